This design comes from an exercise in tuning for small area on the open sky130 flow, not from production work. Function was checked by simulation only, so behaviour that the tests miss may differ from the original. Runs are listed by start time; runs that overlapped did not see each other's results, and the first one shown may already differ from the original design. Not every run is shown, and edits may drop behaviour that the tests do not exercise.

File: design/flow/run.sh
#!/bin/bash
# synth_recipe.tcl (not shown) runs the flow's synth.tcl, then flattens the netlist and writes it again
# the make line also repeats each setting of config.mk as NAME=value (left out here)
make -C /OpenROAD-flow-scripts/flow DESIGN_CONFIG=/design/flow/config.mk WORK_HOME=/design/flow/orfs CLKGATE_MAP_FILE= SYNTH_SCRIPT=/design/flow/synth_recipe.tcl finish
File: design/flow/design.v
module line_buf #(parameter D=129)
	(input iCLK,
	 input [7:0] iX,
	 output [8*D-1:0] oP);
reg [8*D-1:0] sr;
always @(posedge iCLK)
	sr <= {sr[8*(D-1)-1:0], iX};
assign oP = sr;
endmodule
module fa(input a, b, c, output s, co);
  assign s = a ^ b ^ c;
  assign co = (a & b) | (a & c) | (b & c);
endmodule
module ha(input a, b, output s, co);
  assign s = a ^ b;
  assign co = a & b;
endmodule
module rowstage0(
  input [7:0] x0, x1, x2, x3, x4,
  input [7:0] w0, w1, w2, w3, w4,
  output [15:0] s,
  output [15:0] so);
  wire n0 = ~(x0[0] & w0[0]);
  wire n1 = ~(x0[0] & w0[1]);
  wire n2 = ~(x0[0] & w0[2]);
  wire n3 = ~(x0[0] & w0[3]);
  wire n4 = ~(x0[0] & w0[4]);
  wire n5 = ~(x0[0] & w0[5]);
  wire n6 = ~(x0[0] & w0[6]);
  wire n7 = x0[0] & w0[7];
  wire n8 = ~(x0[1] & w0[0]);
  wire n9 = ~(x0[1] & w0[1]);
  wire n10 = ~(x0[1] & w0[2]);
  wire n11 = ~(x0[1] & w0[3]);
  wire n12 = ~(x0[1] & w0[4]);
  wire n13 = ~(x0[1] & w0[5]);
  wire n14 = ~(x0[1] & w0[6]);
  wire n15 = x0[1] & w0[7];
  wire n16 = ~(x0[2] & w0[0]);
  wire n17 = ~(x0[2] & w0[1]);
  wire n18 = ~(x0[2] & w0[2]);
  wire n19 = ~(x0[2] & w0[3]);
  wire n20 = ~(x0[2] & w0[4]);
  wire n21 = ~(x0[2] & w0[5]);
  wire n22 = ~(x0[2] & w0[6]);
  wire n23 = x0[2] & w0[7];
  wire n24 = ~(x0[3] & w0[0]);
  wire n25 = ~(x0[3] & w0[1]);
  wire n26 = ~(x0[3] & w0[2]);
  wire n27 = ~(x0[3] & w0[3]);
  wire n28 = ~(x0[3] & w0[4]);
  wire n29 = ~(x0[3] & w0[5]);
  wire n30 = ~(x0[3] & w0[6]);
  wire n31 = x0[3] & w0[7];
  wire n32 = ~(x0[4] & w0[0]);
  wire n33 = ~(x0[4] & w0[1]);
  wire n34 = ~(x0[4] & w0[2]);
  wire n35 = ~(x0[4] & w0[3]);
  wire n36 = ~(x0[4] & w0[4]);
  wire n37 = ~(x0[4] & w0[5]);
  wire n38 = ~(x0[4] & w0[6]);
  wire n39 = x0[4] & w0[7];
  wire n40 = ~(x0[5] & w0[0]);
  wire n41 = ~(x0[5] & w0[1]);
  wire n42 = ~(x0[5] & w0[2]);
  wire n43 = ~(x0[5] & w0[3]);
  wire n44 = ~(x0[5] & w0[4]);
  wire n45 = ~(x0[5] & w0[5]);
  wire n46 = ~(x0[5] & w0[6]);
  wire n47 = x0[5] & w0[7];
  wire n48 = ~(x0[6] & w0[0]);
  wire n49 = ~(x0[6] & w0[1]);
  wire n50 = ~(x0[6] & w0[2]);
  wire n51 = ~(x0[6] & w0[3]);
  wire n52 = ~(x0[6] & w0[4]);
  wire n53 = ~(x0[6] & w0[5]);
  wire n54 = ~(x0[6] & w0[6]);
  wire n55 = x0[6] & w0[7];
  wire n56 = x0[7] & w0[0];
  wire n57 = x0[7] & w0[1];
  wire n58 = x0[7] & w0[2];
  wire n59 = x0[7] & w0[3];
  wire n60 = x0[7] & w0[4];
  wire n61 = x0[7] & w0[5];
  wire n62 = x0[7] & w0[6];
  wire n63 = ~(x0[7] & w0[7]);
  wire n64 = ~(x1[0] & w1[0]);
  wire n65 = ~(x1[0] & w1[1]);
  wire n66 = ~(x1[0] & w1[2]);
  wire n67 = ~(x1[0] & w1[3]);
  wire n68 = ~(x1[0] & w1[4]);
  wire n69 = ~(x1[0] & w1[5]);
  wire n70 = ~(x1[0] & w1[6]);
  wire n71 = x1[0] & w1[7];
  wire n72 = ~(x1[1] & w1[0]);
  wire n73 = ~(x1[1] & w1[1]);
  wire n74 = ~(x1[1] & w1[2]);
  wire n75 = ~(x1[1] & w1[3]);
  wire n76 = ~(x1[1] & w1[4]);
  wire n77 = ~(x1[1] & w1[5]);
  wire n78 = ~(x1[1] & w1[6]);
  wire n79 = x1[1] & w1[7];
  wire n80 = ~(x1[2] & w1[0]);
  wire n81 = ~(x1[2] & w1[1]);
  wire n82 = ~(x1[2] & w1[2]);
  wire n83 = ~(x1[2] & w1[3]);
  wire n84 = ~(x1[2] & w1[4]);
  wire n85 = ~(x1[2] & w1[5]);
  wire n86 = ~(x1[2] & w1[6]);
  wire n87 = x1[2] & w1[7];
  wire n88 = ~(x1[3] & w1[0]);
  wire n89 = ~(x1[3] & w1[1]);
  wire n90 = ~(x1[3] & w1[2]);
  wire n91 = ~(x1[3] & w1[3]);
  wire n92 = ~(x1[3] & w1[4]);
  wire n93 = ~(x1[3] & w1[5]);
  wire n94 = ~(x1[3] & w1[6]);
  wire n95 = x1[3] & w1[7];
  wire n96 = ~(x1[4] & w1[0]);
  wire n97 = ~(x1[4] & w1[1]);
  wire n98 = ~(x1[4] & w1[2]);
  wire n99 = ~(x1[4] & w1[3]);
  wire n100 = ~(x1[4] & w1[4]);
  wire n101 = ~(x1[4] & w1[5]);
  wire n102 = ~(x1[4] & w1[6]);
  wire n103 = x1[4] & w1[7];
  wire n104 = ~(x1[5] & w1[0]);
  wire n105 = ~(x1[5] & w1[1]);
  wire n106 = ~(x1[5] & w1[2]);
  wire n107 = ~(x1[5] & w1[3]);
  wire n108 = ~(x1[5] & w1[4]);
  wire n109 = ~(x1[5] & w1[5]);
  wire n110 = ~(x1[5] & w1[6]);
  wire n111 = x1[5] & w1[7];
  wire n112 = ~(x1[6] & w1[0]);
  wire n113 = ~(x1[6] & w1[1]);
  wire n114 = ~(x1[6] & w1[2]);
  wire n115 = ~(x1[6] & w1[3]);
  wire n116 = ~(x1[6] & w1[4]);
  wire n117 = ~(x1[6] & w1[5]);
  wire n118 = ~(x1[6] & w1[6]);
  wire n119 = x1[6] & w1[7];
  wire n120 = x1[7] & w1[0];
  wire n121 = x1[7] & w1[1];
  wire n122 = x1[7] & w1[2];
  wire n123 = x1[7] & w1[3];
  wire n124 = x1[7] & w1[4];
  wire n125 = x1[7] & w1[5];
  wire n126 = x1[7] & w1[6];
  wire n127 = ~(x1[7] & w1[7]);
  wire n128 = ~(x2[0] & w2[0]);
  wire n129 = ~(x2[0] & w2[1]);
  wire n130 = ~(x2[0] & w2[2]);
  wire n131 = ~(x2[0] & w2[3]);
  wire n132 = ~(x2[0] & w2[4]);
  wire n133 = ~(x2[0] & w2[5]);
  wire n134 = ~(x2[0] & w2[6]);
  wire n135 = x2[0] & w2[7];
  wire n136 = ~(x2[1] & w2[0]);
  wire n137 = ~(x2[1] & w2[1]);
  wire n138 = ~(x2[1] & w2[2]);
  wire n139 = ~(x2[1] & w2[3]);
  wire n140 = ~(x2[1] & w2[4]);
  wire n141 = ~(x2[1] & w2[5]);
  wire n142 = ~(x2[1] & w2[6]);
  wire n143 = x2[1] & w2[7];
  wire n144 = ~(x2[2] & w2[0]);
  wire n145 = ~(x2[2] & w2[1]);
  wire n146 = ~(x2[2] & w2[2]);
  wire n147 = ~(x2[2] & w2[3]);
  wire n148 = ~(x2[2] & w2[4]);
  wire n149 = ~(x2[2] & w2[5]);
  wire n150 = ~(x2[2] & w2[6]);
  wire n151 = x2[2] & w2[7];
  wire n152 = ~(x2[3] & w2[0]);
  wire n153 = ~(x2[3] & w2[1]);
  wire n154 = ~(x2[3] & w2[2]);
  wire n155 = ~(x2[3] & w2[3]);
  wire n156 = ~(x2[3] & w2[4]);
  wire n157 = ~(x2[3] & w2[5]);
  wire n158 = ~(x2[3] & w2[6]);
  wire n159 = x2[3] & w2[7];
  wire n160 = ~(x2[4] & w2[0]);
  wire n161 = ~(x2[4] & w2[1]);
  wire n162 = ~(x2[4] & w2[2]);
  wire n163 = ~(x2[4] & w2[3]);
  wire n164 = ~(x2[4] & w2[4]);
  wire n165 = ~(x2[4] & w2[5]);
  wire n166 = ~(x2[4] & w2[6]);
  wire n167 = x2[4] & w2[7];
  wire n168 = ~(x2[5] & w2[0]);
  wire n169 = ~(x2[5] & w2[1]);
  wire n170 = ~(x2[5] & w2[2]);
  wire n171 = ~(x2[5] & w2[3]);
  wire n172 = ~(x2[5] & w2[4]);
  wire n173 = ~(x2[5] & w2[5]);
  wire n174 = ~(x2[5] & w2[6]);
  wire n175 = x2[5] & w2[7];
  wire n176 = ~(x2[6] & w2[0]);
  wire n177 = ~(x2[6] & w2[1]);
  wire n178 = ~(x2[6] & w2[2]);
  wire n179 = ~(x2[6] & w2[3]);
  wire n180 = ~(x2[6] & w2[4]);
  wire n181 = ~(x2[6] & w2[5]);
  wire n182 = ~(x2[6] & w2[6]);
  wire n183 = x2[6] & w2[7];
  wire n184 = x2[7] & w2[0];
  wire n185 = x2[7] & w2[1];
  wire n186 = x2[7] & w2[2];
  wire n187 = x2[7] & w2[3];
  wire n188 = x2[7] & w2[4];
  wire n189 = x2[7] & w2[5];
  wire n190 = x2[7] & w2[6];
  wire n191 = ~(x2[7] & w2[7]);
  wire n192 = ~(x3[0] & w3[0]);
  wire n193 = ~(x3[0] & w3[1]);
  wire n194 = ~(x3[0] & w3[2]);
  wire n195 = ~(x3[0] & w3[3]);
  wire n196 = ~(x3[0] & w3[4]);
  wire n197 = ~(x3[0] & w3[5]);
  wire n198 = ~(x3[0] & w3[6]);
  wire n199 = x3[0] & w3[7];
  wire n200 = ~(x3[1] & w3[0]);
  wire n201 = ~(x3[1] & w3[1]);
  wire n202 = ~(x3[1] & w3[2]);
  wire n203 = ~(x3[1] & w3[3]);
  wire n204 = ~(x3[1] & w3[4]);
  wire n205 = ~(x3[1] & w3[5]);
  wire n206 = ~(x3[1] & w3[6]);
  wire n207 = x3[1] & w3[7];
  wire n208 = ~(x3[2] & w3[0]);
  wire n209 = ~(x3[2] & w3[1]);
  wire n210 = ~(x3[2] & w3[2]);
  wire n211 = ~(x3[2] & w3[3]);
  wire n212 = ~(x3[2] & w3[4]);
  wire n213 = ~(x3[2] & w3[5]);
  wire n214 = ~(x3[2] & w3[6]);
  wire n215 = x3[2] & w3[7];
  wire n216 = ~(x3[3] & w3[0]);
  wire n217 = ~(x3[3] & w3[1]);
  wire n218 = ~(x3[3] & w3[2]);
  wire n219 = ~(x3[3] & w3[3]);
  wire n220 = ~(x3[3] & w3[4]);
  wire n221 = ~(x3[3] & w3[5]);
  wire n222 = ~(x3[3] & w3[6]);
  wire n223 = x3[3] & w3[7];
  wire n224 = ~(x3[4] & w3[0]);
  wire n225 = ~(x3[4] & w3[1]);
  wire n226 = ~(x3[4] & w3[2]);
  wire n227 = ~(x3[4] & w3[3]);
  wire n228 = ~(x3[4] & w3[4]);
  wire n229 = ~(x3[4] & w3[5]);
  wire n230 = ~(x3[4] & w3[6]);
  wire n231 = x3[4] & w3[7];
  wire n232 = ~(x3[5] & w3[0]);
  wire n233 = ~(x3[5] & w3[1]);
  wire n234 = ~(x3[5] & w3[2]);
  wire n235 = ~(x3[5] & w3[3]);
  wire n236 = ~(x3[5] & w3[4]);
  wire n237 = ~(x3[5] & w3[5]);
  wire n238 = ~(x3[5] & w3[6]);
  wire n239 = x3[5] & w3[7];
  wire n240 = ~(x3[6] & w3[0]);
  wire n241 = ~(x3[6] & w3[1]);
  wire n242 = ~(x3[6] & w3[2]);
  wire n243 = ~(x3[6] & w3[3]);
  wire n244 = ~(x3[6] & w3[4]);
  wire n245 = ~(x3[6] & w3[5]);
  wire n246 = ~(x3[6] & w3[6]);
  wire n247 = x3[6] & w3[7];
  wire n248 = x3[7] & w3[0];
  wire n249 = x3[7] & w3[1];
  wire n250 = x3[7] & w3[2];
  wire n251 = x3[7] & w3[3];
  wire n252 = x3[7] & w3[4];
  wire n253 = x3[7] & w3[5];
  wire n254 = x3[7] & w3[6];
  wire n255 = ~(x3[7] & w3[7]);
  wire n256 = ~(x4[0] & w4[0]);
  wire n257 = ~(x4[0] & w4[1]);
  wire n258 = ~(x4[0] & w4[2]);
  wire n259 = ~(x4[0] & w4[3]);
  wire n260 = ~(x4[0] & w4[4]);
  wire n261 = ~(x4[0] & w4[5]);
  wire n262 = ~(x4[0] & w4[6]);
  wire n263 = x4[0] & w4[7];
  wire n264 = ~(x4[1] & w4[0]);
  wire n265 = ~(x4[1] & w4[1]);
  wire n266 = ~(x4[1] & w4[2]);
  wire n267 = ~(x4[1] & w4[3]);
  wire n268 = ~(x4[1] & w4[4]);
  wire n269 = ~(x4[1] & w4[5]);
  wire n270 = ~(x4[1] & w4[6]);
  wire n271 = x4[1] & w4[7];
  wire n272 = ~(x4[2] & w4[0]);
  wire n273 = ~(x4[2] & w4[1]);
  wire n274 = ~(x4[2] & w4[2]);
  wire n275 = ~(x4[2] & w4[3]);
  wire n276 = ~(x4[2] & w4[4]);
  wire n277 = ~(x4[2] & w4[5]);
  wire n278 = ~(x4[2] & w4[6]);
  wire n279 = x4[2] & w4[7];
  wire n280 = ~(x4[3] & w4[0]);
  wire n281 = ~(x4[3] & w4[1]);
  wire n282 = ~(x4[3] & w4[2]);
  wire n283 = ~(x4[3] & w4[3]);
  wire n284 = ~(x4[3] & w4[4]);
  wire n285 = ~(x4[3] & w4[5]);
  wire n286 = ~(x4[3] & w4[6]);
  wire n287 = x4[3] & w4[7];
  wire n288 = ~(x4[4] & w4[0]);
  wire n289 = ~(x4[4] & w4[1]);
  wire n290 = ~(x4[4] & w4[2]);
  wire n291 = ~(x4[4] & w4[3]);
  wire n292 = ~(x4[4] & w4[4]);
  wire n293 = ~(x4[4] & w4[5]);
  wire n294 = ~(x4[4] & w4[6]);
  wire n295 = x4[4] & w4[7];
  wire n296 = ~(x4[5] & w4[0]);
  wire n297 = ~(x4[5] & w4[1]);
  wire n298 = ~(x4[5] & w4[2]);
  wire n299 = ~(x4[5] & w4[3]);
  wire n300 = ~(x4[5] & w4[4]);
  wire n301 = ~(x4[5] & w4[5]);
  wire n302 = ~(x4[5] & w4[6]);
  wire n303 = x4[5] & w4[7];
  wire n304 = ~(x4[6] & w4[0]);
  wire n305 = ~(x4[6] & w4[1]);
  wire n306 = ~(x4[6] & w4[2]);
  wire n307 = ~(x4[6] & w4[3]);
  wire n308 = ~(x4[6] & w4[4]);
  wire n309 = ~(x4[6] & w4[5]);
  wire n310 = ~(x4[6] & w4[6]);
  wire n311 = x4[6] & w4[7];
  wire n312 = x4[7] & w4[0];
  wire n313 = x4[7] & w4[1];
  wire n314 = x4[7] & w4[2];
  wire n315 = x4[7] & w4[3];
  wire n316 = x4[7] & w4[4];
  wire n317 = x4[7] & w4[5];
  wire n318 = x4[7] & w4[6];
  wire n319 = ~(x4[7] & w4[7]);
  wire n320, n321;
  fa u0(.a(n5), .b(n12), .c(n19), .s(n320), .co(n321));
  wire n322 = ~n26;
  wire n323, n324;
  fa u1(.a(n6), .b(n13), .c(n20), .s(n323), .co(n324));
  wire n325, n326;
  fa u2(.a(n27), .b(n34), .c(n41), .s(n325), .co(n326));
  wire n327, n328;
  fa u3(.a(n48), .b(n70), .c(n77), .s(n327), .co(n328));
  wire n329, n330;
  fa u4(.a(n84), .b(n91), .c(n98), .s(n329), .co(n330));
  wire n331, n332;
  fa u5(.a(n105), .b(n112), .c(n134), .s(n331), .co(n332));
  wire n333, n334;
  fa u6(.a(n7), .b(n14), .c(n21), .s(n333), .co(n334));
  wire n335, n336;
  fa u7(.a(n28), .b(n35), .c(n42), .s(n335), .co(n336));
  wire n337, n338;
  fa u8(.a(n49), .b(n56), .c(n71), .s(n337), .co(n338));
  wire n339, n340;
  fa u9(.a(n78), .b(n85), .c(n92), .s(n339), .co(n340));
  wire n341, n342;
  fa u10(.a(n99), .b(n106), .c(n113), .s(n341), .co(n342));
  wire n343, n344;
  fa u11(.a(n120), .b(n135), .c(n142), .s(n343), .co(n344));
  wire n345, n346;
  fa u12(.a(n149), .b(n156), .c(n163), .s(n345), .co(n346));
  wire n347, n348;
  fa u13(.a(n170), .b(n177), .c(n184), .s(n347), .co(n348));
  wire n349, n350;
  fa u14(.a(n199), .b(n206), .c(n213), .s(n349), .co(n350));
  wire n351, n352;
  fa u15(.a(n15), .b(n22), .c(n29), .s(n351), .co(n352));
  wire n353, n354;
  fa u16(.a(n36), .b(n43), .c(n50), .s(n353), .co(n354));
  wire n355, n356;
  fa u17(.a(n57), .b(n79), .c(n86), .s(n355), .co(n356));
  wire n357, n358;
  fa u18(.a(n93), .b(n100), .c(n107), .s(n357), .co(n358));
  wire n359, n360;
  fa u19(.a(n114), .b(n121), .c(n143), .s(n359), .co(n360));
  wire n361, n362;
  fa u20(.a(n150), .b(n157), .c(n164), .s(n361), .co(n362));
  wire n363, n364;
  fa u21(.a(n171), .b(n178), .c(n185), .s(n363), .co(n364));
  wire n365, n366;
  fa u22(.a(n207), .b(n214), .c(n221), .s(n365), .co(n366));
  wire n367, n368;
  fa u23(.a(n23), .b(n30), .c(n37), .s(n367), .co(n368));
  wire n369, n370;
  fa u24(.a(n44), .b(n51), .c(n58), .s(n369), .co(n370));
  wire n371, n372;
  fa u25(.a(n87), .b(n94), .c(n101), .s(n371), .co(n372));
  wire n373, n374;
  fa u26(.a(n108), .b(n115), .c(n122), .s(n373), .co(n374));
  wire n375, n376;
  fa u27(.a(n151), .b(n158), .c(n165), .s(n375), .co(n376));
  wire n377, n378;
  fa u28(.a(n31), .b(n38), .c(n45), .s(n377), .co(n378));
  wire n379 = ~n52;
  wire n380, n381;
  fa u29(.a(n3), .b(n10), .c(n17), .s(n380), .co(n381));
  wire n382, n383;
  fa u30(.a(n4), .b(n11), .c(n18), .s(n382), .co(n383));
  wire n384, n385;
  fa u31(.a(n25), .b(n32), .c(n68), .s(n384), .co(n385));
  wire n386, n387;
  fa u32(.a(n75), .b(n82), .c(n89), .s(n386), .co(n387));
  wire n388, n389;
  fa u33(.a(n96), .b(n132), .c(n139), .s(n388), .co(n389));
  wire n390, n391;
  fa u34(.a(n322), .b(n33), .c(n40), .s(n390), .co(n391));
  wire n392, n393;
  fa u35(.a(n69), .b(n76), .c(n83), .s(n392), .co(n393));
  wire n394, n395;
  fa u36(.a(n90), .b(n97), .c(n104), .s(n394), .co(n395));
  wire n396, n397;
  fa u37(.a(n133), .b(n140), .c(n147), .s(n396), .co(n397));
  wire n398, n399;
  fa u38(.a(n154), .b(n161), .c(n168), .s(n398), .co(n399));
  wire n400, n401;
  fa u39(.a(n197), .b(n204), .c(n211), .s(n400), .co(n401));
  wire n402, n403;
  ha h0(.a(n218), .b(n225), .s(n402), .co(n403));
  wire n404, n405;
  fa u40(.a(n26), .b(n141), .c(n148), .s(n404), .co(n405));
  wire n406, n407;
  fa u41(.a(n155), .b(n162), .c(n169), .s(n406), .co(n407));
  wire n408, n409;
  fa u42(.a(n176), .b(n198), .c(n205), .s(n408), .co(n409));
  wire n410, n411;
  fa u43(.a(n212), .b(n219), .c(n226), .s(n410), .co(n411));
  wire n412, n413;
  fa u44(.a(n233), .b(n240), .c(n262), .s(n412), .co(n413));
  wire n414, n415;
  fa u45(.a(n269), .b(n276), .c(n283), .s(n414), .co(n415));
  wire n416, n417;
  fa u46(.a(n290), .b(n297), .c(n304), .s(n416), .co(n417));
  wire n418, n419;
  fa u47(.a(n321), .b(n323), .c(n325), .s(n418), .co(n419));
  wire n420, n421;
  fa u48(.a(n220), .b(n227), .c(n234), .s(n420), .co(n421));
  wire n422, n423;
  fa u49(.a(n241), .b(n248), .c(n263), .s(n422), .co(n423));
  wire n424, n425;
  fa u50(.a(n270), .b(n277), .c(n284), .s(n424), .co(n425));
  wire n426, n427;
  fa u51(.a(n291), .b(n298), .c(n305), .s(n426), .co(n427));
  wire n428, n429;
  fa u52(.a(n312), .b(n324), .c(n326), .s(n428), .co(n429));
  wire n430, n431;
  fa u53(.a(n328), .b(n330), .c(n332), .s(n430), .co(n431));
  wire n432, n433;
  fa u54(.a(n333), .b(n335), .c(n337), .s(n432), .co(n433));
  wire n434, n435;
  fa u55(.a(n339), .b(n341), .c(n343), .s(n434), .co(n435));
  wire n436 = ~n345;
  wire n437, n438;
  fa u56(.a(n228), .b(n235), .c(n242), .s(n437), .co(n438));
  wire n439, n440;
  fa u57(.a(n249), .b(n271), .c(n278), .s(n439), .co(n440));
  wire n441, n442;
  fa u58(.a(n285), .b(n292), .c(n299), .s(n441), .co(n442));
  wire n443, n444;
  fa u59(.a(n306), .b(n313), .c(n334), .s(n443), .co(n444));
  wire n445, n446;
  fa u60(.a(n336), .b(n338), .c(n340), .s(n445), .co(n446));
  wire n447, n448;
  fa u61(.a(n342), .b(n344), .c(n346), .s(n447), .co(n448));
  wire n449, n450;
  fa u62(.a(n348), .b(n350), .c(n351), .s(n449), .co(n450));
  wire n451, n452;
  fa u63(.a(n353), .b(n355), .c(n357), .s(n451), .co(n452));
  wire n453, n454;
  fa u64(.a(n359), .b(n361), .c(n363), .s(n453), .co(n454));
  wire n455, n456;
  fa u65(.a(n172), .b(n179), .c(n186), .s(n455), .co(n456));
  wire n457, n458;
  fa u66(.a(n215), .b(n222), .c(n229), .s(n457), .co(n458));
  wire n459, n460;
  fa u67(.a(n236), .b(n243), .c(n250), .s(n459), .co(n460));
  wire n461, n462;
  fa u68(.a(n279), .b(n286), .c(n293), .s(n461), .co(n462));
  wire n463, n464;
  fa u69(.a(n300), .b(n307), .c(n314), .s(n463), .co(n464));
  wire n465, n466;
  fa u70(.a(n352), .b(n354), .c(n356), .s(n465), .co(n466));
  wire n467, n468;
  fa u71(.a(n358), .b(n360), .c(n362), .s(n467), .co(n468));
  wire n469, n470;
  fa u72(.a(n364), .b(n366), .c(n367), .s(n469), .co(n470));
  wire n471, n472;
  fa u73(.a(n369), .b(n371), .c(n373), .s(n471), .co(n472));
  wire n473, n474;
  fa u74(.a(n379), .b(n59), .c(n95), .s(n473), .co(n474));
  wire n475, n476;
  fa u75(.a(n102), .b(n109), .c(n116), .s(n475), .co(n476));
  wire n477, n478;
  fa u76(.a(n123), .b(n159), .c(n166), .s(n477), .co(n478));
  wire n479, n480;
  fa u77(.a(n173), .b(n180), .c(n187), .s(n479), .co(n480));
  wire n481, n482;
  fa u78(.a(n223), .b(n230), .c(n237), .s(n481), .co(n482));
  wire n483, n484;
  fa u79(.a(n244), .b(n251), .c(n287), .s(n483), .co(n484));
  wire n485, n486;
  fa u80(.a(n294), .b(n301), .c(n308), .s(n485), .co(n486));
  wire n487, n488;
  fa u81(.a(n315), .b(n368), .c(n370), .s(n487), .co(n488));
  wire n489, n490;
  fa u82(.a(n372), .b(n374), .c(n376), .s(n489), .co(n490));
  wire n491, n492;
  fa u83(.a(n52), .b(n39), .c(n46), .s(n491), .co(n492));
  wire n493, n494;
  fa u84(.a(n53), .b(n60), .c(n103), .s(n493), .co(n494));
  wire n495, n496;
  fa u85(.a(n110), .b(n117), .c(n124), .s(n495), .co(n496));
  wire n497, n498;
  fa u86(.a(n167), .b(n174), .c(n181), .s(n497), .co(n498));
  wire n499, n500;
  fa u87(.a(n188), .b(n231), .c(n238), .s(n499), .co(n500));
  wire n501, n502;
  fa u88(.a(n245), .b(n252), .c(n295), .s(n501), .co(n502));
  wire n503, n504;
  fa u89(.a(n47), .b(n54), .c(n61), .s(n503), .co(n504));
  wire n505, n506;
  fa u90(.a(n2), .b(n9), .c(n16), .s(n505), .co(n506));
  wire n507, n508;
  fa u91(.a(n24), .b(n67), .c(n74), .s(n507), .co(n508));
  wire n509, n510;
  fa u92(.a(n81), .b(n88), .c(n131), .s(n509), .co(n510));
  wire n511, n512;
  fa u93(.a(n138), .b(n145), .c(n152), .s(n511), .co(n512));
  wire n513 = ~n195;
  wire n514, n515;
  fa u94(.a(n146), .b(n153), .c(n160), .s(n514), .co(n515));
  wire n516, n517;
  fa u95(.a(n196), .b(n203), .c(n210), .s(n516), .co(n517));
  wire n518, n519;
  fa u96(.a(n217), .b(n224), .c(n260), .s(n518), .co(n519));
  wire n520, n521;
  fa u97(.a(n267), .b(n274), .c(n281), .s(n520), .co(n521));
  wire n522, n523;
  fa u98(.a(n288), .b(n381), .c(n382), .s(n522), .co(n523));
  wire n524, n525;
  fa u99(.a(n232), .b(n261), .c(n268), .s(n524), .co(n525));
  wire n526, n527;
  fa u100(.a(n275), .b(n282), .c(n289), .s(n526), .co(n527));
  wire n528, n529;
  fa u101(.a(n296), .b(n383), .c(n385), .s(n528), .co(n529));
  wire n530, n531;
  fa u102(.a(n387), .b(n389), .c(n390), .s(n530), .co(n531));
  wire n532, n533;
  fa u103(.a(n392), .b(n394), .c(n396), .s(n532), .co(n533));
  wire n534, n535;
  ha h1(.a(n398), .b(n400), .s(n534), .co(n535));
  wire n536, n537;
  fa u104(.a(n391), .b(n393), .c(n395), .s(n536), .co(n537));
  wire n538, n539;
  fa u105(.a(n397), .b(n399), .c(n401), .s(n538), .co(n539));
  wire n540, n541;
  fa u106(.a(n403), .b(n404), .c(n406), .s(n540), .co(n541));
  wire n542, n543;
  fa u107(.a(n408), .b(n410), .c(n412), .s(n542), .co(n543));
  wire n544, n545;
  fa u108(.a(n414), .b(n416), .c(n327), .s(n544), .co(n545));
  wire n546, n547;
  fa u109(.a(n329), .b(n331), .c(n418), .s(n546), .co(n547));
  wire n548, n549;
  fa u110(.a(n405), .b(n407), .c(n409), .s(n548), .co(n549));
  wire n550, n551;
  fa u111(.a(n411), .b(n413), .c(n415), .s(n550), .co(n551));
  wire n552, n553;
  fa u112(.a(n417), .b(n420), .c(n422), .s(n552), .co(n553));
  wire n554, n555;
  fa u113(.a(n424), .b(n426), .c(n436), .s(n554), .co(n555));
  wire n556, n557;
  fa u114(.a(n347), .b(n349), .c(n419), .s(n556), .co(n557));
  wire n558, n559;
  fa u115(.a(n428), .b(n430), .c(n432), .s(n558), .co(n559));
  wire n560, n561;
  fa u116(.a(n421), .b(n423), .c(n425), .s(n560), .co(n561));
  wire n562, n563;
  fa u117(.a(n427), .b(n345), .c(n437), .s(n562), .co(n563));
  wire n564, n565;
  fa u118(.a(n439), .b(n441), .c(n365), .s(n564), .co(n565));
  wire n566, n567;
  fa u119(.a(n429), .b(n431), .c(n433), .s(n566), .co(n567));
  wire n568, n569;
  fa u120(.a(n435), .b(n443), .c(n445), .s(n568), .co(n569));
  wire n570, n571;
  fa u121(.a(n447), .b(n449), .c(n451), .s(n570), .co(n571));
  wire n572, n573;
  fa u122(.a(n438), .b(n440), .c(n442), .s(n572), .co(n573));
  wire n574, n575;
  fa u123(.a(n455), .b(n457), .c(n459), .s(n574), .co(n575));
  wire n576, n577;
  fa u124(.a(n461), .b(n463), .c(n375), .s(n576), .co(n577));
  wire n578, n579;
  fa u125(.a(n444), .b(n446), .c(n448), .s(n578), .co(n579));
  wire n580, n581;
  fa u126(.a(n450), .b(n452), .c(n454), .s(n580), .co(n581));
  wire n582, n583;
  fa u127(.a(n465), .b(n467), .c(n469), .s(n582), .co(n583));
  wire n584, n585;
  fa u128(.a(n456), .b(n458), .c(n460), .s(n584), .co(n585));
  wire n586, n587;
  fa u129(.a(n462), .b(n464), .c(n473), .s(n586), .co(n587));
  wire n588, n589;
  fa u130(.a(n475), .b(n477), .c(n479), .s(n588), .co(n589));
  wire n590, n591;
  fa u131(.a(n481), .b(n483), .c(n485), .s(n590), .co(n591));
  wire n592, n593;
  fa u132(.a(n377), .b(n466), .c(n468), .s(n592), .co(n593));
  wire n594, n595;
  fa u133(.a(n470), .b(n472), .c(n487), .s(n594), .co(n595));
  wire n596, n597;
  fa u134(.a(n302), .b(n309), .c(n316), .s(n596), .co(n597));
  wire n598, n599;
  fa u135(.a(n474), .b(n476), .c(n478), .s(n598), .co(n599));
  wire n600, n601;
  fa u136(.a(n480), .b(n482), .c(n484), .s(n600), .co(n601));
  wire n602, n603;
  fa u137(.a(n486), .b(n491), .c(n493), .s(n602), .co(n603));
  wire n604, n605;
  fa u138(.a(n495), .b(n497), .c(n499), .s(n604), .co(n605));
  wire n606, n607;
  fa u139(.a(n501), .b(n378), .c(n488), .s(n606), .co(n607));
  wire n608, n609;
  fa u140(.a(n111), .b(n118), .c(n125), .s(n608), .co(n609));
  wire n610, n611;
  fa u141(.a(n175), .b(n182), .c(n189), .s(n610), .co(n611));
  wire n612, n613;
  fa u142(.a(n239), .b(n246), .c(n253), .s(n612), .co(n613));
  wire n614, n615;
  fa u143(.a(n303), .b(n310), .c(n317), .s(n614), .co(n615));
  wire n616, n617;
  fa u144(.a(n492), .b(n494), .c(n496), .s(n616), .co(n617));
  wire n618, n619;
  fa u145(.a(n498), .b(n500), .c(n502), .s(n618), .co(n619));
  wire n620, n621;
  fa u146(.a(n55), .b(n62), .c(n119), .s(n620), .co(n621));
  wire n622, n623;
  fa u147(.a(n126), .b(n183), .c(n190), .s(n622), .co(n623));
  wire n624, n625;
  fa u148(.a(n1), .b(n8), .c(n65), .s(n624), .co(n625));
  wire n626, n627;
  fa u149(.a(n66), .b(n73), .c(n80), .s(n626), .co(n627));
  wire n628, n629;
  fa u150(.a(n130), .b(n137), .c(n144), .s(n628), .co(n629));
  wire n630, n631;
  ha h2(.a(n194), .b(n201), .s(n630), .co(n631));
  wire n632, n633;
  fa u151(.a(n513), .b(n202), .c(n209), .s(n632), .co(n633));
  wire n634, n635;
  fa u152(.a(n216), .b(n259), .c(n266), .s(n634), .co(n635));
  wire n636, n637;
  fa u153(.a(n273), .b(n280), .c(n506), .s(n636), .co(n637));
  wire n638, n639;
  ha h3(.a(n507), .b(n509), .s(n638), .co(n639));
  wire n640, n641;
  fa u154(.a(n195), .b(n508), .c(n510), .s(n640), .co(n641));
  wire n642, n643;
  fa u155(.a(n512), .b(n514), .c(n516), .s(n642), .co(n643));
  wire n644, n645;
  fa u156(.a(n518), .b(n520), .c(n384), .s(n644), .co(n645));
  wire n646, n647;
  fa u157(.a(n386), .b(n388), .c(n522), .s(n646), .co(n647));
  wire n648, n649;
  fa u158(.a(n515), .b(n517), .c(n519), .s(n648), .co(n649));
  wire n650, n651;
  fa u159(.a(n521), .b(n524), .c(n526), .s(n650), .co(n651));
  wire n652, n653;
  fa u160(.a(n402), .b(n320), .c(n523), .s(n652), .co(n653));
  wire n654, n655;
  fa u161(.a(n528), .b(n530), .c(n532), .s(n654), .co(n655));
  wire n656, n657;
  fa u162(.a(n525), .b(n527), .c(n529), .s(n656), .co(n657));
  wire n658, n659;
  fa u163(.a(n531), .b(n533), .c(n535), .s(n658), .co(n659));
  wire n660, n661;
  fa u164(.a(n536), .b(n538), .c(n540), .s(n660), .co(n661));
  wire n662, n663;
  fa u165(.a(n542), .b(n544), .c(n546), .s(n662), .co(n663));
  wire n664, n665;
  fa u166(.a(n537), .b(n539), .c(n541), .s(n664), .co(n665));
  wire n666, n667;
  fa u167(.a(n543), .b(n545), .c(n548), .s(n666), .co(n667));
  wire n668, n669;
  fa u168(.a(n550), .b(n552), .c(n554), .s(n668), .co(n669));
  wire n670, n671;
  fa u169(.a(n434), .b(n547), .c(n556), .s(n670), .co(n671));
  wire n672, n673;
  fa u170(.a(n549), .b(n551), .c(n553), .s(n672), .co(n673));
  wire n674, n675;
  fa u171(.a(n555), .b(n560), .c(n562), .s(n674), .co(n675));
  wire n676, n677;
  fa u172(.a(n564), .b(n453), .c(n557), .s(n676), .co(n677));
  wire n678, n679;
  fa u173(.a(n559), .b(n566), .c(n568), .s(n678), .co(n679));
  wire n680, n681;
  fa u174(.a(n561), .b(n563), .c(n565), .s(n680), .co(n681));
  wire n682, n683;
  fa u175(.a(n572), .b(n574), .c(n576), .s(n682), .co(n683));
  wire n684, n685;
  fa u176(.a(n471), .b(n567), .c(n569), .s(n684), .co(n685));
  wire n686, n687;
  fa u177(.a(n571), .b(n578), .c(n580), .s(n686), .co(n687));
  wire n688, n689;
  fa u178(.a(n573), .b(n575), .c(n577), .s(n688), .co(n689));
  wire n690, n691;
  fa u179(.a(n584), .b(n586), .c(n588), .s(n690), .co(n691));
  wire n692, n693;
  fa u180(.a(n590), .b(n489), .c(n579), .s(n692), .co(n693));
  wire n694, n695;
  fa u181(.a(n581), .b(n583), .c(n592), .s(n694), .co(n695));
  wire n696, n697;
  fa u182(.a(n596), .b(n585), .c(n587), .s(n696), .co(n697));
  wire n698, n699;
  fa u183(.a(n589), .b(n591), .c(n598), .s(n698), .co(n699));
  wire n700, n701;
  fa u184(.a(n600), .b(n602), .c(n604), .s(n700), .co(n701));
  wire n702, n703;
  fa u185(.a(n490), .b(n593), .c(n595), .s(n702), .co(n703));
  wire n704, n705;
  fa u186(.a(n597), .b(n608), .c(n610), .s(n704), .co(n705));
  wire n706, n707;
  fa u187(.a(n612), .b(n614), .c(n503), .s(n706), .co(n707));
  wire n708, n709;
  fa u188(.a(n599), .b(n601), .c(n603), .s(n708), .co(n709));
  wire n710, n711;
  fa u189(.a(n605), .b(n616), .c(n618), .s(n710), .co(n711));
  wire n712, n713;
  fa u190(.a(n247), .b(n254), .c(n311), .s(n712), .co(n713));
  wire n714, n715;
  fa u191(.a(n318), .b(n609), .c(n611), .s(n714), .co(n715));
  wire n716, n717;
  fa u192(.a(n613), .b(n615), .c(n620), .s(n716), .co(n717));
  wire n718, n719;
  fa u193(.a(n622), .b(n504), .c(n617), .s(n718), .co(n719));
  wire n720, n721;
  fa u194(.a(n63), .b(n127), .c(n191), .s(n720), .co(n721));
  wire n722, n723;
  fa u195(.a(n72), .b(n129), .c(n136), .s(n722), .co(n723));
  wire n724 = ~n193;
  wire n725, n726;
  fa u196(.a(n208), .b(n258), .c(n265), .s(n725), .co(n726));
  wire n727, n728;
  fa u197(.a(n272), .b(n625), .c(n626), .s(n727), .co(n728));
  wire n729, n730;
  ha h4(.a(n628), .b(n630), .s(n729), .co(n730));
  wire n731, n732;
  fa u198(.a(n627), .b(n629), .c(n631), .s(n731), .co(n732));
  wire n733, n734;
  fa u199(.a(n632), .b(n634), .c(n511), .s(n733), .co(n734));
  wire n735, n736;
  fa u200(.a(n380), .b(n636), .c(n638), .s(n735), .co(n736));
  wire n737, n738;
  fa u201(.a(n633), .b(n635), .c(n637), .s(n737), .co(n738));
  wire n739, n740;
  fa u202(.a(n639), .b(n640), .c(n642), .s(n739), .co(n740));
  wire n741 = ~(n644 ^ n646);
  wire n742 = n644 | n646;
  wire n743, n744;
  fa u203(.a(n641), .b(n643), .c(n645), .s(n743), .co(n744));
  wire n745, n746;
  fa u204(.a(n648), .b(n650), .c(n534), .s(n745), .co(n746));
  wire n747, n748;
  fa u205(.a(n647), .b(n652), .c(n654), .s(n747), .co(n748));
  wire n749, n750;
  fa u206(.a(n649), .b(n651), .c(n653), .s(n749), .co(n750));
  wire n751, n752;
  fa u207(.a(n655), .b(n656), .c(n658), .s(n751), .co(n752));
  wire n753 = ~(n660 ^ n662);
  wire n754 = n660 | n662;
  wire n755, n756;
  fa u208(.a(n657), .b(n659), .c(n661), .s(n755), .co(n756));
  wire n757, n758;
  fa u209(.a(n664), .b(n666), .c(n668), .s(n757), .co(n758));
  wire n759, n760;
  fa u210(.a(n558), .b(n663), .c(n670), .s(n759), .co(n760));
  wire n761, n762;
  fa u211(.a(n665), .b(n667), .c(n669), .s(n761), .co(n762));
  wire n763, n764;
  fa u212(.a(n672), .b(n674), .c(n570), .s(n763), .co(n764));
  wire n765, n766;
  fa u213(.a(n671), .b(n676), .c(n678), .s(n765), .co(n766));
  wire n767, n768;
  fa u214(.a(n673), .b(n675), .c(n680), .s(n767), .co(n768));
  wire n769, n770;
  fa u215(.a(n682), .b(n582), .c(n677), .s(n769), .co(n770));
  wire n771, n772;
  fa u216(.a(n679), .b(n684), .c(n686), .s(n771), .co(n772));
  wire n773, n774;
  fa u217(.a(n681), .b(n683), .c(n688), .s(n773), .co(n774));
  wire n775, n776;
  fa u218(.a(n690), .b(n594), .c(n685), .s(n775), .co(n776));
  wire n777, n778;
  fa u219(.a(n687), .b(n692), .c(n694), .s(n777), .co(n778));
  wire n779, n780;
  fa u220(.a(n689), .b(n691), .c(n696), .s(n779), .co(n780));
  wire n781, n782;
  fa u221(.a(n698), .b(n700), .c(n606), .s(n781), .co(n782));
  wire n783, n784;
  fa u222(.a(n693), .b(n695), .c(n702), .s(n783), .co(n784));
  wire n785, n786;
  fa u223(.a(n704), .b(n706), .c(n697), .s(n785), .co(n786));
  wire n787, n788;
  fa u224(.a(n699), .b(n701), .c(n708), .s(n787), .co(n788));
  wire n789, n790;
  fa u225(.a(n710), .b(n607), .c(n703), .s(n789), .co(n790));
  wire n791, n792;
  fa u226(.a(n712), .b(n705), .c(n707), .s(n791), .co(n792));
  wire n793, n794;
  fa u227(.a(n714), .b(n716), .c(n619), .s(n793), .co(n794));
  wire n795, n796;
  fa u228(.a(n709), .b(n711), .c(n718), .s(n795), .co(n796));
  wire n797, n798;
  fa u229(.a(n255), .b(n319), .c(n713), .s(n797), .co(n798));
  wire n799, n800;
  fa u230(.a(n720), .b(n621), .c(n623), .s(n799), .co(n800));
  wire n801, n802;
  fa u231(.a(n715), .b(n717), .c(n719), .s(n801), .co(n802));
  wire n803, n804;
  ha h5(.a(n0), .b(n64), .s(n803), .co(n804));
  wire n805, n806;
  fa u232(.a(n724), .b(n200), .c(n257), .s(n805), .co(n806));
  wire n807, n808;
  ha h6(.a(n264), .b(n722), .s(n807), .co(n808));
  wire n809, n810;
  fa u233(.a(n193), .b(n723), .c(n725), .s(n809), .co(n810));
  wire n811, n812;
  fa u234(.a(n505), .b(n727), .c(n729), .s(n811), .co(n812));
  wire n813, n814;
  fa u235(.a(n726), .b(n728), .c(n730), .s(n813), .co(n814));
  wire n815, n816;
  fa u236(.a(n731), .b(n733), .c(n735), .s(n815), .co(n816));
  wire n817, n818;
  fa u237(.a(n732), .b(n734), .c(n736), .s(n817), .co(n818));
  wire n819, n820;
  fa u238(.a(n737), .b(n739), .c(n741), .s(n819), .co(n820));
  wire n821, n822;
  fa u239(.a(n738), .b(n740), .c(n743), .s(n821), .co(n822));
  wire n823, n824;
  fa u240(.a(n745), .b(n742), .c(n747), .s(n823), .co(n824));
  wire n825, n826;
  fa u241(.a(n744), .b(n746), .c(n748), .s(n825), .co(n826));
  wire n827, n828;
  fa u242(.a(n749), .b(n751), .c(n753), .s(n827), .co(n828));
  wire n829, n830;
  fa u243(.a(n750), .b(n752), .c(n755), .s(n829), .co(n830));
  wire n831, n832;
  fa u244(.a(n757), .b(n754), .c(n759), .s(n831), .co(n832));
  wire n833, n834;
  fa u245(.a(n756), .b(n758), .c(n761), .s(n833), .co(n834));
  wire n835, n836;
  fa u246(.a(n763), .b(n760), .c(n765), .s(n835), .co(n836));
  wire n837, n838;
  fa u247(.a(n762), .b(n764), .c(n767), .s(n837), .co(n838));
  wire n839, n840;
  fa u248(.a(n766), .b(n769), .c(n771), .s(n839), .co(n840));
  wire n841, n842;
  fa u249(.a(n768), .b(n773), .c(n770), .s(n841), .co(n842));
  wire n843, n844;
  fa u250(.a(n772), .b(n775), .c(n777), .s(n843), .co(n844));
  wire n845, n846;
  fa u251(.a(n774), .b(n779), .c(n781), .s(n845), .co(n846));
  wire n847, n848;
  fa u252(.a(n776), .b(n778), .c(n783), .s(n847), .co(n848));
  wire n849, n850;
  fa u253(.a(n780), .b(n782), .c(n785), .s(n849), .co(n850));
  wire n851, n852;
  fa u254(.a(n787), .b(n784), .c(n789), .s(n851), .co(n852));
  wire n853, n854;
  fa u255(.a(n791), .b(n793), .c(n786), .s(n853), .co(n854));
  wire n855, n856;
  fa u256(.a(n788), .b(n795), .c(n790), .s(n855), .co(n856));
  wire n857, n858;
  fa u257(.a(n797), .b(n799), .c(n792), .s(n857), .co(n858));
  wire n859, n860;
  fa u258(.a(n794), .b(n796), .c(n801), .s(n859), .co(n860));
  wire n861, n862;
  fa u259(.a(n721), .b(n798), .c(n800), .s(n861), .co(n862));
  wire n863 = ~n802;
  wire n864, n865;
  ha h7(.a(n128), .b(n192), .s(n864), .co(n865));
  wire n866, n867;
  fa u260(.a(n804), .b(n805), .c(n624), .s(n866), .co(n867));
  wire n868, n869;
  fa u261(.a(n806), .b(n808), .c(n809), .s(n868), .co(n869));
  wire n870, n871;
  fa u262(.a(n810), .b(n812), .c(n813), .s(n870), .co(n871));
  wire n872, n873;
  fa u263(.a(n814), .b(n816), .c(n817), .s(n872), .co(n873));
  wire n874, n875;
  fa u264(.a(n818), .b(n821), .c(n820), .s(n874), .co(n875));
  wire n876, n877;
  fa u265(.a(n822), .b(n824), .c(n825), .s(n876), .co(n877));
  wire n878, n879;
  fa u266(.a(n826), .b(n829), .c(n828), .s(n878), .co(n879));
  wire n880, n881;
  fa u267(.a(n830), .b(n833), .c(n832), .s(n880), .co(n881));
  wire n882, n883;
  fa u268(.a(n834), .b(n837), .c(n836), .s(n882), .co(n883));
  wire n884, n885;
  fa u269(.a(n838), .b(n840), .c(n841), .s(n884), .co(n885));
  wire n886, n887;
  fa u270(.a(n845), .b(n842), .c(n844), .s(n886), .co(n887));
  wire n888, n889;
  fa u271(.a(n846), .b(n849), .c(n848), .s(n888), .co(n889));
  wire n890, n891;
  fa u272(.a(n850), .b(n853), .c(n852), .s(n890), .co(n891));
  wire n892, n893;
  fa u273(.a(n857), .b(n854), .c(n859), .s(n892), .co(n893));
  wire n894, n895;
  fa u274(.a(n861), .b(n858), .c(n863), .s(n894), .co(n895));
  wire n896 = ~n862;
  wire n897, n898;
  ha h8(.a(n256), .b(n864), .s(n897), .co(n898));
  wire n899, n900;
  fa u275(.a(n865), .b(n866), .c(n807), .s(n899), .co(n900));
  wire n901, n902;
  fa u276(.a(n867), .b(n868), .c(n811), .s(n901), .co(n902));
  wire n903, n904;
  fa u277(.a(n869), .b(n870), .c(n815), .s(n903), .co(n904));
  wire n905, n906;
  fa u278(.a(n871), .b(n872), .c(n819), .s(n905), .co(n906));
  wire n907, n908;
  fa u279(.a(n873), .b(n823), .c(n874), .s(n907), .co(n908));
  wire n909, n910;
  fa u280(.a(n875), .b(n876), .c(n827), .s(n909), .co(n910));
  wire n911, n912;
  fa u281(.a(n877), .b(n831), .c(n878), .s(n911), .co(n912));
  wire n913, n914;
  fa u282(.a(n835), .b(n879), .c(n880), .s(n913), .co(n914));
  wire n915, n916;
  fa u283(.a(n839), .b(n881), .c(n882), .s(n915), .co(n916));
  wire n917, n918;
  fa u284(.a(n843), .b(n883), .c(n884), .s(n917), .co(n918));
  wire n919, n920;
  fa u285(.a(n847), .b(n885), .c(n886), .s(n919), .co(n920));
  wire n921, n922;
  fa u286(.a(n851), .b(n887), .c(n888), .s(n921), .co(n922));
  wire n923, n924;
  fa u287(.a(n855), .b(n889), .c(n890), .s(n923), .co(n924));
  wire n925, n926;
  fa u288(.a(n892), .b(n856), .c(n891), .s(n925), .co(n926));
  wire n927, n928;
  fa u289(.a(n894), .b(n860), .c(n893), .s(n927), .co(n928));
  wire n929, n930;
  fa u290(.a(n896), .b(n802), .c(n895), .s(n929), .co(n930));
  wire [17:0] ra = {n930, n928, n926, n924, n922, n920, n918, n916, n914, n912, n910, n908, n906, n904, n902, n900, n898, n897};
  wire [17:0] rb = {n862, n929, n927, n925, n923, n921, n919, n917, n915, n913, n911, n909, n907, n905, n903, n901, n899, n803};
  wire [17:0] v = ra + rb;
  wire [17:0] t = ~v;
  wire ovf = (t[17:15] != 3'b000) && (t[17:15] != 3'b111);
  assign s = ovf ? {t[17], {15{~t[17]}}} : t[15:0];
  assign so = {s[15], ~s[14:0]};
endmodule
module rowstage(
  input [7:0] x0, x1, x2, x3, x4,
  input [7:0] w0, w1, w2, w3, w4,
  input [15:0] sw,
  output [15:0] s,
  output [15:0] so);
  wire n0 = ~(x0[0] & w0[0]);
  wire n1 = ~(x0[0] & w0[1]);
  wire n2 = ~(x0[0] & w0[2]);
  wire n3 = ~(x0[0] & w0[3]);
  wire n4 = ~(x0[0] & w0[4]);
  wire n5 = ~(x0[0] & w0[5]);
  wire n6 = ~(x0[0] & w0[6]);
  wire n7 = x0[0] & w0[7];
  wire n8 = ~(x0[1] & w0[0]);
  wire n9 = ~(x0[1] & w0[1]);
  wire n10 = ~(x0[1] & w0[2]);
  wire n11 = ~(x0[1] & w0[3]);
  wire n12 = ~(x0[1] & w0[4]);
  wire n13 = ~(x0[1] & w0[5]);
  wire n14 = ~(x0[1] & w0[6]);
  wire n15 = x0[1] & w0[7];
  wire n16 = ~(x0[2] & w0[0]);
  wire n17 = ~(x0[2] & w0[1]);
  wire n18 = ~(x0[2] & w0[2]);
  wire n19 = ~(x0[2] & w0[3]);
  wire n20 = ~(x0[2] & w0[4]);
  wire n21 = ~(x0[2] & w0[5]);
  wire n22 = ~(x0[2] & w0[6]);
  wire n23 = x0[2] & w0[7];
  wire n24 = ~(x0[3] & w0[0]);
  wire n25 = ~(x0[3] & w0[1]);
  wire n26 = ~(x0[3] & w0[2]);
  wire n27 = ~(x0[3] & w0[3]);
  wire n28 = ~(x0[3] & w0[4]);
  wire n29 = ~(x0[3] & w0[5]);
  wire n30 = ~(x0[3] & w0[6]);
  wire n31 = x0[3] & w0[7];
  wire n32 = ~(x0[4] & w0[0]);
  wire n33 = ~(x0[4] & w0[1]);
  wire n34 = ~(x0[4] & w0[2]);
  wire n35 = ~(x0[4] & w0[3]);
  wire n36 = ~(x0[4] & w0[4]);
  wire n37 = ~(x0[4] & w0[5]);
  wire n38 = ~(x0[4] & w0[6]);
  wire n39 = x0[4] & w0[7];
  wire n40 = ~(x0[5] & w0[0]);
  wire n41 = ~(x0[5] & w0[1]);
  wire n42 = ~(x0[5] & w0[2]);
  wire n43 = ~(x0[5] & w0[3]);
  wire n44 = ~(x0[5] & w0[4]);
  wire n45 = ~(x0[5] & w0[5]);
  wire n46 = ~(x0[5] & w0[6]);
  wire n47 = x0[5] & w0[7];
  wire n48 = ~(x0[6] & w0[0]);
  wire n49 = ~(x0[6] & w0[1]);
  wire n50 = ~(x0[6] & w0[2]);
  wire n51 = ~(x0[6] & w0[3]);
  wire n52 = ~(x0[6] & w0[4]);
  wire n53 = ~(x0[6] & w0[5]);
  wire n54 = ~(x0[6] & w0[6]);
  wire n55 = x0[6] & w0[7];
  wire n56 = x0[7] & w0[0];
  wire n57 = x0[7] & w0[1];
  wire n58 = x0[7] & w0[2];
  wire n59 = x0[7] & w0[3];
  wire n60 = x0[7] & w0[4];
  wire n61 = x0[7] & w0[5];
  wire n62 = x0[7] & w0[6];
  wire n63 = ~(x0[7] & w0[7]);
  wire n64 = ~(x1[0] & w1[0]);
  wire n65 = ~(x1[0] & w1[1]);
  wire n66 = ~(x1[0] & w1[2]);
  wire n67 = ~(x1[0] & w1[3]);
  wire n68 = ~(x1[0] & w1[4]);
  wire n69 = ~(x1[0] & w1[5]);
  wire n70 = ~(x1[0] & w1[6]);
  wire n71 = x1[0] & w1[7];
  wire n72 = ~(x1[1] & w1[0]);
  wire n73 = ~(x1[1] & w1[1]);
  wire n74 = ~(x1[1] & w1[2]);
  wire n75 = ~(x1[1] & w1[3]);
  wire n76 = ~(x1[1] & w1[4]);
  wire n77 = ~(x1[1] & w1[5]);
  wire n78 = ~(x1[1] & w1[6]);
  wire n79 = x1[1] & w1[7];
  wire n80 = ~(x1[2] & w1[0]);
  wire n81 = ~(x1[2] & w1[1]);
  wire n82 = ~(x1[2] & w1[2]);
  wire n83 = ~(x1[2] & w1[3]);
  wire n84 = ~(x1[2] & w1[4]);
  wire n85 = ~(x1[2] & w1[5]);
  wire n86 = ~(x1[2] & w1[6]);
  wire n87 = x1[2] & w1[7];
  wire n88 = ~(x1[3] & w1[0]);
  wire n89 = ~(x1[3] & w1[1]);
  wire n90 = ~(x1[3] & w1[2]);
  wire n91 = ~(x1[3] & w1[3]);
  wire n92 = ~(x1[3] & w1[4]);
  wire n93 = ~(x1[3] & w1[5]);
  wire n94 = ~(x1[3] & w1[6]);
  wire n95 = x1[3] & w1[7];
  wire n96 = ~(x1[4] & w1[0]);
  wire n97 = ~(x1[4] & w1[1]);
  wire n98 = ~(x1[4] & w1[2]);
  wire n99 = ~(x1[4] & w1[3]);
  wire n100 = ~(x1[4] & w1[4]);
  wire n101 = ~(x1[4] & w1[5]);
  wire n102 = ~(x1[4] & w1[6]);
  wire n103 = x1[4] & w1[7];
  wire n104 = ~(x1[5] & w1[0]);
  wire n105 = ~(x1[5] & w1[1]);
  wire n106 = ~(x1[5] & w1[2]);
  wire n107 = ~(x1[5] & w1[3]);
  wire n108 = ~(x1[5] & w1[4]);
  wire n109 = ~(x1[5] & w1[5]);
  wire n110 = ~(x1[5] & w1[6]);
  wire n111 = x1[5] & w1[7];
  wire n112 = ~(x1[6] & w1[0]);
  wire n113 = ~(x1[6] & w1[1]);
  wire n114 = ~(x1[6] & w1[2]);
  wire n115 = ~(x1[6] & w1[3]);
  wire n116 = ~(x1[6] & w1[4]);
  wire n117 = ~(x1[6] & w1[5]);
  wire n118 = ~(x1[6] & w1[6]);
  wire n119 = x1[6] & w1[7];
  wire n120 = x1[7] & w1[0];
  wire n121 = x1[7] & w1[1];
  wire n122 = x1[7] & w1[2];
  wire n123 = x1[7] & w1[3];
  wire n124 = x1[7] & w1[4];
  wire n125 = x1[7] & w1[5];
  wire n126 = x1[7] & w1[6];
  wire n127 = ~(x1[7] & w1[7]);
  wire n128 = ~(x2[0] & w2[0]);
  wire n129 = ~(x2[0] & w2[1]);
  wire n130 = ~(x2[0] & w2[2]);
  wire n131 = ~(x2[0] & w2[3]);
  wire n132 = ~(x2[0] & w2[4]);
  wire n133 = ~(x2[0] & w2[5]);
  wire n134 = ~(x2[0] & w2[6]);
  wire n135 = x2[0] & w2[7];
  wire n136 = ~(x2[1] & w2[0]);
  wire n137 = ~(x2[1] & w2[1]);
  wire n138 = ~(x2[1] & w2[2]);
  wire n139 = ~(x2[1] & w2[3]);
  wire n140 = ~(x2[1] & w2[4]);
  wire n141 = ~(x2[1] & w2[5]);
  wire n142 = ~(x2[1] & w2[6]);
  wire n143 = x2[1] & w2[7];
  wire n144 = ~(x2[2] & w2[0]);
  wire n145 = ~(x2[2] & w2[1]);
  wire n146 = ~(x2[2] & w2[2]);
  wire n147 = ~(x2[2] & w2[3]);
  wire n148 = ~(x2[2] & w2[4]);
  wire n149 = ~(x2[2] & w2[5]);
  wire n150 = ~(x2[2] & w2[6]);
  wire n151 = x2[2] & w2[7];
  wire n152 = ~(x2[3] & w2[0]);
  wire n153 = ~(x2[3] & w2[1]);
  wire n154 = ~(x2[3] & w2[2]);
  wire n155 = ~(x2[3] & w2[3]);
  wire n156 = ~(x2[3] & w2[4]);
  wire n157 = ~(x2[3] & w2[5]);
  wire n158 = ~(x2[3] & w2[6]);
  wire n159 = x2[3] & w2[7];
  wire n160 = ~(x2[4] & w2[0]);
  wire n161 = ~(x2[4] & w2[1]);
  wire n162 = ~(x2[4] & w2[2]);
  wire n163 = ~(x2[4] & w2[3]);
  wire n164 = ~(x2[4] & w2[4]);
  wire n165 = ~(x2[4] & w2[5]);
  wire n166 = ~(x2[4] & w2[6]);
  wire n167 = x2[4] & w2[7];
  wire n168 = ~(x2[5] & w2[0]);
  wire n169 = ~(x2[5] & w2[1]);
  wire n170 = ~(x2[5] & w2[2]);
  wire n171 = ~(x2[5] & w2[3]);
  wire n172 = ~(x2[5] & w2[4]);
  wire n173 = ~(x2[5] & w2[5]);
  wire n174 = ~(x2[5] & w2[6]);
  wire n175 = x2[5] & w2[7];
  wire n176 = ~(x2[6] & w2[0]);
  wire n177 = ~(x2[6] & w2[1]);
  wire n178 = ~(x2[6] & w2[2]);
  wire n179 = ~(x2[6] & w2[3]);
  wire n180 = ~(x2[6] & w2[4]);
  wire n181 = ~(x2[6] & w2[5]);
  wire n182 = ~(x2[6] & w2[6]);
  wire n183 = x2[6] & w2[7];
  wire n184 = x2[7] & w2[0];
  wire n185 = x2[7] & w2[1];
  wire n186 = x2[7] & w2[2];
  wire n187 = x2[7] & w2[3];
  wire n188 = x2[7] & w2[4];
  wire n189 = x2[7] & w2[5];
  wire n190 = x2[7] & w2[6];
  wire n191 = ~(x2[7] & w2[7]);
  wire n192 = ~(x3[0] & w3[0]);
  wire n193 = ~(x3[0] & w3[1]);
  wire n194 = ~(x3[0] & w3[2]);
  wire n195 = ~(x3[0] & w3[3]);
  wire n196 = ~(x3[0] & w3[4]);
  wire n197 = ~(x3[0] & w3[5]);
  wire n198 = ~(x3[0] & w3[6]);
  wire n199 = x3[0] & w3[7];
  wire n200 = ~(x3[1] & w3[0]);
  wire n201 = ~(x3[1] & w3[1]);
  wire n202 = ~(x3[1] & w3[2]);
  wire n203 = ~(x3[1] & w3[3]);
  wire n204 = ~(x3[1] & w3[4]);
  wire n205 = ~(x3[1] & w3[5]);
  wire n206 = ~(x3[1] & w3[6]);
  wire n207 = x3[1] & w3[7];
  wire n208 = ~(x3[2] & w3[0]);
  wire n209 = ~(x3[2] & w3[1]);
  wire n210 = ~(x3[2] & w3[2]);
  wire n211 = ~(x3[2] & w3[3]);
  wire n212 = ~(x3[2] & w3[4]);
  wire n213 = ~(x3[2] & w3[5]);
  wire n214 = ~(x3[2] & w3[6]);
  wire n215 = x3[2] & w3[7];
  wire n216 = ~(x3[3] & w3[0]);
  wire n217 = ~(x3[3] & w3[1]);
  wire n218 = ~(x3[3] & w3[2]);
  wire n219 = ~(x3[3] & w3[3]);
  wire n220 = ~(x3[3] & w3[4]);
  wire n221 = ~(x3[3] & w3[5]);
  wire n222 = ~(x3[3] & w3[6]);
  wire n223 = x3[3] & w3[7];
  wire n224 = ~(x3[4] & w3[0]);
  wire n225 = ~(x3[4] & w3[1]);
  wire n226 = ~(x3[4] & w3[2]);
  wire n227 = ~(x3[4] & w3[3]);
  wire n228 = ~(x3[4] & w3[4]);
  wire n229 = ~(x3[4] & w3[5]);
  wire n230 = ~(x3[4] & w3[6]);
  wire n231 = x3[4] & w3[7];
  wire n232 = ~(x3[5] & w3[0]);
  wire n233 = ~(x3[5] & w3[1]);
  wire n234 = ~(x3[5] & w3[2]);
  wire n235 = ~(x3[5] & w3[3]);
  wire n236 = ~(x3[5] & w3[4]);
  wire n237 = ~(x3[5] & w3[5]);
  wire n238 = ~(x3[5] & w3[6]);
  wire n239 = x3[5] & w3[7];
  wire n240 = ~(x3[6] & w3[0]);
  wire n241 = ~(x3[6] & w3[1]);
  wire n242 = ~(x3[6] & w3[2]);
  wire n243 = ~(x3[6] & w3[3]);
  wire n244 = ~(x3[6] & w3[4]);
  wire n245 = ~(x3[6] & w3[5]);
  wire n246 = ~(x3[6] & w3[6]);
  wire n247 = x3[6] & w3[7];
  wire n248 = x3[7] & w3[0];
  wire n249 = x3[7] & w3[1];
  wire n250 = x3[7] & w3[2];
  wire n251 = x3[7] & w3[3];
  wire n252 = x3[7] & w3[4];
  wire n253 = x3[7] & w3[5];
  wire n254 = x3[7] & w3[6];
  wire n255 = ~(x3[7] & w3[7]);
  wire n256 = ~(x4[0] & w4[0]);
  wire n257 = ~(x4[0] & w4[1]);
  wire n258 = ~(x4[0] & w4[2]);
  wire n259 = ~(x4[0] & w4[3]);
  wire n260 = ~(x4[0] & w4[4]);
  wire n261 = ~(x4[0] & w4[5]);
  wire n262 = ~(x4[0] & w4[6]);
  wire n263 = x4[0] & w4[7];
  wire n264 = ~(x4[1] & w4[0]);
  wire n265 = ~(x4[1] & w4[1]);
  wire n266 = ~(x4[1] & w4[2]);
  wire n267 = ~(x4[1] & w4[3]);
  wire n268 = ~(x4[1] & w4[4]);
  wire n269 = ~(x4[1] & w4[5]);
  wire n270 = ~(x4[1] & w4[6]);
  wire n271 = x4[1] & w4[7];
  wire n272 = ~(x4[2] & w4[0]);
  wire n273 = ~(x4[2] & w4[1]);
  wire n274 = ~(x4[2] & w4[2]);
  wire n275 = ~(x4[2] & w4[3]);
  wire n276 = ~(x4[2] & w4[4]);
  wire n277 = ~(x4[2] & w4[5]);
  wire n278 = ~(x4[2] & w4[6]);
  wire n279 = x4[2] & w4[7];
  wire n280 = ~(x4[3] & w4[0]);
  wire n281 = ~(x4[3] & w4[1]);
  wire n282 = ~(x4[3] & w4[2]);
  wire n283 = ~(x4[3] & w4[3]);
  wire n284 = ~(x4[3] & w4[4]);
  wire n285 = ~(x4[3] & w4[5]);
  wire n286 = ~(x4[3] & w4[6]);
  wire n287 = x4[3] & w4[7];
  wire n288 = ~(x4[4] & w4[0]);
  wire n289 = ~(x4[4] & w4[1]);
  wire n290 = ~(x4[4] & w4[2]);
  wire n291 = ~(x4[4] & w4[3]);
  wire n292 = ~(x4[4] & w4[4]);
  wire n293 = ~(x4[4] & w4[5]);
  wire n294 = ~(x4[4] & w4[6]);
  wire n295 = x4[4] & w4[7];
  wire n296 = ~(x4[5] & w4[0]);
  wire n297 = ~(x4[5] & w4[1]);
  wire n298 = ~(x4[5] & w4[2]);
  wire n299 = ~(x4[5] & w4[3]);
  wire n300 = ~(x4[5] & w4[4]);
  wire n301 = ~(x4[5] & w4[5]);
  wire n302 = ~(x4[5] & w4[6]);
  wire n303 = x4[5] & w4[7];
  wire n304 = ~(x4[6] & w4[0]);
  wire n305 = ~(x4[6] & w4[1]);
  wire n306 = ~(x4[6] & w4[2]);
  wire n307 = ~(x4[6] & w4[3]);
  wire n308 = ~(x4[6] & w4[4]);
  wire n309 = ~(x4[6] & w4[5]);
  wire n310 = ~(x4[6] & w4[6]);
  wire n311 = x4[6] & w4[7];
  wire n312 = x4[7] & w4[0];
  wire n313 = x4[7] & w4[1];
  wire n314 = x4[7] & w4[2];
  wire n315 = x4[7] & w4[3];
  wire n316 = x4[7] & w4[4];
  wire n317 = x4[7] & w4[5];
  wire n318 = x4[7] & w4[6];
  wire n319 = ~(x4[7] & w4[7]);
  wire n320, n321;
  fa u0(.a(n5), .b(n12), .c(n19), .s(n320), .co(n321));
  wire n322, n323;
  fa u1(.a(n26), .b(n33), .c(n40), .s(n322), .co(n323));
  wire n324, n325;
  fa u2(.a(n6), .b(n13), .c(n20), .s(n324), .co(n325));
  wire n326, n327;
  fa u3(.a(n27), .b(n34), .c(n41), .s(n326), .co(n327));
  wire n328, n329;
  fa u4(.a(n48), .b(n70), .c(n77), .s(n328), .co(n329));
  wire n330, n331;
  fa u5(.a(n84), .b(n91), .c(n98), .s(n330), .co(n331));
  wire n332, n333;
  fa u6(.a(n105), .b(n112), .c(n134), .s(n332), .co(n333));
  wire n334 = ~n141;
  wire n335, n336;
  fa u7(.a(n7), .b(n14), .c(n21), .s(n335), .co(n336));
  wire n337, n338;
  fa u8(.a(n28), .b(n35), .c(n42), .s(n337), .co(n338));
  wire n339, n340;
  fa u9(.a(n49), .b(n56), .c(n71), .s(n339), .co(n340));
  wire n341, n342;
  fa u10(.a(n78), .b(n85), .c(n92), .s(n341), .co(n342));
  wire n343, n344;
  fa u11(.a(n99), .b(n106), .c(n113), .s(n343), .co(n344));
  wire n345, n346;
  fa u12(.a(n120), .b(n135), .c(n142), .s(n345), .co(n346));
  wire n347, n348;
  fa u13(.a(n149), .b(n156), .c(n163), .s(n347), .co(n348));
  wire n349, n350;
  fa u14(.a(n170), .b(n177), .c(n184), .s(n349), .co(n350));
  wire n351, n352;
  fa u15(.a(n199), .b(n206), .c(n213), .s(n351), .co(n352));
  wire n353, n354;
  fa u16(.a(n220), .b(n227), .c(n234), .s(n353), .co(n354));
  wire n355, n356;
  fa u17(.a(n15), .b(n22), .c(n29), .s(n355), .co(n356));
  wire n357, n358;
  fa u18(.a(n36), .b(n43), .c(n50), .s(n357), .co(n358));
  wire n359, n360;
  fa u19(.a(n57), .b(n79), .c(n86), .s(n359), .co(n360));
  wire n361, n362;
  fa u20(.a(n93), .b(n100), .c(n107), .s(n361), .co(n362));
  wire n363, n364;
  fa u21(.a(n114), .b(n121), .c(n143), .s(n363), .co(n364));
  wire n365, n366;
  fa u22(.a(n150), .b(n157), .c(n164), .s(n365), .co(n366));
  wire n367, n368;
  fa u23(.a(n171), .b(n178), .c(n185), .s(n367), .co(n368));
  wire n369, n370;
  fa u24(.a(n207), .b(n214), .c(n221), .s(n369), .co(n370));
  wire n371, n372;
  fa u25(.a(n228), .b(n235), .c(n242), .s(n371), .co(n372));
  wire n373, n374;
  fa u26(.a(n23), .b(n30), .c(n37), .s(n373), .co(n374));
  wire n375, n376;
  fa u27(.a(n44), .b(n51), .c(n58), .s(n375), .co(n376));
  wire n377, n378;
  fa u28(.a(n87), .b(n94), .c(n101), .s(n377), .co(n378));
  wire n379, n380;
  fa u29(.a(n108), .b(n115), .c(n122), .s(n379), .co(n380));
  wire n381, n382;
  fa u30(.a(n151), .b(n158), .c(n165), .s(n381), .co(n382));
  wire n383, n384;
  fa u31(.a(n172), .b(n179), .c(n186), .s(n383), .co(n384));
  wire n385, n386;
  fa u32(.a(n31), .b(n38), .c(n45), .s(n385), .co(n386));
  wire n387, n388;
  fa u33(.a(n52), .b(n59), .c(n95), .s(n387), .co(n388));
  wire n389 = ~n102;
  wire n390, n391;
  fa u34(.a(n3), .b(n10), .c(n17), .s(n390), .co(n391));
  wire n392 = ~n24;
  wire n393, n394;
  fa u35(.a(n4), .b(n11), .c(n18), .s(n393), .co(n394));
  wire n395, n396;
  fa u36(.a(n25), .b(n32), .c(n68), .s(n395), .co(n396));
  wire n397, n398;
  fa u37(.a(n75), .b(n82), .c(n89), .s(n397), .co(n398));
  wire n399, n400;
  fa u38(.a(n96), .b(n132), .c(n139), .s(n399), .co(n400));
  wire n401, n402;
  fa u39(.a(n146), .b(n153), .c(n160), .s(n401), .co(n402));
  wire n403, n404;
  fa u40(.a(n69), .b(n76), .c(n83), .s(n403), .co(n404));
  wire n405, n406;
  fa u41(.a(n90), .b(n97), .c(n104), .s(n405), .co(n406));
  wire n407, n408;
  fa u42(.a(n133), .b(n140), .c(n147), .s(n407), .co(n408));
  wire n409, n410;
  fa u43(.a(n154), .b(n161), .c(n168), .s(n409), .co(n410));
  wire n411, n412;
  fa u44(.a(n197), .b(n204), .c(n211), .s(n411), .co(n412));
  wire n413, n414;
  fa u45(.a(n218), .b(n225), .c(n232), .s(n413), .co(n414));
  wire n415, n416;
  fa u46(.a(n261), .b(n268), .c(n275), .s(n415), .co(n416));
  wire n417, n418;
  fa u47(.a(n334), .b(n148), .c(n155), .s(n417), .co(n418));
  wire n419, n420;
  fa u48(.a(n162), .b(n169), .c(n176), .s(n419), .co(n420));
  wire n421, n422;
  fa u49(.a(n198), .b(n205), .c(n212), .s(n421), .co(n422));
  wire n423, n424;
  fa u50(.a(n219), .b(n226), .c(n233), .s(n423), .co(n424));
  wire n425, n426;
  fa u51(.a(n240), .b(n262), .c(n269), .s(n425), .co(n426));
  wire n427, n428;
  fa u52(.a(n276), .b(n283), .c(n290), .s(n427), .co(n428));
  wire n429, n430;
  fa u53(.a(n297), .b(n304), .c(sw[6]), .s(n429), .co(n430));
  wire n431, n432;
  fa u54(.a(n321), .b(n323), .c(n324), .s(n431), .co(n432));
  wire n433, n434;
  fa u55(.a(n141), .b(n241), .c(n248), .s(n433), .co(n434));
  wire n435, n436;
  fa u56(.a(n263), .b(n270), .c(n277), .s(n435), .co(n436));
  wire n437, n438;
  fa u57(.a(n284), .b(n291), .c(n298), .s(n437), .co(n438));
  wire n439, n440;
  fa u58(.a(n305), .b(n312), .c(sw[7]), .s(n439), .co(n440));
  wire n441, n442;
  fa u59(.a(n325), .b(n327), .c(n329), .s(n441), .co(n442));
  wire n443, n444;
  fa u60(.a(n331), .b(n333), .c(n335), .s(n443), .co(n444));
  wire n445, n446;
  fa u61(.a(n337), .b(n339), .c(n341), .s(n445), .co(n446));
  wire n447, n448;
  fa u62(.a(n343), .b(n345), .c(n347), .s(n447), .co(n448));
  wire n449 = ~n349;
  wire n450, n451;
  fa u63(.a(n249), .b(n271), .c(n278), .s(n450), .co(n451));
  wire n452, n453;
  fa u64(.a(n285), .b(n292), .c(n299), .s(n452), .co(n453));
  wire n454, n455;
  fa u65(.a(n306), .b(n313), .c(sw[8]), .s(n454), .co(n455));
  wire n456, n457;
  fa u66(.a(n336), .b(n338), .c(n340), .s(n456), .co(n457));
  wire n458, n459;
  fa u67(.a(n342), .b(n344), .c(n346), .s(n458), .co(n459));
  wire n460, n461;
  fa u68(.a(n348), .b(n350), .c(n352), .s(n460), .co(n461));
  wire n462, n463;
  fa u69(.a(n354), .b(n355), .c(n357), .s(n462), .co(n463));
  wire n464, n465;
  fa u70(.a(n359), .b(n361), .c(n363), .s(n464), .co(n465));
  wire n466, n467;
  fa u71(.a(n365), .b(n367), .c(n369), .s(n466), .co(n467));
  wire n468, n469;
  fa u72(.a(n215), .b(n222), .c(n229), .s(n468), .co(n469));
  wire n470, n471;
  fa u73(.a(n236), .b(n243), .c(n250), .s(n470), .co(n471));
  wire n472, n473;
  fa u74(.a(n279), .b(n286), .c(n293), .s(n472), .co(n473));
  wire n474, n475;
  fa u75(.a(n300), .b(n307), .c(n314), .s(n474), .co(n475));
  wire n476, n477;
  fa u76(.a(sw[9]), .b(n356), .c(n358), .s(n476), .co(n477));
  wire n478, n479;
  fa u77(.a(n360), .b(n362), .c(n364), .s(n478), .co(n479));
  wire n480, n481;
  fa u78(.a(n366), .b(n368), .c(n370), .s(n480), .co(n481));
  wire n482, n483;
  fa u79(.a(n372), .b(n373), .c(n375), .s(n482), .co(n483));
  wire n484, n485;
  fa u80(.a(n377), .b(n379), .c(n381), .s(n484), .co(n485));
  wire n486, n487;
  fa u81(.a(n389), .b(n109), .c(n116), .s(n486), .co(n487));
  wire n488, n489;
  fa u82(.a(n123), .b(n159), .c(n166), .s(n488), .co(n489));
  wire n490, n491;
  fa u83(.a(n173), .b(n180), .c(n187), .s(n490), .co(n491));
  wire n492, n493;
  fa u84(.a(n223), .b(n230), .c(n237), .s(n492), .co(n493));
  wire n494, n495;
  fa u85(.a(n244), .b(n251), .c(n287), .s(n494), .co(n495));
  wire n496, n497;
  fa u86(.a(n294), .b(n301), .c(n308), .s(n496), .co(n497));
  wire n498, n499;
  fa u87(.a(n315), .b(sw[10]), .c(n374), .s(n498), .co(n499));
  wire n500, n501;
  fa u88(.a(n376), .b(n378), .c(n380), .s(n500), .co(n501));
  wire n502, n503;
  fa u89(.a(n382), .b(n384), .c(n385), .s(n502), .co(n503));
  wire n504, n505;
  fa u90(.a(n102), .b(n39), .c(n46), .s(n504), .co(n505));
  wire n506, n507;
  fa u91(.a(n53), .b(n60), .c(n103), .s(n506), .co(n507));
  wire n508, n509;
  fa u92(.a(n110), .b(n117), .c(n124), .s(n508), .co(n509));
  wire n510, n511;
  fa u93(.a(n167), .b(n174), .c(n181), .s(n510), .co(n511));
  wire n512, n513;
  fa u94(.a(n188), .b(n231), .c(n238), .s(n512), .co(n513));
  wire n514, n515;
  fa u95(.a(n245), .b(n252), .c(n295), .s(n514), .co(n515));
  wire n516, n517;
  fa u96(.a(n302), .b(n309), .c(n316), .s(n516), .co(n517));
  wire n518, n519;
  fa u97(.a(n47), .b(n54), .c(n61), .s(n518), .co(n519));
  wire n520, n521;
  fa u98(.a(n111), .b(n118), .c(n125), .s(n520), .co(n521));
  wire n522, n523;
  fa u99(.a(n2), .b(n9), .c(n16), .s(n522), .co(n523));
  wire n524, n525;
  ha h0(.a(n66), .b(n73), .s(n524), .co(n525));
  wire n526, n527;
  fa u100(.a(n392), .b(n67), .c(n74), .s(n526), .co(n527));
  wire n528, n529;
  fa u101(.a(n81), .b(n88), .c(n131), .s(n528), .co(n529));
  wire n530, n531;
  fa u102(.a(n138), .b(n145), .c(n152), .s(n530), .co(n531));
  wire n532, n533;
  fa u103(.a(n195), .b(n202), .c(n209), .s(n532), .co(n533));
  wire n534, n535;
  fa u104(.a(n24), .b(n196), .c(n203), .s(n534), .co(n535));
  wire n536, n537;
  fa u105(.a(n210), .b(n217), .c(n224), .s(n536), .co(n537));
  wire n538, n539;
  fa u106(.a(n260), .b(n267), .c(n274), .s(n538), .co(n539));
  wire n540, n541;
  fa u107(.a(n281), .b(n288), .c(sw[4]), .s(n540), .co(n541));
  wire n542, n543;
  fa u108(.a(n391), .b(n393), .c(n395), .s(n542), .co(n543));
  wire n544, n545;
  fa u109(.a(n282), .b(n289), .c(n296), .s(n544), .co(n545));
  wire n546, n547;
  fa u110(.a(sw[5]), .b(n394), .c(n396), .s(n546), .co(n547));
  wire n548, n549;
  fa u111(.a(n398), .b(n400), .c(n402), .s(n548), .co(n549));
  wire n550, n551;
  fa u112(.a(n403), .b(n405), .c(n407), .s(n550), .co(n551));
  wire n552, n553;
  fa u113(.a(n409), .b(n411), .c(n413), .s(n552), .co(n553));
  wire n554 = ~n415;
  wire n555, n556;
  fa u114(.a(n404), .b(n406), .c(n408), .s(n555), .co(n556));
  wire n557, n558;
  fa u115(.a(n410), .b(n412), .c(n414), .s(n557), .co(n558));
  wire n559, n560;
  fa u116(.a(n416), .b(n417), .c(n419), .s(n559), .co(n560));
  wire n561, n562;
  fa u117(.a(n421), .b(n423), .c(n425), .s(n561), .co(n562));
  wire n563, n564;
  fa u118(.a(n427), .b(n429), .c(n326), .s(n563), .co(n564));
  wire n565, n566;
  fa u119(.a(n328), .b(n330), .c(n332), .s(n565), .co(n566));
  wire n567, n568;
  fa u120(.a(n418), .b(n420), .c(n422), .s(n567), .co(n568));
  wire n569, n570;
  fa u121(.a(n424), .b(n426), .c(n428), .s(n569), .co(n570));
  wire n571, n572;
  fa u122(.a(n430), .b(n433), .c(n435), .s(n571), .co(n572));
  wire n573, n574;
  fa u123(.a(n437), .b(n439), .c(n449), .s(n573), .co(n574));
  wire n575, n576;
  fa u124(.a(n351), .b(n353), .c(n432), .s(n575), .co(n576));
  wire n577, n578;
  fa u125(.a(n441), .b(n443), .c(n445), .s(n577), .co(n578));
  wire n579, n580;
  fa u126(.a(n434), .b(n436), .c(n438), .s(n579), .co(n580));
  wire n581, n582;
  fa u127(.a(n440), .b(n349), .c(n450), .s(n581), .co(n582));
  wire n583, n584;
  fa u128(.a(n452), .b(n454), .c(n371), .s(n583), .co(n584));
  wire n585, n586;
  fa u129(.a(n442), .b(n444), .c(n446), .s(n585), .co(n586));
  wire n587, n588;
  fa u130(.a(n448), .b(n456), .c(n458), .s(n587), .co(n588));
  wire n589, n590;
  fa u131(.a(n460), .b(n462), .c(n464), .s(n589), .co(n590));
  wire n591, n592;
  fa u132(.a(n451), .b(n453), .c(n455), .s(n591), .co(n592));
  wire n593, n594;
  fa u133(.a(n468), .b(n470), .c(n472), .s(n593), .co(n594));
  wire n595, n596;
  fa u134(.a(n474), .b(n383), .c(n457), .s(n595), .co(n596));
  wire n597, n598;
  fa u135(.a(n459), .b(n461), .c(n463), .s(n597), .co(n598));
  wire n599, n600;
  fa u136(.a(n465), .b(n467), .c(n476), .s(n599), .co(n600));
  wire n601, n602;
  fa u137(.a(n478), .b(n480), .c(n482), .s(n601), .co(n602));
  wire n603, n604;
  fa u138(.a(n469), .b(n471), .c(n473), .s(n603), .co(n604));
  wire n605, n606;
  fa u139(.a(n475), .b(n486), .c(n488), .s(n605), .co(n606));
  wire n607, n608;
  fa u140(.a(n490), .b(n492), .c(n494), .s(n607), .co(n608));
  wire n609, n610;
  fa u141(.a(n496), .b(n387), .c(n477), .s(n609), .co(n610));
  wire n611, n612;
  fa u142(.a(n479), .b(n481), .c(n483), .s(n611), .co(n612));
  wire n613, n614;
  fa u143(.a(n485), .b(n498), .c(n500), .s(n613), .co(n614));
  wire n615, n616;
  fa u144(.a(sw[11]), .b(n487), .c(n489), .s(n615), .co(n616));
  wire n617, n618;
  fa u145(.a(n491), .b(n493), .c(n495), .s(n617), .co(n618));
  wire n619, n620;
  fa u146(.a(n497), .b(n504), .c(n506), .s(n619), .co(n620));
  wire n621, n622;
  fa u147(.a(n508), .b(n510), .c(n512), .s(n621), .co(n622));
  wire n623, n624;
  fa u148(.a(n514), .b(n516), .c(n386), .s(n623), .co(n624));
  wire n625, n626;
  fa u149(.a(n388), .b(n499), .c(n501), .s(n625), .co(n626));
  wire n627, n628;
  fa u150(.a(n175), .b(n182), .c(n189), .s(n627), .co(n628));
  wire n629, n630;
  fa u151(.a(n239), .b(n246), .c(n253), .s(n629), .co(n630));
  wire n631, n632;
  fa u152(.a(n303), .b(n310), .c(n317), .s(n631), .co(n632));
  wire n633, n634;
  fa u153(.a(sw[12]), .b(n505), .c(n507), .s(n633), .co(n634));
  wire n635, n636;
  fa u154(.a(n509), .b(n511), .c(n513), .s(n635), .co(n636));
  wire n637, n638;
  fa u155(.a(n515), .b(n517), .c(n518), .s(n637), .co(n638));
  wire n639, n640;
  fa u156(.a(n55), .b(n62), .c(n119), .s(n639), .co(n640));
  wire n641, n642;
  fa u157(.a(n126), .b(n183), .c(n190), .s(n641), .co(n642));
  wire n643, n644;
  fa u158(.a(n247), .b(n254), .c(n311), .s(n643), .co(n644));
  wire n645, n646;
  fa u159(.a(n1), .b(n8), .c(n65), .s(n645), .co(n646));
  wire n647 = ~n72;
  wire n648, n649;
  fa u160(.a(n80), .b(n130), .c(n137), .s(n648), .co(n649));
  wire n650, n651;
  fa u161(.a(n144), .b(n194), .c(n201), .s(n650), .co(n651));
  wire n652, n653;
  fa u162(.a(n208), .b(n258), .c(n265), .s(n652), .co(n653));
  wire n654, n655;
  fa u163(.a(n216), .b(n259), .c(n266), .s(n654), .co(n655));
  wire n656, n657;
  fa u164(.a(n273), .b(n280), .c(sw[3]), .s(n656), .co(n657));
  wire n658, n659;
  fa u165(.a(n523), .b(n525), .c(n526), .s(n658), .co(n659));
  wire n660, n661;
  ha h1(.a(n528), .b(n530), .s(n660), .co(n661));
  wire n662, n663;
  fa u166(.a(n527), .b(n529), .c(n531), .s(n662), .co(n663));
  wire n664, n665;
  fa u167(.a(n533), .b(n534), .c(n536), .s(n664), .co(n665));
  wire n666, n667;
  fa u168(.a(n538), .b(n540), .c(n397), .s(n666), .co(n667));
  wire n668, n669;
  fa u169(.a(n399), .b(n401), .c(n542), .s(n668), .co(n669));
  wire n670, n671;
  fa u170(.a(n535), .b(n537), .c(n539), .s(n670), .co(n671));
  wire n672, n673;
  fa u171(.a(n541), .b(n544), .c(n554), .s(n672), .co(n673));
  wire n674, n675;
  fa u172(.a(n320), .b(n322), .c(n543), .s(n674), .co(n675));
  wire n676, n677;
  fa u173(.a(n546), .b(n548), .c(n550), .s(n676), .co(n677));
  wire n678, n679;
  fa u174(.a(n545), .b(n415), .c(n547), .s(n678), .co(n679));
  wire n680, n681;
  fa u175(.a(n549), .b(n551), .c(n553), .s(n680), .co(n681));
  wire n682, n683;
  fa u176(.a(n555), .b(n557), .c(n559), .s(n682), .co(n683));
  wire n684, n685;
  fa u177(.a(n561), .b(n563), .c(n565), .s(n684), .co(n685));
  wire n686, n687;
  fa u178(.a(n556), .b(n558), .c(n560), .s(n686), .co(n687));
  wire n688, n689;
  fa u179(.a(n562), .b(n564), .c(n566), .s(n688), .co(n689));
  wire n690, n691;
  fa u180(.a(n567), .b(n569), .c(n571), .s(n690), .co(n691));
  wire n692, n693;
  fa u181(.a(n573), .b(n447), .c(n575), .s(n692), .co(n693));
  wire n694, n695;
  fa u182(.a(n568), .b(n570), .c(n572), .s(n694), .co(n695));
  wire n696, n697;
  fa u183(.a(n574), .b(n579), .c(n581), .s(n696), .co(n697));
  wire n698, n699;
  fa u184(.a(n583), .b(n466), .c(n576), .s(n698), .co(n699));
  wire n700, n701;
  fa u185(.a(n578), .b(n585), .c(n587), .s(n700), .co(n701));
  wire n702, n703;
  fa u186(.a(n580), .b(n582), .c(n584), .s(n702), .co(n703));
  wire n704, n705;
  fa u187(.a(n591), .b(n593), .c(n484), .s(n704), .co(n705));
  wire n706, n707;
  fa u188(.a(n586), .b(n588), .c(n590), .s(n706), .co(n707));
  wire n708, n709;
  fa u189(.a(n595), .b(n597), .c(n599), .s(n708), .co(n709));
  wire n710, n711;
  fa u190(.a(n592), .b(n594), .c(n603), .s(n710), .co(n711));
  wire n712, n713;
  fa u191(.a(n605), .b(n607), .c(n502), .s(n712), .co(n713));
  wire n714, n715;
  fa u192(.a(n596), .b(n598), .c(n600), .s(n714), .co(n715));
  wire n716, n717;
  fa u193(.a(n602), .b(n609), .c(n611), .s(n716), .co(n717));
  wire n718, n719;
  fa u194(.a(n604), .b(n606), .c(n608), .s(n718), .co(n719));
  wire n720, n721;
  fa u195(.a(n615), .b(n617), .c(n619), .s(n720), .co(n721));
  wire n722, n723;
  fa u196(.a(n621), .b(n623), .c(n503), .s(n722), .co(n723));
  wire n724, n725;
  fa u197(.a(n610), .b(n612), .c(n614), .s(n724), .co(n725));
  wire n726, n727;
  fa u198(.a(n627), .b(n629), .c(n631), .s(n726), .co(n727));
  wire n728, n729;
  fa u199(.a(n520), .b(n616), .c(n618), .s(n728), .co(n729));
  wire n730, n731;
  fa u200(.a(n620), .b(n622), .c(n624), .s(n730), .co(n731));
  wire n732, n733;
  fa u201(.a(n633), .b(n635), .c(n637), .s(n732), .co(n733));
  wire n734, n735;
  fa u202(.a(n318), .b(sw[13]), .c(n628), .s(n734), .co(n735));
  wire n736, n737;
  fa u203(.a(n630), .b(n632), .c(n639), .s(n736), .co(n737));
  wire n738, n739;
  fa u204(.a(n641), .b(n643), .c(n519), .s(n738), .co(n739));
  wire n740, n741;
  fa u205(.a(n521), .b(n634), .c(n636), .s(n740), .co(n741));
  wire n742, n743;
  fa u206(.a(n63), .b(n127), .c(n191), .s(n742), .co(n743));
  wire n744, n745;
  fa u207(.a(n255), .b(n319), .c(sw[14]), .s(n744), .co(n745));
  wire n746 = ~n0;
  wire n747, n748;
  fa u208(.a(n647), .b(n129), .c(n136), .s(n747), .co(n748));
  wire n749, n750;
  fa u209(.a(n193), .b(n200), .c(n257), .s(n749), .co(n750));
  wire n751, n752;
  fa u210(.a(n72), .b(n272), .c(sw[2]), .s(n751), .co(n752));
  wire n753, n754;
  fa u211(.a(n646), .b(n648), .c(n650), .s(n753), .co(n754));
  wire n755, n756;
  ha h2(.a(n652), .b(n522), .s(n755), .co(n756));
  wire n757, n758;
  fa u212(.a(n649), .b(n651), .c(n653), .s(n757), .co(n758));
  wire n759, n760;
  fa u213(.a(n654), .b(n656), .c(n532), .s(n759), .co(n760));
  wire n761, n762;
  fa u214(.a(n390), .b(n658), .c(n660), .s(n761), .co(n762));
  wire n763, n764;
  fa u215(.a(n655), .b(n657), .c(n659), .s(n763), .co(n764));
  wire n765, n766;
  fa u216(.a(n661), .b(n662), .c(n664), .s(n765), .co(n766));
  wire n767 = ~(n666 ^ n668);
  wire n768 = n666 | n668;
  wire n769, n770;
  fa u217(.a(n663), .b(n665), .c(n667), .s(n769), .co(n770));
  wire n771, n772;
  fa u218(.a(n670), .b(n672), .c(n552), .s(n771), .co(n772));
  wire n773, n774;
  fa u219(.a(n669), .b(n674), .c(n676), .s(n773), .co(n774));
  wire n775, n776;
  fa u220(.a(n671), .b(n673), .c(n431), .s(n775), .co(n776));
  wire n777, n778;
  fa u221(.a(n675), .b(n677), .c(n678), .s(n777), .co(n778));
  wire n779, n780;
  fa u222(.a(n680), .b(n682), .c(n684), .s(n779), .co(n780));
  wire n781, n782;
  fa u223(.a(n679), .b(n681), .c(n683), .s(n781), .co(n782));
  wire n783, n784;
  fa u224(.a(n685), .b(n686), .c(n688), .s(n783), .co(n784));
  wire n785, n786;
  fa u225(.a(n690), .b(n577), .c(n692), .s(n785), .co(n786));
  wire n787, n788;
  fa u226(.a(n687), .b(n689), .c(n691), .s(n787), .co(n788));
  wire n789, n790;
  fa u227(.a(n694), .b(n696), .c(n589), .s(n789), .co(n790));
  wire n791, n792;
  fa u228(.a(n693), .b(n698), .c(n700), .s(n791), .co(n792));
  wire n793, n794;
  fa u229(.a(n695), .b(n697), .c(n702), .s(n793), .co(n794));
  wire n795, n796;
  fa u230(.a(n704), .b(n601), .c(n699), .s(n795), .co(n796));
  wire n797, n798;
  fa u231(.a(n701), .b(n706), .c(n708), .s(n797), .co(n798));
  wire n799, n800;
  fa u232(.a(n703), .b(n705), .c(n710), .s(n799), .co(n800));
  wire n801, n802;
  fa u233(.a(n712), .b(n613), .c(n707), .s(n801), .co(n802));
  wire n803, n804;
  fa u234(.a(n709), .b(n714), .c(n716), .s(n803), .co(n804));
  wire n805, n806;
  fa u235(.a(n711), .b(n713), .c(n718), .s(n805), .co(n806));
  wire n807, n808;
  fa u236(.a(n720), .b(n722), .c(n625), .s(n807), .co(n808));
  wire n809, n810;
  fa u237(.a(n715), .b(n717), .c(n724), .s(n809), .co(n810));
  wire n811, n812;
  fa u238(.a(n726), .b(n719), .c(n721), .s(n811), .co(n812));
  wire n813, n814;
  fa u239(.a(n723), .b(n728), .c(n730), .s(n813), .co(n814));
  wire n815, n816;
  fa u240(.a(n732), .b(n626), .c(n725), .s(n815), .co(n816));
  wire n817, n818;
  fa u241(.a(n727), .b(n734), .c(n736), .s(n817), .co(n818));
  wire n819, n820;
  fa u242(.a(n738), .b(n638), .c(n729), .s(n819), .co(n820));
  wire n821, n822;
  fa u243(.a(n731), .b(n733), .c(n740), .s(n821), .co(n822));
  wire n823, n824;
  fa u244(.a(n742), .b(n744), .c(n640), .s(n823), .co(n824));
  wire n825, n826;
  fa u245(.a(n642), .b(n644), .c(n735), .s(n825), .co(n826));
  wire n827, n828;
  fa u246(.a(n737), .b(n739), .c(n741), .s(n827), .co(n828));
  wire n829, n830;
  fa u247(.a(n746), .b(n64), .c(n128), .s(n829), .co(n830));
  wire n831, n832;
  fa u248(.a(n0), .b(n264), .c(sw[1]), .s(n831), .co(n832));
  wire n833, n834;
  ha h3(.a(n747), .b(n749), .s(n833), .co(n834));
  wire n835, n836;
  fa u249(.a(n748), .b(n750), .c(n751), .s(n835), .co(n836));
  wire n837, n838;
  fa u250(.a(n524), .b(n753), .c(n755), .s(n837), .co(n838));
  wire n839, n840;
  fa u251(.a(n752), .b(n754), .c(n756), .s(n839), .co(n840));
  wire n841, n842;
  fa u252(.a(n757), .b(n759), .c(n761), .s(n841), .co(n842));
  wire n843, n844;
  fa u253(.a(n758), .b(n760), .c(n762), .s(n843), .co(n844));
  wire n845, n846;
  fa u254(.a(n763), .b(n765), .c(n767), .s(n845), .co(n846));
  wire n847, n848;
  fa u255(.a(n764), .b(n766), .c(n769), .s(n847), .co(n848));
  wire n849, n850;
  fa u256(.a(n771), .b(n768), .c(n773), .s(n849), .co(n850));
  wire n851, n852;
  fa u257(.a(n770), .b(n772), .c(n775), .s(n851), .co(n852));
  wire n853, n854;
  fa u258(.a(n774), .b(n777), .c(n779), .s(n853), .co(n854));
  wire n855, n856;
  fa u259(.a(n776), .b(n778), .c(n780), .s(n855), .co(n856));
  wire n857, n858;
  fa u260(.a(n781), .b(n783), .c(n785), .s(n857), .co(n858));
  wire n859, n860;
  fa u261(.a(n782), .b(n784), .c(n787), .s(n859), .co(n860));
  wire n861, n862;
  fa u262(.a(n789), .b(n786), .c(n791), .s(n861), .co(n862));
  wire n863, n864;
  fa u263(.a(n788), .b(n790), .c(n793), .s(n863), .co(n864));
  wire n865, n866;
  fa u264(.a(n792), .b(n795), .c(n797), .s(n865), .co(n866));
  wire n867, n868;
  fa u265(.a(n794), .b(n799), .c(n796), .s(n867), .co(n868));
  wire n869, n870;
  fa u266(.a(n798), .b(n801), .c(n803), .s(n869), .co(n870));
  wire n871, n872;
  fa u267(.a(n800), .b(n805), .c(n807), .s(n871), .co(n872));
  wire n873, n874;
  fa u268(.a(n802), .b(n804), .c(n809), .s(n873), .co(n874));
  wire n875, n876;
  fa u269(.a(n806), .b(n808), .c(n811), .s(n875), .co(n876));
  wire n877, n878;
  fa u270(.a(n813), .b(n810), .c(n815), .s(n877), .co(n878));
  wire n879, n880;
  fa u271(.a(n817), .b(n812), .c(n814), .s(n879), .co(n880));
  wire n881, n882;
  fa u272(.a(n819), .b(n821), .c(n816), .s(n881), .co(n882));
  wire n883, n884;
  fa u273(.a(n823), .b(n818), .c(n825), .s(n883), .co(n884));
  wire n885, n886;
  fa u274(.a(n820), .b(n822), .c(n827), .s(n885), .co(n886));
  wire n887, n888;
  fa u275(.a(sw[15]), .b(n743), .c(n745), .s(n887), .co(n888));
  wire n889, n890;
  fa u276(.a(n824), .b(n826), .c(n828), .s(n889), .co(n890));
  wire n891, n892;
  ha h4(.a(n192), .b(n256), .s(n891), .co(n892));
  wire n893, n894;
  fa u277(.a(n830), .b(n831), .c(n645), .s(n893), .co(n894));
  wire n895, n896;
  fa u278(.a(n832), .b(n834), .c(n835), .s(n895), .co(n896));
  wire n897, n898;
  fa u279(.a(n836), .b(n838), .c(n839), .s(n897), .co(n898));
  wire n899, n900;
  fa u280(.a(n840), .b(n842), .c(n843), .s(n899), .co(n900));
  wire n901, n902;
  fa u281(.a(n844), .b(n847), .c(n846), .s(n901), .co(n902));
  wire n903, n904;
  fa u282(.a(n848), .b(n851), .c(n850), .s(n903), .co(n904));
  wire n905, n906;
  fa u283(.a(n852), .b(n854), .c(n855), .s(n905), .co(n906));
  wire n907, n908;
  fa u284(.a(n856), .b(n859), .c(n858), .s(n907), .co(n908));
  wire n909, n910;
  fa u285(.a(n860), .b(n863), .c(n862), .s(n909), .co(n910));
  wire n911, n912;
  fa u286(.a(n864), .b(n866), .c(n867), .s(n911), .co(n912));
  wire n913, n914;
  fa u287(.a(n871), .b(n868), .c(n870), .s(n913), .co(n914));
  wire n915, n916;
  fa u288(.a(n872), .b(n875), .c(n874), .s(n915), .co(n916));
  wire n917, n918;
  fa u289(.a(n876), .b(n879), .c(n878), .s(n917), .co(n918));
  wire n919, n920;
  fa u290(.a(n883), .b(n880), .c(n885), .s(n919), .co(n920));
  wire n921, n922;
  fa u291(.a(n887), .b(n884), .c(n886), .s(n921), .co(n922));
  wire n923 = ~n888;
  wire n924, n925;
  ha h5(.a(sw[0]), .b(n891), .s(n924), .co(n925));
  wire n926, n927;
  fa u292(.a(n892), .b(n893), .c(n833), .s(n926), .co(n927));
  wire n928, n929;
  fa u293(.a(n894), .b(n895), .c(n837), .s(n928), .co(n929));
  wire n930, n931;
  fa u294(.a(n896), .b(n897), .c(n841), .s(n930), .co(n931));
  wire n932, n933;
  fa u295(.a(n898), .b(n899), .c(n845), .s(n932), .co(n933));
  wire n934, n935;
  fa u296(.a(n900), .b(n849), .c(n901), .s(n934), .co(n935));
  wire n936, n937;
  fa u297(.a(n853), .b(n902), .c(n903), .s(n936), .co(n937));
  wire n938, n939;
  fa u298(.a(n904), .b(n905), .c(n857), .s(n938), .co(n939));
  wire n940, n941;
  fa u299(.a(n906), .b(n861), .c(n907), .s(n940), .co(n941));
  wire n942, n943;
  fa u300(.a(n865), .b(n908), .c(n909), .s(n942), .co(n943));
  wire n944, n945;
  fa u301(.a(n869), .b(n910), .c(n911), .s(n944), .co(n945));
  wire n946, n947;
  fa u302(.a(n873), .b(n912), .c(n913), .s(n946), .co(n947));
  wire n948, n949;
  fa u303(.a(n877), .b(n914), .c(n915), .s(n948), .co(n949));
  wire n950, n951;
  fa u304(.a(n881), .b(n916), .c(n917), .s(n950), .co(n951));
  wire n952, n953;
  fa u305(.a(n919), .b(n882), .c(n918), .s(n952), .co(n953));
  wire n954, n955;
  fa u306(.a(n889), .b(n920), .c(n921), .s(n954), .co(n955));
  wire n956, n957;
  fa u307(.a(n923), .b(n890), .c(n922), .s(n956), .co(n957));
  wire [17:0] ra = {n957, n955, n953, n951, n949, n947, n945, n943, n941, n939, n937, n935, n933, n931, n929, n927, n925, n924};
  wire [17:0] rb = {n888, n956, n954, n952, n950, n948, n946, n944, n942, n940, n938, n936, n934, n932, n930, n928, n926, n829};
  wire [17:0] v = ra + rb;
  wire [17:0] t = ~v;
  wire ovf = (t[17:15] != 3'b000) && (t[17:15] != 3'b111);
  assign s = ovf ? {t[17], {15{~t[17]}}} : t[15:0];
  assign so = {s[15], ~s[14:0]};
endmodule
module decoder(input iCLK, iRSTn, iWren,
	input [4:0] iAddr,
	input [7:0] iWeight,
	output reg [199:0] oW);
integer a;
always @(posedge iCLK, negedge iRSTn)
	if (!iRSTn) oW <= 200'd0;
	else if (iWren)
		for (a = 0; a < 25; a = a + 1)
			if (iAddr == a) oW[8*a +: 8] <= iWeight;
endmodule
module control #(parameter STRIDE=1, xs=32, ws=5)
	(input iValid, iCLK, iRSTn,
	 output reg oValid);
reg [9:0] cnt;      
reg v;
always @(posedge iCLK, negedge iRSTn)
	if (!iRSTn) begin
		cnt <= 10'd0;
		v <= 1'b0;
		oValid <= 1'b0;
	end else begin
		if (iValid) cnt <= cnt + 10'd1;
		v <= iValid && cnt[9:7] != 3'd0 && cnt[4:2] != 3'd0;
		oValid <= v;
	end
endmodule
module convolution #(parameter BW1=16, BW2=16, STRIDE=1, xs=32, ws=5)
	(input iCLK, iRSTn, iWren,
	 input [4:0] iADDR,
	 input [7:0] iWeight,
	 input signed [7:0] iX,
	 input iValid,
	 output signed [BW2-1:0] oPsum,
	 output oValid);
wire [199:0] w;
wire [8*129-1:0] p;
decoder dec1(.iCLK(iCLK), .iRSTn(iRSTn), .iWren(iWren), .iAddr(iADDR),
             .iWeight(iWeight), .oW(w));
line_buf lb(.iCLK(iCLK), .iX(iX), .oP(p));
control cc1(.iCLK(iCLK), .iRSTn(iRSTn), .iValid(iValid), .oValid(oValid));
wire [15:0] s0, s1, s2, s3, s4;
wire [15:0] so0, so1, so2, so3, so4;
reg  [15:0] r0, r1, r2, r3;
reg  [15:0] rout;
rowstage0 st0(.x0(p[8*((4-(0))*31+4-(0)) +: 8]), .x1(p[8*((4-(0))*31+4-(1)) +: 8]), .x2(p[8*((4-(0))*31+4-(2)) +: 8]), .x3(p[8*((4-(0))*31+4-(3)) +: 8]), .x4(p[8*((4-(0))*31+4-(4)) +: 8]),
              .w0(w[8*(5*(0)+(0)) +: 8]), .w1(w[8*(5*(0)+(1)) +: 8]), .w2(w[8*(5*(0)+(2)) +: 8]), .w3(w[8*(5*(0)+(3)) +: 8]), .w4(w[8*(5*(0)+(4)) +: 8]),
              .s(s0), .so(so0));
rowstage st1(.x0(p[8*((4-(1))*31+4-(0)) +: 8]), .x1(p[8*((4-(1))*31+4-(1)) +: 8]), .x2(p[8*((4-(1))*31+4-(2)) +: 8]), .x3(p[8*((4-(1))*31+4-(3)) +: 8]), .x4(p[8*((4-(1))*31+4-(4)) +: 8]),
             .w0(w[8*(5*(1)+(0)) +: 8]), .w1(w[8*(5*(1)+(1)) +: 8]), .w2(w[8*(5*(1)+(2)) +: 8]), .w3(w[8*(5*(1)+(3)) +: 8]), .w4(w[8*(5*(1)+(4)) +: 8]),
             .sw(r0), .s(s1), .so(so1));
rowstage st2(.x0(p[8*((4-(2))*31+4-(0)) +: 8]), .x1(p[8*((4-(2))*31+4-(1)) +: 8]), .x2(p[8*((4-(2))*31+4-(2)) +: 8]), .x3(p[8*((4-(2))*31+4-(3)) +: 8]), .x4(p[8*((4-(2))*31+4-(4)) +: 8]),
             .w0(w[8*(5*(2)+(0)) +: 8]), .w1(w[8*(5*(2)+(1)) +: 8]), .w2(w[8*(5*(2)+(2)) +: 8]), .w3(w[8*(5*(2)+(3)) +: 8]), .w4(w[8*(5*(2)+(4)) +: 8]),
             .sw(r1), .s(s2), .so(so2));
rowstage st3(.x0(p[8*((4-(3))*31+4-(0)) +: 8]), .x1(p[8*((4-(3))*31+4-(1)) +: 8]), .x2(p[8*((4-(3))*31+4-(2)) +: 8]), .x3(p[8*((4-(3))*31+4-(3)) +: 8]), .x4(p[8*((4-(3))*31+4-(4)) +: 8]),
             .w0(w[8*(5*(3)+(0)) +: 8]), .w1(w[8*(5*(3)+(1)) +: 8]), .w2(w[8*(5*(3)+(2)) +: 8]), .w3(w[8*(5*(3)+(3)) +: 8]), .w4(w[8*(5*(3)+(4)) +: 8]),
             .sw(r2), .s(s3), .so(so3));
rowstage st4(.x0(p[8*((4-(4))*31+4-(0)) +: 8]), .x1(p[8*((4-(4))*31+4-(1)) +: 8]), .x2(p[8*((4-(4))*31+4-(2)) +: 8]), .x3(p[8*((4-(4))*31+4-(3)) +: 8]), .x4(p[8*((4-(4))*31+4-(4)) +: 8]),
             .w0(w[8*(5*(4)+(0)) +: 8]), .w1(w[8*(5*(4)+(1)) +: 8]), .w2(w[8*(5*(4)+(2)) +: 8]), .w3(w[8*(5*(4)+(3)) +: 8]), .w4(w[8*(5*(4)+(4)) +: 8]),
             .sw(r3), .s(s4), .so(so4));
always @(posedge iCLK) begin
	r0 <= so0;
	r1 <= so1;
	r2 <= so2;
	r3 <= so3;
	rout <= s4;
end
assign oPsum = rout;
endmodule
File: design/flow/config.mk
export PLATFORM = sky130hd
export DESIGN_NAME = convolution
export DESIGN_NICKNAME = convolution
export VERILOG_FILES = /design/flow/design.v
export SDC_FILE = /design/flow/constraint.sdc
export NUM_CORES = 4
export LEC_CHECK = 0
export CAP_MARGIN = 20
export CORE_MARGIN = 2
export CORE_UTILIZATION = 40
export PLACE_DENSITY = 0.6
export SLEW_MARGIN = 20
export SYNTH_HIERARCHICAL = 1
export SYNTH_MINIMUM_KEEP_SIZE = 0
File: design/flow/constraint.sdc
create_clock -name core_clock -period 8.0 [get_ports {iCLK}]
set_input_delay 1.6000 -clock core_clock [delete_from_list [all_inputs] [get_ports {iCLK}]]
set_output_delay 1.6000 -clock core_clock [all_outputs]
set_load 0.01 [all_outputs]
==> load_flow_metrics.sql, run 1 <==
INSERT INTO impl_metrics (metric_group, metric, value, unit) VALUES
('timing', 'timing.slew.headroom', '0.152', ''),
('global_routing', 'initial_antenna_violation_count', '7', ''),
('timing', 'timing.setup.tns', '0', 'ps'),
('yosys', 'mappedNetlistNets', '7638', ''),
('worst_hold_path', 'hp-start', 'lb.sr[857]', ''),
('drt', 'ant_nets', '0', ''),
('timing', 'fin_ws', '538', 'ps'),
('floorplan', 'start_util', '0.402', ''),
('floorplan', 'die_h', '438', 'um'),
('global_routing', 'globalRouteTotalUtil', '0.212', ''),
('global_routing', 'globalRoute.totalOverflow', '0', ''),
('cts', 'clock-sinks', '1324', ''),
('cts', 'htreeDepth', '4', ''),
('worst_hold_path', 'min_delay_worst_endpoint', 'lb.sr[865]', ''),
('drt', 'dr.first_iter.drc_count', '3477', ''),
('placement', 'routabilityCongestion', '0.952', ''),
('cts', 'numCtsBuffers', '134', ''),
('timing', 'fin_skew', '36.8', 'ps'),
('timing', 'grt_setup_unrepaired', 'no', ''),
('floorplan', 'number_of_placement_rows', '159', ''),
('worst_setup_path', 'critPathArrivalTime', '8170', 'ps'),
('drt', 'met1Wirelength', '79900', 'um'),
('worst_hold_path', 'min_path_type', 'register to register', ''),
('worst_setup_path', 'critical_path.endpoint_type', 'register', ''),
('placement', 'port_buffers', '41', ''),
('worst_setup_path', 'start_kind', 'register', ''),
('cts', 'clock_insertion_delay_worst_skew', '790', 'ps'),
('cts', 'clock_tree.root_cell', 'clkbuf_16', ''),
('timing', 'timing.final.crit_share', '0.933', ''),
('floorplan', 'core', '0.188', 'mm^2'),
('cts', 'holdBufCountCts', '0', ''),
('cells_and_area', 'layout-area-overhead-vs-synth', '8.97', '%'),
('yosys', 'synth_area', '0.0754', 'mm^2'),
('worst_hold_path', 'hold-path-cell-count', '0', ''),
('cells_and_area', 'nets', '7438', ''),
('worst_setup_path', 'crit_type', 'register to register', ''),
('timing', 'achievable-frequency', '0.134', 'GHz'),
('job', 'cap_violations', '0', ''),
('cells_and_area', 'layout-drive-gt1-share', '0.0844', ''),
('drt', 'drt-wirelength-per-cell', '23.4', 'um'),
('drt', 'wirelength', '196000', 'um'),
('drt', 'num_vias', '43400', ''),
('timing', 'timing_worst_slew_pin_value', '1270', 'ps'),
('timing', 'final_critical_delay_including_setup_and_external_delays', '7460', 'ps'),
('worst_setup_path', 'r2r_slack', '540', 'ps'),
('run_status', 'outcome', 'no timing/DRC/antenna violations', ''),
('placement', 'place.detailed.hpwl', '153000', 'um'),
('worst_setup_path', 'worstPathRequired', '8710', 'ps'),
('yosys', 'synth.avg_cell_area', '12.7', 'um^2'),
('floorplan', 'io_pins', '42', ''),
('drt', 'route.top_layer_used', 'met4', ''),
('cts', 'tritoncts', 'done', ''),
('worst_setup_path', 'crit-reg2reg-capture', 'r1[0]', ''),
('drt', 'drc_errors', '0', ''),
('cts', 'maximum_number_of_buffers_from_clock_root_to_sink', '3', ''),
('timing', 'final.hold.worst_slack', '312', 'ps'),
('floorplan', 'die_width', '438', 'um'),
('global_routing', 'first_global_vias', '48100', ''),
('drt', 'met3_wirelength', '12900', 'um'),
('global_routing', 'grt_max_degree', '109', ''),
('placement', 'dp_slack', '499', 'ps'),
('cts', 'clk_transition_reported_paths', '70', 'ps'),
('yosys', 'synth.yosys.warnings', '10', ''),
('timing', 'setup-violations-final', '0', ''),
('worst_setup_path', 'crit_fanout', '11', ''),
('drt', 'drt-vias-per-instance', '5.18', ''),
('worst_setup_path', 'reg2reg_from', 'lb.sr[772]', ''),
('global_routing', 'grt_first_pass_wirelength', '305000', 'um'),
('floorplan', 'design.die.area', '0.192', 'mm^2'),
('drt', 'drt-pass1-iter-count', '5', ''),
('timing', 'slew_violations', '0', ''),
('yosys', 'netlist_instances', '5960', ''),
('worst_setup_path', 'worstRegToRegCells', '17', ''),
('drt', 'met2_wire_len', '93400', 'um'),
('timing', 'finalHoldViolations', '0', '');
-- layout by cell type (no fill, tap or decap), types with 8 or more instances in the layout --
cell             instances
fa_1                  1528
nand2_1               1332
dfxtp_1               1112
and2_1                 357
dfrtp_1                212
mux2_2                 182
clkbuf_16              139
ha_1                   125
a21oi_1                 86
inv_1                   76
buf_4                   56
xnor2_1                 43
clkdlybuf4s50_1         40
o21ai_0                 38
xor2_1                  37
nor2_1                  33
o22a_1                  33
clkbuf_1                31
o211ai_1                27
nor3_1                  23
nand4_1                 22
mux2_1                  20
clkbuf_8                19
a211o_1                 17
a211oi_1                16
o22ai_1                 14
a21o_1                  13
and3_1                  12
nor2b_1                 12
a31oi_1                 12
nor3b_1                 12
clkinv_2                12
nand3_1                 11
nor2_2                   8
a22oi_1                  8
a2111oi_0                8
o221ai_1                 8
inv_6                    8
-- critical path, stage by stage (launching register included) --
cell and delay (ps):
dfxtp_1 720, nand2_1 170, fa_1 460, fa_1 530, fa_1 470, fa_1 580, fa_1 470, fa_1 420
fa_1 510, fa_1 410, ha_1 430, nand4_1 270, o221ai_1 270, or4_1 170, nor3_1 50, a311o_1 470
nor2_1 690, o22a_1 280
-- per-layer routing --
| metal | up-vias | track usage |
|---|---|---|
| met1 | 23000 | 0.284 |
| met2 | 1751 | 0.340 |
| met5 | - | 0 |
| met4 | 0 | 0.0929 |
| li1 | 18200 | - |
| met3 | 428 | 0.0362 |
-- state kept, by name, indices dropped and copies added, names as in the netlist, 10 cells and up --
register	count
r1	16
dec1.oW	200
cc1.cnt	10
r3	16
rout	16
lb.sr	1032
r2	16
r0	16
-- cell type report --
type	count	area [um^2]
Antenna cell	2	5.00
Clock buffer	189	3860
Clock inverter	53	672
Fill cell	17000	105000
Inverter	76	285
Multi-Input combinational cell	4126	45800
Sequential cell	1324	27600
Tap cell	2495	3120
Timing Repair Buffer	98	856
-- stage by stage --
stage / instance area, um^2 / std cells / util
after floorplan: 75400 / 5960 / -
after global placement: 77600 / 8119 / 0.414
after detailed placement: 77600 / 8119 / 0.414
after CTS: 82200 / 8361 / 0.438
after global routing: 82200 / 8361 / 0.438
final: 82200 / 8363 / 0.438
-- worst max path at each step --
stage,end,startpoint,slack (ps)
3_3_place_gp,r1[6],lb.sr[772],590
6_report,r1[0],lb.sr[772],540
5_1_grt,r3[7],lb.sr[284],150
3_5_place_dp,r1[7],lb.sr[772],500
2_1_floorplan,r3[13],dec1.oW[121],1470
4_1_cts,r1[7],lb.sr[772],420
-- timing repair --
action	CTS	global route
gates resized for setup	0	3
buffers inserted	0	0
setup endpoints to repair	0	27
Power of run 1 is not shown: default switching activity piles up to over one toggle a cycle in this logic, so the estimate is an artifact.
==> run 2: changes to the inputs <==
--- a/design/flow/config.mk
+++ b/design/flow/config.mk
@@ -9,4 +9,4 @@
 export CORE_MARGIN = 2
-export CORE_UTILIZATION = 40
-export PLACE_DENSITY = 0.6
+export CORE_UTILIZATION = 60
+export PLACE_DENSITY = 0.7
 export SLEW_MARGIN = 20
==> load_flow_metrics.sql, run 2 <==
INSERT INTO impl_metrics (metric_group, metric, value, unit) VALUES
('cts', 'post-cts-setup-buffers', '0', ''),
('cells_and_area', 'num-fill-cells', '9342', ''),
('global_routing', 'globalRoute.totalOverflow', '0', ''),
('worst_setup_path', 'path_cells', 'nand2_1 > fa_1 > fa_1 > fa_1 > fa_1 > fa_1 > fa_1 > fa_1 > fa_1 > ha_1 > nand4_1 > a2111oi_0 > o211ai_1 > and3_1 > nor2_1 > o22a_1', ''),
('cells_and_area', 'layout-area-overhead-vs-synth', '7.47', '%'),
('timing', 'achievable-frequency', '0.133', 'GHz'),
('yosys', 'synth.avg_cell_area', '12.7', 'um^2'),
('drt', 'num_vias', '43800', ''),
('drt', 'drt-wirelength-per-cell', '26.3', 'um'),
('yosys', 'netlist_instances', '5960', ''),
('cts', 'clock-sinks', '1324', ''),
('cells_and_area', 'largest-register', 'lb.sr', ''),
('floorplan', 'core', '0.125', 'mm^2'),
('timing', 'fin_skew', '58.9', 'ps'),
('worst_setup_path', 'critical_path.most_common_cell', 'fa_1', ''),
('cts', 'tritoncts', 'done', ''),
('cells_and_area', 'largest_register_ffs', '1032', ''),
('placement', 'routabilityCongestion', '0.986', ''),
('timing', 'timing_worst_slew_pin_value', '1080', 'ps'),
('run_status', 'outcome', 'no timing/DRC/antenna violations', ''),
('cells_and_area', 'post-route-util', '0.647', ''),
('cts', 'clock_insertion_delay_worst_skew', '800', 'ps'),
('global_routing', 'first_global_vias', '48400', ''),
('worst_setup_path', 'worstRegToRegCells', '16', ''),
('global_routing', 'globalRouteTotalUtil', '0.325', ''),
('worst_setup_path', 'crit-reg2reg-capture', 'r1[12]', ''),
('worst_hold_path', 'min_path_type', 'register to register', ''),
('floorplan', 'die_h', '359', 'um'),
('worst_hold_path', 'min_delay_worst_endpoint', 'lb.sr[334]', ''),
('worst_hold_path', 'hold-path-cell-count', '0', ''),
('floorplan', 'io_pins', '42', ''),
('cells_and_area', 'mostFrequentLayoutCells', 'fa_1 (1528), nand2_1 (1332), dfxtp_1 (1112), and2_1 (357), dfrtp_1 (212)', ''),
('worst_setup_path', 'critical_path.endpoint_type', 'register', ''),
('timing', 'timing.slew.headroom', '0.278', ''),
('global_routing', 'grt_first_pass_wirelength', '304000', 'um'),
('worst_setup_path', 'slowest_library_cell_on_the_worst_path', 'nor2_1', ''),
('cts', 'post_cts_resized', '0', ''),
('worst_setup_path', 'critPathLaunch', 'lb.sr[782]', ''),
('worst_setup_path', 'critPathArrivalTime', '8240', 'ps'),
('worst_setup_path', 'crit_type', 'register to register', ''),
('cells_and_area', 'nets', '7424', ''),
('worst_setup_path', 'start_kind', 'register', ''),
('floorplan', 'design.die.area', '0.129', 'mm^2'),
('drt', 'ant_nets', '0', ''),
('yosys', 'synth_area', '0.0754', 'mm^2'),
('worst_hold_path', 'hp-start', 'lb.sr[326]', ''),
('drt', 'drc_errors', '0', ''),
('placement', 'place.detailed.hpwl', '151000', 'um'),
('yosys', 'synth.yosys.warnings', '10', ''),
('timing', 'timing.final.crit_share', '0.940', ''),
('worst_setup_path', 'crit_fanout', '16', ''),
('cells_and_area', 'sequential_cell_area', '0.0276', 'mm^2'),
('cts', 'holdBufCountCts', '0', ''),
('cells_and_area', 'layout_commonest_cell', 'fa_1', ''),
('drt', 'drt-pass1-iter-count', '6', ''),
('drt', 'drt-vias-per-instance', '5.84', ''),
('drt', 'wirelength', '197000', 'um'),
('global_routing', 'grt_max_degree', '129', ''),
('timing', 'setup-violations-final', '0', ''),
('cells_and_area', 'multi_input_comb_area', '0.0458', 'mm^2'),
('cells_and_area', 'largest_registers', 'lb.sr x1032, dec1.oW x200', ''),
('drt', 'dr.first_iter.drc_count', '3843', ''),
('cells_and_area', 'layout-drive-gt1-share', '0.0851', ''),
('floorplan', 'start_util', '0.602', ''),
('timing', 'finalHoldViolations', '0', ''),
('cts', 'htreeDepth', '4', ''),
('floorplan', 'number_of_placement_rows', '130', ''),
('job', 'cap_violations', '0', ''),
('global_routing', 'initial_antenna_violation_count', '8', ''),
('floorplan', 'die_width', '359', 'um'),
('worst_setup_path', 'worstPathRequired', '8720', 'ps'),
('timing', 'final_critical_delay_including_setup_and_external_delays', '7520', 'ps'),
('cts', 'clk_transition_reported_paths', '70', 'ps'),
('cts', 'clock_tree.root_cell', 'clkbuf_16', ''),
('timing', 'grt_setup_unrepaired', 'no', ''),
('timing', 'timing.setup.tns', '0', 'ps'),
('worst_setup_path', 'r2r_slack', '480', 'ps'),
('cts', 'maximum_number_of_buffers_from_clock_root_to_sink', '3', ''),
('timing', 'slew_violations', '0', ''),
('placement', 'port_buffers', '41', ''),
('yosys', 'mappedNetlistNets', '7638', ''),
('cts', 'numCtsBuffers', '131', ''),
('worst_setup_path', 'worst_path_largest_cell_delay', '770', 'ps'),
('worst_setup_path', 'reg2reg_from', 'lb.sr[782]', '');
## run 2: cell count changes in the layout (fill, tap and decap cells not counted), sizes merged, moves of 2 or more
cell / change
buf: -5
clkbuf: -15
clkdlybuf4s50: -6
clkinv: +12
clkinvlp: +5
diode: +2
## run 2: per-stage QoR
| step | cell area, um^2 | cells | worst slack (ps) | hold WS (ps) |
|---|---|---|---|---|
| after detailed placement | 76500 | 7263 | 610 | 312 |
| after floorplan | 75400 | 5960 | 1470 | 310 |
| final | 81000 | 7509 | 477 | 284 |
| after global placement | 76500 | 7263 | 690 | 310 |
| after global routing | 81000 | 7506 | 25.0 | 283 |
| after CTS | 81000 | 7505 | 580 | 289 |
## run 2: cell type report
class	instances	share of cell area
tap	1650	0.0255
inverter	76	0.00352
timing repair buffer	87	0.00917
sequential	1324	0.340
clock buffer	174	0.0456
clock inverter	68	0.0109
antenna	4	0.000124
multi-input combinational	4126	0.565
## run 2: routing by layer
layer	wire length [um]	GRT usage
met1	74300	0.418
met2	93600	0.511
met3	15300	0.0691
met4	14200	0.200
met5	13	0
## run 2: worst max-delay path, delay by kind of cell, from the launching register on
kind | cells | cell delay (ps)
AO/OA/AOI/OAI | 3 | 1100
adder cells (fa/ha/maj) | 9 | 4230
flip-flops | 1 | 730
AND/OR/NAND/NOR | 4 | 1410
## run 2: how the worst max path moves through the flow
stage,to,slack (ps),cells after the start
floorplan,r3[13],1470,20
global placement,r2[14],690,16
detailed placement,r1[12],610,16
CTS,r2[11],580,16
global route,r1[12],20,16
finish,r1[12],480,16
Power of run 2 is left out for the same reason.
==> run 3: changes to the inputs <==
--- a/design/flow/config.mk
+++ b/design/flow/config.mk
@@ -9,4 +9,6 @@
 export CORE_MARGIN = 2
-export CORE_UTILIZATION = 60
-export PLACE_DENSITY = 0.7
+export CORE_UTILIZATION = 40
+export CTS_BUF_LIST = sky130_fd_sc_hd__clkbuf_8
+export CTS_CLUSTER_SIZE = 30
+export PLACE_DENSITY = 0.6
 export SLEW_MARGIN = 20
==> load_flow_metrics.sql, run 3 <==
INSERT INTO impl_metrics (metric_group, metric, value, unit) VALUES
('cts', 'maximum_number_of_buffers_from_clock_root_to_sink', '3', ''),
('worst_hold_path', 'hold-path-cell-count', '0', ''),
('floorplan', 'core', '0.188', 'mm^2'),
('cts', 'numCtsBuffers', '203', ''),
('timing', 'slew_violations', '0', ''),
('placement', 'routabilityCongestion', '0.952', ''),
('cts', 'tritoncts', 'done', ''),
('cells_and_area', 'largest_registers', 'lb.sr x1032, dec1.oW x200', ''),
('floorplan', 'design.die.area', '0.192', 'mm^2'),
('cells_and_area', 'layout-area-overhead-vs-synth', '9.23', '%'),
('floorplan', 'number_of_placement_rows', '159', ''),
('cells_and_area', 'layout-drive-gt1-share', '0.101', ''),
('cts', 'holdBufCountCts', '0', ''),
('timing', 'fin_skew', '59.3', 'ps'),
('floorplan', 'die_h', '438', 'um'),
('global_routing', 'globalRouteTotalUtil', '0.213', ''),
('yosys', 'synth.avg_cell_area', '12.7', 'um^2'),
('cts', 'clock_tree.root_cell', 'clkbuf_8', ''),
('cts', 'htreeDepth', '4', ''),
('yosys', 'synth_area', '0.0754', 'mm^2'),
('worst_setup_path', 'worstRegToRegCells', '17', ''),
('cts', 'clock_insertion_delay_worst_skew', '980', 'ps'),
('cts', 'clock-sinks', '1324', ''),
('global_routing', 'grt_first_pass_wirelength', '307000', 'um'),
('timing', 'timing_worst_slew_pin_value', '1240', 'ps'),
('timing', 'timing.slew.headroom', '0.170', ''),
('floorplan', 'start_util', '0.402', ''),
('cells_and_area', 'mostFrequentLayoutCells', 'fa_1 (1528), nand2_1 (1332), dfxtp_1 (1112), and2_1 (357), clkbuf_8 (255)', ''),
('worst_hold_path', 'min_path_type', 'register to register', ''),
('worst_setup_path', 'worst_path_largest_cell_delay', '710', 'ps'),
('cells_and_area', 'layout_commonest_cell', 'fa_1', ''),
('cells_and_area', 'nets', '7508', ''),
('worst_setup_path', 'crit_type', 'register to register', ''),
('worst_setup_path', 'slowest_library_cell_on_the_worst_path', 'dfxtp_1', ''),
('timing', 'achievable-frequency', '0.135', 'GHz'),
('job', 'cap_violations', '0', ''),
('drt', 'drc_errors', '0', ''),
('timing', 'grt_setup_unrepaired', 'no', ''),
('timing', 'setup-violations-final', '0', ''),
('drt', 'drt-vias-per-instance', '5.15', ''),
('floorplan', 'io_pins', '42', ''),
('drt', 'wirelength', '196000', 'um'),
('drt', 'drt-pass1-iter-count', '5', ''),
('drt', 'drt-wirelength-per-cell', '23.1', 'um'),
('worst_setup_path', 'crit_fanout', '11', ''),
('floorplan', 'die_width', '438', 'um'),
('cts', 'clk_transition_reported_paths', '60', 'ps'),
('worst_setup_path', 'start_kind', 'register', ''),
('run_status', 'outcome', 'no timing/DRC/antenna violations', ''),
('timing', 'timing.final.crit_share', '0.928', ''),
('global_routing', 'globalRoute.totalOverflow', '0', ''),
('timing', 'timing.setup.tns', '0', 'ps'),
('worst_setup_path', 'worstPathRequired', '8880', 'ps'),
('yosys', 'netlist_instances', '5960', ''),
('worst_setup_path', 'critPathArrivalTime', '8310', 'ps'),
('worst_setup_path', 'critical_path.endpoint_type', 'register', ''),
('drt', 'ant_nets', '0', ''),
('global_routing', 'grt_max_degree', '109', ''),
('global_routing', 'initial_antenna_violation_count', '7', ''),
('cells_and_area', 'largest-register', 'lb.sr', ''),
('worst_setup_path', 'path_cells', 'nand2_1 > fa_1 > fa_1 > fa_1 > fa_1 > fa_1 > fa_1 > fa_1 > fa_1 > ha_1 > nand4_1 > o221ai_1 > or4_1 > nor3_1 > a311o_1 > nor2_1 > o22a_1', ''),
('timing', 'finalHoldViolations', '0', ''),
('cells_and_area', 'largest_register_ffs', '1032', ''),
('worst_setup_path', 'critical_path.most_common_cell', 'fa_1', ''),
('yosys', 'synth.yosys.warnings', '10', ''),
('drt', 'dr.first_iter.drc_count', '3433', ''),
('yosys', 'mappedNetlistNets', '7638', ''),
('placement', 'port_buffers', '41', ''),
('timing', 'final_critical_delay_including_setup_and_external_delays', '7430', 'ps'),
('placement', 'place.detailed.hpwl', '153000', 'um'),
('global_routing', 'first_global_vias', '48800', ''),
('drt', 'num_vias', '43800', '');
run 3: what timing repair did:
item                       CTS  global route
setup endpoints to repair    0            13
buffers inserted             0             0
gates resized for setup      0             2
run 3: per-stage QoR:
step                utilization  cell area (um^2)  setup WS [ps]  cells  hold WS (ps)
floorplan                     -             75400           1470   5960           310
detailed placement        0.414             77600            499   8119           312
CTS                       0.439             82300            391   8496           287
global route              0.439             82400            119   8499           284
finish                    0.439             82400            574   8502           293
global placement          0.414             77600            591   8119           310
run 3: layout make-up:
type / count / area, um^2
clock inverter: 122 / 1200
clock buffer: 255 / 3510
sequential: 1324 / 27600
fill: 17000 / 105000
tap: 2495 / 3120
antenna: 5 / 12.5
multi-input combinational: 4126 / 45800
timing repair buffer: 99 / 863
inverter: 76 / 285
run 3: critical path: cells and delay by family, from the launching register on:
kind	cells	cell delay (ps)
compound gates	3	1010
simple gates	5	1320
flops	1	710
fa+ha+maj	9	4280
run 3: path summary, 6_finish.rpt:
check / from / to / slack (ps)
worst max register to register: lb.sr[772] / r1[0] / 570
worst min-delay path: lb.sr[112] / lb.sr[120] / 290
worst min register to register: lb.sr[112] / lb.sr[120] / 290
max in group asynchronous: iRSTn / dec1.oW[90] / 5940
worst max-delay path: lb.sr[772] / r1[0] / 570
min in group asynchronous: iRSTn / dec1.oW[61] / 690
run 3: metal layers:
| layer | up-vias | wire [um] | track usage |
|---|---|---|---|
| li1 | 18400 | - | - |
| met2 | 1747 | 93700 | 0.339 |
| met3 | 441 | 12900 | 0.0385 |
| met5 | - | 0 | 0 |
| met4 | 0 | 9580 | 0.102 |
| met1 | 23200 | 80300 | 0.283 |
Power of run 3 is left out for the same reason.
==> run 4: changes to the inputs <==
--- a/design/flow/config.mk
+++ b/design/flow/config.mk
@@ -10,4 +10,4 @@
 export CORE_UTILIZATION = 40
-export CTS_BUF_LIST = sky130_fd_sc_hd__clkbuf_8
-export CTS_CLUSTER_SIZE = 30
+export CTS_CLUSTER_DIAMETER = 60
+export CTS_CLUSTER_SIZE = 25
 export PLACE_DENSITY = 0.6
==> load_flow_metrics.sql, run 4 <==
INSERT INTO impl_metrics (metric_group, metric, value, unit) VALUES
('drt', 'dr.first_iter.drc_count', '3595', ''),
('drt', 'wirelength', '195000', 'um'),
('timing', 'slew_violations', '0', ''),
('placement', 'place.detailed.hpwl', '153000', 'um'),
('timing', 'final_critical_delay_including_setup_and_external_delays', '7570', 'ps'),
('timing', 'timing.final.crit_share', '0.947', ''),
('yosys', 'mappedNetlistNets', '7638', ''),
('worst_setup_path', 'slowest_library_cell_on_the_worst_path', 'a211oi_2', ''),
('cells_and_area', 'largest-register', 'lb.sr', ''),
('cts', 'clock-sinks', '1324', ''),
('floorplan', 'die_h', '438', 'um'),
('worst_setup_path', 'crit_type', 'register to register', ''),
('drt', 'ant_nets', '0', ''),
('cts', 'clock_tree.root_cell', 'clkbuf_16', ''),
('cells_and_area', 'layout-drive-gt1-share', '0.0778', ''),
('placement', 'port_buffers', '41', ''),
('drt', 'drt-pass1-iter-count', '5', ''),
('timing', 'finalHoldViolations', '0', ''),
('global_routing', 'global_route.usage.met1', '0.283', ''),
('cts', 'htreeDepth', '3', ''),
('timing', 'achievable-frequency', '0.132', 'GHz'),
('cells_and_area', 'mostFrequentLayoutCells', 'fa_1 (1528), nand2_1 (1332), dfxtp_1 (1112), and2_1 (357), dfrtp_1 (212)', ''),
('cts', 'post-cts-setup-buffers', '0', ''),
('floorplan', 'die_width', '438', 'um'),
('timing', 'timing.slew.headroom', '0.210', ''),
('run_status', 'outcome', 'no timing/DRC/antenna violations', ''),
('yosys', 'synth.yosys.warnings', '10', ''),
('cells_and_area', 'post-route-util', '0.434', ''),
('cts', 'maximum_number_of_buffers_from_clock_root_to_sink', '3', ''),
('worst_setup_path', 'crit_fanout', '15', ''),
('timing', 'timing_worst_slew_pin_value', '1180', 'ps'),
('worst_setup_path', 'critical_path.endpoint_type', 'register', ''),
('drt', 'num_vias', '43200', ''),
('yosys', 'synth.avg_cell_area', '12.7', 'um^2'),
('cts', 'post_cts_resized', '0', ''),
('floorplan', 'start_util', '0.402', ''),
('cells_and_area', 'nets', '7402', ''),
('timing', 'fin_ws', '425', 'ps'),
('yosys', 'netlist_instances', '5960', ''),
('cts', 'numCtsBuffers', '98', ''),
('floorplan', 'io_pins', '42', ''),
('cells_and_area', 'num-fill-cells', '17000', ''),
('timing', 'grt_setup_unrepaired', 'no', ''),
('floorplan', 'number_of_placement_rows', '159', ''),
('drt', 'drt-vias-per-instance', '5.20', ''),
('global_routing', 'globalRouteTotalUtil', '0.211', ''),
('worst_hold_path', 'min_path_type', 'register to register', ''),
('cts', 'holdBufCountCts', '0', ''),
('global_routing', 'grt_max_degree', '109', ''),
('timing', 'fin_skew', '39.1', 'ps'),
('cells_and_area', 'layout-area-overhead-vs-synth', '7.85', '%'),
('global_routing', 'first_global_vias', '47800', ''),
('worst_setup_path', 'worst_path_largest_cell_delay', '780', 'ps'),
('job', 'cap_violations', '0', ''),
('worst_setup_path', 'critical_path.most_common_cell', 'fa_1', ''),
('cells_and_area', 'sequential_cell_area', '0.0276', 'mm^2'),
('cts', 'clock_insertion_delay_worst_skew', '780', 'ps'),
('worst_setup_path', 'path_cells', 'nand2_1 > fa_1 > fa_1 > fa_1 > fa_1 > fa_1 > fa_1 > fa_1 > fa_1 > ha_1 > nand4_1 > a2111oi_0 > o211ai_1 > and3_1 > a211oi_2 > o22a_1', ''),
('placement', 'placedInstanceArea', '0.0776', 'mm^2'),
('worst_setup_path', 'worstPathRequired', '8700', 'ps'),
('placement', 'routabilityCongestion', '0.952', ''),
('placement', 'dp_slack', '499', 'ps'),
('cells_and_area', 'largest_registers', 'lb.sr x1032, dec1.oW x200', ''),
('cts', 'tritoncts', 'done', ''),
('yosys', 'synth_area', '0.0754', 'mm^2'),
('global_routing', 'grt_use_met3', '0.0336', ''),
('worst_setup_path', 'start_kind', 'register', ''),
('global_routing', 'grt_first_pass_wirelength', '303000', 'um'),
('drt', 'drc_errors', '0', ''),
('global_routing', 'initial_antenna_violation_count', '8', ''),
('cells_and_area', 'largest_register_ffs', '1032', ''),
('cells_and_area', 'stdcell_area', '0.0813', 'mm^2'),
('cts', 'clk_transition_reported_paths', '90', 'ps'),
('worst_setup_path', 'critPathArrivalTime', '8270', 'ps'),
('cells_and_area', 'multi_input_comb_area', '0.0458', 'mm^2'),
('floorplan', 'core', '0.188', 'mm^2'),
('global_routing', 'global_route.usage.met2', '0.339', ''),
('cells_and_area', 'layout_commonest_cell', 'fa_1', ''),
('global_routing', 'globalRoute.busiestLayer', 'met2', ''),
('timing', 'timing.setup.tns', '0', 'ps'),
('timing', 'setup-violations-final', '0', ''),
('global_routing', 'globalRoute.totalOverflow', '0', ''),
('drt', 'drt-wirelength-per-cell', '23.5', 'um'),
('floorplan', 'design.die.area', '0.192', 'mm^2');
==> run 4: cell type report <==
class	count	area share
Timing Repair Buffer	98	0.0105
Sequential cell	1324	0.339
Clock inverter	66	0.0141
Clock buffer	110	0.0312
Multi-Input combinational cell	4126	0.563
Tap cell	2495	0.0384
Antenna cell	4	0.000123
Inverter	76	0.00351
==> run 4: through the flow <==
| step | hold WS [ps] | instances |
|---|---|---|
| CTS | 301 | 8295 |
| floorplan | 310 | 5960 |
| global placement | 310 | 8119 |
| detailed placement | 312 | 8119 |
| global route | 315 | 8297 |
| finish | 302 | 8299 |
==> run 4: final timing paths <==
| path | startpoint | to | slack (ps) | cells after the start |
|---|---|---|---|---|
| max | lb.sr[772] | r1[0] | 430 | 16 |
| min | lb.sr[693] | lb.sr[701] | 300 | 0 |
| max reg2reg | lb.sr[772] | r1[0] | 430 | 16 |
| min reg2reg | lb.sr[693] | lb.sr[701] | 300 | 0 |
| max in group asynchronous | iRSTn | dec1.oW[91] | 5770 | 2 |
| min in group asynchronous | iRSTn | dec1.oW[58] | 890 | 1 |
==> run 4: layer usage <==
layer	wire, um	vias to the layer above
met1	79800	23000
met5	0	-
met4	9810	0
met3	12200	454
li1	-	18100
met2	93000	1641
==> run 4: critical path: cells and delay by family, from the launching register on <==
family / cells / cell delay, ps
fa+ha+maj: 9 / 4250
compound gates: 4 / 1850
flops: 1 / 730
simple gates: 3 / 670
Power of run 4 is left out for the same reason.
==> run 5: changes to the inputs <==
--- a/design/flow/config.mk
+++ b/design/flow/config.mk
@@ -10,4 +10,4 @@
 export CORE_UTILIZATION = 40
-export CTS_CLUSTER_DIAMETER = 60
-export CTS_CLUSTER_SIZE = 25
+export CTS_CLUSTER_DIAMETER = 45
+export CTS_CLUSTER_SIZE = 30
 export PLACE_DENSITY = 0.6
==> load_flow_metrics.sql, run 5 <==
INSERT INTO impl_metrics (metric_group, metric, value, unit) VALUES
('run_status', 'outcome', 'no timing/DRC/antenna violations', ''),
('drt', 'wirelength', '195000', 'um'),
('cts', 'clock_insertion_delay_worst_skew', '810', 'ps'),
('yosys', 'mappedNetlistNets', '7638', ''),
('worst_setup_path', 'worstPathRequired', '8720', 'ps'),
('floorplan', 'start_util', '0.402', ''),
('timing', 'timing.slew.headroom', '0.142', ''),
('drt', 'drc_errors', '0', ''),
('cts', 'clock_tree.root_cell', 'clkbuf_16', ''),
('floorplan', 'die_width', '438', 'um'),
('global_routing', 'grt_first_pass_wirelength', '304000', 'um'),
('timing', 'fin_ws', '351', 'ps'),
('cells_and_area', 'layout-area-overhead-vs-synth', '9.37', '%'),
('worst_setup_path', 'critical-path-top-delay-family', 'adder cells', ''),
('timing', 'finalHoldViolations', '0', ''),
('floorplan', 'number_of_placement_rows', '159', ''),
('yosys', 'synth.yosys.warnings', '10', ''),
('timing', 'grt_setup_unrepaired', 'no', ''),
('placement', 'port_buffers', '41', ''),
('cts', 'clock-sinks', '1324', ''),
('worst_setup_path', 'crit_type', 'register to register', ''),
('cells_and_area', 'largest_register_ffs', '1032', ''),
('job', 'cap_violations', '0', ''),
('cells_and_area', 'layout-drive-gt1-share', '0.0891', ''),
('worst_setup_path', 'crit_fanout', '15', ''),
('drt', 'dr.first_iter.drc_count', '3238', ''),
('floorplan', 'core', '0.188', 'mm^2'),
('cts', 'htreeDepth', '4', ''),
('timing', 'timing.final.crit_share', '0.956', ''),
('timing', 'final.hold.worst_slack', '292', 'ps'),
('cells_and_area', 'layout_commonest_cell', 'fa_1', ''),
('worst_setup_path', 'path_cells', 'nand2_1 > fa_1 > fa_1 > fa_1 > fa_1 > fa_1 > fa_1 > fa_1 > fa_1 > ha_1 > nand4_1 > a2111oi_0 > o211ai_1 > and3_1 > a211oi_2 > o22a_1', ''),
('yosys', 'synth.avg_cell_area', '12.7', 'um^2'),
('worst_setup_path', 'slowest_library_cell_on_the_worst_path', 'a211oi_2', ''),
('timing', 'timing.setup.tns', '0', 'ps'),
('cts', 'numCtsBuffers', '133', ''),
('global_routing', 'first_global_vias', '48100', ''),
('worst_setup_path', 'critical_path.most_common_cell', 'fa_1', ''),
('floorplan', 'die_h', '438', 'um'),
('cells_and_area', 'largest_registers', 'lb.sr x1032, dec1.oW x200', ''),
('drt', 'drt-wirelength-per-cell', '23.3', 'um'),
('cells_and_area', 'num-fill-cells', '16900', ''),
('cts', 'clk_transition_reported_paths', '80', 'ps'),
('timing', 'fin_skew', '49.1', 'ps'),
('timing', 'slew_violations', '0', ''),
('cells_and_area', 'multi_input_comb_area', '0.0458', 'mm^2'),
('global_routing', 'globalRouteTotalUtil', '0.211', ''),
('timing', 'timing_worst_slew_pin_value', '1280', 'ps'),
('cts', 'post-cts-setup-buffers', '0', ''),
('drt', 'drt-vias-per-instance', '5.18', ''),
('global_routing', 'globalRoute.totalOverflow', '0', ''),
('drt', 'ant_nets', '0', ''),
('drt', 'num_vias', '43300', ''),
('cells_and_area', 'mostFrequentLayoutCells', 'fa_1 (1528), nand2_1 (1332), dfxtp_1 (1112), and2_1 (357), dfrtp_1 (212)', ''),
('worst_hold_path', 'min_path_type', 'register to register', ''),
('worst_setup_path', 'cp.buffers_inverters', '0', ''),
('cells_and_area', 'sequential_cell_area', '0.0276', 'mm^2'),
('worst_setup_path', 'critical_path.endpoint_type', 'register', ''),
('cts', 'holdBufCountCts', '0', ''),
('global_routing', 'grt_max_degree', '109', ''),
('placement', 'dp_slack', '499', 'ps'),
('drt', 'drt-pass1-iter-count', '6', ''),
('global_routing', 'initial_antenna_violation_count', '7', ''),
('worst_setup_path', 'r2r_slack', '350', 'ps'),
('yosys', 'netlist_instances', '5960', ''),
('placement', 'place.detailed.hpwl', '153000', 'um'),
('worst_setup_path', 'start_kind', 'register', ''),
('timing', 'final_critical_delay_including_setup_and_external_delays', '7650', 'ps'),
('cts', 'maximum_number_of_buffers_from_clock_root_to_sink', '3', ''),
('yosys', 'synth_area', '0.0754', 'mm^2'),
('worst_setup_path', 'critPathArrivalTime', '8370', 'ps'),
('timing', 'setup-violations-final', '0', ''),
('placement', 'post-place-cells', '8119', ''),
('floorplan', 'design.die.area', '0.192', 'mm^2'),
('cells_and_area', 'largest-register', 'lb.sr', ''),
('cells_and_area', 'stdcell_count', '8364', ''),
('timing', 'achievable-frequency', '0.131', 'GHz'),
('worst_setup_path', 'worst_path_largest_cell_delay', '810', 'ps'),
('placement', 'routabilityCongestion', '0.952', ''),
('cells_and_area', 'insertedDiodeCount', '0', ''),
('cts', 'post_cts_resized', '0', ''),
('cts', 'tritoncts', 'done', ''),
('cells_and_area', 'nets', '7437', ''),
('floorplan', 'io_pins', '42', '');
==> run 5: through the flow <==
step | instance area (um^2) | util
after floorplan | 75400 | -
after global placement | 77600 | 0.414
after detailed placement | 77600 | 0.414
after CTS | 82500 | 0.440
after global routing | 82500 | 0.440
final | 82500 | 0.440
==> run 5: worst paths after layout <==
| check | startpoint | endpoint | cells after the start |
|---|---|---|---|
| min in group asynchronous | iRSTn | dec1.oW[63] | 1 |
| worst min register to register | lb.sr[318] | lb.sr[326] | 0 |
| worst max register to register | lb.sr[772] | r1[0] | 16 |
| max in group asynchronous | iRSTn | dec1.oW[137] | 2 |
| worst min-delay path | lb.sr[318] | lb.sr[326] | 0 |
| worst max-delay path | lb.sr[772] | r1[0] | 16 |
==> run 5: final cells by class <==
cell class	instances	share of cell area
clock inverters	100	0.0169
inverters	76	0.00346
multi-input cells	4126	0.555
flip-flops and latches	1324	0.334
well taps	2495	0.0378
clock buffers	145	0.0418
repair buffers	98	0.0104
==> run 5: layer usage <==
layer  vias up  wire, um  track usage  part of all wire
li1      18200         -            -                 -
met1     23000     80100        0.282              0.41
met2      1701     92900        0.339              0.48
met3       441     12500       0.0359             0.064
met4         0      9710       0.0947             0.050
met5         -         0            0                 0
Power of run 5 is left out for the same reason.
==> run 6: changes to the inputs <==
--- a/design/flow/design.v
+++ b/design/flow/design.v
@@ -1938,7 +1938,6 @@
 integer a;
-always @(posedge iCLK, negedge iRSTn)
-	if (!iRSTn) oW <= 200'd0;
-	else if (iWren)
-		for (a = 0; a < 25; a = a + 1)
-			if (iAddr == a) oW[8*a +: 8] <= iWeight;
+wire [7:0] d = iWeight & {8{iRSTn}};
+always @(posedge iCLK)
+	for (a = 0; a < 25; a = a + 1)
+		if (!iRSTn || (iWren && iAddr == a)) oW[8*a +: 8] <= d;
 endmodule
--- a/design/flow/config.mk
+++ b/design/flow/config.mk
@@ -10,4 +10,4 @@
 export CORE_UTILIZATION = 40
-export CTS_CLUSTER_DIAMETER = 45
-export CTS_CLUSTER_SIZE = 30
+export CTS_CLUSTER_DIAMETER = 100
+export CTS_CLUSTER_SIZE = 20
 export PLACE_DENSITY = 0.6
==> load_flow_metrics.sql, run 6 <==
INSERT INTO impl_metrics (metric_group, metric, value, unit) VALUES
('cts', 'maximum_number_of_buffers_from_clock_root_to_sink', '3', ''),
('cts', 'holdBufCountCts', '0', ''),
('floorplan', 'core', '0.183', 'mm^2'),
('timing', 'slew_violations', '0', ''),
('worst_setup_path', 'r2r_slack', '440', 'ps'),
('timing', 'timing_worst_slew_pin_value', '1130', 'ps'),
('cts', 'clock-sinks', '1324', ''),
('yosys', 'netlist_instances', '5743', ''),
('cells_and_area', 'layout_commonest_cell', 'fa_1', ''),
('worst_setup_path', 'start_kind', 'register', ''),
('floorplan', 'start_util', '0.404', ''),
('yosys', 'synth.avg_cell_area', '12.9', 'um^2'),
('cells_and_area', 'largest_register_ffs', '1032', ''),
('worst_setup_path', 'reg2reg_from', 'lb.sr[534]', ''),
('cts', 'post_cts_resized', '0', ''),
('global_routing', 'grt_first_pass_wirelength', '287000', 'um'),
('drt', 'wirelength', '184000', 'um'),
('timing', 'final_critical_delay_including_setup_and_external_delays', '7560', 'ps'),
('cts', 'htreeDepth', '3', ''),
('worst_hold_path', 'hold-path-cell-count', '0', ''),
('worst_setup_path', 'critical_path.endpoint_type', 'register', ''),
('cells_and_area', 'largest_registers', 'lb.sr x1032, dec1.oW x200', ''),
('floorplan', 'io_pins', '42', ''),
('yosys', 'synth.yosys.warnings', '10', ''),
('cts', 'numCtsBuffers', '80', ''),
('yosys', 'mappedNetlistNets', '7421', ''),
('worst_setup_path', 'crit-reg2reg-capture', 'r2[2]', ''),
('placement', 'routabilityCongestion', '0.923', ''),
('floorplan', 'number_of_placement_rows', '157', ''),
('cts', 'tritoncts', 'done', ''),
('drt', 'drt-vias-per-instance', '5.17', ''),
('worst_setup_path', 'critPathArrivalTime', '8190', 'ps'),
('cells_and_area', 'layout-area-overhead-vs-synth', '6.41', '%'),
('global_routing', 'globalRouteTotalUtil', '0.203', ''),
('job', 'cap_violations', '0', ''),
('worst_setup_path', 'worstPathRequired', '8630', 'ps'),
('cts', 'post-cts-setup-buffers', '0', ''),
('cells_and_area', 'mostFrequentLayoutCells', 'fa_1 (1528), nand2_1 (1320), dfxtp_1 (1112), and2_1 (365), edfxtp_1 (200)', ''),
('drt', 'num_vias', '41500', ''),
('floorplan', 'die_h', '434', 'um'),
('global_routing', 'grt_max_degree', '46', ''),
('run_status', 'outcome', 'no timing/DRC/antenna violations', ''),
('yosys', 'synth_area', '0.0741', 'mm^2'),
('cells_and_area', 'largest-register', 'lb.sr', ''),
('drt', 'dr.first_iter.drc_count', '3212', ''),
('cells_and_area', 'layout-drive-gt1-share', '0.0363', ''),
('timing', 'fin_skew', '47.2', 'ps'),
('drt', 'drc_errors', '0', ''),
('worst_hold_path', 'hp-start', 'lb.sr[661]', ''),
('worst_hold_path', 'min_path_type', 'register to register', ''),
('cts', 'clock_tree.root_cell', 'clkbuf_16', ''),
('cts', 'clock_insertion_delay_worst_skew', '730', 'ps'),
('worst_hold_path', 'min_delay_worst_endpoint', 'lb.sr[669]', ''),
('placement', 'port_buffers', '41', ''),
('cells_and_area', 'insertedDiodeCount', '0', ''),
('global_routing', 'globalRoute.totalOverflow', '0', ''),
('placement', 'place.detailed.hpwl', '148000', 'um'),
('cts', 'clk_transition_reported_paths', '80', 'ps'),
('worst_setup_path', 'crit_type', 'register to register', ''),
('cells_and_area', 'nets', '7198', ''),
('timing', 'achievable-frequency', '0.132', 'GHz'),
('drt', 'drt-wirelength-per-cell', '22.9', 'um'),
('worst_setup_path', 'crit_fanout', '16', ''),
('global_routing', 'initial_antenna_violation_count', '2', ''),
('drt', 'ant_nets', '0', ''),
('timing', 'timing.setup.tns', '0', 'ps'),
('drt', 'drt-pass1-iter-count', '7', ''),
('timing', 'timing.slew.headroom', '0.241', ''),
('floorplan', 'design.die.area', '0.189', 'mm^2'),
('timing', 'grt_setup_unrepaired', 'no', ''),
('timing', 'setup-violations-final', '0', ''),
('floorplan', 'die_width', '434', 'um'),
('global_routing', 'first_global_vias', '46100', ''),
('worst_setup_path', 'worstRegToRegCells', '16', ''),
('timing', 'finalHoldViolations', '0', ''),
('timing', 'timing.final.crit_share', '0.945', '');
[run 6: final cells by class]
cell class	count	area (um^2)
tap	2464	3080
timing repair buffer	106	893
sequential	1324	28600
multi-input combinational	3932	43600
clock buffer	106	2220
fill	16800	105000
clock inverter	15	213
inverter	76	285
[run 6: critical path, cell delays in order (launching register included)]
cell	delay (ps)
dfxtp_1	660
nand2_1	160
fa_1	590
fa_1	440
fa_1	410
fa_1	590
fa_1	430
fa_1	400
fa_1	580
fa_1	440
ha_1	430
nand4_1	250
a2111oi_0	640
o211ai_1	180
and3_1	240
nor2_1	720
o22a_1	280
[run 6: layer usage]
metal | GRT usage | vias up | part of all wire
met5 | 0 | - | 0
li1 | - | 17400 | -
met2 | 0.330 | 1670 | 0.48
met4 | 0.0803 | 0 | 0.046
met3 | 0.0337 | 386 | 0.066
met1 | 0.273 | 22000 | 0.41
[run 6: stage by stage]
step / hold slack, ps / cells / setup slack (ps) / instance area, um^2 / utilization
2_1_floorplan: 310 / 5743 / 1480 / 74100 / -
3_3_place_gp: 310 / 7902 / 642 / 76400 / 0.416
3_5_place_dp: 312 / 7902 / 558 / 76400 / 0.416
4_1_cts: 293 / 8023 / 449 / 78800 / 0.430
5_1_grt: 311 / 8023 / 7.81 / 78800 / 0.430
6_report: 296 / 8023 / 439 / 78800 / 0.430
[run 6: worst max-delay path by stage]
stage                     start      to  cells after the start
finish               lb.sr[534]   r2[2]                     16
floorplan           dec1.oW[41]  r1[13]                     20
global route         lb.sr[534]   r2[2]                     16
detailed placement   lb.sr[534]   r2[2]                     16
global placement     lb.sr[534]   r2[9]                     16
CTS                  lb.sr[534]   r2[2]                     16
Power of run 6 is left out for the same reason.
==> run 7: changes to the inputs <==
--- a/design/flow/config.mk
+++ b/design/flow/config.mk
@@ -10,4 +10,4 @@
 export CORE_UTILIZATION = 40
-export CTS_CLUSTER_DIAMETER = 100
-export CTS_CLUSTER_SIZE = 20
+export CTS_CLUSTER_DIAMETER = 150
+export CTS_CLUSTER_SIZE = 22
 export PLACE_DENSITY = 0.6
==> load_flow_metrics.sql, run 7 <==
INSERT INTO impl_metrics (metric_group, metric, value, unit) VALUES
('worst_setup_path', 'worstPathRequired', '8630', 'ps'),
('drt', 'drt-wirelength-per-cell', '22.9', 'um'),
('worst_hold_path', 'min_path_type', 'register to register', ''),
('global_routing', 'grt_max_degree', '46', ''),
('yosys', 'synth.avg_cell_area', '12.9', 'um^2'),
('floorplan', 'number_of_placement_rows', '157', ''),
('worst_setup_path', 'critPathArrivalTime', '8220', 'ps'),
('timing', 'slew_violations', '0', ''),
('floorplan', 'die_width', '434', 'um'),
('cts', 'numCtsBuffers', '70', ''),
('timing', 'timing.setup.tns', '0', 'ps'),
('cells_and_area', 'largest_registers', 'lb.sr x1032, dec1.oW x200', ''),
('cts', 'holdBufCountCts', '0', ''),
('cts', 'htreeDepth', '3', ''),
('drt', 'num_vias', '41200', ''),
('run_status', 'outcome', 'no timing/DRC/antenna violations', ''),
('global_routing', 'globalRoute.totalOverflow', '0', ''),
('floorplan', 'design.die.area', '0.189', 'mm^2'),
('drt', 'drt-vias-per-instance', '5.15', ''),
('placement', 'port_buffers', '41', ''),
('global_routing', 'initial_antenna_violation_count', '2', ''),
('drt', 'dr.first_iter.drc_count', '3356', ''),
('cells_and_area', 'nets', '7188', ''),
('floorplan', 'io_pins', '42', ''),
('cells_and_area', 'insertedDiodeCount', '0', ''),
('worst_setup_path', 'crit_fanout', '16', ''),
('timing', 'grt_setup_unrepaired', 'no', ''),
('worst_setup_path', 'start_kind', 'register', ''),
('cts', 'post-cts-setup-buffers', '0', ''),
('worst_setup_path', 'critical_path.endpoint_type', 'register', ''),
('floorplan', 'start_util', '0.404', ''),
('drt', 'drc_errors', '0', ''),
('cells_and_area', 'layout_commonest_cell', 'fa_1', ''),
('yosys', 'mappedNetlistNets', '7421', ''),
('worst_setup_path', 'crit_type', 'register to register', ''),
('cells_and_area', 'largest-register', 'lb.sr', ''),
('timing', 'achievable-frequency', '0.132', 'GHz'),
('drt', 'route.top_layer_used', 'met4', ''),
('cts', 'clock-sinks', '1324', ''),
('timing', 'timing_worst_slew_pin_value', '1140', 'ps'),
('drt', 'wirelength', '184000', 'um'),
('placement', 'place.detailed.hpwl', '148000', 'um'),
('timing', 'finalHoldViolations', '0', ''),
('job', 'cap_violations', '0', ''),
('drt', 'met2_wire_len', '88400', 'um'),
('floorplan', 'core', '0.183', 'mm^2'),
('cts', 'clock_insertion_delay_worst_skew', '710', 'ps'),
('drt', 'met1Wirelength', '75500', 'um'),
('global_routing', 'grt_first_pass_wirelength', '286000', 'um'),
('cells_and_area', 'layout-area-overhead-vs-synth', '5.75', '%'),
('yosys', 'netlist_instances', '5743', ''),
('cts', 'maximum_number_of_buffers_from_clock_root_to_sink', '3', ''),
('drt', 'drt-pass1-iter-count', '6', ''),
('global_routing', 'first_global_vias', '45900', ''),
('drt', 'met3_wirelength', '11400', 'um'),
('cells_and_area', 'mostFrequentLayoutCells', 'fa_1 (1528), nand2_1 (1320), dfxtp_1 (1112), and2_1 (365), edfxtp_1 (200)', ''),
('timing', 'final_critical_delay_including_setup_and_external_delays', '7590', 'ps'),
('placement', 'routabilityCongestion', '0.923', ''),
('cells_and_area', 'largest_register_ffs', '1032', ''),
('cts', 'tritoncts', 'done', ''),
('cts', 'clk_transition_reported_paths', '110', 'ps'),
('drt', 'ant_nets', '0', ''),
('global_routing', 'globalRouteTotalUtil', '0.203', ''),
('yosys', 'synth.yosys.warnings', '10', ''),
('timing', 'timing.final.crit_share', '0.948', ''),
('floorplan', 'die_h', '434', 'um'),
('cells_and_area', 'layout-drive-gt1-share', '0.0323', ''),
('cts', 'post_cts_resized', '0', ''),
('timing', 'fin_skew', '33.2', 'ps'),
('cts', 'clock_tree.root_cell', 'clkbuf_16', ''),
('timing', 'setup-violations-final', '0', ''),
('timing', 'timing.slew.headroom', '0.233', ''),
('yosys', 'synth_area', '0.0741', 'mm^2');
run 7: worst max-delay path, cell delays in order (launching register included):
cell and delay (ps):
edfxtp_1 650, nand2_1 160, fa_1 480, fa_1 530
fa_1 460, fa_1 590, fa_1 440, fa_1 410
fa_1 580, fa_1 440, ha_1 440, nand4_1 250
a2111oi_0 640, o211ai_1 180, and3_1 240, nor2_1 720
o22a_1 280
run 7: worst paths after layout:
| kind | slack, ps | end | cells past startpoint | start |
|---|---|---|---|---|
| max in group asynchronous | 6570 | cc1.cnt[6] | 1 | iRSTn |
| hold / removal | 310 | lb.sr[716] | 0 | lb.sr[708] |
| hold reg to reg | 310 | lb.sr[716] | 0 | lb.sr[708] |
| min in group asynchronous | 960 | cc1.oValid | 1 | iRSTn |
| setup / recovery | 410 | r2[2] | 16 | dec1.oW[86] |
| setup reg to reg | 410 | r2[2] | 16 | dec1.oW[86] |
run 7: metal layers:
layer,track usage,vias to the layer above
met4,0.0788,0
met2,0.329,1576
met5,0,-
met3,0.0324,376
li1,-,17400
met1,0.274,21900
run 7: layout make-up:
type / count / area [um^2]
clock buffers: 95 / 1870
clock inverters: 7 / 73.8
fillers: 16900 / 105000
inverters: 76 / 285
multi-input cells: 3932 / 43600
flip-flops and latches: 1324 / 28600
well taps: 2464 / 3080
repair buffers: 106 / 893
run 7: stage by stage:
stage | cells | utilization | hold slack [ps] | worst slack (ps) | area [um^2]
after detailed placement | 7902 | 0.416 | 312 | 558 | 76400
after global routing | 8004 | 0.427 | 322 | 6.52 | 78300
after global placement | 7902 | 0.416 | 310 | 642 | 76400
after CTS | 8004 | 0.427 | 315 | 454 | 78300
after floorplan | 5743 | - | 310 | 1480 | 74100
final | 8004 | 0.427 | 311 | 413 | 78300
Power of run 7 is left out for the same reason.
==> run 8: changes to the inputs <==
--- a/design/flow/design.v
+++ b/design/flow/design.v
@@ -1938,6 +1938,7 @@
 integer a;
-wire [7:0] d = iWeight & {8{iRSTn}};
-always @(posedge iCLK)
-	for (a = 0; a < 25; a = a + 1)
-		if (!iRSTn || (iWren && iAddr == a)) oW[8*a +: 8] <= d;
+always @(posedge iCLK, negedge iRSTn)
+	if (!iRSTn) oW <= 200'd0;
+	else if (iWren)
+		for (a = 0; a < 25; a = a + 1)
+			if (iAddr == a) oW[8*a +: 8] <= iWeight;
 endmodule
==> load_flow_metrics.sql, run 8 <==
INSERT INTO impl_metrics (metric_group, metric, value, unit) VALUES
('run_status', 'outcome', 'no timing/DRC/antenna violations', ''),
('cts', 'tritoncts', 'done', ''),
('worst_hold_path', 'hold-path-cell-count', '0', ''),
('cts', 'clock_tree.root_cell', 'clkbuf_16', ''),
('cells_and_area', 'stdcell_area', '0.0797', 'mm^2'),
('timing', 'finalHoldViolations', '0', ''),
('drt', 'wirelength', '194000', 'um'),
('floorplan', 'io_pins', '42', ''),
('cells_and_area', 'largest_registers', 'lb.sr x1032, dec1.oW x200', ''),
('yosys', 'synth_area', '0.0754', 'mm^2'),
('worst_setup_path', 'crit_type', 'register to register', ''),
('worst_setup_path', 'reg2reg_from', 'lb.sr[772]', ''),
('worst_setup_path', 'critical_path.endpoint_type', 'register', ''),
('timing', 'fin_skew', '52.4', 'ps'),
('floorplan', 'core', '0.188', 'mm^2'),
('drt', 'dr.first_iter.drc_count', '3242', ''),
('timing', 'slew_violations', '0', ''),
('timing', 'grt_setup_unrepaired', 'no', ''),
('worst_setup_path', 'start_kind', 'register', ''),
('cells_and_area', 'mostFrequentLayoutCells', 'fa_1 (1528), nand2_1 (1332), dfxtp_1 (1112), and2_1 (357), dfrtp_1 (212)', ''),
('cts', 'clk_transition_reported_paths', '100', 'ps'),
('worst_hold_path', 'min_delay_worst_endpoint', 'lb.sr[704]', ''),
('cts', 'holdBufCountCts', '0', ''),
('worst_setup_path', 'r2r_slack', '350', 'ps'),
('timing', 'timing_worst_slew_pin_value', '1240', 'ps'),
('floorplan', 'die_h', '438', 'um'),
('cells_and_area', 'largest_register_ffs', '1032', ''),
('worst_hold_path', 'hp-start', 'lb.sr[696]', ''),
('placement', 'placedInstanceArea', '0.0776', 'mm^2'),
('drt', 'drt-wirelength-per-cell', '23.6', 'um'),
('worst_setup_path', 'critPathArrivalTime', '8350', 'ps'),
('job', 'cap_violations', '0', ''),
('timing', 'achievable-frequency', '0.131', 'GHz'),
('cells_and_area', 'largest-register', 'lb.sr', ''),
('cts', 'htreeDepth', '3', ''),
('cells_and_area', 'num-fill-cells', '17200', ''),
('drt', 'ant_nets', '0', ''),
('global_routing', 'globalRoute.totalOverflow', '0', ''),
('global_routing', 'grt_first_pass_wirelength', '303000', 'um'),
('floorplan', 'die_width', '438', 'um'),
('cells_and_area', 'nets', '7374', ''),
('cts', 'maximum_number_of_buffers_from_clock_root_to_sink', '3', ''),
('timing', 'timing.slew.headroom', '0.170', ''),
('floorplan', 'start_util', '0.402', ''),
('yosys', 'synth.avg_cell_area', '12.7', 'um^2'),
('global_routing', 'first_global_vias', '47400', ''),
('drt', 'drt-vias-per-instance', '5.21', ''),
('cts', 'numCtsBuffers', '70', ''),
('cts', 'clock-sinks', '1324', ''),
('cells_and_area', 'layout_commonest_cell', 'fa_1', ''),
('yosys', 'mappedNetlistNets', '7638', ''),
('worst_setup_path', 'worstPathRequired', '8690', 'ps'),
('floorplan', 'number_of_placement_rows', '159', ''),
('drt', 'drc_errors', '0', ''),
('worst_setup_path', 'crit_fanout', '15', ''),
('worst_setup_path', 'worstRegToRegCells', '16', ''),
('drt', 'drt-pass1-iter-count', '5', ''),
('placement', 'place.detailed.hpwl', '153000', 'um'),
('worst_hold_path', 'min_path_type', 'register to register', ''),
('timing', 'timing.setup.tns', '0', 'ps'),
('placement', 'port_buffers', '41', ''),
('yosys', 'netlist_instances', '5960', ''),
('floorplan', 'design.die.area', '0.192', 'mm^2'),
('placement', 'routabilityCongestion', '0.952', ''),
('timing', 'setup-violations-final', '0', ''),
('cells_and_area', 'layout-area-overhead-vs-synth', '5.67', '%'),
('global_routing', 'grt_max_degree', '109', ''),
('cts', 'clock_insertion_delay_worst_skew', '760', 'ps'),
('global_routing', 'initial_antenna_violation_count', '8', ''),
('timing', 'final_critical_delay_including_setup_and_external_delays', '7650', 'ps'),
('drt', 'num_vias', '42900', ''),
('worst_setup_path', 'crit-reg2reg-capture', 'r1[0]', ''),
('cells_and_area', 'layout-drive-gt1-share', '0.0633', ''),
('yosys', 'synth.yosys.warnings', '10', ''),
('global_routing', 'globalRouteTotalUtil', '0.210', ''),
('timing', 'timing.final.crit_share', '0.956', '');
==> run 8: worst max-delay path by stage <==
stage | startpoint | endpoint | depth (start not counted)
floorplan | dec1.oW[121] | r3[13] | 20
global placement | lb.sr[772] | r1[6] | 16
detailed placement | lb.sr[772] | r1[7] | 16
CTS | lb.sr[772] | r1[3] | 16
global route | lb.sr[772] | r1[0] | 16
finish | lb.sr[772] | r1[0] | 16
==> run 8: area by class of cell <==
type / instances / area (um^2) / share of cell area
Multi-Input combinational cell: 4126 / 45800 / 0.575
Antenna cell: 2 / 5.00 / 0.0000628
Tap cell: 2495 / 3120 / 0.0392
Clock inverter: 8 / 158 / 0.00198
Clock buffer: 101 / 1890 / 0.0237
Inverter: 76 / 285 / 0.00358
Timing Repair Buffer: 98 / 856 / 0.0107
Sequential cell: 1324 / 27600 / 0.346
==> run 8: metrics by stage <==
stage,worst slack [ps],utilization,instances,hold WS (ps)
after global placement,591,0.414,8119,310
final,349,0.425,8230,307
after global routing,15.4,0.425,8229,310
after detailed placement,499,0.414,8119,312
after CTS,424,0.425,8228,295
after floorplan,1470,-,5960,310
==> run 8: timing repair <==
| item | 4_1_cts | 5_1_grt |
|---|---|---|
| resized for setup | 0 | 2 |
| buffers inserted | 0 | 0 |
| setup endpoints to repair | 0 | 26 |
==> run 8: worst max-delay path, cell delays in order (launching register included) <==
cell       delay (ps)
dfxtp_1           730
nand2_1           160
fa_1              460
fa_1              530
fa_1              470
fa_1              580
fa_1              460
fa_1              410
fa_1              510
fa_1              410
ha_1              430
nand4_1           270
a2111oi_0         680
o211ai_1          180
and3_1            250
a211oi_2          790
o22a_1            250
==> run 8: per-layer routing <==
| layer | up-vias | GRT usage | share of wire |
|---|---|---|---|
| li1 | 18000 | - | - |
| met3 | 400 | 0.0328 | 0.061 |
| met2 | 1638 | 0.339 | 0.48 |
| met1 | 22800 | 0.283 | 0.41 |
| met4 | 0 | 0.0917 | 0.050 |
| met5 | - | 0 | 0 |
Power of run 8 is left out for the same reason.
==> run 9: changes to the inputs <==
--- a/design/flow/config.mk
+++ b/design/flow/config.mk
@@ -9,6 +9,6 @@
 export CORE_MARGIN = 2
-export CORE_UTILIZATION = 40
+export CORE_UTILIZATION = 55
 export CTS_CLUSTER_DIAMETER = 150
 export CTS_CLUSTER_SIZE = 22
-export PLACE_DENSITY = 0.6
+export PLACE_DENSITY = 0.75
 export SLEW_MARGIN = 20
==> load_flow_metrics.sql, run 9 <==
INSERT INTO impl_metrics (metric_group, metric, value, unit) VALUES
('drt', 'num_vias', '43700', ''),
('global_routing', 'grt_max_degree', '124', ''),
('yosys', 'netlist_instances', '5960', ''),
('placement', 'routabilityCongestion', '1.03', ''),
('worst_setup_path', 'critPathArrivalTime', '8040', 'ps'),
('drt', 'wirelength', '192000', 'um'),
('cells_and_area', 'layout-area-overhead-vs-synth', '4.26', '%'),
('yosys', 'synth_area', '0.0754', 'mm^2'),
('cts', 'clock_insertion_delay_worst_skew', '720', 'ps'),
('timing', 'finalHoldViolations', '0', ''),
('floorplan', 'start_util', '0.555', ''),
('cells_and_area', 'layout-drive-gt1-share', '0.0601', ''),
('drt', 'drc_errors', '0', ''),
('timing', 'achievable-frequency', '0.134', 'GHz'),
('floorplan', 'core', '0.136', 'mm^2'),
('floorplan', 'die_width', '374', 'um'),
('worst_setup_path', 'critical_path.most_common_cell', 'fa_1', ''),
('worst_setup_path', 'worstPathRequired', '8580', 'ps'),
('drt', 'drt-pass1-iter-count', '6', ''),
('cells_and_area', 'largest_register_ffs', '1032', ''),
('global_routing', 'first_global_vias', '48500', ''),
('cells_and_area', 'stdcell_count', '7504', ''),
('yosys', 'synth.avg_cell_area', '12.7', 'um^2'),
('timing', 'setup-violations-final', '0', ''),
('placement', 'port_buffers', '41', ''),
('global_routing', 'initial_antenna_violation_count', '10', ''),
('worst_setup_path', 'crit_fanout', '28', ''),
('cts', 'post-cts-setup-buffers', '0', ''),
('timing', 'slew_violations', '0', ''),
('worst_setup_path', 'critical_path.endpoint_type', 'register', ''),
('floorplan', 'io_pins', '42', ''),
('placement', 'place.detailed.hpwl', '149000', 'um'),
('timing', 'fin_skew', '49.0', 'ps'),
('cts', 'htreeDepth', '3', ''),
('worst_setup_path', 'cp.buffers_inverters', '0', ''),
('worst_setup_path', 'start_kind', 'register', ''),
('cts', 'tritoncts', 'done', ''),
('global_routing', 'globalRouteTotalUtil', '0.287', ''),
('floorplan', 'die_h', '374', 'um'),
('run_status', 'outcome', 'no timing/DRC/antenna violations', ''),
('cells_and_area', 'largest_registers', 'lb.sr x1032, dec1.oW x200', ''),
('timing', 'timing_worst_slew_pin_value', '1030', 'ps'),
('cts', 'numCtsBuffers', '70', ''),
('cells_and_area', 'nets', '7358', ''),
('drt', 'ant_nets', '0', ''),
('global_routing', 'grt_first_pass_wirelength', '301000', 'um'),
('drt', 'dr.first_iter.drc_count', '4193', ''),
('timing', 'timing.final.crit_share', '0.933', ''),
('placement', 'post-place-cells', '7389', ''),
('global_routing', 'globalRoute.totalOverflow', '0', ''),
('cts', 'clock-sinks', '1324', ''),
('floorplan', 'number_of_placement_rows', '135', ''),
('yosys', 'mappedNetlistNets', '7638', ''),
('worst_setup_path', 'crit_type', 'register to register', ''),
('timing', 'grt_setup_unrepaired', 'no', ''),
('drt', 'drt-vias-per-instance', '5.83', ''),
('worst_setup_path', 'critical-path-top-delay-family', 'adder cells', ''),
('worst_setup_path', 'path_cells', 'nand2_1 > fa_1 > fa_1 > fa_1 > fa_1 > fa_1 > fa_1 > fa_1 > fa_1 > ha_1 > nand2_1 > a211oi_1 > and3_1 > or3_1 > a22oi_1 > o22ai_1', ''),
('cts', 'clk_transition_reported_paths', '100', 'ps'),
('timing', 'final_critical_delay_including_setup_and_external_delays', '7470', 'ps'),
('cts', 'holdBufCountCts', '0', ''),
('worst_setup_path', 'slowest_library_cell_on_the_worst_path', 'or3_1', ''),
('cells_and_area', 'mostFrequentLayoutCells', 'fa_1 (1528), nand2_1 (1332), dfxtp_1 (1112), and2_1 (357), dfrtp_1 (212)', ''),
('timing', 'timing.setup.tns', '0', 'ps'),
('worst_setup_path', 'worst_path_largest_cell_delay', '750', 'ps'),
('cts', 'clock_tree.root_cell', 'clkbuf_16', ''),
('cells_and_area', 'layout_commonest_cell', 'fa_1', ''),
('drt', 'drt-wirelength-per-cell', '25.6', 'um'),
('worst_hold_path', 'min_path_type', 'register to register', ''),
('cells_and_area', 'largest-register', 'lb.sr', ''),
('floorplan', 'design.die.area', '0.140', 'mm^2'),
('yosys', 'synth.yosys.warnings', '10', ''),
('timing', 'timing.slew.headroom', '0.312', ''),
('cts', 'maximum_number_of_buffers_from_clock_root_to_sink', '3', ''),
('job', 'cap_violations', '0', ''),
('cts', 'post_cts_resized', '0', '');
[run 9: path summary, 6_finish.rpt]
check / end / slack, ps / startpoint / depth (start not counted)
setup / recovery: r0[14] / 530 / dec1.oW[11] / 16
hold / removal: lb.sr[77] / 290 / lb.sr[69] / 0
setup reg to reg: r0[14] / 530 / dec1.oW[11] / 16
hold reg to reg: lb.sr[77] / 290 / lb.sr[69] / 0
max in group asynchronous: dec1.oW[13] / 5690 / iRSTn / 2
min in group asynchronous: dec1.oW[75] / 940 / iRSTn / 1
[run 9: cell type report]
class / count / area, um^2
Fill cell: 10800 / 57200
Multi-Input combinational cell: 4126 / 45800
Sequential cell: 1324 / 27600
Tap cell: 1781 / 2230
Clock buffer: 104 / 1880
Timing Repair Buffer: 82 / 736
Inverter: 76 / 285
Clock inverter: 8 / 123
Antenna cell: 3 / 7.51
[run 9: metal layers]
| metal | wire [um] | global-route usage | share of wire |
|---|---|---|---|
| met2 | 91300 | 0.459 | 0.48 |
| met1 | 72400 | 0.375 | 0.38 |
| met3 | 15700 | 0.0572 | 0.082 |
| met4 | 12500 | 0.149 | 0.065 |
| met5 | 53 | 0 | 0.00028 |
[run 9: metrics by stage]
stage           util  cell area (um^2)  hold slack [ps]  worst slack [ps]
4_1_cts        0.579             78600              293               600
2_1_floorplan      -             75400              310              1470
5_1_grt        0.579             78600              302              41.6
6_report       0.579             78600              291               534
3_5_place_dp   0.564             76600              312               660
3_3_place_gp   0.564             76600              310               724
Power of run 9 is left out for the same reason.
--- run 10: outline of the changes from run 9 ---
design/flow/design.v: 2002 -> 1809 lines; modules unchanged: 5
  sel3: new, 3 lines
  wsum: new, 9 lines
  rowstage0: edited, 944 -> 829 lines, not shown
  rowstage: edited, 972 -> 867 lines, shown in part
  convolution: edited, 42 -> 57 lines
==> module sel3 as of run 10 <==
module sel3(input d1, d2, d3, a, b, c, output yn);
  assign yn = ~((d1 & a) | (d2 & b) | (d3 & c));
endmodule
==> module wsum as of run 10 <==
module wsum(input [7:0] a, b, output [8:0] s);
  wire [8:0] c;
  ha h0(.a(a[0]), .b(b[0]), .s(s[0]), .co(c[1]));
  genvar i;
  generate for (i = 1; i < 8; i = i + 1) begin : g
    fa f(.a(a[i]), .b(b[i]), .c(c[i]), .s(s[i]), .co(c[i+1]));
  end endgenerate
  assign s[8] = a[7] ^ b[7] ^ c[8];
endmodule
==> module rowstage as of run 10, first 45 of 867 lines <==
module rowstage(
  input [7:0] x0, x1, x2, x3, x4,
  input [7:0] w0, w1, w2, w3, w4,
  input [8:0] w01, w23,
  input [15:0] sw,
  output [15:0] s,
  output [15:0] so);
  wire n0 = x0[0] & ~x1[0];
  wire n1 = ~x0[0] & x1[0];
  wire n2 = x0[0] & x1[0];
  wire n3;
  sel3 m4(.d1(n0), .d2(n1), .d3(n2), .a(w0[0]), .b(w1[0]), .c(w01[0]), .yn(n3));
  wire n4;
  sel3 m5(.d1(n0), .d2(n1), .d3(n2), .a(w0[1]), .b(w1[1]), .c(w01[1]), .yn(n4));
  wire n5;
  sel3 m6(.d1(n0), .d2(n1), .d3(n2), .a(w0[2]), .b(w1[2]), .c(w01[2]), .yn(n5));
  wire n6;
  sel3 m7(.d1(n0), .d2(n1), .d3(n2), .a(w0[3]), .b(w1[3]), .c(w01[3]), .yn(n6));
  wire n7;
  sel3 m8(.d1(n0), .d2(n1), .d3(n2), .a(w0[4]), .b(w1[4]), .c(w01[4]), .yn(n7));
  wire n8;
  sel3 m9(.d1(n0), .d2(n1), .d3(n2), .a(w0[5]), .b(w1[5]), .c(w01[5]), .yn(n8));
  wire n9;
  sel3 m10(.d1(n0), .d2(n1), .d3(n2), .a(w0[6]), .b(w1[6]), .c(w01[6]), .yn(n9));
  wire n10;
  sel3 m11(.d1(n0), .d2(n1), .d3(n2), .a(w0[7]), .b(w1[7]), .c(w01[7]), .yn(n10));
  wire n11;
  sel3 m12(.d1(n0), .d2(n1), .d3(n2), .a(w0[7]), .b(w1[7]), .c(w01[8]), .yn(n11));
  wire n12 = ~n11;
  wire n13 = x0[1] & ~x1[1];
  wire n14 = ~x0[1] & x1[1];
  wire n15 = x0[1] & x1[1];
  wire n16;
  sel3 m17(.d1(n13), .d2(n14), .d3(n15), .a(w0[0]), .b(w1[0]), .c(w01[0]), .yn(n16));
  wire n17;
  sel3 m18(.d1(n13), .d2(n14), .d3(n15), .a(w0[1]), .b(w1[1]), .c(w01[1]), .yn(n17));
  wire n18;
  sel3 m19(.d1(n13), .d2(n14), .d3(n15), .a(w0[2]), .b(w1[2]), .c(w01[2]), .yn(n18));
  wire n19;
  sel3 m20(.d1(n13), .d2(n14), .d3(n15), .a(w0[3]), .b(w1[3]), .c(w01[3]), .yn(n19));
  wire n20;
  sel3 m21(.d1(n13), .d2(n14), .d3(n15), .a(w0[4]), .b(w1[4]), .c(w01[4]), .yn(n20));
  wire n21;
  sel3 m22(.d1(n13), .d2(n14), .d3(n15), .a(w0[5]), .b(w1[5]), .c(w01[5]), .yn(n21));
  wire n22;
==> module convolution as of run 10 <==
module convolution #(parameter BW1=16, BW2=16, STRIDE=1, xs=32, ws=5)
	(input iCLK, iRSTn, iWren,
	 input [4:0] iADDR,
	 input [7:0] iWeight,
	 input signed [7:0] iX,
	 input iValid,
	 output signed [BW2-1:0] oPsum,
	 output oValid);
wire [199:0] w;
wire [8*129-1:0] p;
decoder dec1(.iCLK(iCLK), .iRSTn(iRSTn), .iWren(iWren), .iAddr(iADDR),
             .iWeight(iWeight), .oW(w));
line_buf lb(.iCLK(iCLK), .iX(iX), .oP(p));
control cc1(.iCLK(iCLK), .iRSTn(iRSTn), .iValid(iValid), .oValid(oValid));
reg [8:0] ws01 [0:4];
reg [8:0] ws23 [0:4];
wire [8:0] sum01 [0:4];
wire [8:0] sum23 [0:4];
genvar g;
generate for (g = 0; g < 5; g = g + 1) begin : pairsum
	wsum a01(.a(w[40*g +: 8]), .b(w[40*g+8 +: 8]), .s(sum01[g]));
	wsum a23(.a(w[40*g+16 +: 8]), .b(w[40*g+24 +: 8]), .s(sum23[g]));
end endgenerate
integer k;
always @(posedge iCLK)
	for (k = 0; k < 5; k = k + 1) begin
		ws01[k] <= sum01[k];
		ws23[k] <= sum23[k];
	end
wire [15:0] s0, s1, s2, s3, s4;
wire [15:0] so0, so1, so2, so3, so4;
reg  [15:0] r0, r1, r2, r3;
reg  [15:0] rout;
rowstage0 st0(.x0(p[8*((4-(0))*31+4-(0)) +: 8]), .x1(p[8*((4-(0))*31+4-(1)) +: 8]), .x2(p[8*((4-(0))*31+4-(2)) +: 8]), .x3(p[8*((4-(0))*31+4-(3)) +: 8]), .x4(p[8*((4-(0))*31+4-(4)) +: 8]),
              .w0(w[8*(5*(0)+(0)) +: 8]), .w1(w[8*(5*(0)+(1)) +: 8]), .w2(w[8*(5*(0)+(2)) +: 8]), .w3(w[8*(5*(0)+(3)) +: 8]), .w4(w[8*(5*(0)+(4)) +: 8]), .w01(ws01[0]), .w23(ws23[0]),
              .s(s0), .so(so0));
rowstage st1(.x0(p[8*((4-(1))*31+4-(0)) +: 8]), .x1(p[8*((4-(1))*31+4-(1)) +: 8]), .x2(p[8*((4-(1))*31+4-(2)) +: 8]), .x3(p[8*((4-(1))*31+4-(3)) +: 8]), .x4(p[8*((4-(1))*31+4-(4)) +: 8]),
             .w0(w[8*(5*(1)+(0)) +: 8]), .w1(w[8*(5*(1)+(1)) +: 8]), .w2(w[8*(5*(1)+(2)) +: 8]), .w3(w[8*(5*(1)+(3)) +: 8]), .w4(w[8*(5*(1)+(4)) +: 8]), .w01(ws01[1]), .w23(ws23[1]),
             .sw(r0), .s(s1), .so(so1));
rowstage st2(.x0(p[8*((4-(2))*31+4-(0)) +: 8]), .x1(p[8*((4-(2))*31+4-(1)) +: 8]), .x2(p[8*((4-(2))*31+4-(2)) +: 8]), .x3(p[8*((4-(2))*31+4-(3)) +: 8]), .x4(p[8*((4-(2))*31+4-(4)) +: 8]),
             .w0(w[8*(5*(2)+(0)) +: 8]), .w1(w[8*(5*(2)+(1)) +: 8]), .w2(w[8*(5*(2)+(2)) +: 8]), .w3(w[8*(5*(2)+(3)) +: 8]), .w4(w[8*(5*(2)+(4)) +: 8]), .w01(ws01[2]), .w23(ws23[2]),
             .sw(r1), .s(s2), .so(so2));
rowstage st3(.x0(p[8*((4-(3))*31+4-(0)) +: 8]), .x1(p[8*((4-(3))*31+4-(1)) +: 8]), .x2(p[8*((4-(3))*31+4-(2)) +: 8]), .x3(p[8*((4-(3))*31+4-(3)) +: 8]), .x4(p[8*((4-(3))*31+4-(4)) +: 8]),
             .w0(w[8*(5*(3)+(0)) +: 8]), .w1(w[8*(5*(3)+(1)) +: 8]), .w2(w[8*(5*(3)+(2)) +: 8]), .w3(w[8*(5*(3)+(3)) +: 8]), .w4(w[8*(5*(3)+(4)) +: 8]), .w01(ws01[3]), .w23(ws23[3]),
             .sw(r2), .s(s3), .so(so3));
rowstage st4(.x0(p[8*((4-(4))*31+4-(0)) +: 8]), .x1(p[8*((4-(4))*31+4-(1)) +: 8]), .x2(p[8*((4-(4))*31+4-(2)) +: 8]), .x3(p[8*((4-(4))*31+4-(3)) +: 8]), .x4(p[8*((4-(4))*31+4-(4)) +: 8]),
             .w0(w[8*(5*(4)+(0)) +: 8]), .w1(w[8*(5*(4)+(1)) +: 8]), .w2(w[8*(5*(4)+(2)) +: 8]), .w3(w[8*(5*(4)+(3)) +: 8]), .w4(w[8*(5*(4)+(4)) +: 8]), .w01(ws01[4]), .w23(ws23[4]),
             .sw(r3), .s(s4), .so(so4));
always @(posedge iCLK) begin
	r0 <= so0;
	r1 <= so1;
	r2 <= so2;
	r3 <= so3;
	rout <= s4;
end
assign oPsum = rout;
endmodule
--- a/design/flow/config.mk
+++ b/design/flow/config.mk
@@ -9,6 +9,6 @@
 export CORE_MARGIN = 2
-export CORE_UTILIZATION = 55
+export CORE_UTILIZATION = 40
 export CTS_CLUSTER_DIAMETER = 150
 export CTS_CLUSTER_SIZE = 22
-export PLACE_DENSITY = 0.75
+export PLACE_DENSITY = 0.6
 export SLEW_MARGIN = 20
==> load_flow_metrics.sql, run 10 <==
INSERT INTO impl_metrics (metric_group, metric, value, unit) VALUES
('yosys', 'synth_area', '0.0705', 'mm^2'),
('drt', 'drt-vias-per-instance', '6.06', ''),
('cts', 'tritoncts', 'done', ''),
('timing', 'timing_worst_slew_pin_value', '1040', 'ps'),
('cts', 'htreeDepth', '3', ''),
('worst_setup_path', 'worst_path_largest_cell_delay', '710', 'ps'),
('cells_and_area', 'layout-drive-gt1-share', '0.0779', ''),
('worst_hold_path', 'min_path_type', 'register to register', ''),
('cts', 'numCtsBuffers', '74', ''),
('cts', 'clk_transition_reported_paths', '120', 'ps'),
('floorplan', 'number_of_placement_rows', '154', ''),
('cells_and_area', 'largest-register', 'lb.sr', ''),
('worst_setup_path', 'start_kind', 'register', ''),
('timing', 'finalHoldViolations', '0', ''),
('floorplan', 'die_width', '424', 'um'),
('worst_setup_path', 'critical_path.endpoint_type', 'register', ''),
('floorplan', 'die_h', '424', 'um'),
('cells_and_area', 'largest_register_ffs', '1032', ''),
('timing', 'timing.setup.tns', '0', 'ps'),
('worst_setup_path', 'critical-path-top-delay-family', 'adder cells', ''),
('yosys', 'synth.avg_cell_area', '13.9', 'um^2'),
('floorplan', 'start_util', '0.402', ''),
('placement', 'port_buffers', '41', ''),
('cts', 'post_cts_resized', '0', ''),
('global_routing', 'globalRoute.totalOverflow', '0', ''),
('job', 'cap_violations', '0', ''),
('global_routing', 'grt_first_pass_wirelength', '301000', 'um'),
('cts', 'holdBufCountCts', '0', ''),
('drt', 'dr.first_iter.drc_count', '9003', ''),
('timing', 'timing.slew.headroom', '0.306', ''),
('worst_setup_path', 'cp.buffers_inverters', '0', ''),
('drt', 'drc_errors', '0', ''),
('worst_setup_path', 'path_cells', 'nor2b_1 > a222oi_1 > fa_1 > fa_1 > fa_1 > fa_1 > fa_1 > fa_1 > fa_1 > ha_1 > a21oi_1 > o21ai_0 > a31oi_1 > o41ai_4 > xnor2_2 > and2b_1 > a221oi_1', ''),
('placement', 'place.detailed.hpwl', '147000', 'um'),
('floorplan', 'core', '0.176', 'mm^2'),
('cts', 'clock_tree.root_cell', 'clkbuf_16', ''),
('cells_and_area', 'sequential_cell_area', '0.0294', 'mm^2'),
('run_status', 'outcome', 'no timing/DRC/antenna violations', ''),
('cells_and_area', 'largest_registers', 'lb.sr x1032, dec1.oW x200', ''),
('timing', 'slew_violations', '0', ''),
('floorplan', 'io_pins', '42', ''),
('cts', 'maximum_number_of_buffers_from_clock_root_to_sink', '3', ''),
('worst_setup_path', 'crit_fanout', '9', ''),
('timing', 'fin_skew', '59.8', 'ps'),
('cells_and_area', 'mostFrequentLayoutCells', 'dfxtp_1 (1202), fa_1 (1040), a222oi_1 (720), nand2_1 (320), inv_1 (235)', ''),
('worst_setup_path', 'crit_type', 'register to register', ''),
('worst_setup_path', 'critPathArrivalTime', '7750', 'ps'),
('drt', 'num_vias', '45400', ''),
('drt', 'wirelength', '197000', 'um'),
('worst_setup_path', 'critical_path.most_common_cell', 'fa_1', ''),
('drt', 'drt-wirelength-per-cell', '26.3', 'um'),
('yosys', 'mappedNetlistNets', '6285', ''),
('cells_and_area', 'nets', '6324', ''),
('cts', 'post-cts-setup-buffers', '0', ''),
('placement', 'routabilityCongestion', '0.950', ''),
('timing', 'achievable-frequency', '0.141', 'GHz'),
('drt', 'drt-pass1-iter-count', '17', ''),
('timing', 'timing.final.crit_share', '0.886', ''),
('cells_and_area', 'layout-area-overhead-vs-synth', '7.40', '%'),
('cells_and_area', 'layout_commonest_cell', 'dfxtp_1', ''),
('yosys', 'netlist_instances', '5073', ''),
('cts', 'clock-sinks', '1414', ''),
('timing', 'final_critical_delay_including_setup_and_external_delays', '7090', 'ps'),
('global_routing', 'first_global_vias', '47000', ''),
('yosys', 'synth.yosys.warnings', '14', ''),
('cells_and_area', 'multi_input_comb_area', '0.0396', 'mm^2'),
('worst_setup_path', 'slowest_library_cell_on_the_worst_path', 'nor2b_1', ''),
('timing', 'grt_setup_unrepaired', 'no', ''),
('worst_setup_path', 'worstPathRequired', '8660', 'ps'),
('global_routing', 'grt_max_degree', '106', ''),
('cts', 'clock_insertion_delay_worst_skew', '760', 'ps'),
('global_routing', 'initial_antenna_violation_count', '4', ''),
('global_routing', 'globalRouteTotalUtil', '0.220', ''),
('cells_and_area', 'num-fill-cells', '16000', ''),
('floorplan', 'design.die.area', '0.180', 'mm^2'),
('timing', 'setup-violations-final', '0', ''),
('drt', 'ant_nets', '0', '');
==> run 10: path summary, 6_finish.rpt <==
path	startpoint	endpoint	slack (ps)	depth (start not counted)
min in group asynchronous	iRSTn	dec1.oW[15]	920	1
worst max register to register	lb.sr[17]	rout[3]	910	17
worst min-delay path	lb.sr[87]	lb.sr[95]	280	0
max in group asynchronous	iRSTn	dec1.oW[83]	5670	2
worst max-delay path	lb.sr[17]	rout[3]	910	17
worst min register to register	lb.sr[87]	lb.sr[95]	280	0
==> run 10: metal layers <==
layer,global-route usage,share of wire
met1,0.303,0.41
met4,0.0810,0.045
met2,0.349,0.46
met3,0.0398,0.086
met5,0,0
==> run 10: cell type report <==
| class | count | share of cell area |
|---|---|---|
| repair buffers | 90 | 0.0103 |
| multi-input cells | 3297 | 0.523 |
| clock buffers | 107 | 0.0269 |
| inverters | 235 | 0.0117 |
| clock inverters | 7 | 0.00101 |
| well taps | 2340 | 0.0387 |
| flip-flops and latches | 1414 | 0.388 |
| diodes | 4 | 0.000132 |
==> run 10: per-stage QoR <==
step	setup slack (ps)	instances	cell area (um^2)	hold WS (ps)	util
2_1_floorplan	1590	5073	70500	310	-
3_3_place_gp	1010	7376	73600	310	0.419
3_5_place_dp	1010	7376	73600	312	0.419
4_1_cts	986	7490	75700	291	0.431
5_1_grt	579	7491	75700	295	0.431
6_report	912	7494	75700	280	0.431
==> run 10: worst reg2reg max path, stage by stage, from the launching register on <==
cell	delay (ps)
dfxtp_1	460
nor2b_1	710
a222oi_1	300
fa_1	610
fa_1	430
fa_1	600
fa_1	440
fa_1	430
fa_1	540
fa_1	420
ha_1	360
a21oi_1	230
o21ai_0	140
a31oi_1	300
o41ai_4	150
xnor2_2	400
and2b_1	240
a221oi_1	250
Power of run 10 is left out for the same reason.
==> run 11: changes to the inputs <==
--- a/design/flow/design.v
+++ b/design/flow/design.v
@@ -1730,7 +1730,6 @@
 integer a;
-always @(posedge iCLK, negedge iRSTn)
-	if (!iRSTn) oW <= 200'd0;
-	else if (iWren)
-		for (a = 0; a < 25; a = a + 1)
-			if (iAddr == a) oW[8*a +: 8] <= iWeight;
+wire [7:0] d = iWeight & {8{iRSTn}};
+always @(posedge iCLK)
+	for (a = 0; a < 25; a = a + 1)
+		if (!iRSTn || (iWren && iAddr == a)) oW[8*a +: 8] <= d;
 endmodule
==> load_flow_metrics.sql, run 11 <==
INSERT INTO impl_metrics (metric_group, metric, value, unit) VALUES
('run_status', 'outcome', 'no timing/DRC/antenna violations', ''),
('timing', 'achievable-frequency', '0.138', 'GHz'),
('placement', 'port_buffers', '41', ''),
('global_routing', 'globalRoute.busiestLayer', 'met2', ''),
('drt', 'drt-vias-per-instance', '6.03', ''),
('floorplan', 'number_of_placement_rows', '152', ''),
('floorplan', 'design.die.area', '0.176', 'mm^2'),
('timing', 'timing.setup.tns', '0', 'ps'),
('timing', 'setup-violations-final', '0', ''),
('worst_setup_path', 'critical_path.most_common_cell', 'fa_1', ''),
('cells_and_area', 'layout-drive-gt1-share', '0.0470', ''),
('worst_setup_path', 'start_kind', 'register', ''),
('worst_setup_path', 'slowest_library_cell_on_the_worst_path', 'nor2b_1', ''),
('global_routing', 'global_route.usage.met1', '0.307', ''),
('floorplan', 'io_pins', '42', ''),
('drt', 'drc_errors', '0', ''),
('drt', 'num_vias', '43900', ''),
('worst_hold_path', 'min_path_type', 'register to register', ''),
('floorplan', 'die_h', '420', 'um'),
('cells_and_area', 'largest-register', 'lb.sr', ''),
('worst_setup_path', 'worst_path_largest_cell_delay', '580', 'ps'),
('placement', 'place.detailed.hpwl', '146000', 'um'),
('drt', 'drt-pass1-iter-count', '17', ''),
('cts', 'clock_insertion_delay_worst_skew', '750', 'ps'),
('cts', 'clock_tree.root_cell', 'clkbuf_16', ''),
('floorplan', 'core', '0.172', 'mm^2'),
('worst_setup_path', 'path_cells', 'nor2b_1 > a222oi_1 > fa_1 > fa_1 > fa_1 > fa_1 > fa_1 > fa_1 > fa_1 > ha_1 > nand2_1 > nor2_1 > a21o_1 > mux2_2 > nor2_1 > o21a_1 > o21a_1', ''),
('global_routing', 'first_global_vias', '45500', ''),
('timing', 'final_critical_delay_including_setup_and_external_delays', '7240', 'ps'),
('yosys', 'mappedNetlistNets', '6068', ''),
('drt', 'dr.first_iter.drc_count', '9278', ''),
('drt', 'drt-wirelength-per-cell', '26.8', 'um'),
('global_routing', 'globalRouteTotalUtil', '0.223', ''),
('cts', 'post-cts-setup-buffers', '0', ''),
('cells_and_area', 'layout_commonest_cell', 'dfxtp_1', ''),
('global_routing', 'grt_max_degree', '46', ''),
('timing', 'timing_worst_slew_pin_value', '1130', 'ps'),
('floorplan', 'die_width', '420', 'um'),
('cts', 'numCtsBuffers', '74', ''),
('cells_and_area', 'largest_register_ffs', '1032', ''),
('cts', 'clk_transition_reported_paths', '110', 'ps'),
('worst_setup_path', 'critical_path.endpoint_type', 'register', ''),
('cells_and_area', 'stdcell_count', '7287', ''),
('global_routing', 'globalRoute.totalOverflow', '0', ''),
('cells_and_area', 'mostFrequentLayoutCells', 'dfxtp_1 (1202), fa_1 (1040), a222oi_1 (720), nand2_1 (308), inv_1 (235)', ''),
('worst_setup_path', 'worstPathRequired', '8640', 'ps'),
('worst_setup_path', 'crit_type', 'register to register', ''),
('cells_and_area', 'post-route-util', '0.434', ''),
('global_routing', 'grt_first_pass_wirelength', '295000', 'um'),
('yosys', 'synth.yosys.warnings', '14', ''),
('timing', 'timing.slew.headroom', '0.249', ''),
('timing', 'final.hold.worst_slack', '267', 'ps'),
('cts', 'post_cts_resized', '0', ''),
('timing', 'slew_violations', '0', ''),
('timing', 'timing.final.crit_share', '0.906', ''),
('cts', 'clock-sinks', '1414', ''),
('placement', 'routabilityCongestion', '0.933', ''),
('drt', 'ant_nets', '0', ''),
('cells_and_area', 'layout-area-overhead-vs-synth', '7.84', '%'),
('worst_setup_path', 'crit_fanout', '11', ''),
('yosys', 'netlist_instances', '4856', ''),
('placement', 'post-place-cells', '7176', ''),
('timing', 'finalHoldViolations', '0', ''),
('cts', 'htreeDepth', '3', ''),
('yosys', 'synth_area', '0.0692', 'mm^2'),
('floorplan', 'start_util', '0.403', ''),
('global_routing', 'grt_use_met3', '0.0376', ''),
('yosys', 'synth.avg_cell_area', '14.2', 'um^2'),
('drt', 'wirelength', '195000', 'um'),
('timing', 'fin_skew', '67.4', 'ps'),
('job', 'cap_violations', '0', ''),
('global_routing', 'global_route.usage.met2', '0.351', ''),
('cts', 'tritoncts', 'done', ''),
('cells_and_area', 'nets', '6155', ''),
('timing', 'grt_setup_unrepaired', 'no', ''),
('cells_and_area', 'largest_registers', 'lb.sr x1032, dec1.oW x200', ''),
('cts', 'holdBufCountCts', '0', ''),
('global_routing', 'initial_antenna_violation_count', '6', ''),
('cts', 'maximum_number_of_buffers_from_clock_root_to_sink', '3', ''),
('worst_setup_path', 'critPathArrivalTime', '7880', 'ps');
-- run 11: cell types whose count changed in the layout (fill, tap and decap cells not counted), moves of 5 or more --
cell | previous run | this run
mux2_2 | 182 | 2
edfxtp_1 | 0 | 200
buf_4 | 49 | 73
dfrtp_1 | 212 | 12
o21ai_0 | 44 | 57
o21ai_1 | 5 | 12
mux2_1 | 20 | 0
a21o_2 | 30 | 14
nor2_2 | 6 | 0
nand2_1 | 320 | 308
o21ai_2 | 8 | 13
a21o_1 | 38 | 54
-- run 11: path summary, 6_finish.rpt --
path	cells after the start	slack (ps)	startpoint	to
max	17	760	lb.sr[1019]	r0[12]
min	0	270	lb.sr[168]	lb.sr[176]
max reg2reg	17	760	lb.sr[1019]	r0[12]
min reg2reg	0	270	lb.sr[168]	lb.sr[176]
max in group asynchronous	1	6480	iRSTn	cc1.cnt[7]
min in group asynchronous	1	960	iRSTn	cc1.oValid
-- run 11: worst max-delay path, delay by kind of cell (launching register included) --
| family | cells | cell delay, ps |
|---|---|---|
| mux | 1 | 340 |
| flops | 1 | 460 |
| fa+ha+maj | 8 | 3800 |
| simple gates | 4 | 1500 |
| compound gates | 4 | 1030 |
-- run 11: layer usage --
metal / wire length (um) / up-vias
met5: 0 / -
met1: 79700 / 22600
met3: 16800 / 438
li1: - / 18300
met2: 89800 / 2547
met4: 9020 / 0
-- run 11: cell type report --
type | instances | area, um^2
Timing Repair Buffer | 115 | 961
Fill cell | 15600 | 97100
Sequential cell | 1414 | 30400
Inverter | 235 | 882
Clock inverter | 6 | 82.6
Tap cell | 2310 | 2890
Clock buffer | 103 | 2020
Multi-Input combinational cell | 3103 | 37400
Antenna cell | 1 | 2.50
-- run 11: through the flow --
| step | cell area, um^2 | setup WS [ps] |
|---|---|---|
| floorplan | 69200 | 1540 |
| global placement | 72500 | 928 |
| detailed placement | 72500 | 889 |
| CTS | 74600 | 817 |
| global route | 74600 | 407 |
| finish | 74600 | 756 |
Power of run 11 is left out for the same reason.
==> run 12: changes to the inputs <==
--- a/design/flow/config.mk
+++ b/design/flow/config.mk
@@ -12,2 +12,3 @@
 export CTS_CLUSTER_SIZE = 22
+export GPL_TIMING_DRIVEN = 0
 export PLACE_DENSITY = 0.6
==> load_flow_metrics.sql, run 12 <==
INSERT INTO impl_metrics (metric_group, metric, value, unit) VALUES
('run_status', 'outcome', 'no timing/DRC/antenna violations', ''),
('worst_setup_path', 'last_element_of_the_critical_path', 'r0[4]', ''),
('timing', 'timing_worst_slew_pin_value', '1120', 'ps'),
('yosys', 'netlist_instances', '4856', ''),
('worst_setup_path', 'critical_path.endpoint_type', 'register', ''),
('drt', 'met1Wirelength', '79000', 'um'),
('yosys', 'synth.avg_cell_area', '14.2', 'um^2'),
('cells_and_area', 'layout_commonest_cell', 'dfxtp_1', ''),
('cts', 'htreeDepth', '3', ''),
('worst_setup_path', 'worstRegToRegCells', '19', ''),
('placement', 'routabilityCongestion', '0.983', ''),
('floorplan', 'die_width', '420', 'um'),
('cells_and_area', 'mostFrequentLayoutCells', 'dfxtp_1 (1202), fa_1 (1040), a222oi_1 (720), nand2_1 (308), inv_1 (235)', ''),
('placement', 'port_buffers', '40', ''),
('timing', 'timing.setup.tns', '0', 'ps'),
('placement', 'place.detailed.hpwl', '147000', 'um'),
('placement', 'placedInstanceArea', '0.0728', 'mm^2'),
('global_routing', 'grt_first_pass_wirelength', '295000', 'um'),
('global_routing', 'globalRoute.totalOverflow', '0', ''),
('cells_and_area', 'largest_register_ffs', '1032', ''),
('timing', 'final.hold.worst_slack', '300', 'ps'),
('global_routing', 'initial_antenna_violation_count', '5', ''),
('yosys', 'mappedNetlistNets', '6068', ''),
('timing', 'achievable-frequency', '0.138', 'GHz'),
('cts', 'maximum_number_of_buffers_from_clock_root_to_sink', '3', ''),
('timing', 'final_critical_delay_including_setup_and_external_delays', '7230', 'ps'),
('worst_setup_path', 'reg2reg_from', 'lb.sr[1010]', ''),
('timing', 'slew_violations', '0', ''),
('worst_setup_path', 'crit_type', 'register to register', ''),
('cells_and_area', 'layout-area-overhead-vs-synth', '8.31', '%'),
('job', 'cap_violations', '0', ''),
('drt', 'num_vias', '44000', ''),
('worst_hold_path', 'min_path_type', 'register to register', ''),
('cells_and_area', 'num-fill-cells', '15600', ''),
('cts', 'clk_transition_reported_paths', '90', 'ps'),
('drt', 'dr.first_iter.drc_count', '8565', ''),
('global_routing', 'grt_max_degree', '26', ''),
('worst_setup_path', 'crit-reg2reg-capture', 'r0[4]', ''),
('floorplan', 'start_util', '0.403', ''),
('cells_and_area', 'stdcell_count', '7342', ''),
('cells_and_area', 'largest-register', 'lb.sr', ''),
('drt', 'drc_errors', '0', ''),
('drt', 'drt-pass1-iter-count', '15', ''),
('worst_setup_path', 'r2r_slack', '770', 'ps'),
('cells_and_area', 'nets', '6209', ''),
('cells_and_area', 'largest_registers', 'lb.sr x1032, dec1.oW x200', ''),
('timing', 'finalHoldViolations', '0', ''),
('worst_setup_path', 'critPathLaunch', 'lb.sr[1010]', ''),
('cells_and_area', 'layout-drive-gt1-share', '0.0457', ''),
('drt', 'ant_nets', '0', ''),
('cts', 'post-cts-setup-buffers', '0', ''),
('timing', 'timing.final.crit_share', '0.904', ''),
('global_routing', 'first_global_vias', '45800', ''),
('cells_and_area', 'sequential_cell_area', '0.0304', 'mm^2'),
('cells_and_area', 'stdcell_area', '0.0749', 'mm^2'),
('cts', 'tritoncts', 'done', ''),
('cts', 'clock_tree.root_cell', 'clkbuf_16', ''),
('placement', 'post-place-cells', '7229', ''),
('floorplan', 'die_h', '420', 'um'),
('worst_setup_path', 'critPathArrivalTime', '7840', 'ps'),
('worst_setup_path', 'crit_fanout', '9', ''),
('drt', 'drt-wirelength-per-cell', '26.4', 'um'),
('floorplan', 'number_of_placement_rows', '152', ''),
('worst_setup_path', 'worstPathRequired', '8610', 'ps'),
('yosys', 'synth.yosys.warnings', '14', ''),
('timing', 'timing.slew.headroom', '0.252', ''),
('cts', 'holdBufCountCts', '0', ''),
('floorplan', 'io_pins', '42', ''),
('floorplan', 'core', '0.172', 'mm^2'),
('cts', 'clock-sinks', '1414', ''),
('drt', 'drt-vias-per-instance', '5.99', ''),
('drt', 'met3_wirelength', '16900', 'um'),
('worst_setup_path', 'start_kind', 'register', ''),
('cts', 'clock_insertion_delay_worst_skew', '730', 'ps'),
('drt', 'wirelength', '194000', 'um'),
('drt', 'met2_wire_len', '90200', 'um'),
('global_routing', 'globalRouteTotalUtil', '0.222', ''),
('cells_and_area', 'multi_input_comb_area', '0.0374', 'mm^2'),
('yosys', 'synth_area', '0.0692', 'mm^2'),
('cts', 'post_cts_resized', '0', ''),
('timing', 'setup-violations-final', '0', ''),
('floorplan', 'design.die.area', '0.176', 'mm^2'),
('cts', 'numCtsBuffers', '76', ''),
('drt', 'route.top_layer_used', 'met4', ''),
('timing', 'fin_skew', '54.2', 'ps'),
('timing', 'grt_setup_unrepaired', 'no', '');
run 12: through the flow:
| step | utilization | worst slack [ps] |
|---|---|---|
| detailed placement | 0.424 | 923 |
| global route | 0.436 | 475 |
| finish | 0.436 | 766 |
| global placement | 0.422 | 934 |
| floorplan | - | 1540 |
| CTS | 0.436 | 884 |
run 12: how the worst min path moves through the flow:
stage / depth (start not counted) / endpoint / slack (ps) / startpoint
floorplan: 0 / lb.sr[100] / 310 / lb.sr[92]
global placement: 0 / lb.sr[371] / 310 / lb.sr[363]
detailed placement: 0 / lb.sr[873] / 310 / lb.sr[865]
CTS: 0 / lb.sr[91] / 290 / lb.sr[83]
global route: 0 / lb.sr[406] / 320 / lb.sr[398]
finish: 0 / lb.sr[75] / 300 / lb.sr[67]
run 12: layout make-up:
type / instances / share of cell area
antenna: 1 / 0.0000334
buffer: 104 / 0.00721
clock buffer: 101 / 0.0272
clock inverter: 11 / 0.00182
inverter: 235 / 0.0118
multi-input combinational: 3103 / 0.500
sequential: 1414 / 0.405
tap: 2310 / 0.0386
timing repair buffer: 63 / 0.00865
run 12: worst max-delay path, stage by stage, from the launching register on:
cell and delay (ps):
dfxtp_1 370, nor2b_1 750, a222oi_1 300, fa_1 520, fa_1 460, fa_1 520
fa_1 450, fa_1 460, fa_1 520, fa_1 410, ha_1 280, buf_2 160
nand2_1 80, nor2_1 360, a21o_1 200, mux2_2 360, nor2_1 180, clkbuf_1 360
a21oi_1 80, o21ai_0 280
run 12: layer usage:
metal / vias up / GRT usage
li1: 18400 / -
met1: 22800 / 0.307
met2: 2429 / 0.352
met3: 376 / 0.0377
met4: 0 / 0.0807
met5: - / 0
Power of run 12 is left out for the same reason.
==> run 13: changes to the inputs <==
--- a/design/flow/config.mk
+++ b/design/flow/config.mk
@@ -12,4 +12,3 @@
 export CTS_CLUSTER_SIZE = 22
-export GPL_TIMING_DRIVEN = 0
-export PLACE_DENSITY = 0.6
+export PLACE_DENSITY = 0.5
 export SLEW_MARGIN = 20
==> load_flow_metrics.sql, run 13 <==
INSERT INTO impl_metrics (metric_group, metric, value, unit) VALUES
('cts', 'htreeDepth', '3', ''),
('cells_and_area', 'largest-register', 'lb.sr', ''),
('drt', 'dr.first_iter.drc_count', '8898', ''),
('global_routing', 'globalRoute.totalOverflow', '0', ''),
('cells_and_area', 'layout_commonest_cell', 'dfxtp_1', ''),
('cts', 'tritoncts', 'done', ''),
('cts', 'maximum_number_of_buffers_from_clock_root_to_sink', '3', ''),
('worst_setup_path', 'crit_fanout', '11', ''),
('cells_and_area', 'mostFrequentLayoutCells', 'dfxtp_1 (1202), fa_1 (1040), a222oi_1 (720), nand2_1 (308), inv_1 (235)', ''),
('timing', 'setup-violations-final', '0', ''),
('cts', 'holdBufCountCts', '0', ''),
('placement', 'port_buffers', '41', ''),
('placement', 'place.detailed.hpwl', '150000', 'um'),
('drt', 'ant_nets', '0', ''),
('worst_setup_path', 'critical_path.endpoint_type', 'register', ''),
('yosys', 'synth_area', '0.0692', 'mm^2'),
('worst_setup_path', 'reg2reg_from', 'lb.sr[1019]', ''),
('drt', 'drt-pass1-iter-count', '14', ''),
('timing', 'finalHoldViolations', '0', ''),
('worst_setup_path', 'worstRegToRegCells', '17', ''),
('drt', 'drt-wirelength-per-cell', '27.3', 'um'),
('global_routing', 'grt_first_pass_wirelength', '301000', 'um'),
('timing', 'final_critical_delay_including_setup_and_external_delays', '7310', 'ps'),
('yosys', 'netlist_instances', '4856', ''),
('timing', 'timing.slew.headroom', '0.276', ''),
('timing', 'slew_violations', '0', ''),
('worst_setup_path', 'start_kind', 'register', ''),
('global_routing', 'globalRouteTotalUtil', '0.229', ''),
('drt', 'wirelength', '199000', 'um'),
('timing', 'grt_setup_unrepaired', 'no', ''),
('global_routing', 'initial_antenna_violation_count', '1', ''),
('cells_and_area', 'layout-drive-gt1-share', '0.0477', ''),
('drt', 'drc_errors', '0', ''),
('worst_setup_path', 'crit_type', 'register to register', ''),
('worst_setup_path', 'worstPathRequired', '8680', 'ps'),
('cells_and_area', 'layout-area-overhead-vs-synth', '7.97', '%'),
('floorplan', 'start_util', '0.403', ''),
('yosys', 'synth.yosys.warnings', '14', ''),
('worst_setup_path', 'last_element_of_the_critical_path', 'r0[12]', ''),
('worst_hold_path', 'min_path_type', 'register to register', ''),
('timing', 'timing.setup.tns', '0', 'ps'),
('floorplan', 'number_of_placement_rows', '152', ''),
('worst_setup_path', 'critPathLaunch', 'lb.sr[1019]', ''),
('timing', 'timing_worst_slew_pin_value', '1090', 'ps'),
('cts', 'clock-sinks', '1414', ''),
('yosys', 'mappedNetlistNets', '6068', ''),
('cts', 'post-cts-setup-buffers', '0', ''),
('timing', 'fin_skew', '65.6', 'ps'),
('cts', 'post_cts_resized', '0', ''),
('yosys', 'synth.avg_cell_area', '14.2', 'um^2'),
('worst_setup_path', 'critPathArrivalTime', '7990', 'ps'),
('cells_and_area', 'num-fill-cells', '15600', ''),
('cells_and_area', 'largest_registers', 'lb.sr x1032, dec1.oW x200', ''),
('cts', 'numCtsBuffers', '75', ''),
('cells_and_area', 'nets', '6158', ''),
('cts', 'clock_insertion_delay_worst_skew', '760', 'ps'),
('global_routing', 'first_global_vias', '45600', ''),
('cts', 'clk_transition_reported_paths', '100', 'ps'),
('floorplan', 'core', '0.172', 'mm^2'),
('worst_setup_path', 'r2r_slack', '690', 'ps'),
('global_routing', 'grt_max_degree', '46', ''),
('cells_and_area', 'largest_register_ffs', '1032', ''),
('floorplan', 'die_h', '420', 'um'),
('worst_setup_path', 'crit-reg2reg-capture', 'r0[12]', ''),
('floorplan', 'die_width', '420', 'um'),
('timing', 'achievable-frequency', '0.137', 'GHz'),
('placement', 'routabilityCongestion', '0.935', ''),
('cts', 'clock_tree.root_cell', 'clkbuf_16', ''),
('timing', 'timing.final.crit_share', '0.914', ''),
('floorplan', 'io_pins', '42', ''),
('floorplan', 'design.die.area', '0.176', 'mm^2'),
('run_status', 'outcome', 'no timing/DRC/antenna violations', ''),
('drt', 'drt-vias-per-instance', '6.00', ''),
('drt', 'num_vias', '43800', ''),
('job', 'cap_violations', '0', '');
-- run 13: worst min-delay path by stage --
stage,from,end,slack [ps],cells past startpoint
floorplan,lb.sr[92],lb.sr[100],310,0
global placement,lb.sr[714],lb.sr[722],310,0
detailed placement,lb.sr[135],lb.sr[143],310,0
CTS,lb.sr[976],lb.sr[984],300,0
global route,lb.sr[976],lb.sr[984],300,0
finish,lb.sr[976],lb.sr[984],280,0
-- run 13: cell type report --
type	count	area, um^2	share of cell area
clock buffers	109	2070	0.0277
well taps	2310	2890	0.0387
clock inverters	7	106	0.00142
repair buffers	117	976	0.0131
multi-input cells	3103	37400	0.501
diodes	4	10.0	0.000134
flip-flops and latches	1414	30400	0.407
inverters	235	882	0.0118
-- run 13: routing by layer --
metal  wire length, um  vias to the layer above  global-route usage
li1                  -                    18300                   -
met1             83500                    22800               0.323
met2             91200                     2365               0.355
met3             17600                      342              0.0435
met4              6660                        2              0.0713
met5                 7                        -                   0
-- run 13: critical path, cell delays in order, from the launching register on --
cell	delay, ps
dfxtp_1	360
nor2b_1	620
a222oi_1	290
fa_1	540
fa_1	470
fa_1	570
fa_1	450
fa_1	420
fa_1	530
fa_1	430
ha_1	420
nand2_1	110
nor2_1	390
a21o_1	200
mux2_2	350
nor2_1	480
o21a_1	430
o21a_1	170
-- run 13: per-stage QoR --
step           worst slack (ps)  hold WS (ps)   util  cells  area (um^2)
6_report                    689           284  0.435   7299        74700
5_1_grt                     409           301  0.435   7295        74700
4_1_cts                     804           299  0.435   7295        74700
3_5_place_dp                837           312  0.422   7179        72500
3_3_place_gp                949           310  0.422   7179        72500
2_1_floorplan              1540           310      -   4856        69200
Power of run 13 is left out for the same reason.

## static timing again, ports no longer ideal
How much do the figures lean on ideal ports? The routed layouts below were timed once more, with nothing changed but the port constraints.
Step 1: set_driving_cell puts a clkbuf_16 on iCLK and a buf_2 on each other input, an assumption about the parent block.
Step 2 times the ports against the registers' clock, not the clock port: input delays grow and output delays shrink by t, the midpoint of the rising clock arrivals with the driver on.
Three values: ideal, step 1, step 2; two values: the first two.
| run | shift t [ns] | slack for setup (ns) | worst register clock-pin slew, ns |
|---|---|---|---|
| run 1 | 0.853 | 0.538 / 0.538 / 0.538 | 0.07 / 0.07 |
| run 2 | 0.835 | 0.477 / 0.477 / 0.477 | 0.07 / 0.07 |
| run 3 | 1.018 | 0.574 / 0.574 / 0.574 | 0.08 / 0.08 |
| run 4 | 0.830 | 0.425 / 0.425 / 0.425 | 0.09 / 0.09 |
| run 5 | 0.856 | 0.351 / 0.351 / 0.351 | 0.09 / 0.09 |
| run 6 | 0.784 | 0.439 / 0.439 / 0.439 | 0.10 / 0.10 |
| run 7 | 0.766 | 0.413 / 0.413 / 0.413 | 0.11 / 0.11 |
| run 8 | 0.800 | 0.349 / 0.349 / 0.349 | 0.11 / 0.11 |
| run 9 | 0.766 | 0.534 / 0.534 / 0.534 | 0.11 / 0.11 |
| run 10 | 0.799 | 0.912 / 0.912 / 0.912 | 0.12 / 0.12 |
| run 11 | 0.791 | 0.756 / 0.756 / 0.756 | 0.12 / 0.12 |
| run 12 | 0.780 | 0.766 / 0.766 / 0.766 | 0.10 / 0.10 |
| run 13 | 0.819 | 0.689 / 0.689 / 0.689 | 0.10 / 0.10 |
After both steps every run listed still meets setup and hold.
